What follows belongs to an exercise in optimizing a design on an open flow for small area and a short achievable clock period; a production flow would make more cautious choices.
Where RTL was checked, it was by simulation tests only, not by an equivalence proof against the original.
Runs are listed by start time; runs that overlapped did not see each other's results, and the first one shown may already differ from the original design.
Not every run is shown, and edits may drop behaviour that the tests do not exercise.
Only the layout flow was run in runs 2 to 7, 18, 19, 22 and 27; the RTL was not checked for function there.
Power figures rest on the tool's default switching activity, not on a simulated workload.

[design/flow/config.mk]
export PLATFORM = sky130hd
export DESIGN_NAME = ALU
export DESIGN_NICKNAME = ALU
export VERILOG_FILES = /design/flow/design.v
export SDC_FILE = /design/flow/constraint.sdc
export NUM_CORES = 4
export LEC_CHECK = 0
export CAP_MARGIN = 20
export CORE_MARGIN = 2
export CORE_UTILIZATION = 40
export SLEW_MARGIN = 20
[design/flow/constraint.sdc]
create_clock -name core_clock -period 6.0 [get_ports {clk}]
set_input_delay 1.2000 -clock core_clock [delete_from_list [all_inputs] [get_ports {clk}]]
set_output_delay 1.2000 -clock core_clock [all_outputs]
set_load 0.01 [all_outputs]
[design/flow/design.v]
module ALU(
input [13:0] instruction,  
input wire [19:0] A, B,  
input cin, clk, rst,  
output reg [19:0] result,  
output reg [19:0] SX_flags,  
output reg reset,            
output reg carry_out,  
output wire halfword,          
output reg inc                   
);
assign halfword = 1'b0;          
always @(posedge clk or posedge rst) begin       
    if (rst) begin
        SX_flags <= 0;
    end
    else begin
        case(instruction)
        13'h000: begin  
            SX_flags[12] <= 1;        
        end
        13'h1E2: begin  
            if (A == B) begin
                SX_flags[0] <= 1;
            end
            else begin
                SX_flags[0] <= 0;
            end
        end
        13'h1F7: begin  
            if (A > B) begin
                SX_flags[1] <= 1;
            end
            else begin
                SX_flags[1] <= 0;
            end
        end
        13'h20C: begin  
            if (A < B) begin
                SX_flags[1] <= 1;
            end
            else begin
                SX_flags[1] <= 0;
            end
        end
        13'h221: begin  
            if (A >= B) begin
                SX_flags[0] <= 1;
                SX_flags[1] <= 0;
            end
            else begin
                SX_flags[0] <= 0;
                SX_flags[1] <= 1;
            end
        end
        13'h236: begin  
            if (A <= B) begin
                SX_flags[0] <= 1;
                SX_flags[1] <= 1;
            end
            else begin
                SX_flags[0] <= 0;
                SX_flags[1] <= 0;
            end
        end
        default: ;
        endcase
    end
end
always @(posedge clk or posedge rst) begin
    if (rst) begin
        result <= 0;
        carry_out <= 0;
        reset <= 0;
        inc <= 0;
    end
    else begin
    case(instruction) 
    13'h000: begin  
    end
    13'h015: begin  
    end
    13'h029: begin  
        inc <= 1;
    end
    13'h03E: begin  
    end
    13'h053: begin  
    end    
    13'h068: begin  
    end
    13'h07D: begin  
        result <= SX_flags;
    end
    13'h092: begin  
        if(SX_flags[12] == 1) begin
            result <= SX_flags ^ A;
        end
    end
    13'h0A7: begin  
        result <= ~A;
    end
    13'h0D1: begin  
        result <= A | B;
    end
    13'h0BC: begin  
        result <= A & B;
    end
    13'h0E6: begin  
        result <= A ^ B;
    end
    13'h0FB: begin  
        result <= A >> B;
    end
    13'h110: begin  
        result <= A << B;
    end
    13'h125: begin  
        result <= (A >> B) | (A << (20 - B));
    end
    13'h13A: begin  
        result <= (A << B) | (A >> (20 - B));
    end
    13'h164: begin  
        result <= A + 1;
    end
    13'h179: begin  
        result <= A - 1;
    end
    13'h18E: begin  
        result <= A + B;
    end
    13'h1A3: begin  
        result <= A ^ B ^ cin;
        carry_out <= (A & B) | (B & cin) | (cin & A);
    end
    13'h1B8: begin  
        result <= A - B;
    end
    13'h1CD: begin  
        result <= A - B - cin;
        carry_out <= (~A & B) | ((~A | B) & cin);
    end
    13'h2C9: begin  
    end
    13'h2DE: begin  
    end
    13'h1E2, 13'h1F7, 13'h20C, 13'h221, 13'h236: begin
    end
    13'h24B, 13'h260, 13'h275, 13'h28A, 13'h29F, 13'h2B4: begin
    end
    default: result <= 0;
    endcase
    end
end
endmodule
[design/flow/run.sh]
#!/bin/bash
# synth_recipe.tcl (not shown) runs the flow's synth.tcl, then flattens the netlist and writes it again
# the make line also repeats each setting of config.mk as NAME=value (left out here)
make -C /OpenROAD-flow-scripts/flow DESIGN_CONFIG=/design/flow/config.mk WORK_HOME=/design/flow/orfs CLKGATE_MAP_FILE= SYNTH_SCRIPT=/design/flow/synth_recipe.tcl finish
==> out/results.ini, run 1 <==
[status]
status = complete, no violations

[synth]
yosysSeqAreaShare = 0.0636
ys_warn_count = 1
synth-seq-cells = 25
syn_area_sq_um = 9840
synth_edf_count = 0
ys_async_sr_fraction = 1.00
netlist_instances = 1465
syn_avg_cell_area_sq_um = 6.72
ys_top_cells_by_area = ha_1 10%, nand2_1 6.5%, dfrtp_1 6.4%
yosysTopAreaCell = ha_1
synth_most_common_cell = nand2_1
yosysUniqueCellTypes = 84
synthTopCellsByCount = 170 x nand2_1, 139 x nor2_1, 118 x o21ai_0, 90 x a21oi_1, 82 x ha_1
synth_top_area_frac = 0.104
synth-main-ff-cell = dfrtp_1

[clocking]
cts_sinks = 25
cts_tree = yes
clk_pin_slew_ns = 0.07
cts-buffers-inserted = 3
root_buffer = clkbuf_16
cts-htree-levels = 1
worst_skew_pair.late_latency_ns = 0.27
clockBufferDepth = 2
ctsResizeCount = 0
post_cts_buffers = 0
cts_hold_buf = 0

[route]
ant_nets = 0
vias = 12700
drt_iter0_markers = 1869
viasPerCell = 6.85
routedWlPerCell_um = 29.6
dr.pass1.iters = 8
wirelength_mm = 55.0
drc = 0

[worst_setup_path]
worstSetupPathType = in -> reg
cp_data_arrival_time_ns = 5.80
required_ns = 6.18
cp-end-kind = register
crit_fanout = 20
crit_path_start_kind = input pin
r2r_cells = 8

[min_path]
hold_depth = 1
hold_class = reg -> reg

[final_layout]
antenna_cells = 0
final_core_util = 0.469
final_nets = 1679
drive_gt1_frac = 0.108
fillers = 2577
area_delta_synth_final_pct = 15.6

[timing]
hold_viol = 0
rsz0062_at_grt = no
period_share = 0.937
drv_slew = 0
fin_tns_setup_ns = 0
finalSetupViolations = 0
min_period_ns = 5.62
worst_slew_pin_slew_ns = 1.02
finClkSkew_ns = 0.00435
slew_headroom = 0.302
fmax_mhz = 178

[floorplan]
pin_count = 101
die_height_um = 161
die_x_um = 161
rows = 57
die_area_sq_um = 25900
coreArea_sq_um = 24200
initial_core_util = 0.406

[placed_design]
port_buffers = 81
globalplace.congestion = 1.09
dp_hpwl_mm = 43.8

[grt]
grt_max_degree = 57
grt_pass1_vias = 11500
grt_pass1_wl_mm = 79.3
antenna_found_initial = 2
grt_usage = 0.414
grt_overflow = 0

[flow_run]
drv_cap = 0

[pwr]
p_leak_nw = 4.76
power_density_nw_per_um2 = 99.1
ir_drop_v = 0.0000837

cell families after synthesis:
group / share of synthesized area
xor+xnor: 0.0427
mux: 0.0989
simple gates: 0.269
compound gates: 0.329
other cells: 0.000381
fa+ha+maj: 0.112
buf+inv: 0.0836
flops: 0.0636
worst max-delay path, stage by stage:
cell and delay (ns):
clkdlybuf4s50_1 0.39, or4_1 0.67, nor3b_2 0.27, nand2_1 0.12, nor2_1 0.22, buf_4 0.30, a21o_1 0.12, ha_1 0.26
o21ai_0 0.25, o21ai_0 0.14, a21oi_1 0.29, a31oi_1 0.21, a311o_1 0.34, a21o_1 0.23, a2111oi_1 0.41, o21ai_0 0.15
a32oi_1 0.22
sequential cells by signal, indices dropped and copies added, names as in the netlist:
register / count
inc: 1
SX_flags: 3
result: 20
carry_out: 1
final cells by class:
type / count / area, sq um / area share
clock buffers: 4 / 78.8 / 0.00693
inverters: 67 / 251 / 0.0221
multi-input cells: 1264 / 8510 / 0.748
flip-flops and latches: 25 / 626 / 0.0550
well taps: 324 / 405 / 0.0356
repair buffers: 175 / 1500 / 0.132
through the flow:
| step | area [sq um] | cells | total power, W | hold slack, ns | worst slack [ns] |
|---|---|---|---|---|---|
| 2_1_floorplan | 9910 | 1483 | 0.000651 | 0.504 | 0.755 |
| 6_report | 11400 | 1859 | 0.00113 | 0.474 | 0.381 |
| 4_1_cts | 11400 | 1859 | 0.00110 | 0.472 | 0.391 |
| 3_5_place_dp | 11300 | 1855 | 0.000937 | 0.452 | 0.126 |
| 3_3_place_gp | 11300 | 1855 | 0.000938 | 0.453 | 0.206 |
| 5_1_grt | 11400 | 1859 | 0.00118 | 0.477 | 0.0495 |
where the power goes:
group / internal, W / switching (W)
Clock: 0.0000913 / 0.0000673
Sequential: 0.000169 / 0.000000521
Combinational: 0.000277 / 0.000523
worst paths after layout:
check	startpoint	end	slack, ns
worst min-delay path	inc$_DFFE_PP0P_	inc$_DFFE_PP0P_	0.47
max in group asynchronous	rst	result[0]$_DFFE_PP0P_	4.25
worst max register to register	SX_flags[12]$_DFFE_PP0P_	result[17]$_DFFE_PP0P_	3.40
worst min register to register	inc$_DFFE_PP0P_	inc$_DFFE_PP0P_	0.47
worst max-delay path	instruction[11]	result[19]$_DFFE_PP0P_	0.38
min in group asynchronous	rst	result[18]$_DFFE_PP0P_	1.33
cell usage in the layout (no fill, tap or decap), types with 21 or more instances in the layout:
master,count
mux2_2,22
inv_1,63
buf_4,94
dfrtp_1,25
nor2_1,139
nand3_1,40
a21o_1,32
xnor2_1,34
o211ai_1,22
a21oi_1,90
ha_1,82
o21ai_0,118
a211oi_1,21
nand2_1,170
mux2i_1,50
a221oi_1,22
nor3_1,47
clkdlybuf4s50_1,78
layer usage:
metal  wire length (um)  GRT usage  vias to the layer above
li1                   -          -                     5548
met1              22400      0.574                     6072
met2              22300      0.611                      929
met3               6410     0.0842                      186
met4               3810      0.202                        2
met5                 13          0                        -
==> run 2, diff against run 1 <==
==> design/flow/design.v (replaced) <==
module ALU(
    input  [13:0] instruction,
    input  wire [19:0] A, B,
    input  cin, clk, rst,
    output reg [19:0] result,
    output wire [19:0] SX_flags,
    output wire reset,
    output reg carry_out,
    output wire halfword,
    output reg inc
);
assign halfword = 1'b0;
assign reset    = 1'b0;
reg sx0, sx1, sx12;
assign SX_flags = {7'b0, sx12, 10'b0, sx1, sx0};
wire [13:0] I = instruction;
reg keep, valid;
always @* begin
    keep = 1'b0; valid = 1'b0;
    case (I)
    14'h000, 14'h015, 14'h029, 14'h03E, 14'h053, 14'h068,
    14'h1E2, 14'h1F7, 14'h20C, 14'h221, 14'h236,
    14'h24B, 14'h260, 14'h275, 14'h28A, 14'h29F, 14'h2B4,
    14'h2C9, 14'h2DE: keep = 1'b1;
    14'h092: begin keep = ~sx12; valid = sx12; end
    14'h07D, 14'h0A7, 14'h0BC, 14'h0D1, 14'h0E6,
    14'h0FB, 14'h110, 14'h125, 14'h13A,
    14'h164, 14'h179, 14'h18E, 14'h1A3, 14'h1B8, 14'h1CD: valid = 1'b1;
    default: ;
    endcase
end
wire d_trap = (I == 14'h000);
wire d_jmp  = (I == 14'h029);
wire d_eq   = (I == 14'h1E2);
wire d_gt   = (I == 14'h1F7);
wire d_lt   = (I == 14'h20C);
wire d_get  = (I == 14'h221);
wire d_let  = (I == 14'h236);
wire d_cy   = (I == 14'h1A3) | (I == 14'h1CD);    
wire useB = (~I[0] & ~I[1] & ~I[2] & I[8]) |
    (~I[0] & ~I[1] & I[2] & ~I[8]) |
    (~I[0] & I[1] & I[2] & ~I[8]) |
    (~I[0] & I[1] & I[2] & I[8]) |
    (I[0] & ~I[1] & ~I[2] & ~I[8]) |
    (I[0] & ~I[1] & I[2] & I[8]) |
    (I[0] & I[1] & ~I[2] & I[8]) |
    (I[0] & I[1] & I[2] & I[8]);
wire invX = (~I[0] & ~I[2] & I[3] & ~I[9]) |
    (~I[0] & I[2] & ~I[3] & I[9]) |
    (~I[0] & I[2] & I[3] & I[9]) |
    (I[0] & ~I[2] & ~I[3] & I[9]) |
    (I[0] & ~I[2] & I[3] & ~I[9]) |
    (I[0] & I[2] & ~I[3] & ~I[9]) |
    (I[0] & I[2] & I[3] & ~I[9]);
wire c0 = (~I[0] & ~I[4] & ~I[7]) |
    (~I[0] & I[4] & ~I[7]) |
    (~I[0] & I[4] & I[7]) |
    (I[0] & ~I[4] & ~I[7]) |
    (I[0] & ~I[4] & I[7] & ~cin) |
    (I[0] & I[4] & I[7]);
wire sa = (~I[0] & ~I[2] & I[5] & I[7]) |
    (~I[0] & I[2] & ~I[5] & I[7]) |
    (~I[0] & I[2] & I[5] & ~I[7]) |
    (I[0] & ~I[2] & I[5] & ~I[7]) |
    (I[0] & I[2] & ~I[5] & I[7]);
wire ssh = (~I[0] & ~I[1] & ~I[2] & ~I[3]) |
    (~I[0] & I[1] & ~I[2] & I[3]) |
    (I[0] & ~I[1] & I[2] & ~I[3]) |
    (I[0] & I[1] & ~I[2] & I[3]);
wire tp = (~I[3] & I[7]);
wire tg = (~I[1] & I[7] & ~I[8]);
wire lstat = (~I[7] & ~I[8]);
wire xstat = (~I[0] & ~I[2] & ~I[8]);
wire addc = (~I[2] & ~I[4]);
wire left = (~I[0]);
wire rot = (~I[0] & I[1]) |
    (I[0] & ~I[1]);
wire subc = (~I[1]);
wire [19:0] X = ({20{useB}} & B) ^ {20{invX}};
wire [19:0] p = A ^ X;
wire [19:0] g = A & X;
wire [20:0] pg0 = {g, c0};
wire [20:0] pp0 = {p, 1'b0};
wire [20:0] pg1, pp1, pg2, pp2, pg3, pp3, pg4, pp4, pg5, pp5;
genvar k;
generate for (k = 0; k < 21; k = k + 1) begin : g_pre
    if (k & 1)  begin assign pg1[k] = pg0[k] | pp0[k] & pg0[(k|0)-1];   assign pp1[k] = pp0[k] & pp0[(k|0)-1]; end
    else        begin assign pg1[k] = pg0[k]; assign pp1[k] = pp0[k]; end
    if (k & 2)  begin assign pg2[k] = pg1[k] | pp1[k] & pg1[(k|1)-2];   assign pp2[k] = pp1[k] & pp1[(k|1)-2]; end
    else        begin assign pg2[k] = pg1[k]; assign pp2[k] = pp1[k]; end
    if (k & 4)  begin assign pg3[k] = pg2[k] | pp2[k] & pg2[(k|3)-4];   assign pp3[k] = pp2[k] & pp2[(k|3)-4]; end
    else        begin assign pg3[k] = pg2[k]; assign pp3[k] = pp2[k]; end
    if (k & 8)  begin assign pg4[k] = pg3[k] | pp3[k] & pg3[(k|7)-8];   assign pp4[k] = pp3[k] & pp3[(k|7)-8]; end
    else        begin assign pg4[k] = pg3[k]; assign pp4[k] = pp3[k]; end
    if (k & 16) begin assign pg5[k] = pg4[k] | pp4[k] & pg4[(k|15)-16]; assign pp5[k] = pp4[k] & pp4[(k|15)-16]; end
    else        begin assign pg5[k] = pg4[k]; assign pp5[k] = pp4[k]; end
end endgenerate
wire [19:0] sum = p ^ pg5[19:0];    
wire ge = pg5[20];                  
wire eq = (A == B);
wire [4:0] s   = B[4:0];
wire [4:0] amt = left ? (5'd20 - s) : s;
wire [19:0] r0 = amt[0] ? {A[0],     A[19:1]}   : A;
wire [19:0] r1 = amt[1] ? {r0[1:0],  r0[19:2]}  : r0;
wire [19:0] r2 = amt[2] ? {r1[3:0],  r1[19:4]}  : r1;
wire [19:0] r3 = amt[3] ? {r2[7:0],  r2[19:8]}  : r2;
wire [19:0] r4 = amt[4] ? {r3[15:0], r3[19:16]} : r3;
wire bok = ssh & (B[19:5] == 15'b0);
wire [19:0] M;
genvar gi;
generate for (gi = 0; gi < 20; gi = gi + 1) begin : g_m
    assign M[gi] = bok & (rot ? (s <= 5'd20) : left ? (s <= gi) : (s <= 5'd19 - gi));
end endgenerate
wire [19:0] pl = {p[19:13], p[12] ^ xstat, p[11:2], p[1] ^ (xstat & sx1), p[0] ^ (xstat & sx0) ^ (addc & cin)};
wire [19:0] ls = {7'b0, lstat & sx12, 10'b0, lstat & sx1, lstat & sx0};
wire [19:0] op = ({20{sa}} & sum) | ({20{tp}} & pl) | ({20{tg}} & g) | (r4 & M) | ls;
wire [19:0] nres = ({20{keep}} & result) | ({20{valid}} & op);
always @(posedge clk or posedge rst) begin
    if (rst) begin
        result    <= 20'b0;
        carry_out <= 1'b0;
        inc       <= 1'b0;
        sx0       <= 1'b0;
        sx1       <= 1'b0;
        sx12      <= 1'b0;
    end else begin
        result <= nres;
        if (d_cy)
            carry_out <= ((A[0] ^ subc) & B[0]) | ((A[0] ^ subc) & cin) | (B[0] & cin);
        if (d_jmp)
            inc <= 1'b1;
        if (d_trap)
            sx12 <= 1'b1;
        if (d_eq | d_get | d_let)
            sx0 <= d_eq ? eq : d_get ? ge : (~ge | eq);
        if (d_gt | d_lt | d_get | d_let)
            sx1 <= d_gt ? (ge & ~eq) : d_let ? (~ge | eq) : ~ge;
    end
end
endmodule
--- a/design/flow/config.mk
+++ b/design/flow/config.mk
@@ -8,4 +8,5 @@
 export CAP_MARGIN = 20
 export CORE_MARGIN = 2
 export CORE_UTILIZATION = 40
+export SETUP_SLACK_MARGIN = 3.0
 export SLEW_MARGIN = 20
==> out/results.ini, run 2 <==
[floorplan]
rows = 43  ; -25%
die_area_sq_um = 15300  ; -41%
coreArea_sq_um = 13900  ; -43%
die_x_um = 124  ; -23%
pin_count = 101  ; unchanged
die_height_um = 124  ; -23%
initial_core_util = 0.411  ; +0.00489

[final_layout]
ff_latch_area_sq_um = 626  ; unchanged
largest_reg_flops = 20  ; unchanged
area_delta_synth_final_pct = 38.4
final_nets = 907  ; -46%
fillers = 1222  ; -53%
multiInputGateArea_sq_um = 5250  ; -38%
final_core_util = 0.568  ; +0.0994
antenna_cells = 0  ; unchanged
drive_gt1_frac = 0.306  ; +0.198
final_common_cell = buf_4
largest-register = result
layout_common_cells = 76 x buf_4, 69 x clkdlybuf4s50_1, 46 x nand2_1

[clocking]
worst_skew_pair.late_latency_ns = 0.27  ; about the same
clk_pin_slew_ns = 0.07  ; about the same
cts-htree-levels = 1  ; unchanged
root_buffer = clkbuf_16
cts-buffers-inserted = 3  ; unchanged
clockBufferDepth = 2  ; unchanged
cts_sinks = 25  ; unchanged
cts_hold_buf = 0  ; unchanged
cts_tree = yes

[worst_setup_path]
cpPeakStageDelay_ns = 0.39  ; -0.28 ns
worstSetupPathType = in -> reg
cp_data_arrival_time_ns = 4.59  ; -1.21 ns
cp-end-kind = register
required_ns = 6.15  ; -0.03 ns
crit_fanout = 5  ; -75%
path_cells = buf_12 -> clkinv_8 -> ha_4 -> nor2b_4 -> a31oi_1 -> o22a_1 -> buf_6 -> nand2_4 -> xnor2_4 -> fa_2 -> a211oi_4 -> o21ai_4 -> a21oi_2 -> o21bai_2 -> fa_2 -> nor3b_1 -> a221o_1 -> a221o_1
crit_path_start_kind = input pin
worst_path_max_delay_cell = fa_2

[synth]
synthTopCellsByCount = 60 x nand2_1, 42 x a21oi_1, 42 x xnor2_1, 35 x mux2i_1, 35 x nor2_1
synth-seq-cells = 25  ; unchanged
synth_most_common_cell = nand2_1
syn_area_sq_um = 5720  ; -42%
yosysUniqueCellTypes = 79  ; -6.0%
ys_async_sr_fraction = 1.00  ; unchanged
synth_top_area_frac = 0.118  ; +0.0138
yosysSeqAreaShare = 0.109  ; +0.0457
ys_warn_count = 1  ; unchanged
netlist_instances = 691  ; -53%
synth_edf_count = 0  ; unchanged
yosysTopAreaCell = mux4_2
syn_avg_cell_area_sq_um = 8.28  ; +23%
synth-main-ff-cell = dfrtp_1
ys_top_cells_by_area = mux4_2 12%, dfrtp_1 11%, xnor2_1 6.4%

[route]
vias = 6454  ; -49%
drc = 0  ; unchanged
ant_nets = 0  ; unchanged
wirelength_mm = 22.7  ; -59%
dr.pass1.iters = 5  ; -3
drt_iter0_markers = 693  ; -63%
routedWlPerCell_um = 22.8  ; -23%
viasPerCell = 6.48  ; -5.4%

[timing]
drv_slew = 0  ; unchanged
min_period_ns = 4.44  ; -1.18 ns
rsz0062_at_grt = yes
finalSetupViolations = 0  ; unchanged
worst_slack_ns = 1.56  ; +1.18 ns
slew_headroom = 0.328  ; +0.0259
worst_slew_pin_slew_ns = 1.00  ; -0.0192 ns
period_share = 0.740  ; -0.197
fmax_mhz = 225  ; +27%
hold_viol = 0  ; unchanged
fin_tns_setup_ns = 0  ; unchanged
finClkSkew_ns = 0.00279  ; -0.00156 ns

[pwr]
p_comb_frac = 0.746  ; +0.037
p_leak_nw = 3.06  ; -36%
p_switching_w = 0.000566  ; -4.1%
p_clk_frac = 0.123  ; -0.018
p_int_w = 0.000719  ; +34%
power_density_nw_per_um2 = 162  ; +64%
ir_drop_v = 0.000111  ; +33%
p_seq_frac = 0.132  ; -0.018
swShare = 0.441  ; -0.0832

[grt]
grt_overflow = 0  ; unchanged
grt_pass1_wl_mm = 34.6  ; -56%
antenna_found_initial = 0  ; -2
grt_usage = 0.296  ; -0.118
grt_max_degree = 30  ; -47%
grt_pass1_vias = 5967  ; -48%

[placed_design]
port_buffers = 81  ; unchanged
dp_slack_ns = 0.162  ; +0.0361 ns
dp_hpwl_mm = 16.6  ; -62%
globalplace.congestion = 0.988  ; -9.5%

[status]
status = complete, no violations

[min_path]
hold_class = reg -> reg

[flow_run]
drv_cap = 0  ; unchanged

run 2: what timing repair did:
item | 4_1_cts | 5_1_grt
setup buffers | 40 | 33
pin swaps | 41 | 49
endpoints found under the setup margin | 23 | 22
gates resized for setup | 114 | 68
cloned | 1 | 0
run 2: area by class of cell:
class / count / area share
inverters: 19 / 0.0118
flip-flops and latches: 25 / 0.0790
well taps: 180 / 0.0284
multi-input cells: 590 / 0.663
repair buffers: 178 / 0.208
clock buffers: 4 / 0.00995
run 2: final timing paths:
check	from	endpoint	slack, ns	depth (start not counted)
setup / recovery	instruction[0]	result[8]$_DFF_PP0_	1.56	18
hold / removal	inc$_DFFE_PP0P_	inc$_DFFE_PP0P_	0.48	1
setup reg to reg	sx12$_DFFE_PP0P_	result[12]$_DFF_PP0_	3.77	7
hold reg to reg	inc$_DFFE_PP0P_	inc$_DFFE_PP0P_	0.48	1
max in group asynchronous	rst	result[1]$_DFF_PP0_	4.30	2
min in group asynchronous	rst	inc$_DFFE_PP0P_	1.31	2
run 2: metrics by stage:
| step | power [W] | hold slack (ns) | std cells | cell area [sq um] |
|---|---|---|---|---|
| 2_1_floorplan | 0.000684 | 0.488 | 709 | 5910 |
| 3_3_place_gp | 0.000858 | 0.458 | 918 | 6640 |
| 3_5_place_dp | 0.000869 | 0.469 | 918 | 6640 |
| 4_1_cts | 0.00116 | 0.484 | 963 | 7420 |
| 5_1_grt | 0.00136 | 0.514 | 996 | 7920 |
| 6_report | 0.00128 | 0.483 | 996 | 7920 |
run 2: cells by family (layout without fill, tap and decap cells):
family,count (synthesis),after routing,synth area share
compound gates,205,205,0.251
mux,68,68,0.185
fa+ha+maj,34,34,0.0805
other cells,1,19,0.000655
buf+inv,94,201,0.0890
xor+xnor,57,57,0.0932
simple gates,207,207,0.191
flops,25,25,0.109
run 2: layer usage:
metal / vias to the layer above / global-route usage / wire length, um
met5: - / 0 / 0
met4: 0 / 0.0859 / 677
met3: 43 / 0.0440 / 1790
met2: 349 / 0.478 / 10800
met1: 3188 / 0.411 / 9500
li1: 2874 / - / -
run 2: worst max-delay path, delay by kind of cell:
kind,cells,cell delay (ns)
fa+ha+maj,3,0.91
xor+xnor,1,0.15
simple gates,3,0.24
buf+inv,3,0.29
compound gates,8,1.79
run 2: power groups by stage:
stage | logic (W) | clock network [W] | registers (W)
6_report | 0.000958 | 0.000157 | 0.000169
2_1_floorplan | 0.000512 | 0 | 0.000172
3_3_place_gp | 0.000686 | 0 | 0.000172
3_5_place_dp | 0.000697 | 0 | 0.000172
5_1_grt | 0.00102 | 0.000168 | 0.000169
4_1_cts | 0.000830 | 0.000156 | 0.000169
==> run 3, diff against run 2 <==
--- a/design/flow/design.v
+++ b/design/flow/design.v
@@ -37,44 +37,18 @@
 wire d_get  = (I == 14'h221);
 wire d_let  = (I == 14'h236);
 wire d_cy   = (I == 14'h1A3) | (I == 14'h1CD);    
-wire useB = (~I[0] & ~I[1] & ~I[2] & I[8]) |
-    (~I[0] & ~I[1] & I[2] & ~I[8]) |
-    (~I[0] & I[1] & I[2] & ~I[8]) |
-    (~I[0] & I[1] & I[2] & I[8]) |
-    (I[0] & ~I[1] & ~I[2] & ~I[8]) |
-    (I[0] & ~I[1] & I[2] & I[8]) |
-    (I[0] & I[1] & ~I[2] & I[8]) |
-    (I[0] & I[1] & I[2] & I[8]);
-wire invX = (~I[0] & ~I[2] & I[3] & ~I[9]) |
-    (~I[0] & I[2] & ~I[3] & I[9]) |
-    (~I[0] & I[2] & I[3] & I[9]) |
-    (I[0] & ~I[2] & ~I[3] & I[9]) |
-    (I[0] & ~I[2] & I[3] & ~I[9]) |
-    (I[0] & I[2] & ~I[3] & ~I[9]) |
-    (I[0] & I[2] & I[3] & ~I[9]);
-wire c0 = (~I[0] & ~I[4] & ~I[7]) |
-    (~I[0] & I[4] & ~I[7]) |
-    (~I[0] & I[4] & I[7]) |
-    (I[0] & ~I[4] & ~I[7]) |
-    (I[0] & ~I[4] & I[7] & ~cin) |
-    (I[0] & I[4] & I[7]);
-wire sa = (~I[0] & ~I[2] & I[5] & I[7]) |
-    (~I[0] & I[2] & ~I[5] & I[7]) |
-    (~I[0] & I[2] & I[5] & ~I[7]) |
-    (I[0] & ~I[2] & I[5] & ~I[7]) |
-    (I[0] & I[2] & ~I[5] & I[7]);
-wire ssh = (~I[0] & ~I[1] & ~I[2] & ~I[3]) |
-    (~I[0] & I[1] & ~I[2] & I[3]) |
-    (I[0] & ~I[1] & I[2] & ~I[3]) |
-    (I[0] & I[1] & ~I[2] & I[3]);
+wire useB = (~I[0] & I[1] & I[2]) | (~I[1] & ~I[8]) | (I[7] & I[8]);
+wire invX = (I[0] & I[2]) | (~I[2] & I[3]) | (I[9]);
+wire c0 = (~I[0] & ~I[1]) | (~I[3]) | (I[0] & ~I[5] & ~cin);
+wire sa = (I[6] & I[8]) | (~I[0] & I[7] & I[8]);
+wire ssh = (I[0] & I[1] & I[6]) | (~I[6] & ~I[7]);
 wire tp = (~I[3] & I[7]);
 wire tg = (~I[1] & I[7] & ~I[8]);
 wire lstat = (~I[7] & ~I[8]);
 wire xstat = (~I[0] & ~I[2] & ~I[8]);
 wire addc = (~I[2] & ~I[4]);
 wire left = (~I[0]);
-wire rot = (~I[0] & I[1]) |
-    (I[0] & ~I[1]);
+wire rot = (I[5] & ~I[6]);
 wire subc = (~I[1]);
 wire [19:0] X = ({20{useB}} & B) ^ {20{invX}};
 wire [19:0] p = A ^ X;
--- a/design/flow/config.mk
+++ b/design/flow/config.mk
@@ -7,6 +7,7 @@
 export LEC_CHECK = 0
 export CAP_MARGIN = 20
 export CORE_MARGIN = 2
-export CORE_UTILIZATION = 40
+export CORE_UTILIZATION = 60
+export GPL_TIMING_DRIVEN = 0
 export SETUP_SLACK_MARGIN = 3.0
 export SLEW_MARGIN = 20
==> out/results.ini, run 3 <==
[grt]
grt_max_degree = 26
grt_overflow = 14
grt_usage = 0.761

[synth]
synth_top_area_frac = 0.123  ; +0.00463
synthTopCellsByCount = 67 x mux2i_1, 65 x nand2_1, 55 x nor2_1, 49 x a21oi_1, 34 x xor2_1
netlist_instances = 698  ; +1.0%
ys_top_cells_by_area = mux2i_1 12%, dfrtp_1 11%, ha_1 5.5%
synth-seq-cells = 25  ; unchanged
ys_async_sr_fraction = 1.00  ; unchanged
synth_edf_count = 0  ; unchanged
yosysSeqAreaShare = 0.114  ; +0.00513
syn_area_sq_um = 5470  ; -4.5%
yosysUniqueCellTypes = 81  ; +2.5%
synth-main-ff-cell = dfrtp_1
ys_warn_count = 1  ; unchanged
yosysTopAreaCell = mux2i_1
synth_most_common_cell = mux2i_1
syn_avg_cell_area_sq_um = 7.83  ; -5.4%

[floorplan]
pin_count = 101  ; unchanged
rows = 34  ; -21%
initial_core_util = 0.624  ; +0.213
die_x_um = 99.4  ; -20%
die_height_um = 99.4  ; -20%

[clocking]
cts_sinks = 25  ; unchanged
clockBufferDepth = 2  ; unchanged
cts-buffers-inserted = 3  ; unchanged
cts-htree-levels = 1  ; unchanged
root_buffer = clkbuf_8

[placed_design]
dp_hpwl_mm = 16.0  ; -3.6%
globalplace.congestion = 1.07  ; +8.0%
port_buffers = 74  ; -8.6%

[timing]
worst_endpoint = result[13]$_DFF_PP0_/D
worst_endpoint_kind = register data pin

[status]
lastStage = 5_1_grt
status = stopped before the end
error = [ERROR GRT-0232] Routing congestion too high. Check the congestion heatmap in the GUI.

## run 3: changes by cell type after synthesis, moves of 7 or more
cell     change
a21oi_1      +7
a221o_1      -7
a22oi_1     -12
buf_2        -7
mux2i_1     +32
mux4_2      -17
nor2_1      +20
nor3_1       -8
xnor2_1     -25
xor2_1      +22
## run 3: power groups by stage
stage / clock network [W] / logic, W / registers, W
after detailed placement: 0 / 0.000639 / 0.000172
after floorplan: 0 / 0.000466 / 0.000172
after global placement: 0 / 0.000623 / 0.000172
after CTS: 0.000108 / 0.000819 / 0.000169
## run 3: logic make-up after synthesis
kind of cell,count (synthesis),synth area share
AOI/OAI and AO/OA,204,0.257
xor gates and xnor gates,53,0.0897
adders and majority gates,29,0.0733
buffers and inverters,88,0.0847
DFF,25,0.114
muxes,87,0.191
other,1,0.000686
and+or+nand+nor,211,0.189
## run 3: how the worst min path moves through the flow
stage                           end  cells past startpoint                 start  slack, ns
4_1_cts        result[14]$_DFF_PP0_                      2  result[14]$_DFF_PP0_       0.50
3_5_place_dp   result[14]$_DFF_PP0_                      2  result[14]$_DFF_PP0_       0.48
3_3_place_gp   result[19]$_DFF_PP0_                      2  result[19]$_DFF_PP0_       0.47
2_1_floorplan       inc$_DFFE_PP0P_                      1       inc$_DFFE_PP0P_       0.50
## run 3: what timing repair did
item | in CTS
endpoints found under the setup margin | 23
pin swaps | 37
setup buffers | 65
resized for setup | 161
gates cloned | 4
hold buffers | 0
## run 3: per-stage QoR
stage               total power, W  cells  cell area [sq um]  utilization  setup slack (ns)
detailed placement        0.000811    898               6610        0.754             0.514
floorplan                 0.000638    716               5730            -              1.52
global placement          0.000795    898               6610        0.754             0.540
CTS                        0.00110    971               7880        0.899              1.54
## run 3: per-layer routing
metal / global-route usage / overflow
met1: 0.771 / 0
met2: 0.915 / 7
met3: 0.640 / 0
met4: 0.731 / 7
met5: 0.154 / 0
==> run 4, diff against run 3 <==
==> design/flow/flow/run.sh (new file) <==
#!/bin/bash
# Layout: the standard flow (standard.sh) with its own synthesis script
# (flow/my_synth.tcl: ABC maps for delay; no full/half adder cells).
set -uo pipefail
HERE=$(pwd)
bash standard.sh SYNTH_SCRIPT=$HERE/flow/my_synth.tcl ADDER_MAP_FILE= $(cat flow/extra_args 2>/dev/null) finish > flow_standard.log 2>&1
st=$?
exit $st
==> design/flow/flow/abc.script (new file) <==
strash
dch -f
map -D 1000
topo
buffer -c
upsize -D 1000
dnsize -D 1000
==> design/flow/flow/extra_args (new file) <==

==> design/flow/flow/my_synth.tcl (new file) <==
# The standard flow's synthesis script (synth_recipe.tcl), except that ABC maps with
# abc.script beside this file (delay-targeted mapping) instead of ORFS's
# speed script. Registers are mapped exactly as in the standard synthesis.
set ::my_flow_dir [file dirname [file normalize [info script]]]
proc synth {args} { yosys synth -nofsm -noshare {*}$args }
proc abc {args} {
  set out {}
  set skip 0
  foreach a $args {
    if {$skip} { set skip 0; continue }
    if {$a eq "-script" || $a eq "-D"} { set skip 1; continue }
    lappend out $a
  }
  lappend out -script [file join $::my_flow_dir abc.script]
  puts "abc with [file join $::my_flow_dir abc.script]"
  yosys abc {*}$out
}
source $::env(SCRIPTS_DIR)/synth.tcl
# left out here: clear keep_hierarchy, flatten, clean up, hide names made inside functions, write 1_2_yosys.v
==> design/flow/standard.sh (new file) <==
#!/bin/bash
# synth_recipe.tcl (not shown) runs the flow's synth.tcl, then flattens the netlist and writes it again
# the make line also repeats each setting of config.mk as NAME=value (left out here)
make -C /OpenROAD-flow-scripts/flow DESIGN_CONFIG=/design/flow/config.mk WORK_HOME=/design/flow/orfs CLKGATE_MAP_FILE= SYNTH_SCRIPT=/design/flow/synth_recipe.tcl "${@:-finish}"
--- a/design/flow/config.mk
+++ b/design/flow/config.mk
@@ -7,7 +7,6 @@
 export LEC_CHECK = 0
 export CAP_MARGIN = 20
 export CORE_MARGIN = 2
-export CORE_UTILIZATION = 60
-export GPL_TIMING_DRIVEN = 0
-export SETUP_SLACK_MARGIN = 3.0
+export CORE_UTILIZATION = 40
+export SETUP_SLACK_MARGIN = 2.5
 export SLEW_MARGIN = 20
removed: design/flow/run.sh
==> out/results.ini, run 4 <==
[status]
status = complete, no violations

[timing]
fmax_mhz = 282
drv_slew = 0
rsz0062_at_grt = yes
worst_slew_pin_slew_ns = 0.906
min_period_ns = 3.54
finalSetupViolations = 0
hold_viol = 0
finClkSkew_ns = 0.00440
slew_headroom = 0.392
period_share = 0.590
fin_tns_setup_ns = 0

[final_layout]
antenna_cells = 0
final_common_cell = nand2_1
ff_latch_area_sq_um = 626
largest_reg_flops = 20
layout_common_cells = 228 x nand2_1, 95 x nor2_1, 83 x inv_1
multiInputGateArea_sq_um = 5150
fillers = 1353
drive_gt1_frac = 0.228
final_nets = 1199
area_delta_synth_final_pct = 43.0
largest-register = result

[grt]
grt_overflow = 0
grt_pass1_wl_mm = 37.9
grt_usage = 0.321
grt_max_degree = 26
grt_pass1_vias = 6958
antenna_found_initial = 0

[clocking]
clockBufferDepth = 2  ; unchanged
clk_pin_slew_ns = 0.07
cts-buffers-inserted = 3  ; unchanged
cts_tree = yes
worst_skew_pair.late_latency_ns = 0.26
root_buffer = clkbuf_16
cts_sinks = 25  ; unchanged
cts-htree-levels = 1  ; unchanged

[pwr]
p_total_w = 0.00107
p_seq_frac = 0.158
p_leak_nw = 3.44
p_clk_frac = 0.142
power_density_nw_per_um2 = 132
ir_drop_v = 0.000112
p_comb_frac = 0.700
p_switching_w = 0.000531
p_int_w = 0.000541
swShare = 0.496

[synth]
netlist_instances = 1021  ; +46%
ys_async_sr_fraction = 1.00  ; unchanged
synthTopCellsByCount = 249 x nand2_1, 114 x o21ai_0, 106 x nor2_1, 93 x inv_1, 69 x nand3_1
yosysUniqueCellTypes = 58  ; -28%
yosysTopAreaCell = nand2_1
synth_most_common_cell = nand2_1
syn_avg_cell_area_sq_um = 5.56  ; -29%
yosysSeqAreaShare = 0.110  ; -0.00426
ys_warn_count = 1  ; unchanged
ys_top_cells_by_area = nand2_1 16%, dfrtp_1 11%, o21ai_0 10%
synth-main-ff-cell = dfrtp_1
synth_top_area_frac = 0.165  ; +0.0419
synth_edf_count = 0  ; unchanged
synth-seq-cells = 25  ; unchanged
syn_area_sq_um = 5680  ; +3.9%

[worst_setup_path]
cp_num_buf_inv = 2
worst_path_max_delay_cell = clkdlybuf4s50_1
path_depth = 11
crit_fanout = 4
cp_data_arrival_time_ns = 3.73
cp_top_family = compound AO/OA/AOI/OAI gates
crit_path_start_kind = input pin
cp-end-kind = register
r2r_cells = 6
worstSetupPathType = in -> reg
r2r_slack_ns = 4.33
cpPeakStageDelay_ns = 0.61
required_ns = 6.19
path_cells = clkdlybuf4s50_1 -> inv_1 -> o21ai_0 -> mux2i_1 -> nand2_1 -> o21ai_1 -> mux2i_1 -> nor2_1 -> o41ai_2 -> a21oi_1 -> o21ai_1

[flow_run]
drv_cap = 0

[min_path]
hold_depth = 1
hold_class = reg -> reg

[floorplan]
pin_count = 101  ; unchanged
rows = 43  ; +26%
die_height_um = 123  ; +24%
die_area_sq_um = 15200
initial_core_util = 0.409  ; -0.215
die_x_um = 123  ; +24%
coreArea_sq_um = 13900

[route]
drc = 0
vias = 7952
routedWlPerCell_um = 19.5
wirelength_mm = 25.8
dr.pass1.iters = 7
ant_nets = 0
viasPerCell = 6.02
drt_iter0_markers = 1044

[placed_design]
port_buffers = 81  ; +9.5%
globalplace.congestion = 0.984  ; -7.8%
dp_hpwl_mm = 17.7  ; +11%

-- run 4: cell count changes after synthesis, sizes merged, moves of 11 or more --
cell / delta
o221ai: +13
xnor2: -16
o21ai: +87
xor2: -11
mux2i: -59
inv: +79
mux4: -13
nand2: +192
ha: -24
nor2: +54
nand3: +61
-- run 4: what timing repair did --
action / in CTS / in global routing
hold endpoints to repair: 0 / 0
cloned: 12 / 2
pin swaps: 30 / 49
setup endpoints to repair: 22 / 22
gates resized for setup: 158 / 146
buffers inserted: 21 / 39
hold buffers: 0 / 0
-- run 4: power groups by stage --
| stage | logic, W | clock network (W) | registers (W) |
|---|---|---|---|
| 3_3_place_gp | 0.000529 | 0 | 0.000172 |
| 6_report | 0.000751 | 0.000153 | 0.000169 |
| 5_1_grt | 0.000807 | 0.000159 | 0.000169 |
| 2_1_floorplan | 0.000387 | 0 | 0.000172 |
| 3_5_place_dp | 0.000529 | 0 | 0.000172 |
| 4_1_cts | 0.000629 | 0.000154 | 0.000169 |
-- run 4: area by class of cell --
type / instances / share of cell area
clock buffer: 3 / 0.00925
clock inverter: 1 / 0.000925
inverter: 98 / 0.0470
multi-input combinational: 853 / 0.634
sequential: 25 / 0.0771
tap: 180 / 0.0277
timing repair buffer: 160 / 0.203
timing repair inverter: 1 / 0.000925
-- run 4: metrics by stage --
step	util	instances	worst slack [ns]	hold slack (ns)	instance area (sq um)
global route	0.585	1321	2.41	0.492	8120
detailed placement	0.467	1243	1.08	0.463	6480
finish	0.585	1321	2.46	0.477	8120
global placement	0.467	1243	1.07	0.455	6480
floorplan	-	1039	2.74	0.488	5740
CTS	0.531	1280	2.50	0.479	7370
-- run 4: cells by family (layout without fill, tap and decap cells) --
logic type / after synthesis / in the layout / synth area share
buffers and inverters: 168 / 263 / 0.139
other: 1 / 19 / 0.000661
AND/OR/NAND/NOR: 506 / 509 / 0.385
AO/OA/AOI/OAI: 287 / 291 / 0.310
XOR/XNOR: 26 / 26 / 0.0414
flip-flops: 25 / 25 / 0.110
multiplexers: 8 / 8 / 0.0141
-- run 4: final timing paths --
path | from | endpoint
worst min-delay path | inc$_DFFE_PP0P_ | inc$_DFFE_PP0P_
worst max register to register | sx1$_DFFE_PP0P_ | result[1]$_DFF_PP0_
max in group asynchronous | rst | result[6]$_DFF_PP0_
min in group asynchronous | rst | inc$_DFFE_PP0P_
worst max-delay path | A[1] | result[17]$_DFF_PP0_
worst min register to register | inc$_DFFE_PP0P_ | inc$_DFFE_PP0P_
-- run 4: per-layer routing --
metal,wire [um],global-route usage,vias to the layer above,part of all wire
li1,-,-,3756,-
met4,1370,0.136,0,0.053
met5,0,0,-,0
met3,2540,0.0387,94,0.098
met2,11600,0.517,485,0.45
met1,10300,0.433,3617,0.40
==> run 5, diff against run 4 <==
--- a/design/flow/config.mk
+++ b/design/flow/config.mk
@@ -8,5 +8,4 @@
 export CAP_MARGIN = 20
 export CORE_MARGIN = 2
 export CORE_UTILIZATION = 40
-export SETUP_SLACK_MARGIN = 2.5
 export SLEW_MARGIN = 20
==> out/results.ini, run 5 <==
[worst_setup_path]
crit_fanout = 20  ; +16
cp_top_family = simple AND/OR/NAND/NOR gates
crit_path_frequent_cell = nand2_1
path_cells = clkdlybuf4s50_1 -> buf_4 -> nand2_1 -> nand2_1 -> nor2_2 -> buf_4 -> nand3_1 -> nand3_1 -> nand2_1 -> a21oi_1 -> nand4_1 -> a21oi_1 -> o21bai_1 -> nand2_1 -> nand2_1 -> a31oi_1 -> o22ai_1
crit_path_start_kind = input pin
required_ns = 6.11  ; -0.08 ns
cp-end-kind = register
cpPeakStageDelay_ns = 0.67  ; +0.06 ns
worstSetupPathType = in -> reg
cp_data_arrival_time_ns = 4.81  ; +1.08 ns
worst_path_max_delay_cell = nor2_2
cp_num_buf_inv = 3  ; +1

[final_layout]
drive_gt1_frac = 0.0534  ; -0.174
largest-register = result
layout_common_cells = 249 x nand2_1, 114 x o21ai_0, 106 x nor2_1
final_nets = 1126  ; -6.1%
area_delta_synth_final_pct = 16.1
final_common_cell = nand2_1
largest_reg_flops = 20  ; unchanged
antenna_cells = 0  ; unchanged
final_core_util = 0.475  ; -0.110

[pwr]
swShare = 0.493  ; -0.00277
power_density_nw_per_um2 = 132  ; about the same
ir_drop_v = 0.000112  ; -0.11%
p_switching_w = 0.000429  ; -19%
p_int_w = 0.000441  ; -18%
p_comb_frac = 0.629  ; -0.071
p_total_w = 0.000870  ; -19%
p_leak_nw = 2.84  ; -17%
p_seq_frac = 0.194  ; +0.036
p_clk_frac = 0.176  ; +0.034

[timing]
rsz0062_at_grt = no
finClkSkew_ns = 0.00566  ; +0.00126 ns
finalSetupViolations = 0  ; unchanged
min_period_ns = 4.70  ; +1.16 ns
period_share = 0.784  ; +0.194
worst_slew_pin_slew_ns = 1.03  ; +0.121 ns
slew_headroom = 0.297  ; -0.0946
fin_tns_setup_ns = 0  ; unchanged
hold_viol = 0  ; unchanged
fmax_mhz = 213  ; -25%
fin_hold_ws_ns = 0.477  ; +0.000282 ns
worst_slack_ns = 1.30  ; -1.16 ns
drv_slew = 0  ; unchanged

[clocking]
cts_tree = yes
cts-buffers-inserted = 3  ; unchanged
ctsResizeCount = 0  ; -100%
clk_pin_slew_ns = 0.07  ; about the same
clockBufferDepth = 2  ; unchanged
worst_skew_pair.late_latency_ns = 0.26  ; about the same
cts_sinks = 25  ; unchanged
root_buffer = clkbuf_16
cts-htree-levels = 1  ; unchanged
post_cts_buffers = 0  ; -100%
cts_hold_buf = 0  ; unchanged

[status]
status = complete, no violations

[route]
viasPerCell = 5.71  ; -5.1%
drt_iter0_markers = 691  ; -34%
wirelength_mm = 21.7  ; -16%
vias = 7128  ; -10%
routedWlPerCell_um = 17.4  ; -11%
drc = 0  ; unchanged
dr.pass1.iters = 8  ; +1
ant_nets = 0  ; unchanged

[floorplan]
die_height_um = 123  ; unchanged
coreArea_sq_um = 13900  ; unchanged
die_x_um = 123  ; unchanged
rows = 43  ; unchanged
initial_core_util = 0.409  ; unchanged
die_area_sq_um = 15200  ; unchanged
pin_count = 101  ; unchanged

[grt]
grt-busiest-layer = met2
grt_pass1_vias = 6367  ; -8.5%
grt_overflow = 0  ; unchanged
grt_usage = 0.284  ; -0.0376
met2_usage = 0.470  ; -0.0470
grt_max_degree = 49  ; +88%
grt_pass1_wl_mm = 33.9  ; -11%
met1_usage = 0.388  ; -0.0444
use_met3 = 0.0180  ; -0.0208
antenna_found_initial = 0  ; unchanged

[flow_run]
drv_cap = 0  ; unchanged

[synth]
synth-main-ff-cell = dfrtp_1
synth-seq-cells = 25  ; unchanged
syn_avg_cell_area_sq_um = 5.56  ; unchanged
synth_xor_xnor_area_share = 0.0414  ; unchanged
yosysSeqAreaShare = 0.110  ; unchanged
synth_compound_area_frac = 0.310  ; unchanged
yosysUniqueCellTypes = 58  ; unchanged
synthTopCellsByCount = 249 x nand2_1, 114 x o21ai_0, 106 x nor2_1, 93 x inv_1, 69 x nand3_1
synthAdderAreaFrac = 0  ; unchanged
ys_top_cells_by_area = nand2_1 16%, dfrtp_1 11%, o21ai_0 10%
synth_edf_count = 0  ; unchanged
yosysTopAreaCell = nand2_1
synthMuxAreaShare = 0.0141  ; unchanged
syn_area_sq_um = 5680  ; unchanged
ys_async_sr_fraction = 1.00  ; unchanged
yosys.area_share.simple = 0.385  ; unchanged
netlist_instances = 1021  ; unchanged
ys_warn_count = 1  ; unchanged
synth_top_family_by_area = simple AND/OR/NAND/NOR gates
synth_most_common_cell = nand2_1
synth_top_area_frac = 0.165  ; unchanged

[placed_design]
port_buffers = 81  ; unchanged
dp_hpwl_mm = 17.7  ; unchanged
dp_slack_ns = 1.08  ; unchanged
globalplace.congestion = 0.984  ; unchanged

[min_path]
hold_class = reg -> reg

run 5: changes by cell type in the layout (fill, tap and decap cells not counted), moves of 9 or more:
cell             change
inv_1                +9
nand2_2             -13
o21ai_2             -13
a21oi_2             -12
nand3_1             +11
o21ai_1             -24
nor2_1              +11
buf_12               -9
a21oi_1             +16
o21ai_0             +39
buf_4               -41
buf_6               -12
clkdlybuf4s50_1     +18
nand2_1             +21
run 5: worst reg2reg max path: cells and delay by family, from the launching register on:
kind	cells	cell delay, ns
flops	1	0.40
buf+inv	1	0.09
simple gates	2	0.25
compound gates	3	0.83
run 5: power by group through the flow:
stage          combinational [W]  clock [W]  sequential, W
2_1_floorplan           0.000387          0       0.000172
3_3_place_gp            0.000529          0       0.000172
3_5_place_dp            0.000529          0       0.000172
4_1_cts                 0.000533   0.000154       0.000169
5_1_grt                 0.000611   0.000159       0.000169
6_report                0.000547   0.000153       0.000169
run 5: final timing paths:
kind / start / end / slack, ns / cells past startpoint
setup / recovery: instruction[0] / result[18]$_DFF_PP0_ / 1.30 / 17
hold / removal: inc$_DFFE_PP0P_ / inc$_DFFE_PP0P_ / 0.48 / 1
setup reg to reg: sx1$_DFFE_PP0P_ / result[1]$_DFF_PP0_ / 4.31 / 6
hold reg to reg: inc$_DFFE_PP0P_ / inc$_DFFE_PP0P_ / 0.48 / 1
max in group asynchronous: rst / result[6]$_DFF_PP0_ / 4.25 / 2
min in group asynchronous: rst / inc$_DFFE_PP0P_ / 1.32 / 2
run 5: logic make-up (layout without fill, tap and decap cells):
| kind of cell | Yosys count | after routing |
|---|---|---|
| flops | 25 | 25 |
| xor+xnor | 26 | 26 |
| simple gates | 506 | 506 |
| compound gates | 287 | 287 |
| other cells | 1 | 19 |
| mux | 8 | 8 |
| buf+inv | 168 | 197 |
run 5: stage by stage:
step           instance area (sq um)  std cells
2_1_floorplan                   5740       1039
3_3_place_gp                    6480       1243
3_5_place_dp                    6480       1243
4_1_cts                         6560       1247
5_1_grt                         6590       1248
6_report                        6590       1248
run 5: final cells by class:
cell class	instances	area, sq um
fillers	1544	7290
multi-input cells	846	4350
repair buffers	95	936
flip-flops and latches	25	626
inverters	98	368
well taps	180	225
clock buffers	3	75.1
clock inverters	1	7.51
run 5: per-layer routing:
layer / part of all wire / wire [um] / up-vias
li1: - / - / 3576
met1: 0.45 / 9660 / 3190
met2: 0.45 / 9790 / 312
met3: 0.064 / 1390 / 50
met4: 0.038 / 834 / 0
met5: 0 / 0 / -
==> run 6, diff against run 5 <==
--- a/design/flow/design.v
+++ b/design/flow/design.v
@@ -73,8 +73,9 @@
 wire ge = pg5[20];                  
 wire eq = (A == B);
 wire [4:0] s   = B[4:0];
-wire [4:0] amt = left ? (5'd20 - s) : s;
-wire [19:0] r0 = amt[0] ? {A[0],     A[19:1]}   : A;
+wire [4:0] amt = s ^ {5{left}};
+wire [19:0] a9 = left ? {A[8:0], A[19:9]} : A;
+wire [19:0] r0 = amt[0] ? {a9[0],    a9[19:1]}  : a9;
 wire [19:0] r1 = amt[1] ? {r0[1:0],  r0[19:2]}  : r0;
 wire [19:0] r2 = amt[2] ? {r1[3:0],  r1[19:4]}  : r1;
 wire [19:0] r3 = amt[3] ? {r2[7:0],  r2[19:8]}  : r2;
==> design/flow/flow/run.sh (replaced) <==
#!/bin/bash
# Layout: the standard flow (standard.sh) with
#  - its own synthesis script (flow/my_synth.tcl: same as synth_recipe.tcl, but
#    ABC maps with flow/abc.script, a delay-targeted mapping, and no full/half
#    adder cells are extracted), and
#  - small port buffers (buf_1) instead of the default delay-cell buffers;
#    every input and output port still gets its own buffer.
set -uo pipefail
HERE=$(pwd)
bash standard.sh SYNTH_SCRIPT=$HERE/flow/my_synth.tcl ADDER_MAP_FILE= \
  "BUFFER_PORTS_ARGS=-buffer_cell sky130_fd_sc_hd__buf_1" finish > flow_standard.log 2>&1
--- a/design/flow/config.mk
+++ b/design/flow/config.mk
@@ -8,4 +8,5 @@
 export CAP_MARGIN = 20
 export CORE_MARGIN = 2
 export CORE_UTILIZATION = 40
+export SETUP_SLACK_MARGIN = 2.7
 export SLEW_MARGIN = 20
removed: design/flow/flow/extra_args
==> out/results.ini, run 6 <==
[timing]
finClkSkew_ns = 0.00135  ; -0.00431 ns
rsz0062_at_grt = yes
fin_tns_setup_ns = 0  ; unchanged
fmax_mhz = 282  ; +33%
hold_viol = 0  ; unchanged
fin_hold_ws_ns = 0.466  ; -0.0107 ns
worst_slew_pin_slew_ns = 0.881  ; -0.146 ns
period_share = 0.591  ; -0.192
finalSetupViolations = 0  ; unchanged
slew_headroom = 0.409  ; +0.112
drv_slew = 0  ; unchanged
min_period_ns = 3.55  ; -1.15 ns

[floorplan]
pin_count = 101  ; unchanged
rows = 44  ; +2.3%
initial_core_util = 0.411  ; +0.00252
die_height_um = 127  ; +2.9%
die_x_um = 127  ; +2.9%
coreArea_sq_um = 14600  ; +5.5%
die_area_sq_um = 16100  ; +5.9%

[final_layout]
antenna_cells = 0  ; unchanged
area_delta_synth_final_pct = 27.3
drive_gt1_frac = 0.179  ; +0.126
postLayoutCellArea_sq_um = 7670  ; +16%
largest-register = result
final_nets = 1213  ; +7.7%
final_common_cell = nand2_1
largest_reg_flops = 20  ; unchanged
layout_common_cells = 242 x nand2_1, 103 x inv_1, 97 x nand3_1

[synth]
ys_warn_count = 1  ; unchanged
synth_edf_count = 0  ; unchanged
ys_top_cells_by_area = nand2_1 16%, dfrtp_1 10%, nand3_1 9.4%
syn_avg_cell_area_sq_um = 5.66  ; +1.8%
yosysSeqAreaShare = 0.104  ; -0.00638
yosysTopAreaCell = nand2_1
synth_most_common_cell = nand2_1
syn_area_sq_um = 6030  ; +6.1%
synth-seq-cells = 25  ; unchanged
netlist_instances = 1065  ; +4.3%
synthTopCellsByCount = 258 x nand2_1, 113 x nand3_1, 112 x inv_1, 86 x o21ai_0, 84 x nor2_1
synth_top_area_frac = 0.161  ; -0.00393
ys_async_sr_fraction = 1.00  ; unchanged
yosysUniqueCellTypes = 60  ; +3.4%
synth-main-ff-cell = dfrtp_1

[placed_design]
globalplace.congestion = 0.967  ; -1.7%
port_buffers = 81  ; unchanged
dp_hpwl_mm = 19.4  ; +9.5%
dpl_cell_area_sq_um = 6260  ; -3.4%

[clocking]
root_buffer = clkbuf_16
clk_pin_slew_ns = 0.06  ; about the same
clockBufferDepth = 2  ; unchanged
worst_skew_pair.late_latency_ns = 0.26  ; about the same
cts-buffers-inserted = 3  ; unchanged
cts-htree-levels = 1  ; unchanged
cts_tree = yes
cts_sinks = 25  ; unchanged

[worst_setup_path]
crit_fanout = 8  ; -60%
path_cells = clkbuf_16 -> nand3b_4 -> o211ai_4 -> nand2_1 -> nand2_2 -> nand2_1 -> nand2_1 -> nand2_2 -> nor2_4 -> nand4_1 -> o21ai_4 -> nand3_2 -> o211a_1 -> o22ai_1 -> o32ai_1
cp_num_buf_inv = 1  ; -2
cp_data_arrival_time_ns = 3.67  ; -1.14 ns
crit_path_frequent_cell = nand2_1
cp_top_family = simple AND/OR/NAND/NOR gates
cpPeakStageDelay_ns = 0.30  ; -0.37 ns
crit_path_start_kind = input pin
cp-end-kind = register
required_ns = 6.12  ; about the same
worstSetupPathType = in -> reg
worst_path_max_delay_cell = nand3b_4

[route]
drc = 0  ; unchanged
ant_nets = 0  ; unchanged
vias = 8463  ; +19%
wirelength_mm = 27.4  ; +26%
viasPerCell = 6.32  ; +11%
dr.pass1.iters = 8  ; unchanged
routedWlPerCell_um = 20.5  ; +18%
drt_iter0_markers = 1199  ; +74%

[pwr]
p_leak_nw = 3.25  ; +14%
ir_drop_v = 0.0000867  ; -22%
power_density_nw_per_um2 = 143  ; +8.5%

[grt]
antenna_found_initial = 0  ; unchanged
grt_pass1_wl_mm = 39.8  ; +17%
grt_overflow = 0  ; unchanged
grt_max_degree = 49  ; unchanged
grt_pass1_vias = 7236  ; +14%
grt_usage = 0.311  ; +0.0275

[status]
status = complete, no violations

[flow_run]
drv_cap = 0  ; unchanged

[min_path]
hold_class = reg -> reg

## run 6: worst reg2reg max path, cell delays in order, from the launching register on
cell and delay (ns):
dfrtp_1 0.43, inv_1 0.11, nor3_1 0.21, nor3_1 0.07, a221oi_1 0.24, nand3_1 0.15, nand2_1 0.08, o21ai_0 0.07
## run 6: what timing repair did
action / in CTS / in global routing
setup buffers: 7 / 30
hold buffers: 0 / 0
endpoints found under the setup margin: 22 / 22
gates cloned: 11 / 6
pin swaps: 13 / 29
gates resized for setup: 87 / 131
## run 6: report_power, final
group | switching [W] | internal, W
logic | 0.000521 | 0.000262
registers | 0.000000406 | 0.000169
clock network | 0.0000559 | 0.0000907
total | 0.000577 | 0.000522
## run 6: area by class of cell
| type | instances | area [sq um] |
|---|---|---|
| Timing Repair Buffer | 132 | 917 |
| Fill cell | 1513 | 6970 |
| Clock buffer | 4 | 78.8 |
| Sequential cell | 25 | 626 |
| Multi-Input combinational cell | 875 | 5340 |
| Timing Repair inverter | 5 | 35.0 |
| Inverter | 114 | 445 |
| Tap cell | 184 | 230 |
## run 6: kinds of logic after synthesis
family,share of synthesized area
other,0.000622
and+or+nand+nor,0.382
buffers and inverters,0.147
xor gates and xnor gates,0.0463
AOI/OAI and AO/OA,0.310
muxes,0.00997
DFF,0.104
## run 6: path summary, 6_finish.rpt
kind / from / end / slack, ns / depth (start not counted)
min: inc$_DFFE_PP0P_ / inc$_DFFE_PP0P_ / 0.47 / 2
min reg2reg: inc$_DFFE_PP0P_ / inc$_DFFE_PP0P_ / 0.47 / 2
max in group asynchronous: rst / result[12]$_DFF_PP0_ / 4.60 / 2
min in group asynchronous: rst / result[18]$_DFF_PP0_ / 0.99 / 2
max reg2reg: sx1$_DFFE_PP0P_ / result[1]$_DFF_PP0_ / 4.50 / 7
max: instruction[0] / sx1$_DFFE_PP0P_ / 2.45 / 15
## run 6: through the flow
stage	util	power [W]	worst slack [ns]	std cells
after floorplan	-	0.000621	2.78	1083
after global placement	0.428	0.000759	1.73	1281
after detailed placement	0.428	0.000761	1.64	1281
after CTS	0.469	0.000975	2.68	1303
after global routing	0.524	0.00117	2.39	1339
final	0.524	0.00110	2.45	1339
## run 6: metal layers
metal / global-route usage / up-vias / wire [um]
li1: - / 3888 / -
met1: 0.431 / 3878 / 10900
met2: 0.465 / 579 / 11400
met3: 0.0827 / 118 / 3730
met4: 0.114 / 0 / 1340
met5: 0 / - / 0
==> run 7, diff against run 6 <==
--- a/design/flow/config.mk
+++ b/design/flow/config.mk
@@ -8,5 +8,5 @@
 export CAP_MARGIN = 20
 export CORE_MARGIN = 2
 export CORE_UTILIZATION = 40
-export SETUP_SLACK_MARGIN = 2.7
+export SETUP_SLACK_MARGIN = 2.0
 export SLEW_MARGIN = 20
==> out/results.ini, run 7 <==
[status]
status = complete, no violations

[floorplan]
coreArea_sq_um = 14600  ; unchanged
die_area_sq_um = 16100  ; unchanged
rows = 44  ; unchanged
initial_core_util = 0.411  ; unchanged
die_height_um = 127  ; unchanged
pin_count = 101  ; unchanged
die_x_um = 127  ; unchanged

[grt]
grt_max_degree = 51  ; +4.1%
antenna_found_initial = 0  ; unchanged
grt_pass1_vias = 6863  ; -5.2%
grt_overflow = 0  ; unchanged
grt_usage = 0.293  ; -0.0185
grt_pass1_wl_mm = 37.5  ; -5.7%

[final_layout]
drive_gt1_frac = 0.0533  ; -0.126
multiInputGateArea_sq_um = 4660  ; -13%
fillers = 1674  ; +11%
largest_reg_flops = 20  ; unchanged
largest-register = result
ff_latch_area_sq_um = 626  ; unchanged
area_delta_synth_final_pct = 7.18
antenna_cells = 0  ; unchanged
final_common_cell = nand2_1
layout_common_cells = 257 x nand2_1, 113 x nand3_1, 109 x inv_1
final_nets = 1165  ; -4.0%

[synth]
ys_async_sr_fraction = 1.00  ; unchanged
yosysSeqAreaShare = 0.104  ; unchanged
yosysUniqueCellTypes = 60  ; unchanged
syn_avg_cell_area_sq_um = 5.66  ; unchanged
syn_area_sq_um = 6030  ; unchanged
synth_most_common_cell = nand2_1
ys_warn_count = 1  ; unchanged
synth-seq-cells = 25  ; unchanged
synth-main-ff-cell = dfrtp_1
netlist_instances = 1065  ; unchanged
yosysTopAreaCell = nand2_1
synthTopCellsByCount = 258 x nand2_1, 113 x nand3_1, 112 x inv_1, 86 x o21ai_0, 84 x nor2_1
synth_edf_count = 0  ; unchanged
synth_top_area_frac = 0.161  ; unchanged
ys_top_cells_by_area = nand2_1 16%, dfrtp_1 10%, nand3_1 9.4%

[min_path]
hold_path_end = inc$_DFFE_PP0P_
hold_depth = 2  ; unchanged
hp-start = inc$_DFFE_PP0P_
hold_class = reg -> reg

[placed_design]
globalplace.congestion = 0.967  ; unchanged
dp_hpwl_mm = 19.4  ; unchanged
port_buffers = 81  ; unchanged

[worst_setup_path]
path_cells = clkbuf_2 -> clkinvlp_4 -> buf_4 -> a21boi_0 -> o21ai_0 -> nor2_1 -> a21oi_1 -> nand2_1 -> nand2_1 -> nand2_1 -> nand2_1 -> o2111ai_1 -> o221ai_1 -> a21oi_1 -> o22ai_1
crit_path_start_kind = input pin
required_ns = 6.12  ; about the same
r2r_slack_ns = 4.42  ; -0.08 ns
cp_data_arrival_time_ns = 4.08  ; +0.41 ns
r2r-start = sx12$_DFFE_PP0P_
worstSetupPathType = in -> reg
cpPeakStageDelay_ns = 0.52  ; +0.22 ns
reg2reg_to = result[0]$_DFF_PP0_
cp-end-kind = register
crit_fanout = 11  ; +3
r2r_cells = 4  ; -3
crit_path_frequent_cell = nand2_1
worst_path_max_delay_cell = a21boi_0

[route]
ant_nets = 0  ; unchanged
vias = 7912  ; -6.5%
drt_iter0_markers = 1032  ; -14%
routedWlPerCell_um = 19.2  ; -6.2%
wirelength_mm = 24.8  ; -9.6%
drc = 0  ; unchanged
viasPerCell = 6.13  ; -3.0%
dr.pass1.iters = 5  ; -3

[flow_run]
drv_cap = 0  ; unchanged

[timing]
finalSetupViolations = 0  ; unchanged
rsz0062_at_grt = yes
fmax_mhz = 252  ; -10%
min_period_ns = 3.96  ; +0.413 ns
drv_slew = 0  ; unchanged
period_share = 0.660  ; +0.0689
fin_tns_setup_ns = 0  ; unchanged
slew_headroom = 0.411  ; +0.00232
worst_slew_pin_slew_ns = 0.878  ; -0.00347 ns
finClkSkew_ns = 0.00227  ; +0.000925 ns
fin_hold_ws_ns = 0.466  ; -0.000255 ns
hold_viol = 0  ; unchanged

[clocking]
worst_skew_pair.late_latency_ns = 0.26  ; about the same
cts_tree = yes
cts-buffers-inserted = 3  ; unchanged
cts_sinks = 25  ; unchanged
cts-htree-levels = 1  ; unchanged
cts_hold_buf = 0  ; unchanged
clk_pin_slew_ns = 0.06  ; about the same
clockBufferDepth = 2  ; unchanged
root_buffer = clkbuf_16

[pwr]
ir_drop_v = 0.0000859  ; -0.94%
p_leak_nw = 2.81  ; -13%
power_density_nw_per_um2 = 145  ; +1.5%

## run 7: worst max path at each step
stage,startpoint,endpoint,slack (ns),cells past startpoint
finish,instruction[0],result[18]$_DFF_PP0_,2.04,15
floorplan,instruction[8],sx1$_DFFE_PP0P_,2.78,14
detailed placement,instruction[8],result[19]$_DFF_PP0_,1.64,13
global placement,instruction[1],result[19]$_DFF_PP0_,1.73,13
global route,instruction[0],result[18]$_DFF_PP0_,1.93,15
CTS,instruction[0],result[15]$_DFF_PP0_,2.07,11
## run 7: kinds of logic (layout without fill, tap and decap cells)
logic type,after synthesis,count (layout),synth area share
other cells,1,19,0.000622
mux,6,6,0.00997
buf+inv,191,213,0.147
flops,25,25,0.104
compound gates,290,292,0.310
simple gates,521,521,0.382
xor+xnor,31,31,0.0463
## run 7: area by class of cell
cell class | instances | area share
clock buffers | 4 | 0.0122
well taps | 184 | 0.0356
multi-input cells | 869 | 0.722
inverters | 114 | 0.0668
flip-flops and latches | 25 | 0.0969
repair buffers | 94 | 0.0655
repair inverters | 1 | 0.00116
## run 7: report_power, final
group | total, W | internal, W | switching, W
clock | 0.000146 | 0.0000907 | 0.0000555
combinational | 0.000623 | 0.000184 | 0.000439
sequential | 0.000169 | 0.000169 | 0.000000400
## run 7: timing repair
item	in CTS	in global routing
endpoints found under the hold margin	0	0
cloned	1	2
pin swaps	1	1
buffers inserted	0	3
setup endpoints to repair	12	22
gates resized for setup	2	15
## run 7: per-stage QoR
step	setup slack [ns]	instances	cell area, sq um	utilization	total power [W]
final	2.04	1291	6460	0.441	0.000939
after global routing	1.93	1291	6460	0.441	0.00101
after CTS	2.07	1286	6350	0.434	0.000911
after detailed placement	1.64	1281	6260	0.428	0.000761
after global placement	1.73	1281	6260	0.428	0.000759
after floorplan	2.78	1083	6090	-	0.000621
## run 7: metal layers
metal | vias up | track usage | part of all wire
li1 | 3747 | - | -
met1 | 3638 | 0.426 | 0.43
met2 | 467 | 0.452 | 0.42
met3 | 60 | 0.0405 | 0.12
met4 | 0 | 0.0827 | 0.035
met5 | - | 0 | 0
## run 7: worst max-delay path: cells and delay by family
kind                   cells  cell delay, ns
and+or+nand+nor            5            0.43
AOI/OAI and AO/OA          7            1.61
buffers and inverters      3            0.83
==> run 8, diff against run 7 <==
--- a/design/flow/design.v
+++ b/design/flow/design.v
@@ -14,18 +14,21 @@
 reg sx0, sx1, sx12;
 assign SX_flags = {7'b0, sx12, 10'b0, sx1, sx0};
 wire [13:0] I = instruction;
-reg keep, valid;
+reg keep, e_sum, e_p, e_g, e_sh, e_ls;
 always @* begin
-    keep = 1'b0; valid = 1'b0;
+    keep = 1'b0; e_sum = 1'b0; e_p = 1'b0; e_g = 1'b0; e_sh = 1'b0; e_ls = 1'b0;
     case (I)
     14'h000, 14'h015, 14'h029, 14'h03E, 14'h053, 14'h068,
     14'h1E2, 14'h1F7, 14'h20C, 14'h221, 14'h236,
     14'h24B, 14'h260, 14'h275, 14'h28A, 14'h29F, 14'h2B4,
     14'h2C9, 14'h2DE: keep = 1'b1;
-    14'h092: begin keep = ~sx12; valid = sx12; end
-    14'h07D, 14'h0A7, 14'h0BC, 14'h0D1, 14'h0E6,
-    14'h0FB, 14'h110, 14'h125, 14'h13A,
-    14'h164, 14'h179, 14'h18E, 14'h1A3, 14'h1B8, 14'h1CD: valid = 1'b1;
+    14'h092: begin keep = ~sx12; e_p = sx12; end            
+    14'h07D: e_ls = 1'b1;                                    
+    14'h0A7, 14'h0E6, 14'h1A3: e_p = 1'b1;                   
+    14'h0D1: begin e_p = 1'b1; e_g = 1'b1; end               
+    14'h0BC: e_g = 1'b1;                                     
+    14'h0FB, 14'h110, 14'h125, 14'h13A: e_sh = 1'b1;         
+    14'h164, 14'h179, 14'h18E, 14'h1B8, 14'h1CD: e_sum = 1'b1;
     default: ;
     endcase
 end
@@ -38,13 +41,8 @@
 wire d_let  = (I == 14'h236);
 wire d_cy   = (I == 14'h1A3) | (I == 14'h1CD);    
 wire useB = (~I[0] & I[1] & I[2]) | (~I[1] & ~I[8]) | (I[7] & I[8]);
-wire invX = (I[0] & I[2]) | (~I[2] & I[3]) | (I[9]);
+wire invX = (I[0] & I[2]) | (~I[2] & I[3]) | (~I[0] & ~I[2] & ~I[4]) | (I[9]);
 wire c0 = (~I[0] & ~I[1]) | (~I[3]) | (I[0] & ~I[5] & ~cin);
-wire sa = (I[6] & I[8]) | (~I[0] & I[7] & I[8]);
-wire ssh = (I[0] & I[1] & I[6]) | (~I[6] & ~I[7]);
-wire tp = (~I[3] & I[7]);
-wire tg = (~I[1] & I[7] & ~I[8]);
-wire lstat = (~I[7] & ~I[8]);
 wire xstat = (~I[0] & ~I[2] & ~I[8]);
 wire addc = (~I[2] & ~I[4]);
 wire left = (~I[0]);
@@ -71,25 +69,24 @@
 end endgenerate
 wire [19:0] sum = p ^ pg5[19:0];    
 wire ge = pg5[20];                  
-wire eq = (A == B);
+wire eq = &p;                      
 wire [4:0] s   = B[4:0];
-wire [4:0] amt = s ^ {5{left}};
-wire [19:0] a9 = left ? {A[8:0], A[19:9]} : A;
-wire [19:0] r0 = amt[0] ? {a9[0],    a9[19:1]}  : a9;
+wire [4:0] amt = left ? (5'd20 - s) : s;
+wire [19:0] r0 = amt[0] ? {A[0],     A[19:1]}   : A;
 wire [19:0] r1 = amt[1] ? {r0[1:0],  r0[19:2]}  : r0;
 wire [19:0] r2 = amt[2] ? {r1[3:0],  r1[19:4]}  : r1;
 wire [19:0] r3 = amt[3] ? {r2[7:0],  r2[19:8]}  : r2;
 wire [19:0] r4 = amt[4] ? {r3[15:0], r3[19:16]} : r3;
-wire bok = ssh & (B[19:5] == 15'b0);
+wire bok = e_sh & (B[19:5] == 15'b0);
 wire [19:0] M;
 genvar gi;
 generate for (gi = 0; gi < 20; gi = gi + 1) begin : g_m
     assign M[gi] = bok & (rot ? (s <= 5'd20) : left ? (s <= gi) : (s <= 5'd19 - gi));
 end endgenerate
 wire [19:0] pl = {p[19:13], p[12] ^ xstat, p[11:2], p[1] ^ (xstat & sx1), p[0] ^ (xstat & sx0) ^ (addc & cin)};
-wire [19:0] ls = {7'b0, lstat & sx12, 10'b0, lstat & sx1, lstat & sx0};
-wire [19:0] op = ({20{sa}} & sum) | ({20{tp}} & pl) | ({20{tg}} & g) | (r4 & M) | ls;
-wire [19:0] nres = ({20{keep}} & result) | ({20{valid}} & op);
+wire [19:0] ls = {7'b0, sx12, 10'b0, sx1, sx0};
+wire [19:0] nres = ({20{keep}} & result) | ({20{e_sum}} & sum) | ({20{e_p}} & pl) |
+                   ({20{e_g}} & g) | (r4 & M) | ({20{e_ls}} & ls);
 always @(posedge clk or posedge rst) begin
     if (rst) begin
         result    <= 20'b0;
--- a/design/flow/config.mk
+++ b/design/flow/config.mk
@@ -8,5 +8,6 @@
 export CAP_MARGIN = 20
 export CORE_MARGIN = 2
 export CORE_UTILIZATION = 40
-export SETUP_SLACK_MARGIN = 2.0
+export GPL_TIMING_DRIVEN = 0
+export SETUP_SLACK_MARGIN = 1.5
 export SLEW_MARGIN = 20
==> out/results.ini, run 8 <==
[worst_setup_path]
worstSetupPathType = in -> reg
required_ns = 6.18  ; +0.06 ns
cp_data_arrival_time_ns = 4.31  ; +0.23 ns
cp-end-kind = register
r2r_cells = 7  ; +3
crit_fanout = 10  ; -1
crit_path_start_kind = input pin

[placed_design]
dp_hpwl_mm = 19.2  ; -0.84%
dp_slack_ns = 1.56  ; -0.0809 ns
globalplace.congestion = 1.02  ; +5.5%
port_buffers = 77  ; -4.9%

[grt]
grt_pass1_vias = 6233  ; -9.2%
antenna_found_initial = 1  ; +1
grt_usage = 0.312  ; +0.0195
grt_overflow = 0  ; unchanged
grt_pass1_wl_mm = 35.4  ; -5.7%
grt_max_degree = 17  ; -67%

[synth]
synthMuxAreaShare = 0.0348  ; +0.0248
synth-seq-cells = 25  ; unchanged
synth_edf_count = 0  ; unchanged
synth_compound_area_frac = 0.298  ; -0.0129
syn_area_sq_um = 5460  ; -9.3%
syn_avg_cell_area_sq_um = 5.73  ; +1.2%
yosys.area_share.simple = 0.403  ; +0.0215
ys_warn_count = 1  ; unchanged
ys_async_sr_fraction = 1.00  ; unchanged
synth-main-ff-cell = dfrtp_1
netlist_instances = 954  ; -10%
yosysSeqAreaShare = 0.115  ; +0.0107
synthTopCellsByCount = 218 x nand2_1, 105 x nand3_1, 89 x nor2_1, 85 x inv_1, 77 x o21ai_0
synth_most_common_cell = nand2_1
ys_top_cells_by_area = nand2_1 15%, dfrtp_1 11%, nand3_1 9.6%
synth_top_family_by_area = simple AND/OR/NAND/NOR gates
yosysTopAreaCell = nand2_1
synth_xor_xnor_area_share = 0.0128  ; -0.0335
yosysUniqueCellTypes = 63  ; +5.0%
synthAdderAreaFrac = 0  ; unchanged
synth_top_area_frac = 0.150  ; -0.0109

[clocking]
ctsResizeCount = 0  ; -2
cts_sinks = 25  ; unchanged
cts-htree-levels = 1  ; unchanged
post_cts_buffers = 0  ; unchanged
worst_skew_pair.late_latency_ns = 0.28  ; +0.02 ns
root_buffer = clkbuf_16
clk_pin_slew_ns = 0.08  ; +0.02 ns
cts_hold_buf = 0  ; unchanged
clockBufferDepth = 2  ; unchanged
cts_tree = yes
cts-buffers-inserted = 3  ; unchanged

[final_layout]
layout_common_cells = 218 x nand2_1, 105 x nand3_1, 88 x nor2_1
final_common_cell = nand2_1
fillers = 1517  ; -9.4%
drive_gt1_frac = 0.0853  ; +0.0320
area_delta_synth_final_pct = 12.7
multiInputGateArea_sq_um = 4160  ; -11%
antenna_cells = 0  ; unchanged
ff_latch_area_sq_um = 626  ; unchanged
largest_reg_flops = 20  ; unchanged
final_nets = 1113  ; -4.5%
largest-register = result

[min_path]
hold_class = reg -> reg
hold_depth = 2  ; unchanged

[route]
ant_nets = 0  ; unchanged
drt_iter0_markers = 1034  ; +0.19%
drc = 0  ; unchanged
dr.pass1.iters = 12  ; +7
routedWlPerCell_um = 18.8  ; -2.2%
viasPerCell = 5.90  ; -3.7%
vias = 7263  ; -8.2%
wirelength_mm = 23.1  ; -6.8%

[timing]
slew_headroom = 0.411  ; -0.000425
finalSetupViolations = 0  ; unchanged
fmax_mhz = 242  ; -4.1%
worst_slack_ns = 1.87  ; -0.170 ns
fin_hold_ws_ns = 0.466  ; -0.0000230 ns
worst_slew_pin_slew_ns = 0.880  ; +0.00281 ns
drv_slew = 0  ; unchanged
hold_viol = 0  ; unchanged
period_share = 0.689  ; +0.0284
finClkSkew_ns = 0.00387  ; +0.00159 ns
min_period_ns = 4.13  ; +0.170 ns
rsz0062_at_grt = no
fin_tns_setup_ns = 0  ; unchanged

[floorplan]
rows = 42  ; -4.5%
die_area_sq_um = 14600  ; -9.1%
initial_core_util = 0.411  ; -0.000604
die_x_um = 121  ; -4.6%
die_height_um = 121  ; -4.6%
coreArea_sq_um = 13300  ; -9.2%
pin_count = 101  ; unchanged

[pwr]
ir_drop_v = 0.000110  ; +29%
power_density_nw_per_um2 = 141  ; -3.3%
p_leak_nw = 2.73  ; -3.1%

[status]
status = complete, no violations

[flow_run]
drv_cap = 0  ; unchanged

-- run 8: cell count changes after synthesis, sizes merged, moves of 10 or more --
cell and delta:
o221ai -10, inv -26, nand2 -39, o2111ai -10, nand3 -11, xor2 -19
o211ai -16, a221oi +11, mux2i +13, a31oi -13, a21oi +29
-- run 8: through the flow --
| step | cells | power (W) | util | cell area [sq um] |
|---|---|---|---|---|
| after global placement | 1225 | 0.000672 | 0.454 | 6040 |
| after floorplan | 972 | 0.000530 | - | 5530 |
| after CTS | 1230 | 0.000845 | 0.463 | 6150 |
| final | 1231 | 0.000866 | 0.463 | 6160 |
| after global routing | 1231 | 0.000921 | 0.463 | 6160 |
| after detailed placement | 1226 | 0.000673 | 0.456 | 6070 |
-- run 8: metal layers --
layer  GRT usage  vias up  share of wire  wire [um]
met2       0.412      468           0.37       8640
met3      0.0644       56           0.12       2800
li1            -     3507              -          -
met4       0.108        0          0.035        797
met1       0.488     3232           0.47      10900
met5           0        -              0          0
-- run 8: logic make-up (layout without fill, tap and decap cells) --
logic type	count (synthesis)	count (layout)
xor+xnor	8	8
simple gates	485	485
mux	19	19
compound gates	258	258
buf+inv	158	241
other cells	1	19
flops	25	25
-- run 8: worst max-delay path, stage by stage --
cell	delay [ns]
buf_1	0.30
clkbuf_1	0.53
nand2_1	0.17
o2111ai_1	0.51
nand4_1	0.34
nor2_2	0.38
inv_1	0.19
buf_2	0.23
a21oi_1	0.18
a221oi_1	0.10
o21ai_1	0.17
-- run 8: area by class of cell --
class / instances / area share
clock buffer: 3 / 0.0122
clock inverter: 1 / 0.00142
buffer: 71 / 0.0681
multi-input combinational: 789 / 0.676
tap: 176 / 0.0358
sequential: 25 / 0.102
inverter: 87 / 0.0530
timing repair buffer: 79 / 0.0522
-- run 8: final timing paths --
path,start,to,slack (ns)
max in group asynchronous,rst,result[15]$_DFF_PP0_,4.57
hold / removal,inc$_DFFE_PP0P_,inc$_DFFE_PP0P_,0.47
min in group asynchronous,rst,inc$_DFFE_PP0P_,0.94
hold reg to reg,inc$_DFFE_PP0P_,inc$_DFFE_PP0P_,0.47
setup / recovery,B[2],result[9]$_DFF_PP0_,1.87
setup reg to reg,sx12$_DFFE_PP0P_,result[13]$_DFF_PP0_,3.88
-- run 8: where the power goes --
group / internal, W / leakage [nW] / total, W / switching (W)
sequential: 0.000169 / 0.339 / 0.000169 / 0.000000374
clock: 0.0000930 / 0.0415 / 0.000175 / 0.0000823
combinational: 0.000159 / 2.34 / 0.000521 / 0.000362
total: 0.000421 / 2.73 / 0.000866 / 0.000445
==> run 9, diff against run 8 <==
--- a/design/flow/config.mk
+++ b/design/flow/config.mk
@@ -8,6 +8,5 @@
 export CAP_MARGIN = 20
 export CORE_MARGIN = 2
 export CORE_UTILIZATION = 40
-export GPL_TIMING_DRIVEN = 0
-export SETUP_SLACK_MARGIN = 1.5
+export SETUP_SLACK_MARGIN = 2.4
 export SLEW_MARGIN = 20
==> out/results.ini, run 9 <==
[status]
status = complete, no violations

[worst_setup_path]
crit_path_frequent_cell = o21ai_1
required_ns = 6.15  ; -0.03 ns
crit_fanout = 21  ; +11
cp-end-kind = register
worst_path_max_delay_cell = buf_1
cp_data_arrival_time_ns = 3.66  ; -0.65 ns
crit_path_end = result[6]$_DFF_PP0_
r2r_cells = 6  ; -1
r2r-start = sx12$_DFFE_PP0P_
cp-startpoint = B[4]
path_cells = buf_1 -> nor2_1 -> nand2_1 -> o21ai_1 -> buf_4 -> inv_1 -> o21ai_0 -> a221oi_1 -> o21ai_1
cpPeakStageDelay_ns = 0.64  ; +0.11 ns
worstSetupPathType = in -> reg
r2r_slack_ns = 4.15  ; +0.27 ns
crit_path_start_kind = input pin
reg2reg_to = result[17]$_DFF_PP0_

[placed_design]
placedCellCount = 1171  ; -4.5%
port_buffers = 81  ; +5.2%
globalplace.congestion = 1.01  ; -1.3%
dp_hpwl_mm = 17.4  ; -9.6%
dp_slack_ns = 1.62  ; +0.0578 ns
dpl_cell_area_sq_um = 5730  ; -5.5%

[clocking]
cts-buffers-inserted = 3  ; unchanged
worst_skew_pair.late_latency_ns = 0.27  ; about the same
cts_hold_buf = 0  ; unchanged
cts_tree = yes
clockBufferDepth = 2  ; unchanged
cts-htree-levels = 1  ; unchanged
root_buffer = clkbuf_16
clk_pin_slew_ns = 0.08  ; about the same
cts_sinks = 25  ; unchanged

[route]
ant_nets = 0  ; unchanged
vias = 7150  ; -1.6%
drt_iter0_markers = 908  ; -12%
wirelength_mm = 21.8  ; -5.6%
dr.pass1.iters = 5  ; -7
drc = 0  ; unchanged
viasPerCell = 6.02  ; +2.0%
routedWlPerCell_um = 18.3  ; -2.2%

[final_layout]
multiInputGateArea_sq_um = 4330  ; +4.0%
stdcell_count = 1188  ; -3.5%
drive_gt1_frac = 0.103  ; +0.0175
final_common_cell = nand2_1
final_nets = 1070  ; -3.9%
largest-register = result
fillers = 1423  ; -6.2%
antenna_cells = 0  ; unchanged
area_delta_synth_final_pct = 13.1
largest_reg_flops = 20  ; unchanged
postLayoutCellArea_sq_um = 6180  ; +0.35%
layout_common_cells = 217 x nand2_1, 97 x nand3_1, 83 x inv_1, 83 x nor2_1, 73 x buf_1
ff_latch_area_sq_um = 626  ; unchanged

[grt]
grt_pass1_vias = 5972  ; -4.2%
grt_usage = 0.293  ; -0.0186
antenna_found_initial = 1  ; unchanged
grt_pass1_wl_mm = 33.6  ; -4.9%
grt_overflow = 0  ; unchanged
grt_max_degree = 54  ; +37

[synth]
synth-main-ff-cell = dfrtp_1
synth_edf_count = 0  ; unchanged
yosysSeqAreaShare = 0.115  ; unchanged
netlist_instances = 954  ; unchanged
ys_warn_count = 1  ; unchanged
ys_async_sr_fraction = 1.00  ; unchanged
yosysTopAreaCell = nand2_1
synth-seq-cells = 25  ; unchanged
synth_top_area_frac = 0.150  ; unchanged
ys_top_cells_by_area = nand2_1 15%, dfrtp_1 11%, nand3_1 9.6%
synth_most_common_cell = nand2_1
syn_avg_cell_area_sq_um = 5.73  ; unchanged
yosysUniqueCellTypes = 63  ; unchanged
synthTopCellsByCount = 218 x nand2_1, 105 x nand3_1, 89 x nor2_1, 85 x inv_1, 77 x o21ai_0
syn_area_sq_um = 5460  ; unchanged

[floorplan]
die_area_sq_um = 14600  ; unchanged
initial_core_util = 0.411  ; unchanged
die_x_um = 121  ; unchanged
coreArea_sq_um = 13300  ; unchanged
die_height_um = 121  ; unchanged
pin_count = 101  ; unchanged
rows = 42  ; unchanged

[pwr]
p_leak_nw = 2.69  ; -1.3%
p_total_w = 0.000867  ; +0.17%
ir_drop_v = 0.0000773  ; -30%
power_density_nw_per_um2 = 140  ; -0.17%

[min_path]
hold_class = reg -> reg
hold_depth = 2  ; unchanged
hp-start = inc$_DFFE_PP0P_

[timing]
worst_slack_ns = 2.49  ; +0.623 ns
fin_tns_setup_ns = 0  ; unchanged
drv_slew = 0  ; unchanged
worst_slew_pin_slew_ns = 0.872  ; -0.00853 ns
fmax_mhz = 285  ; +18%
rsz0062_at_grt = yes
min_period_ns = 3.51  ; -0.623 ns
finalSetupViolations = 0  ; unchanged
period_share = 0.585  ; -0.104
slew_headroom = 0.419  ; +0.00785
finClkSkew_ns = 0.0126  ; +0.00874 ns
hold_viol = 0  ; unchanged

[flow_run]
drv_cap = 0  ; unchanged

-- run 9: cell counts after synthesis --
Identical to the previous run, type by type.
-- run 9: layer usage --
layer,vias up,global-route usage,share of wire
met5,-,0,0.00060
met4,2,0.0698,0.022
met3,37,0.0592,0.13
met2,465,0.389,0.39
met1,3229,0.470,0.46
li1,3417,-,-
-- run 9: where the power goes --
part / switching (W) / internal [W]
Sequential: 0.000000443 / 0.000169
Clock: 0.0000701 / 0.0000909
Combinational: 0.000369 / 0.000168
-- run 9: cell type report --
class / count / share of cell area
timing repair buffer: 106 / 0.0941
tap: 176 / 0.0356
clock inverter: 1 / 0.00121
clock buffer: 3 / 0.0121
multi-input combinational: 789 / 0.701
sequential: 25 / 0.101
timing repair inverter: 1 / 0.00121
inverter: 87 / 0.0539
-- run 9: worst max-delay path, delay by kind of cell --
| kind | cells | cell delay, ns |
|---|---|---|
| AND/OR/NAND/NOR | 2 | 0.38 |
| buffers and inverters | 3 | 1.31 |
| AO/OA/AOI/OAI | 4 | 0.77 |
-- run 9: worst min-delay path by stage --
stage                        to  slack [ns]
3_3_place_gp    inc$_DFFE_PP0P_        0.45
5_1_grt         inc$_DFFE_PP0P_        0.51
6_report        inc$_DFFE_PP0P_        0.48
3_5_place_dp    inc$_DFFE_PP0P_        0.46
4_1_cts         inc$_DFFE_PP0P_        0.48
2_1_floorplan  sx12$_DFFE_PP0P_        0.49
-- run 9: cell families after synthesis --
logic type / synth area share
DFF: 0.115
xor gates and xnor gates: 0.0128
other: 0.000686
muxes: 0.0348
and+or+nand+nor: 0.403
buffers and inverters: 0.137
AOI/OAI and AO/OA: 0.298
-- run 9: what timing repair did --
item                                    4_1_cts  5_1_grt
cloned                                        1        2
buffers inserted                              0       10
pin swaps                                     0       10
resized for setup                            13       63
endpoints found under the setup margin       22       22
-- run 9: stage by stage --
step / hold slack (ns) / utilization
floorplan: 0.495 / -
global placement: 0.454 / 0.431
detailed placement: 0.456 / 0.431
CTS: 0.476 / 0.440
global route: 0.510 / 0.465
finish: 0.476 / 0.465
==> run 10, diff against run 9 <==
--- a/design/flow/config.mk
+++ b/design/flow/config.mk
@@ -8,5 +8,5 @@
 export CAP_MARGIN = 20
 export CORE_MARGIN = 2
 export CORE_UTILIZATION = 40
-export SETUP_SLACK_MARGIN = 2.4
+export SETUP_SLACK_MARGIN = 2.8
 export SLEW_MARGIN = 20
==> out/results.ini, run 10 <==
[pwr]
p_int_w = 0.000546  ; +28%
p_seq_frac = 0.155  ; -0.040
p_clk_frac = 0.141  ; -0.045
power_density_nw_per_um2 = 139  ; -1.2%
swShare = 0.500  ; -0.00737
p_comb_frac = 0.704  ; +0.085
p_leak_nw = 3.34  ; +24%
p_switching_w = 0.000546  ; +24%
ir_drop_v = 0.0000854  ; +10%

[synth]
synth_compound_area_frac = 0.298  ; unchanged
yosysUniqueCellTypes = 63  ; unchanged
synth-main-ff-cell = dfrtp_1
yosys.area_share.simple = 0.403  ; unchanged
synthTopCellsByCount = 218 x nand2_1, 105 x nand3_1, 89 x nor2_1, 85 x inv_1, 77 x o21ai_0
synthAdderAreaFrac = 0  ; unchanged
synth_edf_count = 0  ; unchanged
syn_avg_cell_area_sq_um = 5.73  ; unchanged
ys_async_sr_fraction = 1.00  ; unchanged
synthMuxAreaShare = 0.0348  ; unchanged
synth-seq-cells = 25  ; unchanged
yosysSeqAreaShare = 0.115  ; unchanged
synth_xor_xnor_area_share = 0.0128  ; unchanged
ys_warn_count = 1  ; unchanged
synth_most_common_cell = nand2_1
yosysTopAreaCell = nand2_1
syn_area_sq_um = 5460  ; unchanged
synth_top_area_frac = 0.150  ; unchanged
synth_top_family_by_area = simple AND/OR/NAND/NOR gates
ys_top_cells_by_area = nand2_1 15%, dfrtp_1 11%, nand3_1 9.6%
netlist_instances = 954  ; unchanged

[placed_design]
dp_hpwl_mm = 17.3  ; -0.46%
placedCellCount = 1168  ; -0.26%
port_buffers = 81  ; unchanged
globalplace.congestion = 1.05  ; +4.7%

[timing]
worst_slew_pin_slew_ns = 0.979  ; +0.107 ns
fin_hold_ws_ns = 0.466  ; -0.0100 ns
drv_slew = 0  ; unchanged
period_share = 0.561  ; -0.0240
fmax_mhz = 297  ; +4.3%
slew_headroom = 0.343  ; -0.0754
rsz0062_at_grt = yes
finClkSkew_ns = 0.00290  ; -0.00970 ns
finalSetupViolations = 0  ; unchanged
hold_viol = 0  ; unchanged
min_period_ns = 3.37  ; -0.144 ns
fin_tns_setup_ns = 0  ; unchanged

[route]
dr.pass1.iters = 6  ; +1
drt_iter0_markers = 1144  ; +26%
vias = 8133  ; +14%
wirelength_mm = 26.8  ; +23%
ant_nets = 0  ; unchanged
routedWlPerCell_um = 21.2  ; +15%
viasPerCell = 6.42  ; +6.7%
drc = 0  ; unchanged

[worst_setup_path]
r2r-start = sx12$_DFFE_PP0P_
crit_path_start_kind = input pin
r2r_cells = 5  ; -1
r2r_slack_ns = 4.23  ; +0.08 ns
worstSetupPathType = in -> reg
crit_fanout = 16  ; -24%
required_ns = 6.12  ; -0.03 ns
cp_data_arrival_time_ns = 3.48  ; -0.18 ns
reg2reg_to = result[9]$_DFF_PP0_
cp-end-kind = register
cp-startpoint = instruction[2]

[status]
status = complete, no violations

[grt]
grt_overflow = 0  ; unchanged
grt_pass1_wl_mm = 37.8  ; +12%
grt_pass1_vias = 6763  ; +13%
antenna_found_initial = 0  ; -1
grt_max_degree = 45  ; -17%
grt_usage = 0.330  ; +0.0366

[floorplan]
coreArea_sq_um = 13300  ; unchanged
rows = 42  ; unchanged
die_area_sq_um = 14600  ; unchanged
pin_count = 101  ; unchanged
initial_core_util = 0.411  ; unchanged
die_height_um = 121  ; unchanged
die_x_um = 121  ; unchanged

[final_layout]
final_core_util = 0.593  ; +0.128
final_common_cell = nand2_1
final_nets = 1148  ; +7.3%
stdcell_count = 1266  ; +6.6%
area_delta_synth_final_pct = 44.2
largest_reg_flops = 20  ; unchanged
drive_gt1_frac = 0.276  ; +0.173
largest-register = result
layout_common_cells = 189 x nand2_1, 81 x nor2_1, 77 x inv_1
antenna_cells = 0  ; unchanged

[clocking]
clockBufferDepth = 2  ; unchanged
cts-htree-levels = 1  ; unchanged
worst_skew_pair.late_latency_ns = 0.26  ; about the same
cts-buffers-inserted = 3  ; unchanged
clk_pin_slew_ns = 0.07  ; about the same
root_buffer = clkbuf_16
cts_sinks = 25  ; unchanged
cts_tree = yes

[min_path]
hold_class = reg -> reg
hold_depth = 2  ; unchanged
hp-start = inc$_DFFE_PP0P_
hold_path_end = inc$_DFFE_PP0P_

[flow_run]
drv_cap = 0  ; unchanged

## run 10: cell counts after synthesis
No cell type changed its count.
## run 10: routing by layer
layer  share of wire  vias to the layer above  global-route usage
met5               0                        -                   0
met3            0.14                      165              0.0493
li1                -                     3612                   -
met1            0.39                     3623               0.494
met2            0.40                      733               0.472
met4           0.065                        0               0.125
## run 10: power by group through the flow
stage | clock network (W) | logic, W | registers [W]
after CTS | 0.000153 | 0.000626 | 0.000169
after global placement | 0 | 0.000476 | 0.000172
after global routing | 0.000161 | 0.000810 | 0.000169
after floorplan | 0 | 0.000361 | 0.000172
after detailed placement | 0 | 0.000473 | 0.000172
final | 0.000154 | 0.000769 | 0.000169
## run 10: kinds of logic (layout without fill, tap and decap cells)
| logic type | after synthesis | in the layout |
|---|---|---|
| multiplexers | 19 | 19 |
| buffers and inverters | 158 | 269 |
| flip-flops | 25 | 25 |
| XOR/XNOR | 8 | 8 |
| AO/OA/AOI/OAI | 258 | 263 |
| other | 1 | 19 |
| AND/OR/NAND/NOR | 485 | 487 |
## run 10: cell type report
| type | instances | area [sq um] |
|---|---|---|
| Multi-Input combinational cell | 796 | 5180 |
| Timing Repair inverter | 2 | 12.5 |
| Timing Repair Buffer | 176 | 1410 |
| Clock inverter | 1 | 5.00 |
| Sequential cell | 25 | 626 |
| Clock buffer | 3 | 75.1 |
| Tap cell | 176 | 220 |
| Inverter | 87 | 347 |
| Fill cell | 1220 | 5420 |
## run 10: how the worst max path moves through the flow
stage | cells after the start | end | slack [ns]
after detailed placement | 13 | sx1$_DFFE_PP0P_ | 1.37
final | 14 | result[8]$_DFF_PP0_ | 2.63
after global placement | 13 | result[8]$_DFF_PP0_ | 1.39
after floorplan | 14 | result[18]$_DFF_PP0_ | 2.79
after CTS | 16 | result[16]$_DFF_PP0_ | 2.78
after global routing | 14 | result[12]$_DFF_PP0_ | 2.55
## run 10: critical path, cell delays in order
cell	delay, ns
buf_12	0.14
a21oi_4	0.29
buf_6	0.16
o311ai_4	0.16
buf_6	0.19
nand2_1	0.12
nand3_2	0.16
nand2_2	0.15
o21a_1	0.21
nand2_4	0.09
a21boi_2	0.19
a21oi_1	0.09
o21ai_0	0.14
o311ai_0	0.18
## run 10: metrics by stage
stage / setup slack [ns] / instance area, sq um / power (W)
2_1_floorplan: 2.79 / 5560 / 0.000533
5_1_grt: 2.55 / 7880 / 0.00114
4_1_cts: 2.78 / 7070 / 0.000948
3_3_place_gp: 1.39 / 5730 / 0.000648
3_5_place_dp: 1.37 / 5730 / 0.000645
6_report: 2.63 / 7880 / 0.00109
## run 10: repair_timing
action	CTS	global route
hold buffers	0	0
endpoints found under the hold margin	0	0
endpoints found under the setup margin	22	22
setup buffers	42	33
pin swaps	45	54
cloned	15	4
resized for setup	171	119
==> run 11, diff against run 10 <==
--- a/design/flow/design.v
+++ b/design/flow/design.v
@@ -71,22 +71,20 @@
 wire ge = pg5[20];                  
 wire eq = &p;                      
 wire [4:0] s   = B[4:0];
+wire sok = e_sh & (B[19:5] == 15'b0) & (s <= 5'd20);
+wire gH  = sok & (rot | left);
+wire gL  = sok & (rot | ~left);
 wire [4:0] amt = left ? (5'd20 - s) : s;
-wire [19:0] r0 = amt[0] ? {A[0],     A[19:1]}   : A;
-wire [19:0] r1 = amt[1] ? {r0[1:0],  r0[19:2]}  : r0;
-wire [19:0] r2 = amt[2] ? {r1[3:0],  r1[19:4]}  : r1;
-wire [19:0] r3 = amt[3] ? {r2[7:0],  r2[19:8]}  : r2;
-wire [19:0] r4 = amt[4] ? {r3[15:0], r3[19:16]} : r3;
-wire bok = e_sh & (B[19:5] == 15'b0);
-wire [19:0] M;
-genvar gi;
-generate for (gi = 0; gi < 20; gi = gi + 1) begin : g_m
-    assign M[gi] = bok & (rot ? (s <= 5'd20) : left ? (s <= gi) : (s <= 5'd19 - gi));
-end endgenerate
+wire [39:0] F0 = {A & {20{gH}}, A & {20{gL}}};
+wire [34:0] F1 = amt[4] ? {16'b0, F0[39:16]} : F0[34:0];
+wire [26:0] F2 = amt[3] ? F1[34:8] : F1[26:0];
+wire [22:0] F3 = amt[2] ? F2[26:4] : F2[22:0];
+wire [20:0] F4 = amt[1] ? F3[22:2] : F3[20:0];
+wire [19:0] sh = amt[0] ? F4[20:1] : F4[19:0];
 wire [19:0] pl = {p[19:13], p[12] ^ xstat, p[11:2], p[1] ^ (xstat & sx1), p[0] ^ (xstat & sx0) ^ (addc & cin)};
 wire [19:0] ls = {7'b0, sx12, 10'b0, sx1, sx0};
 wire [19:0] nres = ({20{keep}} & result) | ({20{e_sum}} & sum) | ({20{e_p}} & pl) |
-                   ({20{e_g}} & g) | (r4 & M) | ({20{e_ls}} & ls);
+                   ({20{e_g}} & g) | sh | ({20{e_ls}} & ls);
 always @(posedge clk or posedge rst) begin
     if (rst) begin
         result    <= 20'b0;
--- a/design/flow/config.mk
+++ b/design/flow/config.mk
@@ -8,5 +8,5 @@
 export CAP_MARGIN = 20
 export CORE_MARGIN = 2
 export CORE_UTILIZATION = 40
-export SETUP_SLACK_MARGIN = 2.8
+export SETUP_SLACK_MARGIN = 2.4
 export SLEW_MARGIN = 20
==> out/results.ini, run 11 <==
[floorplan]
die_area_sq_um = 14200  ; -2.5%
rows = 42  ; unchanged
die_height_um = 119  ; -1.3%
initial_core_util = 0.405  ; -0.00593
die_x_um = 119  ; -1.3%
pin_count = 101  ; unchanged
coreArea_sq_um = 13100  ; -1.2%

[placed_design]
port_buffers = 81  ; unchanged
dpl_cell_area_sq_um = 5590  ; -2.5%
placedCellCount = 1124  ; -3.8%
dp_hpwl_mm = 17.6  ; +1.9%
globalplace.congestion = 1.01  ; -4.1%

[synth]
netlist_instances = 907  ; -4.9%
yosysTopAreaCell = nand3_1
syn_avg_cell_area_sq_um = 5.87  ; +2.4%
ys_top_cells_by_area = nand3_1 13%, nand2_1 13%, dfrtp_1 12%
syn_area_sq_um = 5320  ; -2.6%
synthTopCellsByCount = 181 x nand2_1, 139 x nand3_1, 75 x a21oi_1, 63 x nor2_1, 59 x inv_1
synth-main-ff-cell = dfrtp_1
synth_edf_count = 0  ; unchanged
ys_warn_count = 1  ; unchanged
synth_most_common_cell = nand2_1
ys_async_sr_fraction = 1.00  ; unchanged
yosysSeqAreaShare = 0.118  ; +0.00307
synth-seq-cells = 25  ; unchanged
yosysUniqueCellTypes = 64  ; +1.6%
synth_top_area_frac = 0.131  ; -0.0190

[pwr]
swShare = 0.515  ; +0.0157
p_comb_frac = 0.614  ; -0.090
power_density_nw_per_um2 = 146  ; +5.4%
p_leak_nw = 2.48  ; -26%
p_clk_frac = 0.167  ; +0.026
p_total_w = 0.000937  ; -14%
p_switching_w = 0.000483  ; -11%
ir_drop_v = 0.000107  ; +25%
p_seq_frac = 0.219  ; +0.064
p_int_w = 0.000454  ; -17%

[final_layout]
layout_common_cells = 177 x nand2_1, 133 x nand3_1, 72 x buf_1
drive_gt1_frac = 0.153  ; -0.124
antenna_cells = 0  ; unchanged
final_nets = 1035  ; -9.8%
postLayoutCellArea_sq_um = 6410  ; -19%
multiInputGateArea_sq_um = 4610  ; -11%
final_core_util = 0.488  ; -0.104
largest_reg_flops = 20  ; unchanged
area_delta_synth_final_pct = 20.6
stdcell_count = 1153  ; -8.9%
fillers = 1437  ; +18%
ff_latch_area_sq_um = 626  ; unchanged
largest-register = result
final_common_cell = nand2_1

[worst_setup_path]
crit_fanout = 9  ; -7
r2r_slack_ns = 4.05  ; -0.18 ns
cp-end-kind = register
worstSetupPathType = in -> reg
r2r_cells = 7  ; +2
r2r-start = sx12$_DFFE_PP0P_
reg2reg_to = result[1]$_DFF_PP0_
cp_data_arrival_time_ns = 3.81  ; +0.33 ns
required_ns = 6.18  ; +0.06 ns
crit_path_start_kind = input pin

[timing]
rsz0062_at_grt = yes
drv_slew = 0  ; unchanged
finClkSkew_ns = 0.00582  ; +0.00292 ns
finalSetupViolations = 0  ; unchanged
hold_viol = 0  ; unchanged
period_share = 0.604  ; +0.0436
fmax_mhz = 276  ; -7.2%
min_period_ns = 3.63  ; +0.261 ns
slew_headroom = 0.163  ; -0.180
fin_tns_setup_ns = 0  ; unchanged
worst_slew_pin_slew_ns = 1.25  ; +0.268 ns

[grt]
grt_pass1_vias = 6723  ; -0.59%
grt_overflow = 0  ; unchanged
grt_pass1_wl_mm = 35.2  ; -6.8%
antenna_found_initial = 0  ; unchanged
grt_max_degree = 53  ; +18%
grt_usage = 0.312  ; -0.0179

[clocking]
root_buffer = clkbuf_16
cts_sinks = 25  ; unchanged
cts-buffers-inserted = 3  ; unchanged
clk_pin_slew_ns = 0.07  ; about the same
cts_hold_buf = 0  ; unchanged
clockBufferDepth = 2  ; unchanged
cts-htree-levels = 1  ; unchanged
worst_skew_pair.late_latency_ns = 0.27  ; about the same
cts_tree = yes

[route]
drc = 0  ; unchanged
dr.pass1.iters = 9  ; +3
vias = 7731  ; -4.9%
viasPerCell = 6.71  ; +4.4%
wirelength_mm = 24.6  ; -8.3%
ant_nets = 0  ; unchanged
drt_iter0_markers = 1121  ; -2.0%
routedWlPerCell_um = 21.3  ; +0.72%

[flow_run]
drv_cap = 0  ; unchanged

[min_path]
hold_class = reg -> reg
hold_depth = 1  ; -1
hp-start = inc$_DFFE_PP0P_
hold_path_end = inc$_DFFE_PP0P_

[status]
status = complete, no violations

-- run 11: cell types whose count changed in the layout (fill, tap and decap cells not counted), moves of 18 or more --
cell / previous run / this run
nor2_1: 81 / 53
buf_4: 71 / 24
nand3_1: 66 / 133
nand4_1: 20 / 52
inv_1: 77 / 54
nand2_2: 29 / 11
-- run 11: final cells by class --
cell class / count / area share
Clock buffer: 4 / 0.0123
Inverter: 63 / 0.0390
Multi-Input combinational cell: 772 / 0.719
Sequential cell: 25 / 0.0975
Tap cell: 176 / 0.0343
Timing Repair Buffer: 110 / 0.0952
Timing Repair inverter: 3 / 0.00273
-- run 11: per-stage QoR --
stage / hold slack, ns / setup WS, ns
4_1_cts: 0.487 / 2.39
3_3_place_gp: 0.460 / 1.44
5_1_grt: 0.493 / 2.32
6_report: 0.494 / 2.37
3_5_place_dp: 0.470 / 1.27
2_1_floorplan: 0.487 / 2.74
-- run 11: power by group through the flow --
stage	clock network, W	logic (W)	registers [W]
6_report	0.000157	0.000575	0.000205
5_1_grt	0.000162	0.000619	0.000206
4_1_cts	0.000161	0.000493	0.000205
3_5_place_dp	0	0.000475	0.000208
3_3_place_gp	0	0.000475	0.000208
2_1_floorplan	0	0.000341	0.000212
-- run 11: worst max-delay path by stage --
stage | slack (ns) | from | to
detailed placement | 1.27 | instruction[2] | result[16]$_DFF_PP0_
CTS | 2.39 | instruction[0] | result[16]$_DFF_PP0_
global placement | 1.44 | instruction[2] | result[16]$_DFF_PP0_
finish | 2.37 | instruction[5] | result[2]$_DFF_PP0_
floorplan | 2.74 | instruction[2] | sx0$_DFFE_PP0P_
global route | 2.32 | instruction[5] | result[0]$_DFF_PP0_
-- run 11: cells by family after synthesis --
kind of cell / after synthesis / share of synthesized area
DFF: 25 / 0.118
xor gates and xnor gates: 7 / 0.0115
AOI/OAI and AO/OA: 245 / 0.290
buffers and inverters: 132 / 0.123
adders and majority gates: 1 / 0.00188
other: 1 / 0.000705
and+or+nand+nor: 494 / 0.451
muxes: 2 / 0.00400
-- run 11: metal layers --
| metal | track usage | part of all wire | vias to the layer above |
|---|---|---|---|
| li1 | - | - | 3446 |
| met2 | 0.519 | 0.44 | 596 |
| met5 | 0 | 0 | - |
| met3 | 0.0460 | 0.12 | 143 |
| met4 | 0.134 | 0.063 | 0 |
| met1 | 0.402 | 0.38 | 3546 |
-- run 11: critical path: stages --
cell and delay, ns:
clkbuf_2 0.18, inv_1 0.11, o21ai_1 0.96, nand3_4 0.33
o221ai_2 0.27, nand2_1 0.10, a21oi_1 0.32, o211ai_1 0.15
nand4_1 0.16
-- run 11: timing repair --
action	in CTS	in global routing
setup endpoints to repair	22	22
gates cloned	3	6
setup buffers	3	13
gates resized for setup	32	94
pin swaps	0	17
==> run 12, diff against run 11 <==
--- a/design/flow/design.v
+++ b/design/flow/design.v
@@ -71,20 +71,22 @@
 wire ge = pg5[20];                  
 wire eq = &p;                      
 wire [4:0] s   = B[4:0];
-wire sok = e_sh & (B[19:5] == 15'b0) & (s <= 5'd20);
-wire gH  = sok & (rot | left);
-wire gL  = sok & (rot | ~left);
 wire [4:0] amt = left ? (5'd20 - s) : s;
-wire [39:0] F0 = {A & {20{gH}}, A & {20{gL}}};
-wire [34:0] F1 = amt[4] ? {16'b0, F0[39:16]} : F0[34:0];
-wire [26:0] F2 = amt[3] ? F1[34:8] : F1[26:0];
-wire [22:0] F3 = amt[2] ? F2[26:4] : F2[22:0];
-wire [20:0] F4 = amt[1] ? F3[22:2] : F3[20:0];
-wire [19:0] sh = amt[0] ? F4[20:1] : F4[19:0];
+wire [19:0] r0 = amt[0] ? {A[0],     A[19:1]}   : A;
+wire [19:0] r1 = amt[1] ? {r0[1:0],  r0[19:2]}  : r0;
+wire [19:0] r2 = amt[2] ? {r1[3:0],  r1[19:4]}  : r1;
+wire [19:0] r3 = amt[3] ? {r2[7:0],  r2[19:8]}  : r2;
+wire [19:0] r4 = amt[4] ? {r3[15:0], r3[19:16]} : r3;
+wire bok = e_sh & (B[19:5] == 15'b0);
+wire [19:0] M;
+genvar gi;
+generate for (gi = 0; gi < 20; gi = gi + 1) begin : g_m
+    assign M[gi] = bok & (rot ? (s <= 5'd20) : left ? (s <= gi) : (s <= 5'd19 - gi));
+end endgenerate
 wire [19:0] pl = {p[19:13], p[12] ^ xstat, p[11:2], p[1] ^ (xstat & sx1), p[0] ^ (xstat & sx0) ^ (addc & cin)};
 wire [19:0] ls = {7'b0, sx12, 10'b0, sx1, sx0};
 wire [19:0] nres = ({20{keep}} & result) | ({20{e_sum}} & sum) | ({20{e_p}} & pl) |
-                   ({20{e_g}} & g) | sh | ({20{e_ls}} & ls);
+                   ({20{e_g}} & g) | (r4 & M) | ({20{e_ls}} & ls);
 always @(posedge clk or posedge rst) begin
     if (rst) begin
         result    <= 20'b0;
--- a/design/flow/flow/run.sh
+++ b/design/flow/flow/run.sh
@@ -8,4 +8,4 @@
 set -uo pipefail
 HERE=$(pwd)
 bash standard.sh SYNTH_SCRIPT=$HERE/flow/my_synth.tcl ADDER_MAP_FILE= \
-  "BUFFER_PORTS_ARGS=-buffer_cell sky130_fd_sc_hd__buf_1" finish > flow_standard.log 2>&1
+  "BUFFER_PORTS_ARGS=-buffer_cell sky130_fd_sc_hd__buf_1" RECOVER_POWER=100 finish > flow_standard.log 2>&1
==> out/results.ini, run 12 <==
[status]
status = complete, no violations

[placed_design]
dp_slack_ns = 1.62  ; +0.353 ns
globalplace.congestion = 1.01  ; -0.46%
dp_hpwl_mm = 17.4  ; -1.4%
port_buffers = 81  ; unchanged

[synth]
ys_async_sr_fraction = 1.00  ; unchanged
syn_avg_cell_area_sq_um = 5.73  ; -2.4%
synth_edf_count = 0  ; unchanged
yosysSeqAreaShare = 0.115  ; -0.00307
ys_warn_count = 1  ; unchanged
synthTopCellsByCount = 218 x nand2_1, 105 x nand3_1, 89 x nor2_1, 85 x inv_1, 77 x o21ai_0
yosysUniqueCellTypes = 63  ; -1.6%
synth_top_area_frac = 0.150  ; +0.0190
netlist_instances = 954  ; +5.2%
synth-seq-cells = 25  ; unchanged
synth_most_common_cell = nand2_1
synth-main-ff-cell = dfrtp_1
syn_area_sq_um = 5460  ; +2.7%
yosysTopAreaCell = nand2_1
ys_top_cells_by_area = nand2_1 15%, dfrtp_1 11%, nand3_1 9.6%

[worst_setup_path]
crit_path_start_kind = input pin
r2r_slack_ns = 4.17  ; +0.12 ns
worstSetupPathType = in -> reg
path_cells = clkbuf_1 -> clkbuf_1 -> o211ai_1 -> clkbuf_1 -> buf_4 -> o21ai_0 -> mux2i_1 -> or2_2 -> o21ai_0 -> o21ai_0 -> a221oi_1 -> o21ai_1
cp_data_arrival_time_ns = 4.72  ; +0.91 ns
cp_top_family = buffers and inverters
cp_num_buf_inv = 4  ; +2
cpPeakStageDelay_ns = 0.83  ; -0.13 ns
crit_fanout = 23  ; +14
cp-end-kind = register
required_ns = 6.15  ; -0.03 ns
worst_path_max_delay_cell = clkbuf_1

[timing]
finClkSkew_ns = 0.0125  ; +0.00666 ns
min_period_ns = 4.56  ; +0.935 ns
drv_slew = 0  ; unchanged
worst_slack_ns = 1.44  ; -0.935 ns
slew_headroom = 0.278  ; +0.115
period_share = 0.760  ; +0.156
rsz0062_at_grt = yes
finalSetupViolations = 0  ; unchanged
worst_slew_pin_slew_ns = 1.08  ; -0.165 ns
fin_tns_setup_ns = 0  ; unchanged
fmax_mhz = 219  ; -21%
hold_viol = 0  ; unchanged

[floorplan]
die_height_um = 121  ; +1.3%
die_area_sq_um = 14600  ; +2.6%
pin_count = 101  ; unchanged
rows = 42  ; unchanged
initial_core_util = 0.411  ; +0.00593
coreArea_sq_um = 13300  ; +1.2%
die_x_um = 121  ; +1.3%

[route]
dr.pass1.iters = 6  ; -3
vias = 7098  ; -8.2%
wirelength_mm = 21.8  ; -11%
ant_nets = 0  ; unchanged
drc = 0  ; unchanged
viasPerCell = 5.97  ; -11%
drt_iter0_markers = 955  ; -15%
routedWlPerCell_um = 18.4  ; -14%

[final_layout]
final_nets = 1070  ; +3.4%
layout_common_cells = 218 x nand2_1, 97 x nand3_1, 84 x inv_1
final_core_util = 0.462  ; -0.0258
drive_gt1_frac = 0.0968  ; -0.0557
final_common_cell = nand2_1
largest-register = result
fillers = 1430  ; -0.49%
largest_reg_flops = 20  ; unchanged
area_delta_synth_final_pct = 12.6
antenna_cells = 0  ; unchanged

[clocking]
worst_skew_pair.late_latency_ns = 0.27  ; about the same
clk_pin_slew_ns = 0.08  ; about the same
cts_tree = yes
root_buffer = clkbuf_16
cts-buffers-inserted = 3  ; unchanged
cts-htree-levels = 1  ; unchanged
cts_sinks = 25  ; unchanged
clockBufferDepth = 2  ; unchanged

[grt]
grt_pass1_wl_mm = 33.6  ; -4.5%
grt_pass1_vias = 5972  ; -11%
grt_max_degree = 54  ; +1.9%
grt_usage = 0.293  ; -0.0187
antenna_found_initial = 1  ; +1
grt_overflow = 0  ; unchanged

[min_path]
hold_class = reg -> reg

[pwr]
power_density_nw_per_um2 = 140  ; -4.0%
ir_drop_v = 0.0000772  ; -28%
p_leak_nw = 2.68  ; +7.7%

[flow_run]
drv_cap = 0  ; unchanged

## run 12: cell count changes in the layout (fill, tap and decap cells not counted), moves of 19 or more
cell	change
o21ai_0	+32
nor2_1	+30
mux2i_1	+19
nand4_1	-32
inv_1	+30
nand3_1	-36
nand2_1	+41
## run 12: area by class of cell
class,instances,area [sq um],share of cell area
flip-flops and latches,25,626,0.102
multi-input cells,789,4310,0.701
clock buffers,3,75.1,0.0122
clock inverters,1,7.51,0.00122
repair inverters,1,7.51,0.00122
inverters,87,333,0.0541
repair buffers,106,567,0.0922
well taps,176,220,0.0358
## run 12: metrics by stage
step | area (sq um) | total power (W) | hold WS (ns) | instances
2_1_floorplan | 5530 | 0.000530 | 0.495 | 972
3_3_place_gp | 5730 | 0.000648 | 0.454 | 1171
3_5_place_dp | 5730 | 0.000644 | 0.456 | 1171
4_1_cts | 5860 | 0.000807 | 0.476 | 1176
5_1_grt | 6150 | 0.000918 | 0.510 | 1188
6_report | 6150 | 0.000862 | 0.476 | 1188
## run 12: path summary, 6_finish.rpt
path | startpoint | end | cells after the start
setup / recovery | instruction[0] | result[6]$_DFF_PP0_ | 12
hold / removal | inc$_DFFE_PP0P_ | inc$_DFFE_PP0P_ | 2
setup reg to reg | sx12$_DFFE_PP0P_ | result[17]$_DFF_PP0_ | 6
hold reg to reg | inc$_DFFE_PP0P_ | inc$_DFFE_PP0P_ | 2
max in group asynchronous | rst | result[17]$_DFF_PP0_ | 2
min in group asynchronous | rst | sx12$_DFFE_PP0P_ | 2
## run 12: power breakdown
group          switching [W]  total (W)  internal, W
registers        0.000000424   0.000169     0.000169
logic               0.000367   0.000531     0.000165
clock network      0.0000704   0.000161    0.0000909
## run 12: kinds of logic after synthesis
group                  Yosys count  share of synthesized area
AO/OA/AOI/OAI                  258                      0.298
flip-flops                      25                      0.115
buffers and inverters          158                      0.137
multiplexers                    19                     0.0348
other                            1                   0.000686
AND/OR/NAND/NOR                485                      0.403
XOR/XNOR                         8                     0.0128
## run 12: worst register-to-register path, stage by stage (launching register included)
cell	delay (ns)
dfrtp_1	0.43
inv_1	0.13
o2111ai_2	0.26
inv_2	0.34
o22ai_1	0.17
a221oi_1	0.23
o21ai_1	0.12
## run 12: per-layer routing
| metal | global-route usage | wire length (um) |
|---|---|---|
| met3 | 0.0592 | 2810 |
| met2 | 0.389 | 8460 |
| met4 | 0.0698 | 488 |
| met5 | 0 | 13 |
| met1 | 0.470 | 10100 |
## run 12: repair_timing
action | CTS | global route
resized for setup | 13 | 63
setup endpoints to repair | 22 | 22
hold buffers | 0 | 0
setup buffers | 0 | 10
pin swaps | 0 | 10
cloned | 1 | 2
==> run 13, diff against run 12 <==
--- a/design/flow/flow/run.sh
+++ b/design/flow/flow/run.sh
@@ -8,4 +8,4 @@
 set -uo pipefail
 HERE=$(pwd)
 bash standard.sh SYNTH_SCRIPT=$HERE/flow/my_synth.tcl ADDER_MAP_FILE= \
-  "BUFFER_PORTS_ARGS=-buffer_cell sky130_fd_sc_hd__buf_1" RECOVER_POWER=100 finish > flow_standard.log 2>&1
+  "BUFFER_PORTS_ARGS=-buffer_cell sky130_fd_sc_hd__buf_1" finish > flow_standard.log 2>&1
--- a/design/flow/config.mk
+++ b/design/flow/config.mk
@@ -10,3 +10,4 @@
 export CORE_UTILIZATION = 40
 export SETUP_SLACK_MARGIN = 2.4
 export SLEW_MARGIN = 20
+export TNS_END_PERCENT = 20
==> out/results.ini, run 13 <==
[status]
status = complete, no violations

[placed_design]
dp_hpwl_mm = 17.4  ; unchanged
port_buffers = 81  ; unchanged
dpl_cell_area_sq_um = 5730  ; unchanged
globalplace.congestion = 1.01  ; unchanged

[final_layout]
multiInputGateArea_sq_um = 4300  ; -0.35%
final_common_cell = nand2_1
antenna_cells = 0  ; unchanged
largest-register = result
largest_reg_flops = 20  ; unchanged
ff_latch_area_sq_um = 626  ; unchanged
drive_gt1_frac = 0.0959  ; -0.000893
fillers = 1430  ; unchanged
area_delta_synth_final_pct = 12.0
postLayoutCellArea_sq_um = 6120  ; -0.49%
final_core_util = 0.460  ; -0.00226
final_nets = 1069  ; -0.093%
layout_common_cells = 217 x nand2_1, 99 x nand3_1, 83 x inv_1, 83 x nor2_1, 73 x buf_1

[timing]
min_period_ns = 3.52  ; -1.04 ns
hold_viol = 0  ; unchanged
fmax_mhz = 284  ; +30%
worst_slew_pin_slew_ns = 0.868  ; -0.215 ns
drv_slew = 0  ; unchanged
slew_headroom = 0.422  ; +0.144
fin_tns_setup_ns = 0  ; unchanged
finalSetupViolations = 0  ; unchanged
finClkSkew_ns = 0.0122  ; -0.000245 ns
period_share = 0.586  ; -0.174
rsz0062_at_grt = yes

[synth]
synthTopCellsByCount = 218 x nand2_1, 105 x nand3_1, 89 x nor2_1, 85 x inv_1, 77 x o21ai_0
yosysTopAreaCell = nand2_1
synth_top_family_by_area = simple AND/OR/NAND/NOR gates
yosysUniqueCellTypes = 63  ; unchanged
syn_avg_cell_area_sq_um = 5.73  ; unchanged
synthAdderAreaFrac = 0  ; unchanged
synth_edf_count = 0  ; unchanged
synth-seq-cells = 25  ; unchanged
synth_top_area_frac = 0.150  ; unchanged
yosys.area_share.simple = 0.403  ; unchanged
ys_async_sr_fraction = 1.00  ; unchanged
ys_warn_count = 1  ; unchanged
syn_area_sq_um = 5460  ; unchanged
synth_compound_area_frac = 0.298  ; unchanged
synth-main-ff-cell = dfrtp_1
synth_xor_xnor_area_share = 0.0128  ; unchanged
ys_top_cells_by_area = nand2_1 15%, dfrtp_1 11%, nand3_1 9.6%
netlist_instances = 954  ; unchanged
synth_most_common_cell = nand2_1
yosysSeqAreaShare = 0.115  ; unchanged
synthMuxAreaShare = 0.0348  ; unchanged

[pwr]
p_switching_w = 0.000434  ; -0.75%
power_density_nw_per_um2 = 140  ; about the same
p_seq_frac = 0.197  ; about the same
p_int_w = 0.000422  ; -0.40%
p_clk_frac = 0.188  ; about the same
p_comb_frac = 0.615  ; -0.002
ir_drop_v = 0.0000771  ; -0.16%
p_leak_nw = 2.67  ; -0.31%
swShare = 0.507  ; -0.000869

[route]
dr.pass1.iters = 5  ; -1
top_layer_used = met5
ant_nets = 0  ; unchanged
wl_met2_mm = 8.33  ; -1.6%
drt_iter0_markers = 915  ; -4.2%
viasPerCell = 5.99  ; +0.25%
route.met3.wl_mm = 2.84  ; +1.1%
vias = 7110  ; +0.17%
wirelength_mm = 21.6  ; -0.97%
drc = 0  ; unchanged
wl_met1_mm = 9.98  ; -0.99%
routedWlPerCell_um = 18.2  ; -0.89%

[worst_setup_path]
cp_data_arrival_time_ns = 3.67  ; -1.05 ns
cp-startpoint = B[4]
crit_fanout = 21  ; -8.7%
required_ns = 6.15  ; about the same
r2r-start = sx12$_DFFE_PP0P_
cp-end-kind = register
crit_path_start_kind = input pin
worstSetupPathType = in -> reg

[grt]
grt_pass1_vias = 5972  ; unchanged
grt_pass1_wl_mm = 33.6  ; unchanged
antenna_found_initial = 1  ; unchanged
grt_usage = 0.293  ; unchanged
grt_overflow = 0  ; unchanged
grt_max_degree = 54  ; unchanged

[clocking]
clk_pin_slew_ns = 0.08  ; about the same
clockBufferDepth = 2  ; unchanged
cts_hold_buf = 0  ; unchanged
cts_tree = yes
cts_sinks = 25  ; unchanged
cts-buffers-inserted = 3  ; unchanged
cts-htree-levels = 1  ; unchanged
worst_skew_pair.late_latency_ns = 0.27  ; about the same
root_buffer = clkbuf_16

[floorplan]
die_area_sq_um = 14600  ; unchanged
coreArea_sq_um = 13300  ; unchanged
pin_count = 101  ; unchanged
die_height_um = 121  ; unchanged
rows = 42  ; unchanged
die_x_um = 121  ; unchanged
initial_core_util = 0.411  ; unchanged

[flow_run]
drv_cap = 0  ; unchanged

[min_path]
hp-start = inc$_DFFE_PP0P_
hold_class = reg -> reg

## run 13: cell families after synthesis
logic type / after synthesis
multiplexers: 19
AND/OR/NAND/NOR: 485
flip-flops: 25
AO/OA/AOI/OAI: 258
XOR/XNOR: 8
buffers and inverters: 158
other: 1
## run 13: cell type report
type	instances	share of cell area
tap	176	0.0360
timing repair buffer	105	0.0902
timing repair inverter	1	0.00123
sequential	25	0.102
inverter	87	0.0544
clock inverter	1	0.00123
multi-input combinational	789	0.702
clock buffer	3	0.0123
## run 13: path summary, 6_finish.rpt
path,endpoint,depth (start not counted),slack (ns)
max reg2reg,result[17]$_DFF_PP0_,6,4.15
max,result[6]$_DFF_PP0_,9,2.48
min in group asynchronous,sx12$_DFFE_PP0P_,2,0.97
max in group asynchronous,result[17]$_DFF_PP0_,2,4.63
min reg2reg,inc$_DFFE_PP0P_,2,0.48
min,inc$_DFFE_PP0P_,2,0.48
## run 13: per-stage QoR
step	setup WS [ns]	instances	power [W]	hold slack (ns)
2_1_floorplan	2.75	972	0.000530	0.495
3_3_place_gp	1.56	1171	0.000648	0.454
3_5_place_dp	1.62	1171	0.000644	0.456
4_1_cts	2.36	1176	0.000807	0.476
5_1_grt	2.32	1187	0.000914	0.510
6_report	2.48	1187	0.000857	0.475
## run 13: power groups by stage
stage | logic [W] | clock network, W | registers [W]
final | 0.000526 | 0.000161 | 0.000169
after global routing | 0.000579 | 0.000166 | 0.000169
after CTS | 0.000478 | 0.000159 | 0.000169
after detailed placement | 0.000472 | 0 | 0.000172
after global placement | 0.000476 | 0 | 0.000172
after floorplan | 0.000358 | 0 | 0.000172
## run 13: routing by layer
metal | vias to the layer above | track usage
li1 | 3414 | -
met1 | 3201 | 0.470
met2 | 458 | 0.389
met3 | 35 | 0.0592
met4 | 2 | 0.0698
met5 | - | 0
## run 13: critical path, cell delays in order
cell and delay (ns):
buf_1 0.63, nor2_1 0.23, nand2_1 0.15, o21ai_1 0.09, buf_4 0.22, inv_1 0.44
o21ai_0 0.31, a221oi_1 0.30, o21ai_1 0.10
## run 13: what timing repair did
action                     CTS  global route
setup endpoints to repair   22            22
setup buffers                0            10
pin swaps                    0             9
gates resized for setup     13            50
cloned                       1             1
==> run 14, diff against run 13 <==
--- a/design/flow/config.mk
+++ b/design/flow/config.mk
@@ -8,6 +8,6 @@
 export CAP_MARGIN = 20
 export CORE_MARGIN = 2
 export CORE_UTILIZATION = 40
-export SETUP_SLACK_MARGIN = 2.4
+export SETUP_SLACK_MARGIN = 2.7
 export SLEW_MARGIN = 20
 export TNS_END_PERCENT = 20
==> out/results.ini, run 14 <==
[clocking]
clockBufferDepth = 2  ; unchanged
cts-buffers-inserted = 3  ; unchanged
worst_skew_pair.late_latency_ns = 0.27  ; about the same
cts_hold_buf = 0  ; unchanged
cts_sinks = 25  ; unchanged
clk_pin_slew_ns = 0.08  ; about the same
root_buffer = clkbuf_16
cts-htree-levels = 1  ; unchanged
cts_tree = yes

[route]
vias = 7579  ; +6.6%
ant_nets = 0  ; unchanged
dr.pass1.iters = 9  ; +4
wirelength_mm = 24.3  ; +12%
drt_iter0_markers = 1056  ; +15%
routedWlPerCell_um = 19.7  ; +8.1%
drc = 0  ; unchanged
viasPerCell = 6.15  ; +2.6%

[pwr]
ir_drop_v = 0.0000792  ; +2.8%
p_total_w = 0.000991  ; +16%
power_density_nw_per_um2 = 139  ; -0.62%
p_leak_nw = 3.07  ; +15%

[worst_setup_path]
worst_path_max_delay_cell = a21oi_4
cp_top_family = compound AO/OA/AOI/OAI gates
path_cells = buf_2 -> nand2_2 -> o211ai_4 -> buf_12 -> clkbuf_16 -> nand2_1 -> nand2_1 -> nand3_4 -> nand4_1 -> nor2_4 -> a21oi_4 -> o21ai_4 -> buf_6 -> a22oi_2 -> o22ai_1 -> a31oi_1
required_ns = 6.19  ; +0.04 ns
cp-end-kind = register
crit_fanout = 8  ; -62%
crit_path_start_kind = input pin
worstSetupPathType = in -> reg
cp_data_arrival_time_ns = 3.59  ; -0.08 ns
cp_num_buf_inv = 4  ; +1
crit_path_frequent_cell = nand2_1
cpPeakStageDelay_ns = 0.22  ; -0.41 ns

[status]
status = complete, no violations

[synth]
netlist_instances = 954  ; unchanged
syn_avg_cell_area_sq_um = 5.73  ; unchanged
synth_compound_area_frac = 0.298  ; unchanged
synth_edf_count = 0  ; unchanged
yosysUniqueCellTypes = 63  ; unchanged
synth_most_common_cell = nand2_1
synthMuxAreaShare = 0.0348  ; unchanged
synthTopCellsByCount = 218 x nand2_1, 105 x nand3_1, 89 x nor2_1, 85 x inv_1, 77 x o21ai_0
yosys.area_share.simple = 0.403  ; unchanged
synth-seq-cells = 25  ; unchanged
yosysTopAreaCell = nand2_1
ys_async_sr_fraction = 1.00  ; unchanged
synth_xor_xnor_area_share = 0.0128  ; unchanged
yosysSeqAreaShare = 0.115  ; unchanged
ys_warn_count = 1  ; unchanged
syn_area_sq_um = 5460  ; unchanged
ys_top_cells_by_area = nand2_1 15%, dfrtp_1 11%, nand3_1 9.6%
synthAdderAreaFrac = 0  ; unchanged
synth_top_area_frac = 0.150  ; unchanged
synth_top_family_by_area = simple AND/OR/NAND/NOR gates
synth-main-ff-cell = dfrtp_1

[grt]
grt_overflow = 0  ; unchanged
grt_usage = 0.299  ; +0.00515
antenna_found_initial = 1  ; unchanged
grt_pass1_vias = 6109  ; +2.3%
grt_pass1_wl_mm = 34.3  ; +1.9%
grt_max_degree = 54  ; unchanged

[final_layout]
largest-register = result
stdcell_count = 1233  ; +3.9%
area_delta_synth_final_pct = 30.4
final_core_util = 0.536  ; +0.0756
antenna_cells = 0  ; unchanged
final_common_cell = nand2_1
final_nets = 1115  ; +4.3%
drive_gt1_frac = 0.191  ; +0.0952
layout_common_cells = 210 x nand2_1, 82 x nor2_1, 79 x inv_1
largest_reg_flops = 20  ; unchanged

[placed_design]
globalplace.congestion = 1.01  ; unchanged
dp_hpwl_mm = 17.4  ; unchanged
port_buffers = 81  ; unchanged
placedCellCount = 1171  ; unchanged

[timing]
drv_slew = 0  ; unchanged
finalSetupViolations = 0  ; unchanged
fin_tns_setup_ns = 0  ; unchanged
period_share = 0.566  ; -0.0209
rsz0062_at_grt = yes
hold_viol = 0  ; unchanged
min_period_ns = 3.39  ; -0.126 ns
slew_headroom = 0.552  ; +0.131
worst_slew_pin_slew_ns = 0.661  ; -0.206 ns
fmax_mhz = 295  ; +3.7%
finClkSkew_ns = 0.0105  ; -0.00171 ns

[floorplan]
die_x_um = 121  ; unchanged
rows = 42  ; unchanged
initial_core_util = 0.411  ; unchanged
die_height_um = 121  ; unchanged
die_area_sq_um = 14600  ; unchanged
coreArea_sq_um = 13300  ; unchanged
pin_count = 101  ; unchanged

[flow_run]
drv_cap = 0  ; unchanged

[min_path]
hold_class = reg -> reg

-- run 14: changes by cell type in the layout (fill, tap and decap cells not counted), moves of 9 or more --
cell	change
nand3_4	+11
a21oi_1	-9
buf_4	+24
buf_6	+10
nand3_2	+13
nand3_1	-23
-- run 14: metal layers --
metal,GRT usage,wire (um),part of all wire,vias to the layer above
met5,0,11,0.00045,-
met4,0.0785,847,0.035,2
met3,0.0695,3370,0.14,73
met2,0.397,9710,0.40,573
met1,0.469,10300,0.43,3410
li1,-,-,-,3521
-- run 14: through the flow --
| step | area [sq um] | hold WS, ns | setup slack [ns] |
|---|---|---|---|
| after global placement | 5730 | 0.454 | 1.56 |
| after CTS | 6180 | 0.476 | 2.67 |
| after floorplan | 5530 | 0.495 | 2.75 |
| after global routing | 7120 | 0.510 | 2.50 |
| after detailed placement | 5730 | 0.456 | 1.62 |
| final | 7120 | 0.472 | 2.61 |
-- run 14: what timing repair did --
action / in CTS / in global routing
cloned: 2 / 14
setup endpoints to repair: 22 / 22
pin swaps: 11 / 37
endpoints found under the hold margin: 0 / 0
resized for setup: 78 / 95
setup buffers: 8 / 33
-- run 14: path summary, 6_finish.rpt --
check | cells past startpoint | startpoint | slack (ns) | to
setup reg to reg | 6 | sx12$_DFFE_PP0P_ | 4.13 | result[17]$_DFF_PP0_
hold / removal | 2 | inc$_DFFE_PP0P_ | 0.47 | inc$_DFFE_PP0P_
min in group asynchronous | 2 | rst | 0.82 | inc$_DFFE_PP0P_
hold reg to reg | 2 | inc$_DFFE_PP0P_ | 0.47 | inc$_DFFE_PP0P_
setup / recovery | 16 | instruction[8] | 2.61 | sx1$_DFFE_PP0P_
max in group asynchronous | 3 | rst | 4.78 | result[17]$_DFF_PP0_
-- run 14: worst reg2reg max path, cell delays in order (launching register included) --
cell and delay, ns:
dfrtp_1 0.43, inv_1 0.14, o2111ai_2 0.27, inv_2 0.36, o22ai_1 0.18, a221oi_1 0.23
o21ai_1 0.12
-- run 14: report_power, final --
group	internal, W	leakage [nW]	switching, W	total (W)
clock	0.0000910	0.0371	0.0000706	0.000162
sequential	0.000169	0.339	0.000000428	0.000169
combinational	0.000238	2.69	0.000423	0.000660
total	0.000498	3.07	0.000494	0.000991
-- run 14: final cells by class --
cell class | count | area (sq um)
Clock inverter | 1 | 7.51
Timing Repair Buffer | 148 | 1120
Inverter | 87 | 340
Clock buffer | 3 | 75.1
Fill cell | 1291 | 6170
Timing Repair inverter | 3 | 20.0
Sequential cell | 25 | 626
Tap cell | 176 | 220
Multi-Input combinational cell | 790 | 4710
-- run 14: logic make-up (layout without fill, tap and decap cells) --
kind of cell              Yosys count  count (layout)
xor gates and xnor gates            8               8
buffers and inverters             158             242
other                               1              19
and+or+nand+nor                   485             486
muxes                              19              19
AOI/OAI and AO/OA                 258             258
DFF                                25              25
==> run 15, diff against run 14 <==
--- a/design/flow/config.mk
+++ b/design/flow/config.mk
@@ -8,6 +8,6 @@
 export CAP_MARGIN = 20
 export CORE_MARGIN = 2
 export CORE_UTILIZATION = 40
-export SETUP_SLACK_MARGIN = 2.7
+export SETUP_SLACK_MARGIN = 2.2
 export SLEW_MARGIN = 20
 export TNS_END_PERCENT = 20
==> out/results.ini, run 15 <==
[status]
status = complete, no violations

[route]
drt_iter0_markers = 826  ; -22%
routedWlPerCell_um = 18.0  ; -8.7%
viasPerCell = 5.91  ; -3.8%
drc = 0  ; unchanged
vias = 6954  ; -8.2%
dr.pass1.iters = 7  ; -2
ant_nets = 0  ; unchanged
wirelength_mm = 21.2  ; -13%

[clocking]
worst_skew_pair.late_latency_ns = 0.27  ; about the same
cts-htree-levels = 1  ; unchanged
cts_tree = yes
clockBufferDepth = 2  ; unchanged
clk_pin_slew_ns = 0.08  ; about the same
cts_hold_buf = 0  ; unchanged
cts-buffers-inserted = 3  ; unchanged
root_buffer = clkbuf_16
cts_sinks = 25  ; unchanged
post_cts_buffers = 0  ; -8

[synth]
yosysTopAreaCell = nand2_1
syn_avg_cell_area_sq_um = 5.73  ; unchanged
yosysUniqueCellTypes = 63  ; unchanged
synth_most_common_cell = nand2_1
synth-main-ff-cell = dfrtp_1
synth-seq-cells = 25  ; unchanged
netlist_instances = 954  ; unchanged
ys_top_cells_by_area = nand2_1 15%, dfrtp_1 11%, nand3_1 9.6%
ys_warn_count = 1  ; unchanged
syn_area_sq_um = 5460  ; unchanged
ys_async_sr_fraction = 1.00  ; unchanged
synth_top_area_frac = 0.150  ; unchanged
yosysSeqAreaShare = 0.115  ; unchanged
synth_edf_count = 0  ; unchanged
synthTopCellsByCount = 218 x nand2_1, 105 x nand3_1, 89 x nor2_1, 85 x inv_1, 77 x o21ai_0

[grt]
grt_usage = 0.293  ; -0.00594
grt_pass1_wl_mm = 33.6  ; -2.1%
grt_overflow = 0  ; unchanged
grt_max_degree = 54  ; unchanged
grt_pass1_vias = 5949  ; -2.6%
antenna_found_initial = 1  ; unchanged

[worst_setup_path]
crit_fanout = 27  ; +19
required_ns = 6.14  ; -0.05 ns
cpPeakStageDelay_ns = 0.34  ; +0.12 ns
cp_num_buf_inv = 3  ; -1
cp_data_arrival_time_ns = 3.81  ; +0.22 ns
cp_top_family = simple AND/OR/NAND/NOR gates
cp-end-kind = register
crit_path_start_kind = input pin
worst_path_max_delay_cell = nand3b_2
worstSetupPathType = in -> reg
crit_path_frequent_cell = nand3_1
path_cells = clkbuf_4 -> inv_1 -> nand2_2 -> o311a_1 -> buf_6 -> nand3_1 -> nand3_1 -> nand4_1 -> nand3b_2 -> o21ai_4 -> nand3_1 -> a21oi_1 -> o21ai_1

[final_layout]
largest-register = result
largest_reg_flops = 20  ; unchanged
ff_latch_area_sq_um = 626  ; unchanged
final_nets = 1058  ; -5.1%
layout_common_cells = 218 x nand2_1, 101 x nand3_1, 86 x nor2_1
final_common_cell = nand2_1
fillers = 1450  ; +12%
drive_gt1_frac = 0.0760  ; -0.115
antenna_cells = 0  ; unchanged
area_delta_synth_final_pct = 8.41
multiInputGateArea_sq_um = 4230  ; -10%

[timing]
slew_headroom = 0.431  ; -0.121
drv_slew = 0  ; unchanged
min_period_ns = 3.67  ; +0.277 ns
worst_slew_pin_slew_ns = 0.854  ; +0.193 ns
fmax_mhz = 272  ; -7.6%
finalSetupViolations = 0  ; unchanged
hold_viol = 0  ; unchanged
finClkSkew_ns = 0.0118  ; +0.00128 ns
period_share = 0.612  ; +0.0462
fin_tns_setup_ns = 0  ; unchanged
rsz0062_at_grt = yes

[floorplan]
die_area_sq_um = 14600  ; unchanged
die_x_um = 121  ; unchanged
coreArea_sq_um = 13300  ; unchanged
rows = 42  ; unchanged
initial_core_util = 0.411  ; unchanged
die_height_um = 121  ; unchanged
pin_count = 101  ; unchanged

[min_path]
hold_class = reg -> reg

[placed_design]
globalplace.congestion = 1.01  ; unchanged
dp_hpwl_mm = 17.4  ; unchanged
port_buffers = 81  ; unchanged

[pwr]
p_total_w = 0.000832  ; -16%
power_density_nw_per_um2 = 140  ; +0.93%
p_leak_nw = 2.56  ; -16%
ir_drop_v = 0.0000761  ; -3.9%

[flow_run]
drv_cap = 0  ; unchanged

[run 15: cell count changes in the layout (fill, tap and decap cells not counted), sizes merged]
cell,previous run,this run
inv,83,86
buf,137,90
clkbuf,14,7
clkinvlp,7,3
nand3,110,109
clkinv,1,0
[run 15: metrics by stage]
| step | hold WS (ns) | instance area [sq um] | utilization | setup slack, ns | cells |
|---|---|---|---|---|---|
| finish | 0.472 | 5920 | 0.445 | 2.33 | 1176 |
| global route | 0.510 | 5920 | 0.445 | 2.14 | 1176 |
| CTS | 0.476 | 5820 | 0.438 | 2.22 | 1175 |
| detailed placement | 0.456 | 5730 | 0.431 | 1.62 | 1171 |
| global placement | 0.454 | 5730 | 0.431 | 1.56 | 1171 |
| floorplan | 0.495 | 5530 | - | 2.75 | 972 |
[run 15: tightest hold or removal path, stage by stage, from the launching register on]
cell	delay [ns]
dfrtp_1	0.35
inv_1	0.04
nand2_1	0.05
[run 15: kinds of logic after synthesis]
family	Yosys count	synth area share
simple gates	485	0.403
buf+inv	158	0.137
compound gates	258	0.298
other cells	1	0.000686
flops	25	0.115
mux	19	0.0348
xor+xnor	8	0.0128
[run 15: per-layer routing]
layer | track usage | vias up | part of all wire
li1 | - | 3405 | -
met1 | 0.470 | 3104 | 0.47
met2 | 0.384 | 411 | 0.38
met3 | 0.0592 | 32 | 0.12
met4 | 0.0756 | 2 | 0.025
met5 | 0 | - | 0.00061
[run 15: final timing paths]
kind | startpoint | slack, ns | cells past startpoint | to
max in group asynchronous | rst | 4.63 | 2 | result[17]$_DFF_PP0_
min in group asynchronous | rst | 0.96 | 2 | sx12$_DFFE_PP0P_
worst min register to register | inc$_DFFE_PP0P_ | 0.47 | 2 | inc$_DFFE_PP0P_
worst min-delay path | inc$_DFFE_PP0P_ | 0.47 | 2 | inc$_DFFE_PP0P_
worst max-delay path | instruction[2] | 2.33 | 13 | result[18]$_DFF_PP0_
worst max register to register | sx12$_DFFE_PP0P_ | 4.17 | 6 | result[17]$_DFF_PP0_
[run 15: what timing repair did]
action / in CTS / in global routing
setup endpoints to repair: 21 / 22
resized for setup: 4 / 26
pin swaps: 0 / 1
gates cloned: 0 / 1
[run 15: cell type report]
type,count,area share
clock inverters,1,0.00127
repair inverters,1,0.000845
flip-flops and latches,25,0.106
multi-input cells,789,0.714
inverters,87,0.0558
clock buffers,3,0.0127
well taps,176,0.0372
repair buffers,94,0.0727
[run 15: power breakdown]
part | switching, W | internal (W) | leakage [nW]
Clock | 0.0000699 | 0.0000909 | 0.0371
Combinational | 0.000352 | 0.000149 | 2.19
Sequential | 0.000000427 | 0.000169 | 0.339
Total | 0.000423 | 0.000409 | 2.56
==> run 16, diff against run 15 <==
--- a/design/flow/flow/run.sh
+++ b/design/flow/flow/run.sh
@@ -8,4 +8,4 @@
 set -uo pipefail
 HERE=$(pwd)
 bash standard.sh SYNTH_SCRIPT=$HERE/flow/my_synth.tcl ADDER_MAP_FILE= \
-  "BUFFER_PORTS_ARGS=-buffer_cell sky130_fd_sc_hd__buf_1" finish > flow_standard.log 2>&1
+  "BUFFER_PORTS_ARGS=-buffer_cell sky130_fd_sc_hd__buf_1" SKIP_REPAIR_TIE_FANOUT=1 finish > flow_standard.log 2>&1
--- a/design/flow/config.mk
+++ b/design/flow/config.mk
@@ -8,6 +8,7 @@
 export CAP_MARGIN = 20
 export CORE_MARGIN = 2
 export CORE_UTILIZATION = 40
-export SETUP_SLACK_MARGIN = 2.2
+export CTS_BUF_LIST = sky130_fd_sc_hd__clkbuf_8
+export SETUP_SLACK_MARGIN = 2.4
 export SLEW_MARGIN = 20
 export TNS_END_PERCENT = 20
==> out/results.ini, run 16 <==
[timing]
worst_slack_ns = 2.39  ; +0.0636 ns
fin_tns_setup_ns = 0  ; unchanged
fmax_mhz = 277  ; +1.8%
drv_slew = 0  ; unchanged
finClkSkew_ns = 0.0145  ; +0.00275 ns
slew_headroom = 0.365  ; -0.0660
period_share = 0.601  ; -0.0106
hold_viol = 0  ; unchanged
rsz0062_at_grt = yes
worst_slew_pin_slew_ns = 0.947  ; +0.0931 ns
finalSetupViolations = 0  ; unchanged
min_period_ns = 3.61  ; -0.0636 ns

[grt]
met2_usage = 0.409  ; +0.0256
grt_pass1_wl_mm = 34.2  ; +1.7%
grt_max_degree = 44  ; -19%
grt-busiest-layer = met1
met1_usage = 0.462  ; -0.00831
antenna_found_initial = 0  ; -1
grt_pass1_vias = 6075  ; +2.1%
grt_overflow = 0  ; unchanged
use_met3 = 0.0738  ; +0.0146
grt_usage = 0.302  ; +0.00899

[synth]
synth-main-ff-cell = dfrtp_1
synth_most_common_cell = nand2_1
ys_warn_count = 1  ; unchanged
synthTopCellsByCount = 218 x nand2_1, 105 x nand3_1, 89 x nor2_1, 85 x inv_1, 77 x o21ai_0
synth-seq-cells = 25  ; unchanged
syn_avg_cell_area_sq_um = 5.73  ; unchanged
syn_area_sq_um = 5460  ; unchanged
ys_top_cells_by_area = nand2_1 15%, dfrtp_1 11%, nand3_1 9.6%
ys_async_sr_fraction = 1.00  ; unchanged
netlist_instances = 954  ; unchanged
synth_edf_count = 0  ; unchanged
yosysUniqueCellTypes = 63  ; unchanged
yosysSeqAreaShare = 0.115  ; unchanged
yosysTopAreaCell = nand2_1
synth_top_area_frac = 0.150  ; unchanged

[clocking]
root_buffer = clkbuf_8
cts_tree = yes
cts_hold_buf = 0  ; unchanged
cts-buffers-inserted = 3  ; unchanged
cts-htree-levels = 1  ; unchanged
worst_skew_pair.late_latency_ns = 0.28  ; about the same
clk_pin_slew_ns = 0.10  ; +0.02 ns
cts_sinks = 25  ; unchanged
clockBufferDepth = 2  ; unchanged

[final_layout]
fillers = 1445  ; -0.34%
area_delta_synth_final_pct = 12.6
antenna_cells = 0  ; unchanged
largest-register = result
final_common_cell = nand2_1
drive_gt1_frac = 0.110  ; +0.0343
postLayoutCellArea_sq_um = 6150  ; +3.9%
final_nets = 1055  ; -0.28%
largest_reg_flops = 20  ; unchanged
layout_common_cells = 217 x nand2_1, 97 x nand3_1, 85 x nor2_1

[flow_run]
drv_cap = 0  ; unchanged

[route]
dr.pass1.iters = 6  ; -1
viasPerCell = 6.13  ; +3.7%
ant_nets = 0  ; unchanged
wirelength_mm = 23.0  ; +8.6%
drc = 0  ; unchanged
routedWlPerCell_um = 19.6  ; +8.8%
vias = 7194  ; +3.5%
drt_iter0_markers = 1019  ; +23%

[worst_setup_path]
cp_data_arrival_time_ns = 3.76  ; -0.05 ns
worstSetupPathType = in -> reg
r2r-start = sx12$_DFFE_PP0P_
reg2reg_to = result[13]$_DFF_PP0_
r2r_slack_ns = 3.99  ; -0.18 ns
crit_path_start_kind = input pin
crit_fanout = 28  ; +3.7%
cp-end-kind = register
r2r_cells = 6  ; unchanged
required_ns = 6.16  ; +0.02 ns

[pwr]
p_seq_frac = 0.207  ; +0.004
p_leak_nw = 2.62  ; +2.2%
ir_drop_v = 0.0000691  ; -9.2%
p_int_w = 0.000381  ; -6.8%
p_switching_w = 0.000434  ; +2.6%
swShare = 0.532  ; +0.0240
p_clk_frac = 0.127  ; -0.066
p_comb_frac = 0.666  ; +0.063
power_density_nw_per_um2 = 132  ; -5.7%

[floorplan]
rows = 42  ; unchanged
die_x_um = 121  ; unchanged
coreArea_sq_um = 13300  ; unchanged
die_height_um = 121  ; unchanged
die_area_sq_um = 14600  ; unchanged
pin_count = 101  ; unchanged
initial_core_util = 0.411  ; unchanged

[placed_design]
port_buffers = 81  ; unchanged
dp_hpwl_mm = 17.5  ; +0.63%
dpl_cell_area_sq_um = 5640  ; -1.6%
globalplace.congestion = 0.962  ; -4.4%
dp_slack_ns = 1.18  ; -0.440 ns

[min_path]
hold_path_end = inc$_DFFE_PP0P_
hold_depth = 2  ; unchanged
hp-start = inc$_DFFE_PP0P_
hold_class = reg -> reg

[status]
status = complete, no violations

## run 16: worst max path at each step
stage                   startpoint                   end  slack, ns  cells past startpoint
finish              instruction[0]   result[6]$_DFF_PP0_       2.39                     12
global route                  B[1]  result[13]$_DFF_PP0_       2.29                     14
CTS                 instruction[4]   result[5]$_DFF_PP0_       2.36                     11
detailed placement  instruction[2]   result[8]$_DFF_PP0_       1.18                     13
global placement    instruction[2]   result[8]$_DFF_PP0_       1.26                     13
floorplan           instruction[3]       sx0$_DFFE_PP0P_       2.75                     15
## run 16: cells by family after synthesis
group                     count (synthesis)  share of synthesized area
DFF                                      25                      0.115
muxes                                    19                     0.0348
AOI/OAI and AO/OA                       258                      0.298
other                                     1                   0.000686
and+or+nand+nor                         485                      0.403
buffers and inverters                   158                      0.137
xor gates and xnor gates                  8                     0.0128
## run 16: repair_timing
item                                    CTS  global route
resized for setup                        26            54
gates cloned                              4             3
endpoints found under the setup margin   22            22
buffers inserted                          1            12
pin swaps                                 3             5
## run 16: per-stage QoR
step           utilization  cells  hold slack [ns]  total power (W)
3_5_place_dp         0.424   1149            0.448         0.000643
5_1_grt              0.463   1173            0.490         0.000874
3_3_place_gp         0.424   1149            0.447         0.000646
6_report             0.463   1173            0.469         0.000815
4_1_cts              0.438   1158            0.473         0.000763
2_1_floorplan            -    954            0.495         0.000530
## run 16: area by class of cell
type | count | area (sq um) | share of cell area
multi-input cells | 776 | 4380 | 0.712
flip-flops and latches | 25 | 626 | 0.102
repair buffers | 104 | 534 | 0.0868
inverters | 87 | 337 | 0.0547
well taps | 176 | 220 | 0.0358
clock buffers | 3 | 41.3 | 0.00671
clock inverters | 1 | 7.51 | 0.00122
repair inverters | 1 | 7.51 | 0.00122
## run 16: power groups by stage
stage | clock network [W] | registers [W] | logic (W)
4_1_cts | 0.000105 | 0.000169 | 0.000489
5_1_grt | 0.000112 | 0.000169 | 0.000592
6_report | 0.000103 | 0.000169 | 0.000543
2_1_floorplan | 0 | 0.000172 | 0.000358
3_5_place_dp | 0 | 0.000172 | 0.000470
3_3_place_gp | 0 | 0.000172 | 0.000473
## run 16: layer usage
metal / vias up / wire length [um]
li1: 3427 / -
met1: 3241 / 10400
met2: 479 / 9060
met3: 47 / 2770
met4: 0 / 753
met5: - / 0
## run 16: critical path, cell delays in order
cell and delay, ns:
clkbuf_4 0.24, buf_8 0.25, o211ai_1 0.15, buf_4 0.18, clkbuf_4 0.22, o21ai_0 0.35
mux2i_1 0.18, or2_2 0.32, nand3_1 0.08, o21ai_0 0.16, a221oi_1 0.29, o21ai_1 0.12
==> run 17, diff against run 16 <==
--- a/design/flow/config.mk
+++ b/design/flow/config.mk
@@ -7,8 +7,7 @@
 export LEC_CHECK = 0
 export CAP_MARGIN = 20
 export CORE_MARGIN = 2
-export CORE_UTILIZATION = 40
-export CTS_BUF_LIST = sky130_fd_sc_hd__clkbuf_8
+export CORE_UTILIZATION = 50
 export SETUP_SLACK_MARGIN = 2.4
 export SLEW_MARGIN = 20
 export TNS_END_PERCENT = 20
==> out/results.ini, run 17 <==
[floorplan]
die_x_um = 109  ; -10%
die_height_um = 109  ; -10%
initial_core_util = 0.508  ; +0.0975
pin_count = 101  ; unchanged
coreArea_sq_um = 10700  ; -19%
rows = 38  ; -9.5%
die_area_sq_um = 11800  ; -19%

[worst_setup_path]
crit_path_start_kind = input pin
worst_path_max_delay_cell = o21ai_0
r2r_cells = 6  ; unchanged
path_cells = clkbuf_2 -> buf_12 -> nand3b_4 -> buf_4 -> nor3_1 -> o21ai_0 -> o2111ai_2 -> inv_2 -> o22ai_1 -> a221oi_1 -> o21ai_0
cp-end-kind = register
worstSetupPathType = in -> reg
cp_data_arrival_time_ns = 3.78  ; +0.02 ns
required_ns = 6.15  ; about the same
cpPeakStageDelay_ns = 0.46  ; +0.11 ns
crit_fanout = 17  ; -39%
crit_path_frequent_cell = o21ai_0

[route]
wirelength_mm = 23.4  ; +1.9%
vias = 7422  ; +3.2%
drt_iter0_markers = 982  ; -3.6%
routedWlPerCell_um = 20.4  ; +4.1%
dr.pass1.iters = 6  ; unchanged
drc = 0  ; unchanged
viasPerCell = 6.47  ; +5.4%
ant_nets = 0  ; unchanged

[grt]
grt_max_degree = 45  ; +2.3%
grt_pass1_vias = 6122  ; +0.77%
grt_usage = 0.366  ; +0.0644
antenna_found_initial = 0  ; unchanged
grt_overflow = 0  ; unchanged
grt_pass1_wl_mm = 33.3  ; -2.5%

[pwr]
p_leak_nw = 2.71  ; +3.6%
ir_drop_v = 0.0000893  ; +29%
power_density_nw_per_um2 = 133  ; +0.60%
p_clk_frac = 0.132  ; +0.005
p_seq_frac = 0.202  ; -0.005
swShare = 0.531  ; -0.00108
p_comb_frac = 0.666  ; about the same
p_int_w = 0.000393  ; +3.0%
p_switching_w = 0.000445  ; +2.6%

[final_layout]
multiInputGateArea_sq_um = 4470  ; +2.1%
antenna_cells = 0  ; unchanged
drive_gt1_frac = 0.123  ; +0.0127
largest_reg_flops = 20  ; unchanged
postLayoutCellArea_sq_um = 6290  ; +2.2%
fillers = 1100  ; -24%
layout_common_cells = 215 x nand2_1, 98 x nand3_1, 85 x nor2_1
largest-register = result
final_common_cell = nand2_1
final_nets = 1066  ; +1.0%
area_delta_synth_final_pct = 15.1
ff_latch_area_sq_um = 626  ; unchanged

[flow_run]
drv_cap = 0  ; unchanged

[min_path]
hold_depth = 2  ; unchanged
hold_class = reg -> reg

[synth]
synthTopCellsByCount = 218 x nand2_1, 105 x nand3_1, 89 x nor2_1, 85 x inv_1, 77 x o21ai_0
syn_avg_cell_area_sq_um = 5.73  ; unchanged
ys_warn_count = 1  ; unchanged
synth_edf_count = 0  ; unchanged
yosysTopAreaCell = nand2_1
synth-main-ff-cell = dfrtp_1
ys_async_sr_fraction = 1.00  ; unchanged
yosysUniqueCellTypes = 63  ; unchanged
synth_top_area_frac = 0.150  ; unchanged
netlist_instances = 954  ; unchanged
synth-seq-cells = 25  ; unchanged
syn_area_sq_um = 5460  ; unchanged
synth_most_common_cell = nand2_1
ys_top_cells_by_area = nand2_1 15%, dfrtp_1 11%, nand3_1 9.6%
yosysSeqAreaShare = 0.115  ; unchanged

[placed_design]
port_buffers = 81  ; unchanged
dp_hpwl_mm = 17.0  ; -3.0%
globalplace.congestion = 1.05  ; +9.5%
dpl_cell_area_sq_um = 5600  ; -0.69%

[status]
status = complete, no violations

[timing]
fmax_mhz = 275  ; -0.77%
min_period_ns = 3.63  ; +0.0281 ns
drv_slew = 0  ; unchanged
fin_tns_setup_ns = 0  ; unchanged
rsz0062_at_grt = yes
slew_headroom = 0.356  ; -0.00832
hold_viol = 0  ; unchanged
finalSetupViolations = 0  ; unchanged
finClkSkew_ns = 0.00876  ; -0.00579 ns
worst_slew_pin_slew_ns = 0.965  ; +0.0183 ns
period_share = 0.606  ; +0.00468

[clocking]
clk_pin_slew_ns = 0.10  ; about the same
worst_skew_pair.late_latency_ns = 0.28  ; about the same
root_buffer = clkbuf_8
cts-buffers-inserted = 3  ; unchanged
cts_hold_buf = 0  ; unchanged
cts_sinks = 25  ; unchanged
cts_tree = yes
clockBufferDepth = 2  ; unchanged
cts-htree-levels = 1  ; unchanged

run 17: cell counts after synthesis:
No cell type changed its count.
run 17: path summary, 6_finish.rpt:
check                                 start                   end  slack [ns]
setup / recovery             instruction[0]  result[15]$_DFF_PP0_        2.37
hold / removal              inc$_DFFE_PP0P_       inc$_DFFE_PP0P_        0.48
setup reg to reg           sx12$_DFFE_PP0P_  result[15]$_DFF_PP0_        4.10
hold reg to reg             inc$_DFFE_PP0P_       inc$_DFFE_PP0P_        0.48
max in group asynchronous               rst  result[18]$_DFF_PP0_        4.65
min in group asynchronous               rst   result[2]$_DFF_PP0_        0.94
run 17: per-layer routing:
| metal | GRT usage | share of wire |
|---|---|---|
| met4 | 0.179 | 0.069 |
| met3 | 0.0555 | 0.10 |
| met1 | 0.470 | 0.38 |
| met5 | 0 | 0 |
| met2 | 0.596 | 0.44 |
run 17: through the flow:
stage                     setup WS (ns)  utilization  std cells  hold WS, ns  power (W)
final                              2.37        0.585       1148        0.483   0.000838
after CTS                          2.36        0.536       1121        0.492   0.000758
after global placement             1.19        0.521       1114        0.457   0.000639
after detailed placement           1.17        0.521       1114        0.465   0.000635
after global routing               2.30        0.585       1148        0.519   0.000893
after floorplan                    2.75            -        954        0.495   0.000530
run 17: logic make-up (layout without fill, tap and decap cells):
| group | after synthesis | count (layout) | share of synthesized area |
|---|---|---|---|
| DFF | 25 | 25 | 0.115 |
| other | 1 | 1 | 0.000686 |
| and+or+nand+nor | 485 | 486 | 0.403 |
| buffers and inverters | 158 | 205 | 0.137 |
| xor gates and xnor gates | 8 | 8 | 0.0128 |
| muxes | 19 | 19 | 0.0348 |
| AOI/OAI and AO/OA | 258 | 264 | 0.298 |
run 17: power groups by stage:
stage / Sequential (W) / Combinational, W / Clock (W)
after global placement: 0.000172 / 0.000466 / 0
after detailed placement: 0.000172 / 0.000463 / 0
final: 0.000169 / 0.000558 / 0.000111
after global routing: 0.000169 / 0.000605 / 0.000119
after floorplan: 0.000172 / 0.000358 / 0
after CTS: 0.000169 / 0.000476 / 0.000113
run 17: area by class of cell:
cell class	instances	area share
clock buffers	3	0.00657
clock inverters	1	0.00119
inverters	87	0.0525
multi-input cells	778	0.712
flip-flops and latches	25	0.0995
well taps	140	0.0279
repair buffers	113	0.0997
repair inverters	1	0.00119
run 17: critical path: cells and delay by family:
| kind | cells | cell delay [ns] |
|---|---|---|
| AOI/OAI and AO/OA | 5 | 1.38 |
| buffers and inverters | 4 | 0.92 |
| and+or+nand+nor | 2 | 0.28 |
run 17: what timing repair did:
| item | 4_1_cts | 5_1_grt |
|---|---|---|
| setup buffers | 0 | 19 |
| resized for setup | 21 | 66 |
| cloned | 3 | 8 |
| endpoints found under the setup margin | 22 | 22 |
| pin swaps | 1 | 16 |
==> run 18, diff against run 17 <==
--- a/design/flow/design.v
+++ b/design/flow/design.v
@@ -67,26 +67,27 @@
     if (k & 16) begin assign pg5[k] = pg4[k] | pp4[k] & pg4[(k|15)-16]; assign pp5[k] = pp4[k] & pp4[(k|15)-16]; end
     else        begin assign pg5[k] = pg4[k]; assign pp5[k] = pp4[k]; end
 end endgenerate
-wire [19:0] sum = p ^ pg5[19:0];    
 wire ge = pg5[20];                  
 wire eq = &p;                      
 wire [4:0] s   = B[4:0];
+wire sok = e_sh & (B[19:5] == 15'b0) & (s <= 5'd20);
+wire gH  = sok & (rot | left);
+wire gL  = sok & (rot | ~left);
 wire [4:0] amt = left ? (5'd20 - s) : s;
-wire [19:0] r0 = amt[0] ? {A[0],     A[19:1]}   : A;
-wire [19:0] r1 = amt[1] ? {r0[1:0],  r0[19:2]}  : r0;
-wire [19:0] r2 = amt[2] ? {r1[3:0],  r1[19:4]}  : r1;
-wire [19:0] r3 = amt[3] ? {r2[7:0],  r2[19:8]}  : r2;
-wire [19:0] r4 = amt[4] ? {r3[15:0], r3[19:16]} : r3;
-wire bok = e_sh & (B[19:5] == 15'b0);
-wire [19:0] M;
-genvar gi;
-generate for (gi = 0; gi < 20; gi = gi + 1) begin : g_m
-    assign M[gi] = bok & (rot ? (s <= 5'd20) : left ? (s <= gi) : (s <= 5'd19 - gi));
-end endgenerate
+wire [39:0] F0 = {A & {20{gH}}, A & {20{gL}}};
+wire [34:0] F1 = amt[4] ? {16'b0, F0[39:16]} : F0[34:0];
+wire [26:0] F2 = amt[3] ? F1[34:8] : F1[26:0];
+wire [22:0] F3 = amt[2] ? F2[26:4] : F2[22:0];
+wire [20:0] F4 = amt[1] ? F3[22:2] : F3[20:0];
+wire [19:0] sh = amt[0] ? F4[20:1] : F4[19:0];
 wire [19:0] pl = {p[19:13], p[12] ^ xstat, p[11:2], p[1] ^ (xstat & sx1), p[0] ^ (xstat & sx0) ^ (addc & cin)};
 wire [19:0] ls = {7'b0, sx12, 10'b0, sx1, sx0};
-wire [19:0] nres = ({20{keep}} & result) | ({20{e_sum}} & sum) | ({20{e_p}} & pl) |
-                   ({20{e_g}} & g) | (r4 & M) | ({20{e_ls}} & ls);
+wire [19:0] rest = ({20{keep}} & result) | ({20{e_p}} & pl) | ({20{e_g}} & g) | sh |
+                   ({20{e_ls}} & ls);
+wire [19:0] n1 = rest | ({20{e_sum}} & ~p);
+wire [19:0] n0 = rest | ({20{e_sum}} & p);
+wire [19:0] cy = pg5[19:0];
+wire [19:0] nres = (cy & n1) | (~cy & n0);
 always @(posedge clk or posedge rst) begin
     if (rst) begin
         result    <= 20'b0;
--- a/design/flow/config.mk
+++ b/design/flow/config.mk
@@ -7,7 +7,7 @@
 export LEC_CHECK = 0
 export CAP_MARGIN = 20
 export CORE_MARGIN = 2
-export CORE_UTILIZATION = 50
+export CORE_UTILIZATION = 40
 export SETUP_SLACK_MARGIN = 2.4
 export SLEW_MARGIN = 20
 export TNS_END_PERCENT = 20
==> out/results.ini, run 18 <==
[final_layout]
largest-register = result
antenna_cells = 0  ; unchanged
final_core_util = 0.462  ; -0.123
final_nets = 1074  ; +0.75%
final_common_cell = nand2_1
multiInputGateArea_sq_um = 4520  ; +1.1%
stdcell_count = 1196  ; +4.2%
drive_gt1_frac = 0.131  ; +0.00789
fillers = 1502  ; +37%
area_delta_synth_final_pct = 13.2
largest_reg_flops = 20  ; unchanged
layout_common_cells = 206 x nand2_1, 164 x nand3_1, 71 x inv_1
ff_latch_area_sq_um = 626  ; unchanged

[timing]
period_share = 0.600  ; -0.00553
worst_slew_pin_slew_ns = 0.937  ; -0.0286 ns
hold_viol = 0  ; unchanged
fmax_mhz = 278  ; +0.92%
finalSetupViolations = 0  ; unchanged
fin_tns_setup_ns = 0  ; unchanged
worst_slack_ns = 2.40  ; +0.0332 ns
drv_slew = 0  ; unchanged
slew_headroom = 0.372  ; +0.0152
finClkSkew_ns = 0.00171  ; -0.00705 ns
min_period_ns = 3.60  ; -0.0332 ns
rsz0062_at_grt = yes

[placed_design]
dp_slack_ns = 0.992  ; -0.177 ns
dp_hpwl_mm = 20.0  ; +18%
port_buffers = 81  ; unchanged
placedCellCount = 1169  ; +4.9%
globalplace.congestion = 0.999  ; -5.1%

[min_path]
hold_class = reg -> reg

[floorplan]
initial_core_util = 0.408  ; -0.100
coreArea_sq_um = 13800  ; +29%
die_height_um = 123  ; +13%
die_area_sq_um = 15100  ; +28%
die_x_um = 123  ; +13%
rows = 43  ; +13%
pin_count = 101  ; unchanged

[clocking]
cts-buffers-inserted = 3  ; unchanged
cts-htree-levels = 1  ; unchanged
root_buffer = clkbuf_16
cts_tree = yes
cts_hold_buf = 0  ; unchanged
clockBufferDepth = 2  ; unchanged
clk_pin_slew_ns = 0.06  ; -0.04 ns
worst_skew_pair.late_latency_ns = 0.26  ; -0.02 ns
cts_sinks = 25  ; unchanged

[worst_setup_path]
cp_data_arrival_time_ns = 3.71  ; -0.07 ns
path_cells = buf_1 -> buf_4 -> inv_1 -> a31oi_1 -> nor2_2 -> clkinvlp_4 -> a311oi_1 -> a311oi_1 -> o21bai_1 -> nand3_1
cp-end-kind = register
worst_path_max_delay_cell = a311oi_1
required_ns = 6.11  ; -0.04 ns
cpPeakStageDelay_ns = 0.53  ; +0.07 ns
crit_path_start_kind = input pin
crit_path_frequent_cell = a311oi_1
crit_fanout = 27  ; +10
worstSetupPathType = in -> reg
cp_top_family = compound AO/OA/AOI/OAI gates
cp_num_buf_inv = 4  ; unchanged

[synth]
ys_top_cells_by_area = nand3_1 15%, nand2_1 14%, dfrtp_1 11%
synth_top_area_frac = 0.146  ; -0.00342
syn_area_sq_um = 5640  ; +3.3%
netlist_instances = 970  ; +1.7%
synth_most_common_cell = nand2_1
yosysTopAreaCell = nand3_1
syn_avg_cell_area_sq_um = 5.82  ; +1.6%
ys_async_sr_fraction = 1.00  ; unchanged
synthTopCellsByCount = 211 x nand2_1, 165 x nand3_1, 76 x inv_1, 66 x nor2_1, 64 x a21oi_1
synth-main-ff-cell = dfrtp_1
yosysSeqAreaShare = 0.111  ; -0.00363
synth_edf_count = 0  ; unchanged
ys_warn_count = 1  ; unchanged
yosysUniqueCellTypes = 74  ; +17%
synth-seq-cells = 25  ; unchanged

[status]
status = complete, no violations

[grt]
grt_pass1_wl_mm = 39.0  ; +17%
grt_max_degree = 55  ; +22%
grt_overflow = 0  ; unchanged
antenna_found_initial = 0  ; unchanged
grt_usage = 0.338  ; -0.0280
grt_pass1_vias = 7119  ; +16%

[route]
wirelength_mm = 25.7  ; +9.8%
drc = 0  ; unchanged
dr.pass1.iters = 8  ; +2
routedWlPerCell_um = 21.5  ; +5.4%
viasPerCell = 6.40  ; -0.97%
ant_nets = 0  ; unchanged
drt_iter0_markers = 982  ; unchanged
vias = 7657  ; +3.2%

[flow_run]
drv_cap = 0  ; unchanged

[pwr]
ir_drop_v = 0.000103  ; +15%
power_density_nw_per_um2 = 146  ; +9.6%
p_leak_nw = 2.63  ; -3.0%

==> run 18: changes by cell type after synthesis, moves of 7 or more <==
cell / before / now
a21oi_1: 74 / 64
nor2_1: 89 / 66
clkbuf_1: 27 / 20
o21ai_0: 77 / 49
inv_1: 85 / 76
nand4_1: 20 / 38
a221oi_1: 13 / 4
nand2_1: 218 / 211
o21ai_1: 10 / 31
nand3_1: 105 / 165
mux2i_1: 19 / 0
==> run 18: final timing paths <==
check                                 endpoint  cells past startpoint              from  slack (ns)
max                        result[0]$_DFF_PP0_                     10              B[0]        2.40
min                            inc$_DFFE_PP0P_                      1   inc$_DFFE_PP0P_        0.47
max reg2reg                result[1]$_DFF_PP0_                      8  sx12$_DFFE_PP0P_        4.00
min reg2reg                    inc$_DFFE_PP0P_                      1   inc$_DFFE_PP0P_        0.47
max in group asynchronous  result[2]$_DFF_PP0_                      2               rst        4.56
min in group asynchronous  result[0]$_DFF_PP0_                      2               rst        1.01
==> run 18: final cells by class <==
class,count,area share
tap,180,0.0353
clock inverter,1,0.000783
timing repair buffer,112,0.0973
inverter,78,0.0484
clock buffer,3,0.0118
timing repair inverter,1,0.000783
sequential,25,0.0979
multi-input combinational,796,0.708
==> run 18: repair_timing <==
action | CTS | global route
setup endpoints to repair | 22 | 22
resized for setup | 43 | 47
pin swaps | 4 | 10
setup buffers | 5 | 13
cloned | 1 | 4
==> run 18: where the power goes <==
group | switching (W) | leakage (nW) | total [W] | internal (W)
logic | 0.000405 | 2.29 | 0.000578 | 0.000173
clock network | 0.0000585 | 0.0409 | 0.000148 | 0.0000898
registers | 0.0000171 | 0.303 | 0.000207 | 0.000190
==> run 18: logic make-up (layout without fill, tap and decap cells) <==
| family | Yosys count | count (layout) | share of synthesized area |
|---|---|---|---|
| AOI/OAI and AO/OA | 253 | 255 | 0.292 |
| other | 1 | 1 | 0.000665 |
| buffers and inverters | 152 | 195 | 0.137 |
| DFF | 25 | 25 | 0.111 |
| and+or+nand+nor | 536 | 537 | 0.455 |
| xor gates and xnor gates | 3 | 3 | 0.00466 |
==> run 18: worst register-to-register path, stage by stage, from the launching register on <==
cell and delay [ns]:
dfrtp_1 0.38, inv_1 0.08, a2111oi_1 0.38, nand3_1 0.13
buf_4 0.25, a21oi_1 0.16, o21ai_1 0.10, a31oi_1 0.28
nand3_1 0.11
==> run 18: routing by layer <==
metal	vias to the layer above	routed length (um)	GRT usage	share of wire
met5	-	0	0	0
met1	3541	9900	0.421	0.39
met3	113	2040	0.0297	0.079
met4	0	1950	0.208	0.076
li1	3548	-	-	-
met2	455	11800	0.562	0.46
==> run 18: per-stage QoR <==
| stage | area [sq um] | hold WS, ns | total power [W] |
|---|---|---|---|
| after global placement | 5790 | 0.455 | 0.000725 |
| after global routing | 6390 | 0.487 | 0.000993 |
| after floorplan | 5640 | 0.482 | 0.000582 |
| after CTS | 6060 | 0.471 | 0.000887 |
| final | 6390 | 0.469 | 0.000933 |
| after detailed placement | 5790 | 0.457 | 0.000723 |
==> run 19, diff against run 18 <==
--- a/design/flow/design.v
+++ b/design/flow/design.v
@@ -51,23 +51,79 @@
 wire [19:0] X = ({20{useB}} & B) ^ {20{invX}};
 wire [19:0] p = A ^ X;
 wire [19:0] g = A & X;
-wire [20:0] pg0 = {g, c0};
-wire [20:0] pp0 = {p, 1'b0};
-wire [20:0] pg1, pp1, pg2, pp2, pg3, pp3, pg4, pp4, pg5, pp5;
-genvar k;
-generate for (k = 0; k < 21; k = k + 1) begin : g_pre
-    if (k & 1)  begin assign pg1[k] = pg0[k] | pp0[k] & pg0[(k|0)-1];   assign pp1[k] = pp0[k] & pp0[(k|0)-1]; end
-    else        begin assign pg1[k] = pg0[k]; assign pp1[k] = pp0[k]; end
-    if (k & 2)  begin assign pg2[k] = pg1[k] | pp1[k] & pg1[(k|1)-2];   assign pp2[k] = pp1[k] & pp1[(k|1)-2]; end
-    else        begin assign pg2[k] = pg1[k]; assign pp2[k] = pp1[k]; end
-    if (k & 4)  begin assign pg3[k] = pg2[k] | pp2[k] & pg2[(k|3)-4];   assign pp3[k] = pp2[k] & pp2[(k|3)-4]; end
-    else        begin assign pg3[k] = pg2[k]; assign pp3[k] = pp2[k]; end
-    if (k & 8)  begin assign pg4[k] = pg3[k] | pp3[k] & pg3[(k|7)-8];   assign pp4[k] = pp3[k] & pp3[(k|7)-8]; end
-    else        begin assign pg4[k] = pg3[k]; assign pp4[k] = pp3[k]; end
-    if (k & 16) begin assign pg5[k] = pg4[k] | pp4[k] & pg4[(k|15)-16]; assign pp5[k] = pp4[k] & pp4[(k|15)-16]; end
-    else        begin assign pg5[k] = pg4[k]; assign pp5[k] = pp4[k]; end
-end endgenerate
-wire ge = pg5[20];                  
+wire [20:0] g0 = {g, c0};
+wire [20:0] p0 = {p, 1'b0};
+wire bg1 = g0[1] | p0[1] & g0[0];
+wire bp1 = p0[1] & p0[0];
+wire bg2 = g0[3] | p0[3] & g0[2];
+wire bp2 = p0[3] & p0[2];
+wire bg3 = g0[5] | p0[5] & g0[4];
+wire bp3 = p0[5] & p0[4];
+wire bg4 = g0[7] | p0[7] & g0[6];
+wire bp4 = p0[7] & p0[6];
+wire bg5 = g0[9] | p0[9] & g0[8];
+wire bp5 = p0[9] & p0[8];
+wire bg6 = g0[11] | p0[11] & g0[10];
+wire bp6 = p0[11] & p0[10];
+wire bg7 = g0[13] | p0[13] & g0[12];
+wire bp7 = p0[13] & p0[12];
+wire bg8 = g0[15] | p0[15] & g0[14];
+wire bp8 = p0[15] & p0[14];
+wire bg9 = g0[17] | p0[17] & g0[16];
+wire bp9 = p0[17] & p0[16];
+wire bg10 = g0[19] | p0[19] & g0[18];
+wire bp10 = p0[19] & p0[18];
+wire bg11 = bg2 | bp2 & bg1;
+wire bp11 = bp2 & bp1;
+wire bg12 = bg4 | bp4 & bg3;
+wire bp12 = bp4 & bp3;
+wire bg13 = bg6 | bp6 & bg5;
+wire bp13 = bp6 & bp5;
+wire bg14 = bg8 | bp8 & bg7;
+wire bp14 = bp8 & bp7;
+wire bg15 = bg10 | bp10 & bg9;
+wire bp15 = bp10 & bp9;
+wire bg16 = bg12 | bp12 & bg11;
+wire bp16 = bp12 & bp11;
+wire bg17 = bg14 | bp14 & bg13;
+wire bp17 = bp14 & bp13;
+wire bg18 = bg17 | bp17 & bg16;
+wire bp18 = bp17 & bp16;
+wire bg19 = bg13 | bp13 & bg16;
+wire bp19 = bp13 & bp16;
+wire bg20 = bg15 | bp15 & bg18;
+wire bp20 = bp15 & bp18;
+wire bg21 = bg3 | bp3 & bg11;
+wire bp21 = bp3 & bp11;
+wire bg22 = bg5 | bp5 & bg16;
+wire bp22 = bp5 & bp16;
+wire bg23 = bg7 | bp7 & bg19;
+wire bp23 = bp7 & bp19;
+wire bg24 = bg9 | bp9 & bg18;
+wire bp24 = bp9 & bp18;
+wire bg25 = g0[2] | p0[2] & bg1;
+wire bp25 = p0[2] & bp1;
+wire bg26 = g0[4] | p0[4] & bg11;
+wire bp26 = p0[4] & bp11;
+wire bg27 = g0[6] | p0[6] & bg21;
+wire bp27 = p0[6] & bp21;
+wire bg28 = g0[8] | p0[8] & bg16;
+wire bp28 = p0[8] & bp16;
+wire bg29 = g0[10] | p0[10] & bg22;
+wire bp29 = p0[10] & bp22;
+wire bg30 = g0[12] | p0[12] & bg19;
+wire bp30 = p0[12] & bp19;
+wire bg31 = g0[14] | p0[14] & bg23;
+wire bp31 = p0[14] & bp23;
+wire bg32 = g0[16] | p0[16] & bg18;
+wire bp32 = p0[16] & bp18;
+wire bg33 = g0[18] | p0[18] & bg24;
+wire bp33 = p0[18] & bp24;
+wire bg34 = g0[20] | p0[20] & bg20;
+wire bp34 = p0[20] & bp20;
+wire [20:0] cy = {bg34, bg20, bg33, bg24, bg32, bg18, bg31, bg23, bg30, bg19, bg29, bg22, bg28, bg16, bg27, bg21, bg26, bg11, bg25, bg1, g0[0]};
+wire [19:0] sum = p ^ cy[19:0];     
+wire ge = cy[20];                  
 wire eq = &p;                      
 wire [4:0] s   = B[4:0];
 wire sok = e_sh & (B[19:5] == 15'b0) & (s <= 5'd20);
@@ -82,12 +138,8 @@
 wire [19:0] sh = amt[0] ? F4[20:1] : F4[19:0];
 wire [19:0] pl = {p[19:13], p[12] ^ xstat, p[11:2], p[1] ^ (xstat & sx1), p[0] ^ (xstat & sx0) ^ (addc & cin)};
 wire [19:0] ls = {7'b0, sx12, 10'b0, sx1, sx0};
-wire [19:0] rest = ({20{keep}} & result) | ({20{e_p}} & pl) | ({20{e_g}} & g) | sh |
-                   ({20{e_ls}} & ls);
-wire [19:0] n1 = rest | ({20{e_sum}} & ~p);
-wire [19:0] n0 = rest | ({20{e_sum}} & p);
-wire [19:0] cy = pg5[19:0];
-wire [19:0] nres = (cy & n1) | (~cy & n0);
+wire [19:0] nres = ({20{keep}} & result) | ({20{e_sum}} & sum) | ({20{e_p}} & pl) |
+                   ({20{e_g}} & g) | sh | ({20{e_ls}} & ls);
 always @(posedge clk or posedge rst) begin
     if (rst) begin
         result    <= 20'b0;
==> out/results.ini, run 19 <==
[pwr]
p_comb_frac = 0.608  ; -0.011
p_seq_frac = 0.227  ; +0.005
p_switching_w = 0.000450  ; -6.5%
p_leak_nw = 2.45  ; -7.0%
p_total_w = 0.000900  ; -3.6%
swShare = 0.500  ; -0.0154
p_clk_frac = 0.165  ; +0.006
p_int_w = 0.000450  ; -0.51%
power_density_nw_per_um2 = 147  ; +0.29%
ir_drop_v = 0.000117  ; +13%

[worst_setup_path]
crit_path_end = sx1$_DFFE_PP0P_
reg2reg_to = result[3]$_DFF_PP0_
crit_fanout = 15  ; -44%
r2r-start = sx12$_DFFE_PP0P_
cpPeakStageDelay_ns = 0.69  ; +0.16 ns
r2r_slack_ns = 4.28  ; +0.28 ns
cp-startpoint = instruction[0]
r2r_cells = 7  ; -1
cp-end-kind = register
worstSetupPathType = in -> reg
cp_data_arrival_time_ns = 3.70  ; about the same
worst_path_max_delay_cell = o311ai_4
required_ns = 6.14  ; +0.03 ns
path_cells = buf_8 -> o311ai_4 -> buf_4 -> nand2_1 -> nand3_1 -> nand4_1 -> nor2_2 -> nand2_1 -> o21ai_4 -> a21o_1 -> a21oi_1 -> o22ai_1 -> o22ai_1
crit_path_start_kind = input pin

[clocking]
cts-htree-levels = 1  ; unchanged
cts_sinks = 25  ; unchanged
cts-buffers-inserted = 3  ; unchanged
root_buffer = clkbuf_16
clk_pin_slew_ns = 0.06  ; about the same
worst_skew_pair.late_latency_ns = 0.26  ; about the same
cts_hold_buf = 0  ; unchanged
cts_tree = yes
clockBufferDepth = 2  ; unchanged

[timing]
fin_tns_setup_ns = 0  ; unchanged
period_share = 0.594  ; -0.00674
fmax_mhz = 281  ; +1.1%
min_period_ns = 3.56  ; -0.0405 ns
drv_slew = 0  ; unchanged
slew_headroom = 0.408  ; +0.0363
rsz0062_at_grt = yes
finalSetupViolations = 0  ; unchanged
finClkSkew_ns = 0.00307  ; +0.00136 ns
worst_slew_pin_slew_ns = 0.883  ; -0.0542 ns
hold_viol = 0  ; unchanged
fin_hold_ws_ns = 0.475  ; +0.00577 ns

[grt]
grt_overflow = 0  ; unchanged
grt-busiest-layer = met2
antenna_found_initial = 0  ; unchanged
grt_pass1_wl_mm = 36.3  ; -7.0%
met2_usage = 0.564  ; +0.00142
grt_max_degree = 29  ; -47%
grt_usage = 0.328  ; -0.0103
use_met3 = 0.0541  ; +0.0243
grt_pass1_vias = 6602  ; -7.3%
met1_usage = 0.395  ; -0.0263

[synth]
synth-main-ff-cell = dfrtp_1
yosysTopAreaCell = nand2_1
synthTopCellsByCount = 175 x nand2_1, 115 x nand3_1, 72 x a21oi_1, 67 x inv_1, 58 x nor2_1
synth_edf_count = 0  ; unchanged
ys_async_sr_fraction = 1.00  ; unchanged
yosysSeqAreaShare = 0.119  ; +0.00833
ys_warn_count = 1  ; unchanged
synth-seq-cells = 25  ; unchanged
ys_top_cells_by_area = nand2_1 13%, dfrtp_1 12%, nand3_1 11%
synth_top_area_frac = 0.125  ; -0.0212
syn_area_sq_um = 5250  ; -7.0%
yosysUniqueCellTypes = 67  ; -9.5%
synth_most_common_cell = nand2_1
netlist_instances = 878  ; -9.5%
syn_avg_cell_area_sq_um = 5.98  ; +2.8%

[min_path]
hold_class = reg -> reg

[final_layout]
largest-register = result
final_nets = 998  ; -7.1%
drive_gt1_frac = 0.159  ; +0.0276
fillers = 1418  ; -5.6%
largest_reg_flops = 20  ; unchanged
area_delta_synth_final_pct = 17.0
antenna_cells = 0  ; unchanged
layout_common_cells = 173 x nand2_1, 110 x nand3_1, 72 x buf_1
final_common_cell = nand2_1

[floorplan]
coreArea_sq_um = 12700  ; -8.0%
die_height_um = 119  ; -3.4%
die_x_um = 119  ; -3.4%
initial_core_util = 0.412  ; +0.00445
rows = 41  ; -4.7%
pin_count = 101  ; unchanged
die_area_sq_um = 14100  ; -6.8%

[route]
ant_nets = 0  ; unchanged
viasPerCell = 6.47  ; +1.0%
drc = 0  ; unchanged
drt_iter0_markers = 725  ; -26%
dr.pass1.iters = 7  ; -1
wirelength_mm = 24.0  ; -6.5%
routedWlPerCell_um = 21.6  ; +0.60%
vias = 7191  ; -6.1%

[placed_design]
port_buffers = 81  ; unchanged
globalplace.congestion = 0.990  ; -0.84%
dp_hpwl_mm = 18.1  ; -9.5%

[status]
status = complete, no violations

[flow_run]
drv_cap = 0  ; unchanged

-- run 19: changes by cell type after synthesis, moves of 7 or more --
cell,change
nand3_1,-50
o21bai_1,-7
buf_2,-7
o21ai_0,-18
nor2_1,-8
inv_1,-9
o21ai_1,-7
o211ai_1,+29
nand2_1,-36
a21oi_1,+8
-- run 19: worst max-delay path: cells and delay by family --
family | cells | cell delay (ns)
compound gates | 6 | 1.41
simple gates | 5 | 0.70
buf+inv | 2 | 0.38
-- run 19: logic make-up (layout without fill, tap and decap cells) --
| family | Yosys count | in the layout | share of synthesized area |
|---|---|---|---|
| other | 1 | 1 | 0.000715 |
| AND/OR/NAND/NOR | 448 | 449 | 0.408 |
| flip-flops | 25 | 25 | 0.119 |
| AO/OA/AOI/OAI | 255 | 256 | 0.322 |
| XOR/XNOR | 10 | 10 | 0.0167 |
| buffers and inverters | 139 | 199 | 0.134 |
-- run 19: worst min-delay path by stage --
| stage | to | depth (start not counted) | start | slack, ns |
|---|---|---|---|---|
| 6_report | inc$_DFFE_PP0P_ | 1 | inc$_DFFE_PP0P_ | 0.47 |
| 5_1_grt | inc$_DFFE_PP0P_ | 1 | inc$_DFFE_PP0P_ | 0.50 |
| 4_1_cts | inc$_DFFE_PP0P_ | 1 | inc$_DFFE_PP0P_ | 0.49 |
| 3_5_place_dp | inc$_DFFE_PP0P_ | 1 | inc$_DFFE_PP0P_ | 0.47 |
| 3_3_place_gp | inc$_DFFE_PP0P_ | 1 | inc$_DFFE_PP0P_ | 0.45 |
| 2_1_floorplan | sx12$_DFFE_PP0P_ | 2 | sx12$_DFFE_PP0P_ | 0.50 |
-- run 19: power groups by stage --
stage / logic [W] / clock network [W] / registers [W]
3_5_place_dp: 0.000469 / 0 / 0.000208
5_1_grt: 0.000590 / 0.000160 / 0.000206
2_1_floorplan: 0.000332 / 0 / 0.000212
4_1_cts: 0.000497 / 0.000151 / 0.000204
3_3_place_gp: 0.000473 / 0 / 0.000207
6_report: 0.000547 / 0.000149 / 0.000204
-- run 19: final cells by class --
type	count	area, sq um	share of cell area
inverter	74	298	0.0485
timing repair buffer	119	694	0.113
timing repair inverter	2	12.5	0.00204
multi-input combinational	716	4210	0.686
sequential	25	626	0.102
clock inverter	1	7.51	0.00122
tap	172	215	0.0350
clock buffer	3	75.1	0.0122
-- run 19: metal layers --
metal / wire length [um] / vias to the layer above / part of all wire
met5: 0 / - / 0
met4: 1400 / 0 / 0.058
met3: 2260 / 95 / 0.094
met2: 11400 / 461 / 0.47
met1: 8990 / 3336 / 0.37
li1: - / 3299 / -
-- run 19: stage by stage --
stage | instance area [sq um] | util | cells | worst slack, ns
after floorplan | 5250 | - | 878 | 2.64
final | 6140 | 0.483 | 1112 | 2.44
after global placement | 5420 | 0.426 | 1076 | 1.48
after global routing | 6140 | 0.483 | 1112 | 2.34
after detailed placement | 5420 | 0.426 | 1076 | 1.41
after CTS | 5760 | 0.453 | 1094 | 2.38
-- run 19: timing repair --
action | 4_1_cts | 5_1_grt
hold endpoints to repair | 0 | 0
resized for setup | 34 | 60
gates cloned | 6 | 1
setup endpoints to repair | 22 | 22
pin swaps | 6 | 15
buffers inserted | 8 | 17
==> run 20, diff against run 19 <==
==> design/flow/design.v: back to that of run 8 <==
==> design/flow/flow/run.sh (replaced) <==
#!/bin/bash
# Layout: the standard flow (standard.sh) with
#  - its own synthesis script (flow/my_synth.tcl: same as synth_recipe.tcl, but
#    ABC maps with flow/abc.script, a delay-targeted mapping, and no full/half
#    adder cells are extracted),
#  - small port buffers (buf_1) instead of the default delay-cell buffers,
#    resized after global placement for the load each input port drives
#    (flow/post_gpl.tcl); every input and output port keeps its own buffer,
#  - one tie cell for the constant outputs.
set -uo pipefail
HERE=$(pwd)
bash standard.sh SYNTH_SCRIPT=$HERE/flow/my_synth.tcl ADDER_MAP_FILE= \
  "BUFFER_PORTS_ARGS=-buffer_cell sky130_fd_sc_hd__buf_1" \
  POST_GLOBAL_PLACE_TCL=$HERE/flow/post_gpl.tcl \
  SKIP_REPAIR_TIE_FANOUT=1 finish > flow_standard.log 2>&1
==> design/flow/flow/post_gpl.tcl (new file) <==
# Size each input port's buffer for the load it drives (buffer_ports puts the
# same small buffer on every port). Every port keeps exactly one buffer.
foreach inst [get_cells input*] {
  set master [get_property $inst ref_name]
  if {![string match "sky130_fd_sc_hd__buf_*" $master]} continue
  set net [get_nets -of_objects [get_pins [get_full_name $inst]/X]]
  set fo [llength [get_pins -of_objects $net -filter "direction == input"]]
  if {$fo >= 10} {
    set cell sky130_fd_sc_hd__buf_4
  } elseif {$fo >= 5} {
    set cell sky130_fd_sc_hd__buf_2
  } else {
    continue
  }
  puts "port buffer [get_full_name $inst]: fanout $fo, $master -> $cell"
  replace_cell [get_full_name $inst] $cell
}
==> out/results.ini, run 20 <==
[synth]
synth_most_common_cell = nand2_1
ys_top_cells_by_area = nand2_1 15%, dfrtp_1 11%, nand3_1 9.6%
synth_edf_count = 0  ; unchanged
synth-seq-cells = 25  ; unchanged
syn_area_sq_um = 5460  ; +4.1%
netlist_instances = 954  ; +8.7%
yosysUniqueCellTypes = 63  ; -6.0%
ys_async_sr_fraction = 1.00  ; unchanged
ys_warn_count = 1  ; unchanged
yosysSeqAreaShare = 0.115  ; -0.00470
synth-main-ff-cell = dfrtp_1
syn_avg_cell_area_sq_um = 5.73  ; -4.2%
yosysTopAreaCell = nand2_1
synth_top_area_frac = 0.150  ; +0.0246
synthTopCellsByCount = 218 x nand2_1, 105 x nand3_1, 89 x nor2_1, 85 x inv_1, 77 x o21ai_0

[grt]
grt_pass1_wl_mm = 33.6  ; -7.4%
antenna_found_initial = 0  ; unchanged
grt_pass1_vias = 6023  ; -8.8%
grt_overflow = 0  ; unchanged
grt_usage = 0.295  ; -0.0324
grt_max_degree = 44  ; +52%

[timing]
period_share = 0.591  ; -0.00213
rsz0062_at_grt = yes
drv_slew = 0  ; unchanged
worst_slack_ns = 2.45  ; +0.0128 ns
hold_viol = 0  ; unchanged
worst_slew_pin_slew_ns = 0.896  ; +0.0137 ns
fmax_mhz = 282  ; +0.36%
finClkSkew_ns = 0.00757  ; +0.00451 ns
min_period_ns = 3.55  ; -0.0128 ns
fin_tns_setup_ns = 0  ; unchanged
slew_headroom = 0.403  ; -0.00551
finalSetupViolations = 0  ; unchanged

[worst_setup_path]
crit_path_start_kind = input pin
worst_path_max_delay_cell = a221oi_1
cp_data_arrival_time_ns = 3.67  ; -0.03 ns
worstSetupPathType = in -> reg
cp-end-kind = register
path_cells = clkbuf_4 -> buf_12 -> nand2_1 -> o211ai_1 -> buf_4 -> buf_4 -> buf_6 -> o21ai_0 -> mux2i_1 -> o21ai_0 -> mux2i_1 -> a221oi_1 -> o31ai_1
path_depth = 13  ; unchanged
cp_top_family = compound AO/OA/AOI/OAI gates
required_ns = 6.13  ; about the same
cpPeakStageDelay_ns = 0.32  ; -0.37 ns
crit_fanout = 28  ; +13
cp-startpoint = instruction[0]
r2r_cells = 6  ; -1
r2r-start = sx12$_DFFE_PP0P_
cp_num_buf_inv = 5  ; +3

[floorplan]
die_x_um = 121  ; +2.0%
coreArea_sq_um = 13300  ; +4.5%
initial_core_util = 0.411  ; -0.00159
rows = 42  ; +2.4%
pin_count = 101  ; unchanged
die_height_um = 121  ; +2.0%
die_area_sq_um = 14600  ; +4.0%

[final_layout]
largest_reg_flops = 20  ; unchanged
antenna_cells = 0  ; unchanged
final_nets = 1060  ; +6.2%
final_common_cell = nand2_1
stdcell_count = 1178  ; +5.9%
drive_gt1_frac = 0.125  ; -0.0338
largest-register = result
area_delta_synth_final_pct = 15.5
final_core_util = 0.475  ; -0.00820
layout_common_cells = 217 x nand2_1, 98 x nand3_1, 82 x inv_1, 82 x nor2_1, 70 x a21oi_1

[pwr]
power_density_nw_per_um2 = 139  ; -4.9%
ir_drop_v = 0.0000784  ; -33%
p_leak_nw = 2.71  ; +11%
p_total_w = 0.000879  ; -2.3%

[clocking]
worst_skew_pair.late_latency_ns = 0.27  ; about the same
clockBufferDepth = 2  ; unchanged
cts-buffers-inserted = 3  ; unchanged
root_buffer = clkbuf_16
cts_tree = yes
cts-htree-levels = 1  ; unchanged
clk_pin_slew_ns = 0.07  ; about the same
cts_sinks = 25  ; unchanged

[route]
drt_iter0_markers = 935  ; +29%
ant_nets = 0  ; unchanged
routedWlPerCell_um = 19.8  ; -8.4%
wirelength_mm = 23.3  ; -2.9%
drc = 0  ; unchanged
dr.pass1.iters = 6  ; -1
vias = 7183  ; -0.11%
viasPerCell = 6.10  ; -5.7%

[status]
status = complete, no violations

[min_path]
hold_class = reg -> reg
hold_depth = 2  ; +1
hp-start = inc$_DFFE_PP0P_

[placed_design]
dp_slack_ns = 1.60  ; +0.189 ns
dp_hpwl_mm = 17.6  ; -2.6%
port_buffers = 81  ; unchanged
placedCellCount = 1149  ; +6.8%

[flow_run]
drv_cap = 0  ; unchanged

==> run 20: final timing paths <==
| kind | end | slack (ns) |
|---|---|---|
| worst min register to register | inc$_DFFE_PP0P_ | 0.46 |
| min in group asynchronous | result[0]$_DFF_PP0_ | 0.84 |
| max in group asynchronous | result[17]$_DFF_PP0_ | 4.77 |
| worst min-delay path | inc$_DFFE_PP0P_ | 0.46 |
| worst max register to register | result[13]$_DFF_PP0_ | 4.07 |
| worst max-delay path | result[13]$_DFF_PP0_ | 2.45 |
==> run 20: routing by layer <==
metal / GRT usage / vias to the layer above / part of all wire
met5: 0 / - / 0
met4: 0.102 / 0 / 0.036
met3: 0.0404 / 44 / 0.12
met2: 0.393 / 500 / 0.39
met1: 0.472 / 3202 / 0.45
li1: - / 3437 / -
==> run 20: cells by family (layout without fill, tap and decap cells) <==
group / count (synthesis) / count (layout) / share of synthesized area
compound gates: 258 / 262 / 0.298
xor+xnor: 8 / 8 / 0.0128
buf+inv: 158 / 201 / 0.137
flops: 25 / 25 / 0.115
mux: 19 / 19 / 0.0348
other cells: 1 / 1 / 0.000686
simple gates: 485 / 486 / 0.403
==> run 20: where the power goes <==
group          leakage, nW  internal [W]  switching (W)
Clock               0.0371     0.0000907      0.0000643
Combinational         2.33      0.000175       0.000380
Sequential           0.339      0.000169    0.000000379
==> run 20: stage by stage <==
step	area, sq um	hold slack [ns]
after CTS	5810	0.468
after detailed placement	5670	0.449
after global routing	6310	0.486
final	6310	0.461
after floorplan	5460	0.495
after global placement	5640	0.447
==> run 20: what timing repair did <==
action,4_1_cts,5_1_grt
gates resized for setup,9,73
buffers inserted,0,15
cloned,1,8
endpoints found under the setup margin,22,22
hold buffers,0,0
pin swaps,1,9
==> run 20: cell type report <==
| class | instances | area, sq um |
|---|---|---|
| clock buffer | 3 | 75.1 |
| clock inverter | 1 | 7.51 |
| fill | 1427 | 6990 |
| inverter | 87 | 337 |
| multi-input combinational | 776 | 4400 |
| sequential | 25 | 626 |
| tap | 176 | 220 |
| timing repair buffer | 109 | 641 |
| timing repair inverter | 1 | 7.51 |
==> run 20: worst min-delay path, cell delays in order, from the launching register on <==
cell and delay [ns]:
dfrtp_1 0.34, inv_1 0.04, nand2_1 0.05
==> run 21, diff against run 20 <==
==> design/flow/flow/abc.script (replaced) <==
strash
dch -f
map -D 1500
topo
buffer -c
upsize -D 1500
dnsize -D 1500
==> out/results.ini, run 21 <==
[worst_setup_path]
cp-end-kind = register
cp_data_arrival_time_ns = 3.62  ; -0.05 ns
required_ns = 6.15  ; +0.02 ns
crit_path_frequent_cell = nand2_1
crit_fanout = 13  ; -54%
crit_path_start_kind = input pin
path_cells = buf_6 -> inv_4 -> nand2_8 -> o21ai_2 -> nor3_4 -> buf_12 -> bufbuf_16 -> nand2_1 -> nand3_4 -> nand4_1 -> inv_2 -> nand4_2 -> o21ai_4 -> nand2_1 -> a21oi_1 -> o211ai_2
cpPeakStageDelay_ns = 0.29  ; -0.03 ns
cp_top_family = simple AND/OR/NAND/NOR gates
cp_num_buf_inv = 5  ; unchanged
worst_path_max_delay_cell = bufbuf_16
worstSetupPathType = in -> reg

[route]
routedWlPerCell_um = 18.4  ; -7.0%
drt_iter0_markers = 722  ; -23%
ant_nets = 0  ; unchanged
vias = 6813  ; -5.2%
wirelength_mm = 21.2  ; -9.2%
top_layer_used = met4
route.met3.wl_mm = 2.19  ; -25%
drc = 0  ; unchanged
wl_met2_mm = 8.94  ; -1.8%
viasPerCell = 5.92  ; -2.8%
dr.pass1.iters = 8  ; +2
wl_met1_mm = 9.28  ; -11%

[placed_design]
dp_hpwl_mm = 15.9  ; -9.8%
placedCellCount = 1131  ; -1.6%
port_buffers = 81  ; unchanged
dpl_cell_area_sq_um = 5550  ; -2.1%

[grt]
grt_overflow = 0  ; unchanged
grt_usage = 0.283  ; -0.0120
antenna_found_initial = 0  ; unchanged
grt_pass1_wl_mm = 31.9  ; -5.0%
grt_max_degree = 45  ; +2.3%
grt_pass1_vias = 5794  ; -3.8%

[floorplan]
die_area_sq_um = 14200  ; -2.8%
die_height_um = 119  ; -1.4%
coreArea_sq_um = 13100  ; -1.6%
pin_count = 101  ; unchanged
rows = 42  ; unchanged
initial_core_util = 0.405  ; -0.00564
die_x_um = 119  ; -1.4%

[final_layout]
largest_reg_flops = 20  ; unchanged
largest-register = result
final_common_cell = nand2_1
postLayoutCellArea_sq_um = 6070  ; -3.8%
drive_gt1_frac = 0.120  ; -0.00463
layout_common_cells = 236 x nand2_1, 96 x nor2_1, 85 x inv_1
antenna_cells = 0  ; unchanged
fillers = 1461  ; +2.4%
area_delta_synth_final_pct = 14.5
final_nets = 1032  ; -2.6%
stdcell_count = 1150  ; -2.4%

[synth]
synth_edf_count = 0  ; unchanged
synth_top_area_frac = 0.167  ; +0.0173
netlist_instances = 928  ; -2.7%
yosysTopAreaCell = nand2_1
synth-seq-cells = 25  ; unchanged
yosysUniqueCellTypes = 68  ; +7.9%
ys_warn_count = 1  ; unchanged
yosysSeqAreaShare = 0.118  ; +0.00346
syn_area_sq_um = 5300  ; -2.9%
ys_top_cells_by_area = nand2_1 17%, dfrtp_1 12%, o21ai_0 7.7%
ys_async_sr_fraction = 1.00  ; unchanged
synth_most_common_cell = nand2_1
syn_avg_cell_area_sq_um = 5.71  ; -0.21%
synthTopCellsByCount = 236 x nand2_1, 103 x nor2_1, 89 x inv_1, 82 x o21ai_0, 58 x nand3_1
synth-main-ff-cell = dfrtp_1

[clocking]
cts_tree = yes
cts-htree-levels = 1  ; unchanged
clk_pin_slew_ns = 0.08  ; about the same
clockBufferDepth = 2  ; unchanged
cts_sinks = 25  ; unchanged
cts_hold_buf = 0  ; unchanged
cts-buffers-inserted = 3  ; unchanged
root_buffer = clkbuf_16
worst_skew_pair.late_latency_ns = 0.27  ; about the same

[timing]
finalSetupViolations = 0  ; unchanged
period_share = 0.579  ; -0.0123
worst_slew_pin_slew_ns = 0.756  ; -0.140 ns
fin_hold_ws_ns = 0.470  ; +0.00858 ns
slew_headroom = 0.492  ; +0.0895
rsz0062_at_grt = yes
finClkSkew_ns = 0.00494  ; -0.00264 ns
min_period_ns = 3.47  ; -0.0741 ns
drv_slew = 0  ; unchanged
hold_viol = 0  ; unchanged
fin_tns_setup_ns = 0  ; unchanged
fmax_mhz = 288  ; +2.1%

[pwr]
power_density_nw_per_um2 = 141  ; +1.1%
ir_drop_v = 0.0000904  ; +15%
p_leak_nw = 2.71  ; about the same

[min_path]
hold_class = reg -> reg

[flow_run]
drv_cap = 0  ; unchanged

[status]
status = complete, no violations

==> run 21: cells by family after synthesis <==
logic type                Yosys count  synth area share
buffers and inverters             162             0.143
AOI/OAI and AO/OA                 241             0.287
muxes                              22            0.0422
and+or+nand+nor                   464             0.385
xor gates and xnor gates           13            0.0243
other                               1          0.000707
DFF                                25             0.118
==> run 21: tightest hold or removal path: cells and delay by family, from the launching register on <==
kind                   cells  cell delay [ns]
buffers and inverters      1             0.05
DFF                        1             0.34
and+or+nand+nor            1             0.05
==> run 21: repair_timing <==
item,in CTS,in global routing
pin swaps,6,11
cloned,2,2
endpoints found under the setup margin,20,20
setup buffers,7,4
resized for setup,28,39
==> run 21: metrics by stage <==
step                setup WS, ns  power, W  utilization
floorplan                   2.77  0.000522            -
global placement            1.74  0.000622        0.422
detailed placement          1.78  0.000623        0.424
CTS                         2.41  0.000816        0.447
global route                2.36  0.000912        0.464
finish                      2.53  0.000855        0.464
==> run 21: worst paths after layout <==
kind / startpoint / endpoint / slack (ns) / cells after the start
setup / recovery: instruction[2] / result[19]$_DFF_PP0_ / 2.53 / 16
hold / removal: inc$_DFFE_PP0P_ / inc$_DFFE_PP0P_ / 0.47 / 2
setup reg to reg: sx12$_DFFE_PP0P_ / result[9]$_DFF_PP0_ / 4.02 / 7
hold reg to reg: inc$_DFFE_PP0P_ / inc$_DFFE_PP0P_ / 0.47 / 2
max in group asynchronous: rst / result[10]$_DFF_PP0_ / 4.63 / 2
min in group asynchronous: rst / carry_out$_DFFE_PP0P_ / 0.97 / 2
==> run 21: area by class of cell <==
cell class / instances / area (sq um) / share of cell area
tap: 176 / 220 / 0.0363
multi-input combinational: 743 / 4130 / 0.681
sequential: 25 / 626 / 0.103
clock inverter: 1 / 7.51 / 0.00124
timing repair buffer: 104 / 622 / 0.102
clock buffer: 3 / 75.1 / 0.0124
inverter: 98 / 385 / 0.0635
==> run 21: report_power, final <==
group / internal, W / switching [W]
clock: 0.0000911 / 0.0000721
combinational: 0.000168 / 0.000355
sequential: 0.000169 / 0.000000362
total: 0.000428 / 0.000427
==> run 21: layer usage <==
layer / global-route usage / vias to the layer above
met5: 0 / -
li1: - / 3259
met2: 0.428 / 399
met3: 0.0489 / 48
met4: 0.105 / 0
met1: 0.402 / 3107
==> run 22, diff against run 21 <==
==> design/flow/design.v: back to that of run 19 <==
==> out/results.ini, run 22 <==
[status]
status = complete, no violations

[synth]
ys_async_sr_fraction = 1.00  ; unchanged
syn_avg_cell_area_sq_um = 5.94  ; +4.0%
synth-main-ff-cell = dfrtp_1
yosysTopAreaCell = nand2_1
netlist_instances = 867  ; -6.6%
yosysUniqueCellTypes = 64  ; -5.9%
synth_most_common_cell = nand2_1
synth_top_area_frac = 0.130  ; -0.0374
ys_top_cells_by_area = nand2_1 13%, dfrtp_1 12%, nand3_1 11%
syn_area_sq_um = 5150  ; -2.8%
synthTopCellsByCount = 178 x nand2_1, 115 x nand3_1, 68 x inv_1, 64 x nor2_1, 60 x a21oi_1
synth-seq-cells = 25  ; unchanged
ys_warn_count = 1  ; unchanged
synth_edf_count = 0  ; unchanged
yosysSeqAreaShare = 0.121  ; +0.00344

[clocking]
root_buffer = clkbuf_16
worst_skew_pair.late_latency_ns = 0.27  ; about the same
cts_tree = yes
clockBufferDepth = 2  ; unchanged
cts_sinks = 25  ; unchanged
cts-htree-levels = 1  ; unchanged
cts-buffers-inserted = 3  ; unchanged
clk_pin_slew_ns = 0.07  ; about the same

[route]
routedWlPerCell_um = 20.9  ; +13%
wirelength_mm = 23.1  ; +9.1%
route.met3.wl_mm = 3.14  ; +43%
vias = 7116  ; +4.4%
wl_met2_mm = 9.69  ; +8.4%
drt_iter0_markers = 934  ; +29%
viasPerCell = 6.43  ; +8.6%
top_layer_used = met4
dr.pass1.iters = 7  ; -1
wl_met1_mm = 9.26  ; -0.24%
drc = 0  ; unchanged
ant_nets = 0  ; unchanged

[floorplan]
initial_core_util = 0.408  ; +0.00305
pin_count = 101  ; unchanged
die_x_um = 117  ; -1.4%
die_height_um = 117  ; -1.4%
rows = 41  ; -2.4%
coreArea_sq_um = 12600  ; -3.6%
die_area_sq_um = 13800  ; -2.7%

[worst_setup_path]
cp-end-kind = register
r2r_cells = 9  ; +2
cp_data_arrival_time_ns = 3.70  ; +0.08 ns
crit_path_start_kind = input pin
required_ns = 6.15  ; about the same
crit_fanout = 6  ; -7
r2r-start = sx12$_DFFE_PP0P_
r2r_slack_ns = 4.21  ; +0.19 ns
reg2reg_to = result[12]$_DFF_PP0_
worstSetupPathType = in -> reg

[final_layout]
final_nets = 991  ; -4.0%
stdcell_count = 1106  ; -3.8%
final_common_cell = nand2_1
multiInputGateArea_sq_um = 4330  ; +4.8%
layout_common_cells = 167 x nand2_1, 98 x nand3_1, 68 x buf_1
largest-register = result
ff_latch_area_sq_um = 626  ; unchanged
fillers = 1344  ; -8.0%
area_delta_synth_final_pct = 20.7
largest_reg_flops = 20  ; unchanged
drive_gt1_frac = 0.188  ; +0.0674
final_core_util = 0.493  ; +0.0289

[grt]
antenna_found_initial = 1  ; +1
grt_usage = 0.302  ; +0.0188
grt_max_degree = 31  ; -31%
grt_overflow = 0  ; unchanged
grt_pass1_vias = 5906  ; +1.9%
grt_pass1_wl_mm = 33.4  ; +4.8%

[timing]
fin_tns_setup_ns = 0  ; unchanged
worst_slew_pin_slew_ns = 0.828  ; +0.0719 ns
fmax_mhz = 281  ; -2.2%
finClkSkew_ns = 0.00125  ; -0.00369 ns
min_period_ns = 3.55  ; +0.0797 ns
drv_slew = 0  ; unchanged
finalSetupViolations = 0  ; unchanged
hold_viol = 0  ; unchanged
period_share = 0.592  ; +0.0133
rsz0062_at_grt = yes
slew_headroom = 0.447  ; -0.0447

[pwr]
p_leak_nw = 2.50  ; -7.8%
ir_drop_v = 0.000103  ; +14%
power_density_nw_per_um2 = 148  ; +5.2%
p_total_w = 0.000921  ; +7.7%

[min_path]
hold_depth = 1  ; -1
hold_class = reg -> reg
hp-start = inc$_DFFE_PP0P_
hold_path_end = inc$_DFFE_PP0P_

[flow_run]
drv_cap = 0  ; unchanged

[placed_design]
dp_hpwl_mm = 15.9  ; +0.43%
placedCellCount = 1064  ; -5.9%
port_buffers = 81  ; unchanged

[run 22: cell types whose count changed after synthesis, sizes merged, moves of 20 or more]
cell,delta
inv,-20
nand2,-60
nor2,-34
nand3,+55
o21ai,-35
o211ai,+21
[run 22: worst max-delay path, cell delays in order]
cell and delay, ns:
buf_2 0.16, inv_2 0.12, nor2_4 0.07, nor3_4 0.31, buf_6 0.21, nand3_1 0.09, nand3_1 0.14, nand4_1 0.19
buf_4 0.20, o21ai_4 0.19, a21o_1 0.17, a22oi_1 0.10, nand3b_1 0.21, nand2_1 0.08, nand3_1 0.06, nand3_1 0.10
nand3_1 0.08
[run 22: worst max path at each step]
| stage | end | from | slack, ns |
|---|---|---|---|
| final | result[10]$_DFF_PP0_ | instruction[3] | 2.45 |
| after global routing | result[14]$_DFF_PP0_ | instruction[3] | 2.32 |
| after CTS | result[1]$_DFF_PP0_ | instruction[0] | 2.38 |
| after detailed placement | result[14]$_DFF_PP0_ | instruction[1] | 1.75 |
| after global placement | result[14]$_DFF_PP0_ | instruction[1] | 1.64 |
| after floorplan | result[3]$_DFF_PP0_ | B[1] | 2.75 |
[run 22: final cells by class]
cell class	instances	area share
timing repair inverter	3	0.00322
sequential	25	0.101
multi-input combinational	711	0.697
timing repair buffer	117	0.104
clock inverter	1	0.000805
clock buffer	3	0.0121
inverter	73	0.0475
antenna	1	0.000402
tap	172	0.0346
[run 22: repair_timing]
| action | 4_1_cts | 5_1_grt |
|---|---|---|
| pin swaps | 6 | 19 |
| cloned | 3 | 9 |
| endpoints found under the setup margin | 22 | 22 |
| setup buffers | 10 | 15 |
| gates resized for setup | 22 | 87 |
| hold buffers | 0 | 0 |
[run 22: per-layer routing]
layer  up-vias  track usage
li1       3249            -
met1      3212        0.435
met2       556        0.461
met3        99       0.0538
met4         0       0.0873
met5         -            0
[run 22: cell families (layout without fill, tap and decap cells)]
| family | Yosys count | count (layout) | synth area share |
|---|---|---|---|
| AO/OA/AOI/OAI | 247 | 252 | 0.326 |
| other | 1 | 2 | 0.000728 |
| AND/OR/NAND/NOR | 445 | 446 | 0.403 |
| XOR/XNOR | 11 | 11 | 0.0187 |
| buffers and inverters | 137 | 197 | 0.128 |
| multiplexers | 1 | 1 | 0.00194 |
| flip-flops | 25 | 25 | 0.121 |
[run 22: where the power goes]
part / internal (W) / switching (W)
Sequential: 0.000189 / 0.0000160
Clock: 0.0000904 / 0.0000713
Combinational: 0.000176 / 0.000379
[run 22: per-stage QoR]
stage / worst slack [ns] / area (sq um) / hold slack, ns
after CTS: 2.38 / 5660 / 0.477
final: 2.45 / 6220 / 0.481
after floorplan: 2.75 / 5150 / 0.500
after global placement: 1.64 / 5360 / 0.456
after detailed placement: 1.75 / 5380 / 0.461
after global routing: 2.32 / 6220 / 0.495
==> run 23, diff against run 22 <==
==> design/flow/design.v: back to that of run 8 <==
==> design/flow/flow/abc.script (replaced) <==
strash
dch -f
map -D 1500 -B 0.5
topo
buffer -c
upsize -D 1500
dnsize -D 1500
==> out/results.ini, run 23 <==
[status]
status = complete, no violations

[synth]
yosysSeqAreaShare = 0.117  ; -0.00405
synth_top_area_frac = 0.206  ; +0.0767
syn_avg_cell_area_sq_um = 5.60  ; -5.7%
syn_area_sq_um = 5330  ; +3.4%
yosysTopAreaCell = nand2_1
netlist_instances = 951  ; +9.7%
synth-seq-cells = 25  ; unchanged
synth_most_common_cell = nand2_1
ys_async_sr_fraction = 1.00  ; unchanged
synthTopCellsByCount = 293 x nand2_1, 92 x inv_1, 80 x o21ai_0, 79 x nand3_1, 63 x nor2_1
ys_warn_count = 1  ; unchanged
yosysUniqueCellTypes = 58  ; -9.4%
synth-main-ff-cell = dfrtp_1
ys_top_cells_by_area = nand2_1 21%, dfrtp_1 12%, o21ai_0 7.5%
synth_edf_count = 0  ; unchanged

[route]
viasPerCell = 5.79  ; -10%
routedWlPerCell_um = 17.3  ; -17%
ant_nets = 0  ; unchanged
dr.pass1.iters = 6  ; -1
wirelength_mm = 20.4  ; -11%
vias = 6825  ; -4.1%
drt_iter0_markers = 792  ; -15%
drc = 0  ; unchanged

[grt]
grt_max_degree = 45  ; +45%
grt_usage = 0.268  ; -0.0345
grt_pass1_vias = 5835  ; -1.2%
grt_pass1_wl_mm = 30.4  ; -9.0%
grt_overflow = 0  ; unchanged
antenna_found_initial = 0  ; -1

[timing]
finalSetupViolations = 0  ; unchanged
fin_tns_setup_ns = 0  ; unchanged
drv_slew = 0  ; unchanged
finClkSkew_ns = 0.00730  ; +0.00605 ns
fmax_mhz = 286  ; +1.6%
slew_headroom = 0.313  ; -0.134
hold_viol = 0  ; unchanged
min_period_ns = 3.50  ; -0.0574 ns
fin_hold_ws_ns = 0.467  ; -0.0136 ns
rsz0062_at_grt = yes
period_share = 0.583  ; -0.00957
worst_slew_pin_slew_ns = 1.03  ; +0.202 ns

[clocking]
worst_skew_pair.late_latency_ns = 0.27  ; about the same
cts-htree-levels = 1  ; unchanged
clk_pin_slew_ns = 0.07  ; about the same
cts-buffers-inserted = 3  ; unchanged
clockBufferDepth = 2  ; unchanged
root_buffer = clkbuf_16
cts_sinks = 25  ; unchanged
cts_tree = yes
cts_hold_buf = 0  ; unchanged

[final_layout]
drive_gt1_frac = 0.128  ; -0.0599
layout_common_cells = 291 x nand2_1, 90 x inv_1, 77 x nand3_1, 77 x o21ai_0, 68 x buf_1
fillers = 1475  ; +9.7%
area_delta_synth_final_pct = 12.8
antenna_cells = 0  ; -1
ff_latch_area_sq_um = 626  ; unchanged
largest_reg_flops = 20  ; unchanged
final_nets = 1061  ; +7.1%
final_core_util = 0.458  ; -0.0351
multiInputGateArea_sq_um = 4110  ; -5.2%
final_common_cell = nand2_1
largest-register = result

[worst_setup_path]
crit_path_start_kind = input pin
cp-end-kind = register
worstSetupPathType = in -> reg
cp-startpoint = instruction[0]
r2r_slack_ns = 4.18  ; -0.03 ns
crit_fanout = 28  ; +22
crit_path_frequent_cell = nor2_1
crit_path_end = result[18]$_DFF_PP0_
r2r_cells = 6  ; -3
cp_num_buf_inv = 4  ; unchanged
r2r-start = sx12$_DFFE_PP0P_
cpPeakStageDelay_ns = 0.35  ; +0.04 ns
path_cells = buf_1 -> buf_12 -> nor2_1 -> inv_1 -> nor2_1 -> nand3_1 -> o221ai_1 -> nand2_1 -> o41ai_1 -> nand2_2 -> clkinvlp_4 -> o31ai_1 -> a21oi_1 -> a211oi_1 -> o21ai_1
path_depth = 15  ; -2
worst_path_max_delay_cell = a21oi_1
required_ns = 6.19  ; +0.04 ns
cp_data_arrival_time_ns = 3.69  ; about the same
reg2reg_to = result[13]$_DFF_PP0_
cp_top_family = simple AND/OR/NAND/NOR gates

[floorplan]
die_area_sq_um = 14300  ; +3.3%
rows = 42  ; +2.4%
pin_count = 101  ; unchanged
coreArea_sq_um = 13100  ; +4.1%
die_height_um = 119  ; +1.7%
die_x_um = 119  ; +1.7%
initial_core_util = 0.406  ; -0.00257

[placed_design]
dp_hpwl_mm = 15.2  ; -4.3%
port_buffers = 81  ; unchanged

[pwr]
p_total_w = 0.000827  ; -10%
p_leak_nw = 2.78  ; +11%
power_density_nw_per_um2 = 138  ; -7.1%
ir_drop_v = 0.0000836  ; -19%

[flow_run]
drv_cap = 0  ; unchanged

[min_path]
hold_class = reg -> reg

==> run 23: repair_timing <==
action | in CTS | in global routing
cloned | 2 | 2
setup buffers | 3 | 18
setup endpoints to repair | 22 | 22
resized for setup | 10 | 27
pin swaps | 3 | 3
==> run 23: worst min path at each step <==
| stage | from | endpoint | depth (start not counted) |
|---|---|---|---|
| finish | inc$_DFFE_PP0P_ | inc$_DFFE_PP0P_ | 2 |
| global route | inc$_DFFE_PP0P_ | inc$_DFFE_PP0P_ | 2 |
| CTS | inc$_DFFE_PP0P_ | inc$_DFFE_PP0P_ | 2 |
| detailed placement | inc$_DFFE_PP0P_ | inc$_DFFE_PP0P_ | 2 |
| global placement | inc$_DFFE_PP0P_ | inc$_DFFE_PP0P_ | 2 |
| floorplan | sx12$_DFFE_PP0P_ | sx12$_DFFE_PP0P_ | 2 |
==> run 23: cell type report <==
class	count	share of cell area
clock buffers	4	0.0131
well taps	176	0.0366
repair buffers	108	0.0961
inverters	104	0.0672
multi-input cells	762	0.683
flip-flops and latches	25	0.104
==> run 23: power by group <==
group | leakage, nW | total [W] | switching [W] | internal (W)
clock network | 0.0382 | 0.000160 | 0.0000687 | 0.0000913
logic | 2.41 | 0.000498 | 0.000343 | 0.000155
registers | 0.334 | 0.000169 | 0.000000343 | 0.000169
total | 2.78 | 0.000827 | 0.000412 | 0.000415
==> run 23: routing by layer <==
metal	share of wire	up-vias	GRT usage	wire, um
li1	-	3316	-	-
met1	0.42	3092	0.363	8510
met2	0.46	361	0.443	9350
met3	0.082	56	0.0350	1670
met4	0.045	0	0.0809	910
met5	0	-	0	0
==> run 23: stage by stage <==
stage	instance area (sq um)	instances	worst slack, ns
4_1_cts	5700	1159	2.38
3_5_place_dp	5530	1150	1.60
5_1_grt	6010	1179	2.34
3_3_place_gp	5510	1150	1.57
6_report	6010	1179	2.50
2_1_floorplan	5330	951	2.96
==> run 23: cells by family (layout without fill, tap and decap cells) <==
group,Yosys count,after routing,share of synthesized area
flip-flops,25,25,0.117
multiplexers,11,11,0.0209
buffers and inverters,168,216,0.148
XOR/XNOR,10,10,0.0228
AND/OR/NAND/NOR,515,518,0.441
AO/OA/AOI/OAI,221,222,0.250
other,1,1,0.000704
==> run 23: tightest hold or removal path, stage by stage, from the launching register on <==
cell and delay, ns:
dfrtp_1 0.34, inv_1 0.04, nand2_1 0.05
==> run 24, diff against run 23 <==
--- a/design/flow/design.v
+++ b/design/flow/design.v
@@ -71,22 +71,20 @@
 wire ge = pg5[20];                  
 wire eq = &p;                      
 wire [4:0] s   = B[4:0];
+wire sok = e_sh & (B[19:5] == 15'b0) & (s <= 5'd20);
+wire gH  = sok & (rot | left);
+wire gL  = sok & (rot | ~left);
 wire [4:0] amt = left ? (5'd20 - s) : s;
-wire [19:0] r0 = amt[0] ? {A[0],     A[19:1]}   : A;
-wire [19:0] r1 = amt[1] ? {r0[1:0],  r0[19:2]}  : r0;
-wire [19:0] r2 = amt[2] ? {r1[3:0],  r1[19:4]}  : r1;
-wire [19:0] r3 = amt[3] ? {r2[7:0],  r2[19:8]}  : r2;
-wire [19:0] r4 = amt[4] ? {r3[15:0], r3[19:16]} : r3;
-wire bok = e_sh & (B[19:5] == 15'b0);
-wire [19:0] M;
-genvar gi;
-generate for (gi = 0; gi < 20; gi = gi + 1) begin : g_m
-    assign M[gi] = bok & (rot ? (s <= 5'd20) : left ? (s <= gi) : (s <= 5'd19 - gi));
-end endgenerate
+wire [39:0] F0 = {A & {20{gH}}, A & {20{gL}}};
+wire [34:0] F1 = amt[4] ? {16'b0, F0[39:16]} : F0[34:0];
+wire [26:0] F2 = amt[3] ? F1[34:8] : F1[26:0];
+wire [22:0] F3 = amt[2] ? F2[26:4] : F2[22:0];
+wire [20:0] F4 = amt[1] ? F3[22:2] : F3[20:0];
+wire [19:0] sh = amt[0] ? F4[20:1] : F4[19:0];
 wire [19:0] pl = {p[19:13], p[12] ^ xstat, p[11:2], p[1] ^ (xstat & sx1), p[0] ^ (xstat & sx0) ^ (addc & cin)};
 wire [19:0] ls = {7'b0, sx12, 10'b0, sx1, sx0};
 wire [19:0] nres = ({20{keep}} & result) | ({20{e_sum}} & sum) | ({20{e_p}} & pl) |
-                   ({20{e_g}} & g) | (r4 & M) | ({20{e_ls}} & ls);
+                   ({20{e_g}} & g) | sh | ({20{e_ls}} & ls);
 always @(posedge clk or posedge rst) begin
     if (rst) begin
         result    <= 20'b0;
--- a/design/flow/config.mk
+++ b/design/flow/config.mk
@@ -8,6 +8,6 @@
 export CAP_MARGIN = 20
 export CORE_MARGIN = 2
 export CORE_UTILIZATION = 40
-export SETUP_SLACK_MARGIN = 2.4
+export SETUP_SLACK_MARGIN = 2.7
 export SLEW_MARGIN = 20
 export TNS_END_PERCENT = 20
==> out/results.ini, run 24 <==
[status]
status = complete, no violations

[clocking]
clockBufferDepth = 2  ; unchanged
worst_skew_pair.late_latency_ns = 0.28  ; about the same
cts-htree-levels = 1  ; unchanged
root_buffer = clkbuf_16
cts_tree = yes
clk_pin_slew_ns = 0.07  ; about the same
cts-buffers-inserted = 3  ; unchanged
cts_sinks = 25  ; unchanged
cts_hold_buf = 0  ; unchanged

[worst_setup_path]
r2r-start = sx12$_DFFE_PP0P_
cp-end-kind = register
required_ns = 6.17  ; -0.02 ns
path_cells = buf_12 -> clkinvlp_4 -> nand2_4 -> buf_12 -> nand3_2 -> nand3_1 -> nand3_4 -> nand4_1 -> o21ai_2 -> nand2_2 -> nand2_4 -> nand2_4 -> nand2_4 -> nand2_2 -> nand2_2 -> o21ai_1 -> nand2_1 -> nand2_1
worstSetupPathType = in -> reg
cpPeakStageDelay_ns = 0.31  ; -0.04 ns
crit_fanout = 8  ; -71%
crit_path_frequent_cell = nand2_4
reg2reg_to = result[4]$_DFF_PP0_
crit_path_start_kind = input pin
worst_path_max_delay_cell = o21ai_2
cp_num_buf_inv = 3  ; -1
cp_data_arrival_time_ns = 3.49  ; -0.20 ns
r2r_slack_ns = 4.08  ; -0.10 ns
r2r_cells = 9  ; +3
cp_top_family = simple AND/OR/NAND/NOR gates

[grt]
grt_pass1_wl_mm = 35.5  ; +17%
grt_usage = 0.321  ; +0.0538
antenna_found_initial = 0  ; unchanged
grt_overflow = 0  ; unchanged
grt_pass1_vias = 6661  ; +14%
grt_max_degree = 26  ; -42%

[synth]
yosysTopAreaCell = nand2_1
synth-main-ff-cell = dfrtp_1
ys_async_sr_fraction = 1.00  ; unchanged
netlist_instances = 956  ; +0.53%
synth_most_common_cell = nand2_1
synthTopCellsByCount = 295 x nand2_1, 182 x nand3_1, 73 x inv_1, 67 x nor2_1, 45 x a21oi_1
ys_top_cells_by_area = nand2_1 21%, nand3_1 18%, dfrtp_1 12%
synth_top_area_frac = 0.214  ; +0.00805
syn_avg_cell_area_sq_um = 5.40  ; -3.6%
ys_warn_count = 1  ; unchanged
syn_area_sq_um = 5160  ; -3.1%
yosysUniqueCellTypes = 56  ; -3.4%
synth-seq-cells = 25  ; unchanged
yosysSeqAreaShare = 0.121  ; +0.00375
synth_edf_count = 0  ; unchanged

[route]
drt_iter0_markers = 763  ; -3.7%
vias = 7358  ; +7.8%
dr.pass1.iters = 7  ; +1
wirelength_mm = 23.5  ; +15%
viasPerCell = 6.08  ; +5.0%
ant_nets = 0  ; unchanged
drc = 0  ; unchanged
routedWlPerCell_um = 19.4  ; +12%

[min_path]
hold_depth = 1  ; -1
hp-start = inc$_DFFE_PP0P_
hold_class = reg -> reg
hold_path_end = inc$_DFFE_PP0P_

[floorplan]
die_x_um = 118  ; -1.5%
die_area_sq_um = 13800  ; -3.0%
die_height_um = 118  ; -1.5%
pin_count = 101  ; unchanged
initial_core_util = 0.409  ; +0.00357
coreArea_sq_um = 12600  ; -3.9%
rows = 41  ; -2.4%

[final_layout]
largest-register = result
stdcell_count = 1210  ; +2.6%
drive_gt1_frac = 0.191  ; +0.0631
final_common_cell = nand2_1
layout_common_cells = 274 x nand2_1, 174 x nand3_1, 63 x inv_1
largest_reg_flops = 20  ; unchanged
area_delta_synth_final_pct = 23.0
antenna_cells = 0  ; unchanged
final_nets = 1096  ; +3.3%

[timing]
drv_slew = 0  ; unchanged
slew_headroom = 0.400  ; +0.0869
rsz0062_at_grt = yes
hold_viol = 0  ; unchanged
fmax_mhz = 301  ; +5.4%
fin_tns_setup_ns = 0  ; unchanged
finalSetupViolations = 0  ; unchanged
min_period_ns = 3.32  ; -0.179 ns
finClkSkew_ns = 0.00444  ; -0.00286 ns
worst_slew_pin_slew_ns = 0.890  ; -0.140 ns
period_share = 0.553  ; -0.0299

[placed_design]
port_buffers = 81  ; unchanged
dp_hpwl_mm = 16.5  ; +8.0%
placedCellCount = 1154  ; +0.35%

[pwr]
power_density_nw_per_um2 = 149  ; +8.0%
ir_drop_v = 0.000102  ; +22%
p_leak_nw = 2.98  ; +7.1%

[flow_run]
drv_cap = 0  ; unchanged

## run 24: cell types whose count changed in the layout (fill, tap and decap cells not counted), sizes merged, moves of 10 or more
| cell | delta |
|---|---|
| inv | -24 |
| nand4 | +12 |
| buf | +20 |
| nand3 | +98 |
| o21ai | -55 |
| mux2i | -10 |
## run 24: what timing repair did
item,4_1_cts,5_1_grt
gates resized for setup,42,81
gates cloned,6,4
endpoints found under the setup margin,22,22
pin swaps,10,25
setup buffers,22,20
## run 24: how the worst max path moves through the flow
stage,from,to,slack [ns],cells past startpoint
6_report,instruction[2],sx0$_DFFE_PP0P_,2.68,18
2_1_floorplan,instruction[2],result[16]$_DFF_PP0_,2.94,18
3_5_place_dp,B[1],result[17]$_DFF_PP0_,1.85,14
3_3_place_gp,instruction[0],result[15]$_DFF_PP0_,1.58,15
5_1_grt,instruction[2],result[14]$_DFF_PP0_,2.63,18
4_1_cts,instruction[9],result[17]$_DFF_PP0_,2.69,11
## run 24: where the power goes
| part | internal, W | switching (W) | leakage (nW) |
|---|---|---|---|
| sequential | 0.000189 | 0.0000159 | 0.315 |
| combinational | 0.000182 | 0.000389 | 2.63 |
| clock | 0.0000912 | 0.0000756 | 0.0371 |
## run 24: worst register-to-register path, delay by kind of cell, from the launching register on
| family | cells | cell delay (ns) |
|---|---|---|
| compound gates | 2 | 0.42 |
| buf+inv | 3 | 0.52 |
| flops | 1 | 0.45 |
| simple gates | 4 | 0.41 |
## run 24: per-stage QoR
stage | hold slack (ns) | cell area [sq um] | power [W] | utilization | setup WS, ns
2_1_floorplan | 0.494 | 5160 | 0.000543 | - | 2.94
4_1_cts | 0.474 | 5890 | 0.000879 | 0.467 | 2.69
3_3_place_gp | 0.453 | 5360 | 0.000673 | 0.425 | 1.58
5_1_grt | 0.478 | 6350 | 0.00100 | 0.503 | 2.63
6_report | 0.482 | 6350 | 0.000944 | 0.503 | 2.68
3_5_place_dp | 0.456 | 5390 | 0.000672 | 0.427 | 1.85
## run 24: cell families after synthesis
logic type	count (synthesis)	synth area share
AND/OR/NAND/NOR	638	0.564
buffers and inverters	143	0.132
AO/OA/AOI/OAI	142	0.168
flip-flops	25	0.121
XOR/XNOR	7	0.0133
other	1	0.000726
## run 24: layout make-up
type,count,area [sq um]
fillers,1384,6270
repair buffers,130,791
multi-input cells,796,4300
inverters,81,327
clock inverters,1,7.51
repair inverters,2,10.0
clock buffers,3,75.1
well taps,172,215
flip-flops and latches,25,626
## run 24: per-layer routing
metal | up-vias | global-route usage | part of all wire
met5 | - | 0 | 0
met4 | 0 | 0.186 | 0.069
met3 | 104 | 0.0615 | 0.10
met2 | 467 | 0.509 | 0.44
met1 | 3378 | 0.406 | 0.39
li1 | 3409 | - | -
==> run 25, diff against run 24 <==
--- a/design/flow/config.mk
+++ b/design/flow/config.mk
@@ -8,6 +8,6 @@
 export CAP_MARGIN = 20
 export CORE_MARGIN = 2
 export CORE_UTILIZATION = 40
-export SETUP_SLACK_MARGIN = 2.7
+export SETUP_SLACK_MARGIN = 2.4
 export SLEW_MARGIN = 20
 export TNS_END_PERCENT = 20
==> out/results.ini, run 25 <==
[status]
status = complete, no violations

[synth]
syn_area_sq_um = 5160  ; unchanged
synth_top_area_frac = 0.214  ; unchanged
yosysUniqueCellTypes = 56  ; unchanged
synth_edf_count = 0  ; unchanged
netlist_instances = 956  ; unchanged
synth-seq-cells = 25  ; unchanged
synth_most_common_cell = nand2_1
ys_warn_count = 1  ; unchanged
yosysSeqAreaShare = 0.121  ; unchanged
ys_async_sr_fraction = 1.00  ; unchanged
synth-main-ff-cell = dfrtp_1
synthTopCellsByCount = 295 x nand2_1, 182 x nand3_1, 73 x inv_1, 67 x nor2_1, 45 x a21oi_1
syn_avg_cell_area_sq_um = 5.40  ; unchanged
ys_top_cells_by_area = nand2_1 21%, nand3_1 18%, dfrtp_1 12%
yosysTopAreaCell = nand2_1

[timing]
min_period_ns = 3.52  ; +0.205 ns
hold_viol = 0  ; unchanged
finClkSkew_ns = 0.00273  ; -0.00171 ns
drv_slew = 0  ; unchanged
worst_slew_pin_slew_ns = 0.760  ; -0.131 ns
finalSetupViolations = 0  ; unchanged
rsz0062_at_grt = yes
fin_hold_ws_ns = 0.472  ; -0.00965 ns
slew_headroom = 0.489  ; +0.0889
fin_tns_setup_ns = 0  ; unchanged
period_share = 0.587  ; +0.0341
fmax_mhz = 284  ; -5.8%

[pwr]
power_density_nw_per_um2 = 152  ; +2.0%
p_leak_nw = 2.79  ; -6.2%
ir_drop_v = 0.0000944  ; -7.5%

[route]
dr.pass1.iters = 8  ; +1
routedWlPerCell_um = 19.0  ; -2.1%
viasPerCell = 6.01  ; -1.1%
vias = 7100  ; -3.5%
drt_iter0_markers = 748  ; -2.0%
drc = 0  ; unchanged
wirelength_mm = 22.4  ; -4.4%
ant_nets = 0  ; unchanged

[final_layout]
final_core_util = 0.460  ; -0.0437
antenna_cells = 0  ; unchanged
final_common_cell = nand2_1
layout_common_cells = 291 x nand2_1, 179 x nand3_1, 71 x inv_1
largest-register = result
largest_reg_flops = 20  ; unchanged
area_delta_synth_final_pct = 12.3
final_nets = 1067  ; -2.6%
drive_gt1_frac = 0.121  ; -0.0698
fillers = 1422  ; +2.7%

[clocking]
worst_skew_pair.late_latency_ns = 0.28  ; about the same
clk_pin_slew_ns = 0.07  ; about the same
cts-htree-levels = 1  ; unchanged
clockBufferDepth = 2  ; unchanged
cts-buffers-inserted = 3  ; unchanged
root_buffer = clkbuf_16
cts_hold_buf = 0  ; unchanged
cts_sinks = 25  ; unchanged
cts_tree = yes

[worst_setup_path]
r2r_slack_ns = 4.16  ; +0.08 ns
r2r_cells = 9  ; unchanged
reg2reg_to = result[4]$_DFF_PP0_
cp-end-kind = register
worstSetupPathType = in -> reg
required_ns = 6.22  ; +0.05 ns
crit_path_start_kind = input pin
cp_data_arrival_time_ns = 3.74  ; +0.25 ns
r2r-start = sx12$_DFFE_PP0P_
crit_fanout = 11  ; +3

[grt]
grt_max_degree = 43  ; +65%
grt-busiest-layer = met2
grt_pass1_wl_mm = 33.7  ; -5.1%
grt_usage = 0.304  ; -0.0172
met2_usage = 0.493  ; -0.0160
use_met3 = 0.0455  ; -0.0160
antenna_found_initial = 0  ; unchanged
met1_usage = 0.392  ; -0.0139
grt_pass1_vias = 6327  ; -5.0%
grt_overflow = 0  ; unchanged

[placed_design]
port_buffers = 81  ; unchanged
dp_hpwl_mm = 16.5  ; unchanged

[floorplan]
coreArea_sq_um = 12600  ; unchanged
initial_core_util = 0.409  ; unchanged
die_height_um = 118  ; unchanged
die_area_sq_um = 13800  ; unchanged
rows = 41  ; unchanged
pin_count = 101  ; unchanged
die_x_um = 118  ; unchanged

[min_path]
hp-start = inc$_DFFE_PP0P_
hold_path_end = inc$_DFFE_PP0P_
hold_depth = 1  ; unchanged
hold_class = reg -> reg

[flow_run]
drv_cap = 0  ; unchanged

run 25: changes by cell type in the layout (fill, tap and decap cells not counted), sizes merged:
cell / change
and3: -2
inv: +2
nand3: +1
clkinvlp: -3
buf: -25
clkbuf: -2
run 25: timing repair:
action,in CTS,in global routing
endpoints found under the setup margin,22,22
pin swaps,1,10
buffers inserted,1,14
gates resized for setup,7,26
cloned,2,6
run 25: per-layer routing:
layer  wire (um)  share of wire
met3        2230           0.10
met5           0              0
met1        9020           0.40
met2        9750           0.43
met4        1420          0.063
run 25: critical path: stages:
cell	delay (ns)
buf_4	0.20
inv_1	0.17
nand2_4	0.16
nand2_2	0.13
nor2_4	0.15
buf_4	0.16
nor2_1	0.06
o21bai_1	0.23
nand2_1	0.15
inv_2	0.09
nand2_2	0.07
nor2_2	0.21
nand2_1	0.14
nor2_2	0.24
a21oi_1	0.10
a21oi_1	0.15
nand2_1	0.06
nand2_1	0.06
run 25: cells by family after synthesis:
kind of cell	synth area share
XOR/XNOR	0.0133
buffers and inverters	0.132
other	0.000726
flip-flops	0.121
AND/OR/NAND/NOR	0.564
AO/OA/AOI/OAI	0.168
run 25: final cells by class:
class                   count  area [sq um]  area share
clock buffers               3          75.1      0.0129
clock inverters             1          7.51     0.00129
inverters                  81           309      0.0533
multi-input cells         795          4050       0.699
flip-flops and latches     25           626       0.108
well taps                 172           215      0.0371
repair buffers            103           509      0.0878
repair inverters            1          5.00    0.000863
run 25: how the worst max path moves through the flow:
stage	startpoint	endpoint	slack, ns
final	instruction[2]	sx1$_DFFE_PP0P_	2.48
after global routing	instruction[0]	result[16]$_DFF_PP0_	2.34
after CTS	instruction[0]	result[17]$_DFF_PP0_	2.38
after detailed placement	B[1]	result[17]$_DFF_PP0_	1.85
after global placement	instruction[0]	result[15]$_DFF_PP0_	1.58
after floorplan	instruction[2]	result[16]$_DFF_PP0_	2.94
run 25: metrics by stage:
step	power [W]	instance area [sq um]	cells	worst slack (ns)
after floorplan	0.000543	5160	956	2.94
after global placement	0.000673	5360	1154	1.58
after detailed placement	0.000672	5390	1154	1.85
after CTS	0.000844	5520	1161	2.38
after global routing	0.000943	5800	1181	2.34
final	0.000879	5800	1181	2.48
run 25: power by group:
| part | total, W | leakage, nW | switching, W | internal [W] |
|---|---|---|---|---|
| sequential | 0.000205 | 0.315 | 0.0000156 | 0.000189 |
| clock | 0.000164 | 0.0371 | 0.0000730 | 0.0000911 |
| combinational | 0.000510 | 2.44 | 0.000362 | 0.000148 |
| total | 0.000879 | 2.79 | 0.000451 | 0.000428 |
==> run 26, diff against run 25 <==
--- a/design/flow/config.mk
+++ b/design/flow/config.mk
@@ -8,6 +8,6 @@
 export CAP_MARGIN = 20
 export CORE_MARGIN = 2
 export CORE_UTILIZATION = 40
-export SETUP_SLACK_MARGIN = 2.4
+export SETUP_SLACK_MARGIN = 2.5
 export SLEW_MARGIN = 20
-export TNS_END_PERCENT = 20
+export TNS_END_PERCENT = 5
==> out/results.ini, run 26 <==
[clocking]
cts_hold_buf = 0  ; unchanged
root_buffer = clkbuf_16
cts_tree = yes
clockBufferDepth = 2  ; unchanged
worst_skew_pair.late_latency_ns = 0.27  ; about the same
cts-buffers-inserted = 3  ; unchanged
cts_sinks = 25  ; unchanged
clk_pin_slew_ns = 0.07  ; about the same
cts-htree-levels = 1  ; unchanged

[worst_setup_path]
crit_fanout = 11  ; unchanged
r2r_cells = 9  ; unchanged
required_ns = 6.17  ; -0.05 ns
r2r_slack_ns = 4.17  ; about the same
cp_data_arrival_time_ns = 3.61  ; -0.13 ns
worstSetupPathType = in -> reg
r2r-start = sx12$_DFFE_PP0P_
cp-end-kind = register
crit_path_start_kind = input pin
reg2reg_to = result[4]$_DFF_PP0_

[final_layout]
final_nets = 1076  ; +0.84%
layout_common_cells = 289 x nand2_1, 175 x nand3_1, 69 x inv_1
final_common_cell = nand2_1
postLayoutCellArea_sq_um = 5970  ; +3.0%
largest_reg_flops = 20  ; unchanged
drive_gt1_frac = 0.141  ; +0.0205
antenna_cells = 0  ; unchanged
area_delta_synth_final_pct = 15.7
largest-register = result

[timing]
worst_slew_pin_slew_ns = 0.871  ; +0.112 ns
rsz0062_at_grt = yes
finClkSkew_ns = 0.00248  ; -0.000252 ns
fmax_mhz = 290  ; +2.2%
drv_slew = 0  ; unchanged
min_period_ns = 3.45  ; -0.0744 ns
fin_tns_setup_ns = 0  ; unchanged
finalSetupViolations = 0  ; unchanged
period_share = 0.575  ; -0.0124
hold_viol = 0  ; unchanged
slew_headroom = 0.413  ; -0.0759
fin_hold_ws_ns = 0.472  ; -0.000203 ns

[synth]
ys_top_cells_by_area = nand2_1 21%, nand3_1 18%, dfrtp_1 12%
yosysUniqueCellTypes = 56  ; unchanged
synthMuxAreaShare = 0  ; unchanged
synth-main-ff-cell = dfrtp_1
synth_edf_count = 0  ; unchanged
yosysTopAreaCell = nand2_1
synth_xor_xnor_area_share = 0.0133  ; unchanged
syn_area_sq_um = 5160  ; unchanged
synth_compound_area_frac = 0.168  ; unchanged
synth_top_family_by_area = simple AND/OR/NAND/NOR gates
ys_async_sr_fraction = 1.00  ; unchanged
yosys.area_share.simple = 0.564  ; unchanged
synth-seq-cells = 25  ; unchanged
synthTopCellsByCount = 295 x nand2_1, 182 x nand3_1, 73 x inv_1, 67 x nor2_1, 45 x a21oi_1
syn_avg_cell_area_sq_um = 5.40  ; unchanged
synth_top_area_frac = 0.214  ; unchanged
synthAdderAreaFrac = 0  ; unchanged
yosysSeqAreaShare = 0.121  ; unchanged
ys_warn_count = 1  ; unchanged
netlist_instances = 956  ; unchanged
synth_most_common_cell = nand2_1

[pwr]
ir_drop_v = 0.0000957  ; +1.4%
power_density_nw_per_um2 = 151  ; -0.51%
p_leak_nw = 2.84  ; +1.5%

[route]
drt_iter0_markers = 784  ; +4.8%
ant_nets = 0  ; unchanged
vias = 7240  ; +2.0%
drc = 0  ; unchanged
dr.pass1.iters = 9  ; +1
wirelength_mm = 23.1  ; +3.2%
routedWlPerCell_um = 19.4  ; +2.4%
viasPerCell = 6.08  ; +1.2%

[min_path]
hold_path_end = inc$_DFFE_PP0P_
hp-start = inc$_DFFE_PP0P_
hold_class = reg -> reg
hold_depth = 1  ; unchanged

[grt]
grt_pass1_vias = 6424  ; +1.5%
grt_usage = 0.312  ; +0.00777
grt_pass1_wl_mm = 34.4  ; +2.2%
antenna_found_initial = 0  ; unchanged
grt_overflow = 0  ; unchanged
grt_max_degree = 26  ; -40%

[placed_design]
dpl_cell_area_sq_um = 5390  ; unchanged
dp_hpwl_mm = 16.5  ; unchanged
port_buffers = 81  ; unchanged

[floorplan]
pin_count = 101  ; unchanged
die_height_um = 118  ; unchanged
die_area_sq_um = 13800  ; unchanged
coreArea_sq_um = 12600  ; unchanged
die_x_um = 118  ; unchanged
initial_core_util = 0.409  ; unchanged
rows = 41  ; unchanged

[status]
status = complete, no violations

[flow_run]
drv_cap = 0  ; unchanged

[run 26: layer usage]
metal	GRT usage	vias to the layer above	wire, um
met1	0.401	3278	9180
met3	0.0504	90	2490
met4	0.151	0	1330
met5	0	-	0
met2	0.507	494	10100
li1	-	3378	-
[run 26: cell type report]
type                            count  area (sq um)
Clock buffer                        3          75.1
Clock inverter                      1          7.51
Fill cell                        1412          6650
Inverter                           81           319
Multi-Input combinational cell    797          4160
Sequential cell                    25           626
Tap cell                          172           215
Timing Repair Buffer              109           562
Timing Repair inverter              2          10.0
[run 26: through the flow]
stage	util	cells	total power (W)	setup slack (ns)
final	0.473	1190	0.000901	2.55
after global routing	0.473	1190	0.000963	2.40
after CTS	0.443	1166	0.000853	2.51
after detailed placement	0.427	1154	0.000672	1.85
after global placement	0.425	1154	0.000673	1.58
after floorplan	-	956	0.000543	2.94
[run 26: where the power goes]
group | switching (W) | internal [W] | total (W) | leakage [nW]
Combinational | 0.000374 | 0.000158 | 0.000532 | 2.48
Clock | 0.0000727 | 0.0000911 | 0.000164 | 0.0371
Sequential | 0.0000160 | 0.000189 | 0.000205 | 0.315
Total | 0.000463 | 0.000439 | 0.000901 | 2.84
[run 26: critical path, stage by stage]
cell and delay, ns:
buf_6 0.16, clkinvlp_4 0.17, nand2_1 0.18, nor2_1 0.08, nand2_1 0.06, nand3_1 0.10, nand2_1 0.22, nand2_1 0.21
and3_2 0.33, nand3_1 0.09, o21ai_0 0.11, o21ai_2 0.23, nand2_1 0.11, and2_1 0.17, a21oi_1 0.13, nand2_1 0.06
[run 26: how the worst max path moves through the flow]
| stage | slack (ns) | endpoint | cells past startpoint | start |
|---|---|---|---|---|
| floorplan | 2.94 | result[16]$_DFF_PP0_ | 18 | instruction[2] |
| global placement | 1.58 | result[15]$_DFF_PP0_ | 15 | instruction[0] |
| detailed placement | 1.85 | result[17]$_DFF_PP0_ | 14 | B[1] |
| CTS | 2.51 | result[16]$_DFF_PP0_ | 19 | instruction[2] |
| global route | 2.40 | sx1$_DFFE_PP0P_ | 15 | instruction[0] |
| finish | 2.55 | result[19]$_DFF_PP0_ | 16 | instruction[2] |
[run 26: kinds of logic (layout without fill, tap and decap cells)]
family	Yosys count	after routing
flops	25	25
simple gates	638	646
buf+inv	143	196
xor+xnor	7	7
other cells	1	1
compound gates	142	143
[run 26: what timing repair did]
action / in CTS / in global routing
gates resized for setup: 13 / 47
setup endpoints to repair: 22 / 22
gates cloned: 4 / 7
pin swaps: 2 / 11
buffers inserted: 4 / 17
==> run 27, diff against run 26 <==
--- a/design/flow/design.v
+++ b/design/flow/design.v
@@ -14,12 +14,15 @@
 reg sx0, sx1, sx12;
 assign SX_flags = {7'b0, sx12, 10'b0, sx1, sx0};
 wire [13:0] I = instruction;
-reg keep, e_sum, e_p, e_g, e_sh, e_ls;
+reg keep, e_sum, e_p, e_g, e_sh, e_ls, u0, u1;
 always @* begin
     keep = 1'b0; e_sum = 1'b0; e_p = 1'b0; e_g = 1'b0; e_sh = 1'b0; e_ls = 1'b0;
+    u0 = 1'b0; u1 = 1'b0;
     case (I)
+    14'h1E2:          begin keep = 1'b1; u0 = 1'b1; end              
+    14'h1F7, 14'h20C: begin keep = 1'b1; u1 = 1'b1; end              
+    14'h221, 14'h236: begin keep = 1'b1; u0 = 1'b1; u1 = 1'b1; end   
     14'h000, 14'h015, 14'h029, 14'h03E, 14'h053, 14'h068,
-    14'h1E2, 14'h1F7, 14'h20C, 14'h221, 14'h236,
     14'h24B, 14'h260, 14'h275, 14'h28A, 14'h29F, 14'h2B4,
     14'h2C9, 14'h2DE: keep = 1'b1;
     14'h092: begin keep = ~sx12; e_p = sx12; end            
@@ -34,11 +37,6 @@
 end
 wire d_trap = (I == 14'h000);
 wire d_jmp  = (I == 14'h029);
-wire d_eq   = (I == 14'h1E2);
-wire d_gt   = (I == 14'h1F7);
-wire d_lt   = (I == 14'h20C);
-wire d_get  = (I == 14'h221);
-wire d_let  = (I == 14'h236);
 wire d_cy   = (I == 14'h1A3) | (I == 14'h1CD);    
 wire useB = (~I[0] & I[1] & I[2]) | (~I[1] & ~I[8]) | (I[7] & I[8]);
 wire invX = (I[0] & I[2]) | (~I[2] & I[3]) | (~I[0] & ~I[2] & ~I[4]) | (I[9]);
@@ -48,6 +46,10 @@
 wire left = (~I[0]);
 wire rot = (I[5] & ~I[6]);
 wire subc = (~I[1]);
+wire c_eq = (I[6]);
+wire c_get = (I[0]);
+wire c_gt = (I[6]);
+wire c_let = (~I[0] & I[1]);
 wire [19:0] X = ({20{useB}} & B) ^ {20{invX}};
 wire [19:0] p = A ^ X;
 wire [19:0] g = A & X;
@@ -101,10 +103,10 @@
             inc <= 1'b1;
         if (d_trap)
             sx12 <= 1'b1;
-        if (d_eq | d_get | d_let)
-            sx0 <= d_eq ? eq : d_get ? ge : (~ge | eq);
-        if (d_gt | d_lt | d_get | d_let)
-            sx1 <= d_gt ? (ge & ~eq) : d_let ? (~ge | eq) : ~ge;
+        if (u0)          
+            sx0 <= c_eq ? eq : c_get ? ge : (~ge | eq);
+        if (u1)          
+            sx1 <= c_gt ? (ge & ~eq) : c_let ? (~ge | eq) : ~ge;
     end
 end
 endmodule
--- a/design/flow/config.mk
+++ b/design/flow/config.mk
@@ -10,4 +10,4 @@
 export CORE_UTILIZATION = 40
 export SETUP_SLACK_MARGIN = 2.5
 export SLEW_MARGIN = 20
-export TNS_END_PERCENT = 5
+export TNS_END_PERCENT = 20
==> out/results.ini, run 27 <==
[status]
status = complete, no violations

[final_layout]
largest-register = result
final_core_util = 0.475  ; +0.00120
largest_reg_flops = 20  ; unchanged
multiInputGateArea_sq_um = 4150  ; -0.24%
fillers = 1450  ; +2.7%
antenna_cells = 0  ; unchanged
layout_common_cells = 310 x nand2_1, 163 x nand3_1, 67 x inv_1
ff_latch_area_sq_um = 626  ; unchanged
drive_gt1_frac = 0.157  ; +0.0153
final_nets = 1079  ; +0.28%
final_common_cell = nand2_1
area_delta_synth_final_pct = 14.7

[floorplan]
die_height_um = 119  ; +0.92%
rows = 41  ; unchanged
initial_core_util = 0.414  ; +0.00447
die_x_um = 119  ; +0.92%
die_area_sq_um = 14100  ; +1.9%
pin_count = 101  ; unchanged
coreArea_sq_um = 12700  ; +0.81%

[route]
wirelength_mm = 22.2  ; -4.0%
routedWlPerCell_um = 18.6  ; -4.3%
dr.pass1.iters = 8  ; -1
viasPerCell = 6.00  ; -1.4%
drc = 0  ; unchanged
ant_nets = 0  ; unchanged
vias = 7160  ; -1.1%
drt_iter0_markers = 933  ; +19%

[pwr]
p_total_w = 0.000898  ; -0.36%
p_switching_w = 0.000456  ; -1.4%
p_comb_frac = 0.590  ; about the same
ir_drop_v = 0.000106  ; +11%
power_density_nw_per_um2 = 149  ; -1.4%
p_seq_frac = 0.227  ; about the same
p_leak_nw = 2.88  ; +1.5%
p_int_w = 0.000442  ; +0.77%
p_clk_frac = 0.183  ; about the same
swShare = 0.508  ; -0.00552

[synth]
synthMuxAreaShare = 0  ; unchanged
synth_top_area_frac = 0.225  ; +0.0102
synthTopCellsByCount = 315 x nand2_1, 169 x nand3_1, 70 x inv_1, 58 x nor2_1, 43 x nand4_1
ys_async_sr_fraction = 1.00  ; unchanged
synth_edf_count = 0  ; unchanged
netlist_instances = 959  ; +0.31%
yosysSeqAreaShare = 0.119  ; -0.00227
syn_avg_cell_area_sq_um = 5.49  ; +1.6%
ys_top_cells_by_area = nand2_1 22%, nand3_1 16%, dfrtp_1 12%
ys_warn_count = 1  ; unchanged
synth-seq-cells = 25  ; unchanged
synthAdderAreaFrac = 0  ; unchanged
syn_area_sq_um = 5260  ; +1.9%
synth_top_family_by_area = simple AND/OR/NAND/NOR gates
yosysTopAreaCell = nand2_1
synth_compound_area_frac = 0.153  ; -0.0153
yosys.area_share.simple = 0.579  ; +0.0148
synth_xor_xnor_area_share = 0.0166  ; +0.00332
synth-main-ff-cell = dfrtp_1
synth_most_common_cell = nand2_1
yosysUniqueCellTypes = 56  ; unchanged

[worst_setup_path]
crit_path_start_kind = input pin
cp_data_arrival_time_ns = 3.54  ; -0.07 ns
cp_top_family = compound AO/OA/AOI/OAI gates
worst_path_max_delay_cell = a21oi_1
path_cells = buf_1 -> buf_6 -> o21a_1 -> nor2_2 -> nand3_1 -> o21ai_2 -> buf_6 -> buf_4 -> nor2_1 -> a21oi_1 -> o21ai_0 -> nand2_1 -> nand2_1 -> nand2_1 -> nand2_1 -> nand3_1 -> o2111ai_1
worstSetupPathType = in -> reg
cp_num_buf_inv = 4  ; +2
cpPeakStageDelay_ns = 0.26  ; -0.07 ns
crit_fanout = 26  ; +15
crit_path_frequent_cell = nand2_1
cp-end-kind = register
required_ns = 6.13  ; -0.04 ns

[timing]
slew_headroom = 0.396  ; -0.0173
fin_hold_ws_ns = 0.485  ; +0.0133 ns
period_share = 0.568  ; -0.00688
rsz0062_at_grt = yes
fmax_mhz = 294  ; +1.2%
min_period_ns = 3.41  ; -0.0413 ns
worst_slack_ns = 2.59  ; +0.0413 ns
finClkSkew_ns = 0.00975  ; +0.00727 ns
finalSetupViolations = 0  ; unchanged
fin_tns_setup_ns = 0  ; unchanged
worst_slew_pin_slew_ns = 0.892  ; +0.0211 ns
hold_viol = 0  ; unchanged
drv_slew = 0  ; unchanged

[placed_design]
port_buffers = 81  ; unchanged
dp_hpwl_mm = 16.9  ; +2.7%
dp_slack_ns = 1.84  ; -0.0172 ns

[grt]
antenna_found_initial = 0  ; unchanged
met1_usage = 0.409  ; +0.00778
met2_usage = 0.484  ; -0.0231
grt-busiest-layer = met2
grt_pass1_wl_mm = 33.9  ; -1.6%
grt_overflow = 0  ; unchanged
grt_pass1_vias = 6285  ; -2.2%
grt_usage = 0.301  ; -0.0112
grt_max_degree = 31  ; +19%
use_met3 = 0.0328  ; -0.0176

[clocking]
clk_pin_slew_ns = 0.08  ; about the same
worst_skew_pair.late_latency_ns = 0.28  ; about the same
cts-buffers-inserted = 3  ; unchanged
root_buffer = clkbuf_16
cts_tree = yes
cts_sinks = 25  ; unchanged
cts-htree-levels = 1  ; unchanged
cts_hold_buf = 0  ; unchanged
clockBufferDepth = 2  ; unchanged

[flow_run]
drv_cap = 0  ; unchanged

[min_path]
hold_class = reg -> reg

## run 27: cell types whose count changed in the layout (fill, tap and decap cells not counted), moves of 6 or more
| cell | change |
|---|---|
| nand3_2 | +6 |
| nand3_4 | -6 |
| nor2_1 | -14 |
| nand2_1 | +21 |
| o21ai_0 | -13 |
| a21oi_1 | -12 |
| nor2_2 | +7 |
| nand4_1 | +14 |
| nand3_1 | -12 |
## run 27: final timing paths
kind	start	to	slack (ns)	cells past startpoint
max	B[0]	result[14]$_DFF_PP0_	2.59	17
min	inc$_DFFE_PP0P_	inc$_DFFE_PP0P_	0.49	1
max in group asynchronous	rst	result[1]$_DFF_PP0_	4.55	3
min reg2reg	inc$_DFFE_PP0P_	inc$_DFFE_PP0P_	0.49	1
min in group asynchronous	rst	result[12]$_DFF_PP0_	0.96	2
max reg2reg	sx12$_DFFE_PP0P_	result[3]$_DFF_PP0_	4.12	9
## run 27: metal layers
| layer | vias up | wire, um |
|---|---|---|
| met2 | 417 | 9940 |
| met3 | 73 | 2090 |
| met1 | 3290 | 9120 |
| met5 | - | 0 |
| li1 | 3380 | - |
| met4 | 0 | 1050 |
## run 27: layout make-up
class	count	share of cell area
Clock buffer	3	0.0124
Clock inverter	1	0.00124
Inverter	77	0.0497
Multi-Input combinational cell	795	0.687
Sequential cell	25	0.104
Tap cell	172	0.0356
Timing Repair Buffer	119	0.109
Timing Repair inverter	1	0.000829
## run 27: power by group through the flow
stage               Clock [W]  Combinational (W)  Sequential [W]
finish               0.000164           0.000530        0.000204
global route         0.000173           0.000582        0.000206
CTS                  0.000167           0.000485        0.000204
detailed placement          0           0.000478        0.000207
global placement            0           0.000475        0.000207
floorplan                   0           0.000341        0.000213
## run 27: cell families after synthesis
family,Yosys count
and+or+nand+nor,657
buffers and inverters,141
AOI/OAI and AO/OA,125
DFF,25
xor gates and xnor gates,10
other,1
## run 27: metrics by stage
step | std cells | area, sq um
finish | 1193 | 6040
CTS | 1171 | 5700
floorplan | 959 | 5260
global route | 1193 | 6040
global placement | 1159 | 5470
detailed placement | 1160 | 5520
## run 27: worst reg2reg max path: stages, from the launching register on
cell      delay, ns
dfrtp_1        0.43
inv_1          0.09
nor2_1         0.06
nor3_2         0.14
buf_4          0.27
inv_1          0.16
a22oi_1        0.20
nor2_1         0.07
a211oi_1       0.20
nand3_1        0.12
## run 27: repair_timing
item / CTS / global route
endpoints found under the hold margin: 0 / 0
setup buffers: 7 / 18
gates resized for setup: 12 / 47
gates cloned: 0 / 4
endpoints found under the setup margin: 22 / 22
pin swaps: 3 / 9
==> run 28, diff against run 27 <==
--- a/design/flow/design.v
+++ b/design/flow/design.v
@@ -14,15 +14,12 @@
 reg sx0, sx1, sx12;
 assign SX_flags = {7'b0, sx12, 10'b0, sx1, sx0};
 wire [13:0] I = instruction;
-reg keep, e_sum, e_p, e_g, e_sh, e_ls, u0, u1;
+reg keep, e_sum, e_p, e_g, e_sh, e_ls;
 always @* begin
     keep = 1'b0; e_sum = 1'b0; e_p = 1'b0; e_g = 1'b0; e_sh = 1'b0; e_ls = 1'b0;
-    u0 = 1'b0; u1 = 1'b0;
     case (I)
-    14'h1E2:          begin keep = 1'b1; u0 = 1'b1; end              
-    14'h1F7, 14'h20C: begin keep = 1'b1; u1 = 1'b1; end              
-    14'h221, 14'h236: begin keep = 1'b1; u0 = 1'b1; u1 = 1'b1; end   
     14'h000, 14'h015, 14'h029, 14'h03E, 14'h053, 14'h068,
+    14'h1E2, 14'h1F7, 14'h20C, 14'h221, 14'h236,
     14'h24B, 14'h260, 14'h275, 14'h28A, 14'h29F, 14'h2B4,
     14'h2C9, 14'h2DE: keep = 1'b1;
     14'h092: begin keep = ~sx12; e_p = sx12; end            
@@ -37,6 +34,11 @@
 end
 wire d_trap = (I == 14'h000);
 wire d_jmp  = (I == 14'h029);
+wire d_eq   = (I == 14'h1E2);
+wire d_gt   = (I == 14'h1F7);
+wire d_lt   = (I == 14'h20C);
+wire d_get  = (I == 14'h221);
+wire d_let  = (I == 14'h236);
 wire d_cy   = (I == 14'h1A3) | (I == 14'h1CD);    
 wire useB = (~I[0] & I[1] & I[2]) | (~I[1] & ~I[8]) | (I[7] & I[8]);
 wire invX = (I[0] & I[2]) | (~I[2] & I[3]) | (~I[0] & ~I[2] & ~I[4]) | (I[9]);
@@ -46,10 +48,6 @@
 wire left = (~I[0]);
 wire rot = (I[5] & ~I[6]);
 wire subc = (~I[1]);
-wire c_eq = (I[6]);
-wire c_get = (I[0]);
-wire c_gt = (I[6]);
-wire c_let = (~I[0] & I[1]);
 wire [19:0] X = ({20{useB}} & B) ^ {20{invX}};
 wire [19:0] p = A ^ X;
 wire [19:0] g = A & X;
@@ -103,10 +101,10 @@
             inc <= 1'b1;
         if (d_trap)
             sx12 <= 1'b1;
-        if (u0)          
-            sx0 <= c_eq ? eq : c_get ? ge : (~ge | eq);
-        if (u1)          
-            sx1 <= c_gt ? (ge & ~eq) : c_let ? (~ge | eq) : ~ge;
+        if (d_eq | d_get | d_let)
+            sx0 <= d_eq ? eq : d_get ? ge : (~ge | eq);
+        if (d_gt | d_lt | d_get | d_let)
+            sx1 <= d_gt ? (ge & ~eq) : d_let ? (~ge | eq) : ~ge;
     end
 end
 endmodule
--- a/design/flow/config.mk
+++ b/design/flow/config.mk
@@ -7,7 +7,7 @@
 export LEC_CHECK = 0
 export CAP_MARGIN = 20
 export CORE_MARGIN = 2
-export CORE_UTILIZATION = 40
+export CORE_UTILIZATION = 35
 export SETUP_SLACK_MARGIN = 2.5
 export SLEW_MARGIN = 20
 export TNS_END_PERCENT = 20
==> out/results.ini, run 28 <==
[worst_setup_path]
worst_path_max_delay_cell = nor3_4
cpPeakStageDelay_ns = 0.33  ; +0.07 ns
crit_path_start_kind = input pin
crit_path_frequent_cell = nand2_1
crit_fanout = 11  ; -58%
worstSetupPathType = in -> reg
cp_data_arrival_time_ns = 3.64  ; +0.10 ns
cp-end-kind = register
required_ns = 6.21  ; +0.08 ns
path_cells = buf_6 -> clkinvlp_4 -> nand2_4 -> nand2_4 -> nor2_4 -> buf_12 -> nand2_1 -> nand3_1 -> nand4_2 -> nor3_4 -> nand4_1 -> nor2_2 -> a21oi_1 -> a21oi_1 -> nand2_1 -> nand2_1

[route]
drt_iter0_markers = 1020  ; +9.3%
wirelength_mm = 23.0  ; +3.6%
drc = 0  ; unchanged
vias = 7185  ; +0.35%
routedWlPerCell_um = 19.2  ; +3.0%
dr.pass1.iters = 6  ; -2
ant_nets = 0  ; unchanged
viasPerCell = 5.99  ; -0.24%

[placed_design]
dpl_cell_area_sq_um = 5410  ; -2.1%
port_buffers = 81  ; unchanged
dp_hpwl_mm = 16.6  ; -2.1%

[grt]
antenna_found_initial = 0  ; unchanged
grt_pass1_vias = 6314  ; +0.46%
grt_max_degree = 43  ; +39%
grt_pass1_wl_mm = 33.2  ; -2.0%
grt_overflow = 0  ; unchanged
grt_usage = 0.260  ; -0.0409

[synth]
ys_top_cells_by_area = nand2_1 21%, nand3_1 18%, dfrtp_1 12%
synthAdderAreaFrac = 0  ; unchanged
synth_top_family_by_area = simple AND/OR/NAND/NOR gates
synth_edf_count = 0  ; unchanged
ys_async_sr_fraction = 1.00  ; unchanged
yosysUniqueCellTypes = 56  ; unchanged
synth-seq-cells = 25  ; unchanged
ys_warn_count = 1  ; unchanged
synth_top_area_frac = 0.214  ; -0.0102
synth-main-ff-cell = dfrtp_1
yosys.area_share.simple = 0.564  ; -0.0148
yosysSeqAreaShare = 0.121  ; +0.00227
synthTopCellsByCount = 295 x nand2_1, 182 x nand3_1, 73 x inv_1, 67 x nor2_1, 45 x a21oi_1
yosysTopAreaCell = nand2_1
synthMuxAreaShare = 0  ; unchanged
synth_compound_area_frac = 0.168  ; +0.0153
synth_xor_xnor_area_share = 0.0133  ; -0.00332
syn_avg_cell_area_sq_um = 5.40  ; -1.6%
netlist_instances = 956  ; -0.31%
synth_most_common_cell = nand2_1
syn_area_sq_um = 5160  ; -1.9%

[clocking]
worst_skew_pair.late_latency_ns = 0.27  ; about the same
clk_pin_slew_ns = 0.07  ; about the same
cts_hold_buf = 0  ; unchanged
cts-htree-levels = 1  ; unchanged
cts_sinks = 25  ; unchanged
clockBufferDepth = 2  ; unchanged
root_buffer = clkbuf_16
cts_tree = yes
cts-buffers-inserted = 3  ; unchanged

[min_path]
hold_class = reg -> reg

[timing]
rsz0062_at_grt = yes
fin_hold_ws_ns = 0.480  ; -0.00496 ns
hold_viol = 0  ; unchanged
fin_tns_setup_ns = 0  ; unchanged
drv_slew = 0  ; unchanged
worst_slew_pin_slew_ns = 0.730  ; -0.162 ns
finalSetupViolations = 0  ; unchanged
period_share = 0.572  ; +0.00418
finClkSkew_ns = 0.00142  ; -0.00833 ns
slew_headroom = 0.510  ; +0.114
fmax_mhz = 291  ; -0.73%
min_period_ns = 3.43  ; +0.0251 ns

[final_layout]
area_delta_synth_final_pct = 16.7
fillers = 1636  ; +13%
drive_gt1_frac = 0.136  ; -0.0209
largest-register = result
final_common_cell = nand2_1
final_nets = 1074  ; -0.46%
layout_common_cells = 289 x nand2_1, 178 x nand3_1, 69 x inv_1
postLayoutCellArea_sq_um = 6030  ; -0.21%
antenna_cells = 0  ; unchanged
final_core_util = 0.416  ; -0.0584
largest_reg_flops = 20  ; unchanged

[floorplan]
die_x_um = 125  ; +5.7%
coreArea_sq_um = 14500  ; +14%
initial_core_util = 0.357  ; -0.0570
die_area_sq_um = 15700  ; +12%
die_height_um = 125  ; +5.7%
rows = 44  ; +7.3%
pin_count = 101  ; unchanged

[pwr]
p_leak_nw = 2.85  ; -0.96%
ir_drop_v = 0.0000855  ; -20%
swShare = 0.512  ; +0.00411
p_switching_w = 0.000463  ; +1.5%
p_comb_frac = 0.594  ; +0.004
p_clk_frac = 0.180  ; -0.003
p_seq_frac = 0.227  ; about the same
power_density_nw_per_um2 = 150  ; +0.93%
p_int_w = 0.000441  ; -0.12%

[flow_run]
drv_cap = 0  ; unchanged

[status]
status = complete, no violations

==> run 28: cell families (layout without fill, tap and decap cells) <==
family | Yosys count | after routing
other | 1 | 1
flip-flops | 25 | 25
AO/OA/AOI/OAI | 142 | 142
buffers and inverters | 143 | 194
AND/OR/NAND/NOR | 638 | 647
XOR/XNOR | 7 | 7
==> run 28: power groups by stage <==
stage	clock network [W]	registers, W	logic (W)
after detailed placement	0	0.000209	0.000462
after CTS	0.000167	0.000205	0.000472
after global routing	0.000169	0.000207	0.000585
after global placement	0	0.000209	0.000461
after floorplan	0	0.000214	0.000330
final	0.000163	0.000205	0.000537
==> run 28: final timing paths <==
check	from	endpoint	slack (ns)	cells after the start
hold / removal	inc$_DFFE_PP0P_	inc$_DFFE_PP0P_	0.48	1
hold reg to reg	inc$_DFFE_PP0P_	inc$_DFFE_PP0P_	0.48	1
setup reg to reg	sx12$_DFFE_PP0P_	result[3]$_DFF_PP0_	3.98	8
max in group asynchronous	rst	inc$_DFFE_PP0P_	4.54	3
min in group asynchronous	rst	result[15]$_DFF_PP0_	0.95	2
setup / recovery	instruction[2]	sx1$_DFFE_PP0P_	2.57	16
==> run 28: worst max-delay path, delay by kind of cell <==
kind	cells	cell delay (ns)
AND/OR/NAND/NOR	11	1.71
buffers and inverters	3	0.49
AO/OA/AOI/OAI	2	0.23
==> run 28: area by class of cell <==
type | count | area, sq um | area share
clock buffer | 3 | 75.1 | 0.0125
clock inverter | 1 | 7.51 | 0.00125
inverter | 81 | 320 | 0.0532
multi-input combinational | 797 | 4170 | 0.691
sequential | 25 | 626 | 0.104
tap | 184 | 230 | 0.0382
timing repair buffer | 107 | 591 | 0.0980
timing repair inverter | 2 | 10.0 | 0.00166
==> run 28: what timing repair did <==
action / CTS / global route
endpoints found under the setup margin: 22 / 22
cloned: 2 / 9
buffers inserted: 4 / 15
hold endpoints to repair: 0 / 0
gates resized for setup: 11 / 48
pin swaps: 2 / 14
==> run 28: metrics by stage <==
step / instances / setup WS [ns] / total power (W)
after CTS: 1176 / 2.50 / 0.000844
after global placement: 1165 / 1.30 / 0.000670
after floorplan: 956 / 2.94 / 0.000543
after global routing: 1200 / 2.46 / 0.000961
final: 1200 / 2.57 / 0.000904
after detailed placement: 1166 / 1.71 / 0.000671
==> run 28: layer usage <==
| metal | wire length [um] | track usage | vias to the layer above |
|---|---|---|---|
| met5 | 0 | 0 | - |
| li1 | - | - | 3371 |
| met4 | 1080 | 0.0974 | 0 |
| met3 | 2580 | 0.0407 | 81 |
| met1 | 9650 | 0.354 | 3260 |
| met2 | 9700 | 0.414 | 473 |
==> run 29, diff against run 28 <==
--- a/design/flow/config.mk
+++ b/design/flow/config.mk
@@ -7,7 +7,8 @@
 export LEC_CHECK = 0
 export CAP_MARGIN = 20
 export CORE_MARGIN = 2
-export CORE_UTILIZATION = 35
+export CORE_UTILIZATION = 40
+export CTS_BUF_LIST = sky130_fd_sc_hd__clkbuf_8
 export SETUP_SLACK_MARGIN = 2.5
 export SLEW_MARGIN = 20
 export TNS_END_PERCENT = 20
==> out/results.ini, run 29 <==
[timing]
min_period_ns = 3.44  ; +0.00626 ns
finClkSkew_ns = 0.0102  ; +0.00880 ns
worst_slew_pin_slew_ns = 0.788  ; +0.0579 ns
drv_slew = 0  ; unchanged
hold_viol = 0  ; unchanged
fin_tns_setup_ns = 0  ; unchanged
fin_hold_ws_ns = 0.479  ; -0.000740 ns
rsz0062_at_grt = yes
finalSetupViolations = 0  ; unchanged
fmax_mhz = 291  ; -0.18%
period_share = 0.573  ; +0.00104
slew_headroom = 0.470  ; -0.0397
worst_slack_ns = 2.56  ; -0.00626 ns

[worst_setup_path]
required_ns = 6.23  ; +0.02 ns
r2r_slack_ns = 4.15  ; +0.17 ns
crit_path_end = sx1$_DFFE_PP0P_
crit_path_frequent_cell = nand2_1
cp_data_arrival_time_ns = 3.67  ; +0.03 ns
worstSetupPathType = in -> reg
r2r_cells = 9  ; +1
cp-end-kind = register
reg2reg_to = result[4]$_DFF_PP0_
crit_fanout = 11  ; unchanged
cpPeakStageDelay_ns = 0.23  ; -0.10 ns
path_depth = 18  ; +2
crit_path_start_kind = input pin
r2r-start = sx12$_DFFE_PP0P_
cp_top_family = simple AND/OR/NAND/NOR gates
cp_num_buf_inv = 4  ; +1
path_cells = buf_6 -> clkinvlp_4 -> nand2_4 -> nand2_2 -> nor2_4 -> buf_4 -> nor2_1 -> o21bai_1 -> nand2_1 -> inv_2 -> nand2_2 -> nor2_2 -> nand2_1 -> nor2_4 -> a21oi_1 -> a21oi_1 -> nand2_1 -> nand2_1
cp-startpoint = instruction[2]
worst_path_max_delay_cell = o21bai_1

[synth]
synth_most_common_cell = nand2_1
ys_async_sr_fraction = 1.00  ; unchanged
ys_top_cells_by_area = nand2_1 21%, nand3_1 18%, dfrtp_1 12%
synthTopCellsByCount = 295 x nand2_1, 182 x nand3_1, 73 x inv_1, 67 x nor2_1, 45 x a21oi_1
synth-seq-cells = 25  ; unchanged
yosysSeqAreaShare = 0.121  ; unchanged
ys_warn_count = 1  ; unchanged
synth_top_area_frac = 0.214  ; unchanged
yosysTopAreaCell = nand2_1
synth_edf_count = 0  ; unchanged
netlist_instances = 956  ; unchanged
syn_avg_cell_area_sq_um = 5.40  ; unchanged
synth-main-ff-cell = dfrtp_1
syn_area_sq_um = 5160  ; unchanged
yosysUniqueCellTypes = 56  ; unchanged

[route]
drt_iter0_markers = 807  ; -21%
drc = 0  ; unchanged
dr.pass1.iters = 7  ; +1
wirelength_mm = 22.9  ; -0.43%
viasPerCell = 6.02  ; +0.59%
vias = 7209  ; +0.33%
ant_nets = 0  ; unchanged
routedWlPerCell_um = 19.1  ; -0.18%

[final_layout]
final_nets = 1083  ; +0.84%
largest_reg_flops = 20  ; unchanged
ff_latch_area_sq_um = 626  ; unchanged
stdcell_count = 1197  ; -0.25%
multiInputGateArea_sq_um = 4140  ; -0.57%
fillers = 1405  ; -14%
drive_gt1_frac = 0.144  ; +0.00856
layout_common_cells = 290 x nand2_1, 175 x nand3_1, 69 x inv_1
final_common_cell = nand2_1
largest-register = result
area_delta_synth_final_pct = 16.4
antenna_cells = 0  ; unchanged

[placed_design]
dp_hpwl_mm = 16.5  ; -0.56%
dp_slack_ns = 1.85  ; +0.146 ns
placedCellCount = 1154  ; -1.0%
port_buffers = 81  ; unchanged

[clocking]
cts-htree-levels = 1  ; unchanged
root_buffer = clkbuf_8
clk_pin_slew_ns = 0.10  ; +0.03 ns
cts_hold_buf = 0  ; unchanged
worst_skew_pair.late_latency_ns = 0.30  ; +0.03 ns
clockBufferDepth = 2  ; unchanged
cts-buffers-inserted = 3  ; unchanged
cts_sinks = 25  ; unchanged
cts_tree = yes

[status]
status = complete, no violations

[floorplan]
die_height_um = 118  ; -6.3%
initial_core_util = 0.409  ; +0.0526
rows = 41  ; -6.8%
pin_count = 101  ; unchanged
die_area_sq_um = 13800  ; -12%
die_x_um = 118  ; -6.3%
coreArea_sq_um = 12600  ; -13%

[pwr]
ir_drop_v = 0.0000834  ; -2.4%
power_density_nw_per_um2 = 142  ; -5.2%
p_leak_nw = 2.87  ; +0.75%

[grt]
grt_pass1_vias = 6403  ; +1.4%
grt_pass1_wl_mm = 34.4  ; +3.6%
grt_overflow = 0  ; unchanged
grt_max_degree = 26  ; -40%
antenna_found_initial = 0  ; unchanged
grt_usage = 0.311  ; +0.0514

[min_path]
hold_class = reg -> reg

[flow_run]
drv_cap = 0  ; unchanged

-- run 29: worst reg2reg max path: cells and delay by family (launching register included) --
kind	cells	cell delay (ns)
AOI/OAI and AO/OA	2	0.41
buffers and inverters	3	0.51
and+or+nand+nor	4	0.38
DFF	1	0.46
-- run 29: repair_timing --
action | CTS | global route
endpoints found under the setup margin | 22 | 22
buffers inserted | 4 | 26
gates resized for setup | 13 | 42
cloned | 3 | 6
pin swaps | 1 | 13
-- run 29: metal layers --
layer | vias to the layer above | track usage | routed length [um]
met1 | 3271 | 0.404 | 9180
met2 | 462 | 0.503 | 9980
met5 | - | 0 | 0
li1 | 3384 | - | -
met4 | 0 | 0.157 | 1400
met3 | 92 | 0.0436 | 2350
-- run 29: layout make-up --
class,count,area share
clock inverter,1,0.00125
clock buffer,3,0.00686
tap,172,0.0358
multi-input combinational,795,0.689
inverter,81,0.0533
timing repair inverter,2,0.00166
sequential,25,0.104
timing repair buffer,118,0.108
-- run 29: through the flow --
step / instance area [sq um] / utilization / total power [W]
3_5_place_dp: 5390 / 0.427 / 0.000672
3_3_place_gp: 5360 / 0.425 / 0.000673
5_1_grt: 6010 / 0.477 / 0.000921
4_1_cts: 5550 / 0.440 / 0.000803
6_report: 6010 / 0.477 / 0.000856
2_1_floorplan: 5160 / - / 0.000543
-- run 29: power by group --
part           internal (W)  switching [W]  leakage (nW)  total, W
combinational      0.000162       0.000374          2.53  0.000536
sequential         0.000189      0.0000156         0.315  0.000205
clock             0.0000476      0.0000671        0.0217  0.000115
total              0.000399       0.000457          2.87  0.000856
-- run 29: logic make-up (layout without fill, tap and decap cells) --
group,Yosys count,after routing,share of synthesized area
AOI/OAI and AO/OA,142,142,0.168
buffers and inverters,143,205,0.132
and+or+nand+nor,638,645,0.564
DFF,25,25,0.121
other,1,1,0.000726
xor gates and xnor gates,7,7,0.0133
-- run 29: how the worst min path moves through the flow --
stage	startpoint	end	cells after the start
2_1_floorplan	sx1$_DFFE_PP0P_	sx1$_DFFE_PP0P_	2
6_report	inc$_DFFE_PP0P_	inc$_DFFE_PP0P_	1
5_1_grt	inc$_DFFE_PP0P_	inc$_DFFE_PP0P_	1
4_1_cts	inc$_DFFE_PP0P_	inc$_DFFE_PP0P_	1
3_3_place_gp	inc$_DFFE_PP0P_	inc$_DFFE_PP0P_	1
3_5_place_dp	inc$_DFFE_PP0P_	inc$_DFFE_PP0P_	1
==> run 30, diff against run 29 <==
--- a/design/flow/config.mk
+++ b/design/flow/config.mk
@@ -8,7 +8,6 @@
 export CAP_MARGIN = 20
 export CORE_MARGIN = 2
 export CORE_UTILIZATION = 40
-export CTS_BUF_LIST = sky130_fd_sc_hd__clkbuf_8
 export SETUP_SLACK_MARGIN = 2.5
 export SLEW_MARGIN = 20
 export TNS_END_PERCENT = 20
==> out/results.ini, run 30 <==
[pwr]
ir_drop_v = 0.0000956  ; +15%
power_density_nw_per_um2 = 151  ; +5.8%
p_leak_nw = 2.84  ; -1.2%

[final_layout]
layout_common_cells = 288 x nand2_1, 175 x nand3_1, 68 x inv_1
stdcell_count = 1190  ; -0.58%
postLayoutCellArea_sq_um = 5980  ; -0.58%
area_delta_synth_final_pct = 15.8
final_core_util = 0.474  ; -0.00278
antenna_cells = 0  ; unchanged
drive_gt1_frac = 0.143  ; -0.000972
final_common_cell = nand2_1
largest_reg_flops = 20  ; unchanged
final_nets = 1076  ; -0.65%
largest-register = result

[synth]
syn_avg_cell_area_sq_um = 5.40  ; unchanged
yosysUniqueCellTypes = 56  ; unchanged
synth_top_area_frac = 0.214  ; unchanged
syn_area_sq_um = 5160  ; unchanged
synth_most_common_cell = nand2_1
ys_warn_count = 1  ; unchanged
synth-main-ff-cell = dfrtp_1
yosysTopAreaCell = nand2_1
netlist_instances = 956  ; unchanged
synthTopCellsByCount = 295 x nand2_1, 182 x nand3_1, 73 x inv_1, 67 x nor2_1, 45 x a21oi_1
ys_top_cells_by_area = nand2_1 21%, nand3_1 18%, dfrtp_1 12%
yosysSeqAreaShare = 0.121  ; unchanged
synth_edf_count = 0  ; unchanged
synth-seq-cells = 25  ; unchanged
ys_async_sr_fraction = 1.00  ; unchanged

[grt]
grt-busiest-layer = met2
grt_usage = 0.312  ; +0.000715
met2_usage = 0.507  ; +0.00363
met1_usage = 0.401  ; -0.00267
use_met3 = 0.0504  ; +0.00678
grt_pass1_vias = 6424  ; +0.33%
grt_overflow = 0  ; unchanged
grt_pass1_wl_mm = 34.4  ; about the same
grt_max_degree = 26  ; unchanged
antenna_found_initial = 0  ; unchanged

[clocking]
cts_hold_buf = 0  ; unchanged
cts-buffers-inserted = 3  ; unchanged
cts_tree = yes
cts_sinks = 25  ; unchanged
root_buffer = clkbuf_16
clockBufferDepth = 2  ; unchanged
worst_skew_pair.late_latency_ns = 0.27  ; -0.03 ns
clk_pin_slew_ns = 0.07  ; -0.03 ns
cts-htree-levels = 1  ; unchanged

[worst_setup_path]
cp-end-kind = register
crit_fanout = 14  ; +3
cp_num_buf_inv = 2  ; -2
worst_path_max_delay_cell = nor3_2
cp_data_arrival_time_ns = 3.67  ; about the same
required_ns = 6.22  ; about the same
crit_path_frequent_cell = nand2_1
cp_top_family = simple AND/OR/NAND/NOR gates
cpPeakStageDelay_ns = 0.45  ; +0.22 ns
crit_path_start_kind = input pin
path_cells = buf_4 -> nor3_2 -> nor2_4 -> buf_12 -> nand2_1 -> a21o_1 -> nand4_2 -> nor3_4 -> nand4_1 -> nor2_4 -> a21oi_1 -> a21oi_1 -> nand2_1 -> nand2_1
worstSetupPathType = in -> reg

[timing]
finClkSkew_ns = 0.00242  ; -0.00780 ns
fmax_mhz = 289  ; -0.57%
hold_viol = 0  ; unchanged
finalSetupViolations = 0  ; unchanged
drv_slew = 0  ; unchanged
min_period_ns = 3.46  ; +0.0195 ns
rsz0062_at_grt = yes
slew_headroom = 0.434  ; -0.0355
period_share = 0.576  ; +0.00326
worst_slew_pin_slew_ns = 0.840  ; +0.0517 ns
fin_tns_setup_ns = 0  ; unchanged

[floorplan]
coreArea_sq_um = 12600  ; unchanged
die_x_um = 118  ; unchanged
initial_core_util = 0.409  ; unchanged
rows = 41  ; unchanged
die_area_sq_um = 13800  ; unchanged
pin_count = 101  ; unchanged
die_height_um = 118  ; unchanged

[route]
wirelength_mm = 23.1  ; +0.95%
routedWlPerCell_um = 19.4  ; +1.5%
drt_iter0_markers = 833  ; +3.2%
vias = 7232  ; +0.32%
drc = 0  ; unchanged
ant_nets = 0  ; unchanged
dr.pass1.iters = 8  ; +1
viasPerCell = 6.08  ; +0.91%

[flow_run]
drv_cap = 0  ; unchanged

[placed_design]
dp_hpwl_mm = 16.5  ; unchanged
placedCellCount = 1154  ; unchanged
port_buffers = 81  ; unchanged
dpl_cell_area_sq_um = 5390  ; unchanged

[min_path]
hold_class = reg -> reg

[status]
status = complete, no violations

run 30: through the flow:
stage | total power [W] | hold slack (ns) | setup WS, ns
2_1_floorplan | 0.000543 | 0.494 | 2.94
3_3_place_gp | 0.000673 | 0.453 | 1.58
3_5_place_dp | 0.000672 | 0.456 | 1.85
4_1_cts | 0.000853 | 0.474 | 2.51
5_1_grt | 0.000963 | 0.478 | 2.42
6_report | 0.000900 | 0.473 | 2.54
run 30: layout make-up:
class | count | area, sq um
Fill cell | 1412 | 6640
Multi-Input combinational cell | 797 | 4160
Sequential cell | 25 | 626
Timing Repair Buffer | 109 | 562
Inverter | 81 | 322
Tap cell | 172 | 215
Clock buffer | 3 | 75.1
Timing Repair inverter | 2 | 10.0
Clock inverter | 1 | 7.51
run 30: final timing paths:
check / start / to / slack [ns] / cells past startpoint
worst min register to register: inc$_DFFE_PP0P_ / inc$_DFFE_PP0P_ / 0.47 / 1
max in group asynchronous: rst / result[4]$_DFF_PP0_ / 4.63 / 2
worst max register to register: sx12$_DFFE_PP0P_ / result[4]$_DFF_PP0_ / 4.15 / 9
min in group asynchronous: rst / result[18]$_DFF_PP0_ / 0.98 / 2
worst max-delay path: instruction[0] / sx1$_DFFE_PP0P_ / 2.54 / 14
worst min-delay path: inc$_DFFE_PP0P_ / inc$_DFFE_PP0P_ / 0.47 / 1
run 30: kinds of logic (layout without fill, tap and decap cells):
logic type / Yosys count / count (layout) / share of synthesized area
compound gates: 142 / 143 / 0.168
flops: 25 / 25 / 0.121
buf+inv: 143 / 196 / 0.132
xor+xnor: 7 / 7 / 0.0133
other cells: 1 / 1 / 0.000726
simple gates: 638 / 646 / 0.564
run 30: layer usage:
| metal | wire, um | vias to the layer above | part of all wire |
|---|---|---|---|
| li1 | - | 3376 | - |
| met1 | 9050 | 3258 | 0.39 |
| met2 | 9920 | 493 | 0.43 |
| met3 | 2610 | 105 | 0.11 |
| met4 | 1540 | 0 | 0.066 |
| met5 | 0 | - | 0 |
run 30: power by group:
group          switching (W)  internal (W)
Sequential         0.0000158      0.000189
Combinational       0.000374      0.000158
Clock              0.0000726     0.0000911
run 30: what timing repair did:
action	in CTS	in global routing
setup endpoints to repair	22	22
gates cloned	4	7
buffers inserted	4	17
pin swaps	2	12
gates resized for setup	13	50
run 30: worst register-to-register path, stage by stage, from the launching register on:
cell and delay (ns):
dfrtp_1 0.45, inv_1 0.09, nor2_1 0.05, nor3_2 0.14, buf_4 0.28, inv_1 0.14, a22oi_1 0.25, nand2_1 0.09
a21oi_1 0.15, nand3_1 0.09

==> afterwards: timing with drivers on the ports <==
How much do the figures lean on ideal ports? The routed layouts below were timed once more, with nothing changed but the port constraints.
Step 1, drivers: a clkbuf_16 drives clk and a buf_2 each remaining input, both assumed.
Step 2, shift: input delay + t, output delay - t, t = (earliest + latest rising clock arrival at the registers) / 2. This alone moves slack from input paths to output paths.
a / b / c = no drivers / after step 1 / after step 2; a / b = the first two.
run | t, ns | slack for setup (ns) | worst setup path after step 2 | clock arrival spread, ns | worst data-port slew with drivers (ns)
run 1 | 0.307 | 0.381 / 0.397 / 0.090 | input to register | 0.005 / 0.005 | 0.04
run 2 | 0.298 | 1.561 / 1.532 / 1.234 | input to register | 0.003 / 0.004 | 0.06
run 4 | 0.288 | 2.459 / 2.463 / 2.175 | input to register | 0.004 / 0.004 | 0.05
run 5 | 0.289 | 1.298 / 1.297 / 1.008 | input to register | 0.006 / 0.006 | 0.04
run 6 | 0.285 | 2.452 / 2.429 / 2.144 | input to register | 0.002 / 0.002 | 0.06
run 7 | 0.284 | 2.038 / 2.047 / 1.762 | input to register | 0.003 / 0.003 | 0.06
run 8 | 0.314 | 1.868 / 1.873 / 1.560 | input to register | 0.005 / 0.005 | 0.04
run 9 | 0.300 | 2.490 / 2.497 / 2.197 | input to register | 0.014 / 0.014 | 0.03
run 10 | 0.297 | 2.634 / 2.594 / 2.297 | input to register | 0.003 / 0.003 | 0.10
run 11 | 0.300 | 2.373 / 2.385 / 2.085 | input to register | 0.006 / 0.006 | 0.04
run 12 | 0.301 | 1.438 / 1.447 / 1.145 | input to register | 0.013 / 0.013 | 0.04
run 13 | 0.301 | 2.481 / 2.487 / 2.186 | input to register | 0.014 / 0.014 | 0.04
run 14 | 0.301 | 2.607 / 2.575 / 2.274 | input to register | 0.012 / 0.012 | 0.11
run 15 | 0.300 | 2.330 / 2.335 / 2.034 | input to register | 0.013 / 0.013 | 0.03
run 16 | 0.298 | 2.393 / 2.396 / 2.097 | input to register | 0.015 / 0.015 | 0.03
run 17 | 0.309 | 2.365 / 2.369 / 2.059 | input to register | 0.009 / 0.009 | 0.04
run 18 | 0.288 | 2.398 / 2.410 / 2.122 | input to register | 0.004 / 0.004 | 0.05
run 19 | 0.290 | 2.439 / 2.434 / 2.143 | input to register | 0.004 / 0.005 | 0.05
run 20 | 0.300 | 2.452 / 2.465 / 2.165 | input to register | 0.008 / 0.008 | 0.04
run 21 | 0.308 | 2.526 / 2.521 / 2.213 | input to register | 0.006 / 0.006 | 0.04
run 22 | 0.305 | 2.446 / 2.466 / 2.161 | input to register | 0.002 / 0.002 | 0.08
run 23 | 0.297 | 2.503 / 2.516 / 2.218 | input to register | 0.009 / 0.009 | 0.03
run 24 | 0.312 | 2.683 / 2.656 / 2.344 | input to register | 0.005 / 0.006 | 0.07
run 25 | 0.308 | 2.478 / 2.479 / 2.171 | input to register | 0.004 / 0.004 | 0.04
run 26 | 0.307 | 2.552 / 2.544 / 2.236 | input to register | 0.004 / 0.003 | 0.04
run 27 | 0.311 | 2.594 / 2.612 / 2.301 | input to register | 0.011 / 0.011 | 0.04
run 28 | 0.307 | 2.568 / 2.567 / 2.260 | input to register | 0.003 / 0.002 | 0.04
run 29 | 0.324 | 2.562 / 2.550 / 2.226 | input to register | 0.014 / 0.013 | 0.04
run 30 | 0.307 | 2.543 / 2.555 / 2.248 | input to register | 0.004 / 0.003 | 0.04
After both steps setup and hold are still met in every run listed. The setup slack of run 24, which loses most, moves by -0.027 ns with the drivers and by -0.339 ns with both steps.
